Background: an optimization exercise with open tools, aiming at small area, a short achievable clock period and few clock cycles. Do not read the settings as production practice. In this exercise RTL edits were held to simulation tests only and were not proved equivalent to the original. Runs are listed by start time; runs that overlapped did not see each other's results, and the first one shown may already differ from the original design. Some runs may be left out. An edit can pass the tests and still lose a function that they never use. The flow treats the clock pin as an ideal source, which a real chip does not have. No activity file was given, so power comes from the tool's default toggle rates.

==> flow/design.v <==
`timescale 1ns/1ps
module text_matrix (
    input  wire [63:0] text,
    input  wire [63:0] RKey,
    output wire [63:0] txt_matrix,
    output wire [63:0] key_matrix
);
genvar n;
generate
    for (n = 0; n < 16; n = n + 1) begin : g_cell
        assign txt_matrix[4*n +: 4] = text[4*(15-n) +: 4];
        assign key_matrix[4*n +: 4] = RKey[4*(15-n) +: 4];
    end
endgenerate
endmodule
`timescale 1ns/1ps
module round_const (
    input  wire [5:0]  j,
    output wire [63:0] round_cnst
);
reg [7:0] rc;
always @(*) begin
    case (j)
        6'd0:  rc = 8'h01;
        6'd1:  rc = 8'h03;
        6'd2:  rc = 8'h07;
        6'd3:  rc = 8'h0F;
        6'd4:  rc = 8'h1F;
        6'd5:  rc = 8'h3E;
        6'd6:  rc = 8'h3D;
        6'd7:  rc = 8'h3B;
        6'd8:  rc = 8'h37;
        6'd9:  rc = 8'h2F;
        6'd10: rc = 8'h1E;
        6'd11: rc = 8'h3C;
        6'd12: rc = 8'h39;
        6'd13: rc = 8'h33;
        6'd14: rc = 8'h27;
        6'd15: rc = 8'h0E;
        6'd16: rc = 8'h1D;
        6'd17: rc = 8'h3A;
        6'd18: rc = 8'h35;
        6'd19: rc = 8'h2B;
        6'd20: rc = 8'h16;
        6'd21: rc = 8'h2C;
        6'd22: rc = 8'h18;
        6'd23: rc = 8'h30;
        6'd24: rc = 8'h21;
        6'd25: rc = 8'h02;
        6'd26: rc = 8'h05;
        6'd27: rc = 8'h0B;
        6'd28: rc = 8'h17;
        6'd29: rc = 8'h2E;
        6'd30: rc = 8'h1C;
        6'd31: rc = 8'h38;
        6'd32: rc = 8'h31;
        default: rc = 8'h00;
    endcase
end
wire [3:0] hi = {1'b0, rc[5:3]};
wire [3:0] lo = {1'b0, rc[2:0]};
assign round_cnst = { lo, 4'd4, 4'd0, 4'd0, hi, 4'd2, 4'd0, 4'd0, lo, 4'd1, 4'd0, 4'd0, hi, 4'd0, 4'd0, 4'd0 };
endmodule
`timescale 1ns/1ps
module subcells (
    input  wire [63:0] in_matrix,
    output wire [63:0] out_matrix
);
function [3:0] s_box;
    input [3:0] x;
    begin
        case (x)
            4'h0: s_box = 4'hC;
            4'h1: s_box = 4'hA;
            4'h2: s_box = 4'hD;
            4'h3: s_box = 4'h3;
            4'h4: s_box = 4'hE;
            4'h5: s_box = 4'hB;
            4'h6: s_box = 4'hF;
            4'h7: s_box = 4'h7;
            4'h8: s_box = 4'h9;
            4'h9: s_box = 4'h8;
            4'hA: s_box = 4'h1;
            4'hB: s_box = 4'h5;
            4'hC: s_box = 4'h0;
            4'hD: s_box = 4'h2;
            4'hE: s_box = 4'h4;
            default: s_box = 4'h6;
        endcase
    end
endfunction
genvar m;
generate
    for (m = 0; m < 16; m = m + 1) begin : g_cell
        assign out_matrix[4*m +: 4] = s_box(in_matrix[4*m +: 4]);
    end
endgenerate
endmodule
`timescale 1ns/1ps
module Mixrow (
    input  wire [63:0] st_mixrow,
    output reg  [63:0] mixr_state
);
reg [3:0] mixrow_matrix [0:3][0:3];
reg [3:0] temp;
integer j, k, l;
function [3:0] galiosmultiplication;
    input [3:0] a, b;
    reg [3:0] ans;
    reg [3:0] temp_a;
    integer i;
    begin
        ans = 4'b0000;
        temp_a = a;
        for (i = 0; i < 4; i = i + 1) begin
            if (b[i] == 1'b1) begin
                ans = ans ^ temp_a;
            end
            if (temp_a[3] == 1'b1) begin
                temp_a = (temp_a << 1) ^ 4'h3;  
            end else begin
                temp_a = temp_a << 1;
            end
        end
        galiosmultiplication = ans;
    end
endfunction
always @(*) begin
    mixrow_matrix[0][0] = 4'd1;  mixrow_matrix[0][1] = 4'd4;  mixrow_matrix[0][2] = 4'd9;  mixrow_matrix[0][3] = 4'd13;
    mixrow_matrix[1][0] = 4'd4;  mixrow_matrix[1][1] = 4'd1;  mixrow_matrix[1][2] = 4'd13; mixrow_matrix[1][3] = 4'd9;
    mixrow_matrix[2][0] = 4'd9;  mixrow_matrix[2][1] = 4'd13; mixrow_matrix[2][2] = 4'd1;  mixrow_matrix[2][3] = 4'd4;
    mixrow_matrix[3][0] = 4'd13; mixrow_matrix[3][1] = 4'd9;  mixrow_matrix[3][2] = 4'd4;  mixrow_matrix[3][3] = 4'd1;
    mixr_state = 64'd0;
    for (j = 0; j < 4; j = j + 1) begin
        for (k = 0; k < 4; k = k + 1) begin
            temp = 4'b0000;
            for (l = 0; l < 4; l = l + 1) begin
                temp = temp ^ galiosmultiplication(st_mixrow[4*(4*j+l) +: 4], mixrow_matrix[l][k]);
            end
            mixr_state[4*(4*j+k) +: 4] = temp;
        end
    end
end
endmodule
`timescale 1ns/1ps
module Mixcoloumn (
    input  wire [63:0] st_mixcoloumn,
    output reg  [63:0] mixc_state
);
reg [3:0] mixcoloumn_matrix [0:3][0:3];
reg [3:0] temp;
integer j, k, l;
function [3:0] galiosmultiplication;
    input [3:0] a, b;
    reg [3:0] ans;
    reg [3:0] temp_a;
    integer i;
    begin
        ans = 4'b0000;
        temp_a = a;
        for (i = 0; i < 4; i = i + 1) begin
            if (b[i] == 1'b1) begin
                ans = ans ^ temp_a;
            end
            if (temp_a[3] == 1'b1) begin
                temp_a = (temp_a << 1) ^ 4'h3;  
            end else begin
                temp_a = temp_a << 1;
            end
        end
        galiosmultiplication = ans;
    end
endfunction
always @(*) begin
    mixcoloumn_matrix[0][0] = 4'd13; mixcoloumn_matrix[0][1] = 4'd9;  mixcoloumn_matrix[0][2] = 4'd4;  mixcoloumn_matrix[0][3] = 4'd1;
    mixcoloumn_matrix[1][0] = 4'd9;  mixcoloumn_matrix[1][1] = 4'd13; mixcoloumn_matrix[1][2] = 4'd1;  mixcoloumn_matrix[1][3] = 4'd4;
    mixcoloumn_matrix[2][0] = 4'd4;  mixcoloumn_matrix[2][1] = 4'd1;  mixcoloumn_matrix[2][2] = 4'd13; mixcoloumn_matrix[2][3] = 4'd9;
    mixcoloumn_matrix[3][0] = 4'd1;  mixcoloumn_matrix[3][1] = 4'd4;  mixcoloumn_matrix[3][2] = 4'd9;  mixcoloumn_matrix[3][3] = 4'd13;
    mixc_state = 64'd0;
    for (j = 0; j < 4; j = j + 1) begin
        for (k = 0; k < 4; k = k + 1) begin
            temp = 4'b0000;
            for (l = 0; l < 4; l = l + 1) begin
                temp = temp ^ galiosmultiplication(mixcoloumn_matrix[l][k], st_mixcoloumn[4*(4*j+l) +: 4]);
            end
            mixc_state[4*(4*j+k) +: 4] = temp;
        end
    end
end
endmodule
`timescale 1ns/1ps
module LOONG_ENC (
    input  wire        clk,
    input  wire        reset,         
    input  wire        start,
    input  wire [63:0] plaintext,
    input  wire [63:0] roundKey,
    output reg  [63:0] ciphertext,
    output reg         done
);
localparam [63:0] CIPHER_CONST = 64'h6407_1204_6107_1004;
wire [63:0] txt_m;
wire [63:0] key_m;
text_matrix matirx_form (
    .text(plaintext),
    .RKey(roundKey),
    .txt_matrix(txt_m),
    .key_matrix(key_m)
);
always @(posedge clk or negedge reset) begin
    if (~reset) done <= 1'b0;
    else        done <= start;
end
always @(posedge clk) begin
    ciphertext <= txt_m ^ key_m ^ CIPHER_CONST;
end
endmodule
==> flow/run.sh <==
#!/bin/bash
# synth_recipe.tcl (not shown) runs the flow's synth.tcl, then flattens the netlist and writes it again
# the make line also repeats each setting of config.mk as NAME=value (left out here)
make -C /OpenROAD-flow-scripts/flow DESIGN_CONFIG=/design/flow/config.mk WORK_HOME=/design/flow/orfs CLKGATE_MAP_FILE= SYNTH_SCRIPT=/design/flow/synth_recipe.tcl finish
==> flow/config.mk <==
export PLATFORM = sky130hd
export DESIGN_NAME = LOONG_ENC
export DESIGN_NICKNAME = LOONG_ENC
export VERILOG_FILES = /design/flow/design.v
export SDC_FILE = /design/flow/constraint.sdc
export NUM_CORES = 4
export LEC_CHECK = 0
export CAP_MARGIN = 20
export CORE_MARGIN = 2
export CORE_UTILIZATION = 40
export SLEW_MARGIN = 20
==> flow/constraint.sdc <==
create_clock -name core_clock -period 5.0 [get_ports {clk}]
set_input_delay 1.0000 -clock core_clock [delete_from_list [all_inputs] [get_ports {clk}]]
set_output_delay 1.0000 -clock core_clock [all_outputs]
set_load 0.01 [all_outputs]
==> results of run 1 <==
-- placed cells by master (no fill, tap or decap), drive strengths merged --
cell type	instances
clkbuf	14
xnor2	17
clkdlybuf4s50	195
dfxtp	64
dfrtp	1
bufinv	1
xor2	47
clkinv	1
-- kinds of logic (layout without fill, tap and decap cells) --
group     after synthesis  in the layout
xor+xnor               64             64
buf+inv                 0            211
flops                  65             65
-- synth_stat cells --
| master | n | area (um^2) |
|---|---|---|
| xor2_1 | 47 | 412 |
| dfrtp_1 | 1 | 25.0 |
| dfxtp_1 | 64 | 1280 |
| xnor2_1 | 17 | 149 |
-- per-stage QoR --
stage / cells / util / power, mW / area (um^2) / hold slack [ns]
floorplan: 129 / - / 0.660 / 1870 / 0.704
global placement: 376 / 0.880 / 0.880 / 3880 / 1.15
detailed placement: 376 / 0.880 / 0.892 / 3880 / 1.15
CTS: 392 / 0.927 / 1.38 / 4090 / 0.782
global route: 392 / 0.927 / 1.41 / 4090 / 0.776
finish: 392 / 0.927 / 1.38 / 4090 / 0.791
-- layer usage --
metal / GRT usage / up-vias / wire, um
li1: - / 802 / -
met1: 0.282 / 862 / 2510
met2: 0.679 / 149 / 5090
met3: 0.118 / 37 / 798
met4: 0.243 / 0 / 477
met5: 0 / - / 0
-- where the power goes --
group | switching, mW | internal [mW]
clock | 0.214 | 0.271
combinational | 0.103 | 0.201
sequential | 0.0188 | 0.573
total | 0.335 | 1.05
-- worst min-delay path by stage --
stage | to | slack (ns)
6_report | done | 0.79
5_1_grt | done | 0.78
4_1_cts | done | 0.78
3_5_place_dp | done | 1.15
3_3_place_gp | done | 1.15
2_1_floorplan | done | 0.70
-- cell type report --
cell class,instances,area [um^2],area share
clock buffer,14,173,0.0422
clock inverter,2,35.0,0.00856
multi-input combinational,64,561,0.137
sequential,65,1310,0.319
tap,52,65.1,0.0159
timing repair buffer,195,1950,0.477
-- sequential cells by signal, indices dropped and copies added (netlist names) --
register / count
ciphertext: 64
done: 1
==> impl_metrics.ini, run 1 <==
[critical_path]
max_stage_delay_ns = 0.58
arrival_ns = 1.24
startpoint_type = flip-flop
path_depth = 1
crit_fanout = 1
timing_worst_setup_path_type = reg2out
crit_start = ciphertext[19]
path_cells = clkdlybuf4s50_1
worst_setup_path_end_kind = output pin
cp_num_buf_inv = 1
crit_end = ciphertext[19]
slowest_stage = clkdlybuf4s50_1
crit_family = buffers and inverters
required_ns = 4.00

[pwr]
p_leak_nw = 1.66
p_per_area_mw_per_mm2 = 338
ir_worst_vdd_mv = 0.295

[timing]
fin_crit_ns = 2.24
relSlewSlack = 0.815
setup_viol = 0
final_hold_viol_count = 0
max_freq_ghz = 0.446
tightest_slew_ns = 0.275
finalCritPeriodShare = 0.449
fin_setup_tns_ns = 0
slew_violations = 0
setup_ws_ns = 2.76
rsz0062_at_grt = false

[placement]
finalWeightedCongestion = 0.753
hpwl_um = 5350
io_buffers = 195
dpl_worst_slack_ns = 3.13

[floorplan]
start_util = 0.423
die_y_um = 72.3
rows = 24
coreArea_mm2 = 0.00441
dieWidth_um = 72.3
io_pins = 196
dieArea_mm2 = 0.00523

[clocking]
clock_sinks = 65
ctsResizeCount = 0
ctsHtreeMaxLevel = 3
cts_setup_buffers = 0
cts_tree = done
postCtsHoldBufs = 0
cts_made_buffers = 9
cts_buffer_depth = 2
clk_pin_slew_ns = 0.07
cts-root-buf = clkbuf_8

[logic_synthesis]
synth_compound_area_frac = 0
muxShareOfSynthArea = 0
ys.warnings.count = 1
ys_types = 4
synth_top_family_by_area = XOR/XNOR gates
synth_area_per_cell_um2 = 14.5
synth_xor_area_frac = 0.300
ys_ff_latch = 65
synthCells = 129
synthAdderAreaFrac = 0
syn_nets = 260
synth-simple-area-share = 0
seq_area_frac_synth = 0.700
synth_area_mm2 = 0.00187

[grt]
grt.total_usage = 0.348
grt_pass1_wl_um = 12600
antenna_found_initial = 0
grt_pass1_vias = 2207
grt_max_degree = 11
grt.overflow.total = 0

[job]
drv_cap = 0

[routing]
avgViaCountPerCell = 4.72
drt_pass1_iterations = 4
wl_per_cell_um = 22.6
routed_wl_um = 8870
ant_nets = 0
drc = 0
drt_iter0_drc = 59
vias = 1850

[hold_path]
holdCritPathClass = in2async

[finish]
nNetsFinal = 466
diodes = 0
nFillCells = 119
drive_gt1_frac = 0.0412
syn_to_final_growth_pct = 119

[outcome]
status = timing/DRC/antenna clean
Testbench counts, summed over its fixed seeds: cycles 960.
==> run 2, diff against run 1 <==
==> flow/flow/run.sh (new file) <==
#!/bin/bash
# Layout flow: the standard flow, with small port buffers and a one-level
# clock tree without dummy loads. Each tool's output goes to its own log here.
set -euo pipefail
W=$(pwd)
bash standard.sh synth > "$W/synth.log" 2>&1
bash standard.sh \
  BUFFER_PORTS_ARGS="-buffer_cell sky130_fd_sc_hd__buf_1" \
  CTS_ARGS="-sink_clustering_enable -sink_clustering_size 100 -sink_clustering_max_diameter 500 -root_buf sky130_fd_sc_hd__clkbuf_16 -buf_list sky130_fd_sc_hd__clkbuf_16 -dont_use_dummy_load -repair_clock_nets" \
  finish > "$W/layout.log" 2>&1
==> flow/standard.sh (new file) <==
#!/bin/bash
# synth_recipe.tcl (not shown) runs the flow's synth.tcl, then flattens the netlist and writes it again
# the make line also repeats each setting of config.mk as NAME=value (left out here)
make -C /OpenROAD-flow-scripts/flow DESIGN_CONFIG=/design/flow/config.mk WORK_HOME=/design/flow/orfs CLKGATE_MAP_FILE= SYNTH_SCRIPT=/design/flow/synth_recipe.tcl "${@:-finish}"
removed: flow/run.sh
==> impl_metrics.ini, run 2 <==
[timing]
max_freq_ghz = 0.559
slew_violations = 0
relSlewSlack = 0.883
rsz0062_at_grt = false
final_hold_viol_count = 0
fin_crit_ns = 1.79
setup_viol = 0
fin_setup_tns_ns = 0
finalCritPeriodShare = 0.358
tightest_slew_ns = 0.176

[pwr]
pwr-share-comb = 0.123
p_per_area_mw_per_mm2 = 423
p_seq_frac = 0.481
ir_worst_vdd_mv = 0.280
pwr-share-clk = 0.396
p_sw_frac = 0.218
p_leak_nw = 1.13
p_sw_uw = 266
intPower_uw = 955

[routing]
avgViaCountPerCell = 3.98
routed_wl_um = 4350
drt_pass1_iterations = 4
drc = 0
ant_nets = 0
wl_per_cell_um = 11.3
vias = 1532
drt_iter0_drc = 32

[grt]
antenna_found_initial = 0
grt_max_degree = 11
grt_pass1_vias = 1332
grt.overflow.total = 0
grt.total_usage = 0.158
grt_pass1_wl_um = 5930

[logic_synthesis]
synthCells = 129
synth-simple-area-share = 0
ys_types = 4
synth_most_common_cell = dfxtp_1
synth_top_cell_area_share = 0.686
synthAdderAreaFrac = 0
synth_flop_cell = dfxtp_1
ys_ff_latch = 65
yosysTopAreaCell = dfxtp_1
synth_top_family_by_area = XOR/XNOR gates
seq_area_frac_synth = 0.700
synth_area_per_cell_um2 = 14.5
synth_edf_count = 0
syn_nets = 260
synthArstFlopShare = 0.0154
synth_area_mm2 = 0.00187
synth_xor_area_frac = 0.300
synth_commonest_cells = dfxtp_1, xor2_1, xnor2_1
ys.warnings.count = 1
synth_area_leaders = dfxtp_1, xor2_1, xnor2_1
muxShareOfSynthArea = 0
synth_compound_area_frac = 0

[job]
drv_cap = 0

[floorplan]
io_pins = 196
dieWidth_um = 72.3
dieArea_mm2 = 0.00523
rows = 24
die_y_um = 72.3
start_util = 0.423
coreArea_mm2 = 0.00441

[critical_path]
crit_fanout = 1
path_depth = 1
path_cells = buf_1
startpoint_type = flip-flop
max_stage_delay_ns = 0.31
timing_worst_setup_path_type = reg2out
crit_end = ciphertext[30]
crit_start = ciphertext[30]
arrival_ns = 0.79
worst_setup_path_end_kind = output pin
required_ns = 4.00
crit_family = flip-flops
slowest_stage = dfxtp_1
cp_num_buf_inv = 1

[clocking]
ctsHtreeMaxLevel = 3
cts-root-buf = clkbuf_16
cts_setup_buffers = 0
ctsResizeCount = 0
clk_pin_slew_ns = 0.05
postCtsHoldBufs = 0
cts_made_buffers = 9
cts_buffer_depth = 2
cts_tree = done
clock_sinks = 65

[finish]
final_cell_mix = buf_1, dfxtp_1, xor2_1
finalNonFillerCells = 385
diodes = 0
top_regs = ciphertext (64), done (1)
syn_to_final_growth_pct = 54.8
drive_gt1_frac = 0.0270
nNetsFinal = 466
final_common_cell = buf_1
largest_reg_flops = 64
top_register = ciphertext
final_cell_area_mm2 = 0.00289

[hold_path]
holdCritPathClass = in2async

[placement]
place_inst = 376
io_buffers = 195
hpwl_um = 3670
place_area_mm2 = 0.00266
finalWeightedCongestion = 0.791

[outcome]
status = timing/DRC/antenna clean
run 2: area by class of cell:
class                   count  area, um^2
clock buffers               9         225
fillers                   380        1530
multi-input cells          64         561
flip-flops and latches     65        1310
well taps                  52        65.1
repair buffers            195         732
run 2: worst min path at each step:
stage,cells after the start,start,slack [ns],end
2_1_floorplan,0,reset,0.70,done
3_3_place_gp,1,reset,0.76,done
3_5_place_dp,1,reset,0.76,done
4_1_cts,1,reset,0.44,done
5_1_grt,1,reset,0.43,done
6_report,1,reset,0.45,done
run 2: cells by family after synthesis:
logic type | count (synthesis)
DFF | 65
xor gates and xnor gates | 64
run 2: per-stage QoR:
stage | setup slack, ns | util | hold WS, ns | total power, mW
final | 3.21 | 0.654 | 0.448 | 1.22
after global routing | 3.16 | 0.654 | 0.435 | 1.28
after CTS | 3.20 | 0.654 | 0.435 | 1.24
after detailed placement | 3.53 | 0.603 | 0.764 | 0.750
after global placement | 3.53 | 0.603 | 0.764 | 0.749
after floorplan | 3.62 | - | 0.704 | 0.660
run 2: power groups by stage:
stage                     clock [mW]  sequential (mW)  combinational [mW]
final                          0.484            0.588               0.150
after global routing           0.524            0.592               0.165
after CTS                      0.502            0.588               0.153
after detailed placement           0            0.597               0.152
after global placement             0            0.596               0.152
after floorplan                    0            0.628              0.0320
run 2: per-layer routing:
metal / wire length (um) / share of wire / track usage / vias up
li1: - / - / - / 800
met4: 104 / 0.024 / 0.107 / 0
met5: 0 / 0 / 0 / -
met1: 1390 / 0.32 / 0.143 / 628
met3: 426 / 0.098 / 0.0542 / 7
met2: 2430 / 0.56 / 0.293 / 97
==> run 3, diff against run 2 <==
==> flow/flow/run.sh (replaced) <==
#!/bin/bash
# Layout flow: the standard synthesis and flow, with small port buffers and
# a one-level clock distribution (flow/clk.tcl) in place of the CTS tree.
# Each tool's output goes to its own log in the work folder.
set -euo pipefail
W=$(pwd)
bash standard.sh synth > "$W/synth.log" 2>&1
bash standard.sh \
  BUFFER_PORTS_ARGS="-buffer_cell sky130_fd_sc_hd__buf_1" \
  PRE_CTS_TCL="$W/flow/pre_cts.tcl" \
  finish > "$W/layout.log" 2>&1
==> flow/flow/clk.tcl (new file) <==
# Clock distribution: the clock port drives NCLK buffers, each at the centre
# of the registers of one sector of the die around the registers' centre.
proc my_clock_buffers { ncl cell } {
  set block [ord::get_db_block]
  set dbu [$block getDbUnitsPerMicron]
  set pins {}
  set xs 0.0; set ys 0.0
  foreach p [get_pins -of_objects [get_nets clk] -filter "direction==input"] {
    set inst [[sta::sta_to_db_pin $p] getInst]
    set bb [$inst getBBox]
    set x [expr {([$bb xMin] + [$bb xMax]) / 2.0 / $dbu}]
    set y [expr {([$bb yMin] + [$bb yMax]) / 2.0 / $dbu}]
    lappend pins [list $p $x $y]
    set xs [expr {$xs + $x}]; set ys [expr {$ys + $y}]
  }
  set n [llength $pins]
  set cx [expr {$xs / $n}]; set cy [expr {$ys / $n}]
  set pi 3.14159265358979
  set groups {}
  for {set g 0} {$g < $ncl} {incr g} { dict set groups $g {} }
  foreach e $pins {
    lassign $e p x y
    set a [expr {atan2($y - $cy, $x - $cx) + $pi}]
    set g [expr {int($a / (2 * $pi) * $ncl) % $ncl}]
    dict lappend groups $g $e
  }
  set k 0
  dict for {g es} $groups {
    if {[llength $es] == 0} continue
    set gx 0.0; set gy 0.0; set lp {}
    foreach e $es { lassign $e p x y; set gx [expr {$gx + $x}]; set gy [expr {$gy + $y}]; lappend lp $p }
    set m [llength $es]
    insert_buffer -buffer_cell $cell -net clk -load_pins $lp \
      -location [list [expr {$gx / $m}] [expr {$gy / $m}]] \
      -buffer_name clkbuf_$k -net_name clknet_$k
    puts "clock buffer clkbuf_$k: $m registers"
    incr k
  }
  foreach net [$block getNets] {
    if {[string match clknet_* [$net getName]] || [$net getName] eq "clk"} { $net setSigType CLOCK }
  }
}
==> flow/flow/pre_cts.tcl (new file) <==
# Runs before ORFS's CTS step: build the clock distribution here (the clock
# port drives four buffers, each feeding the registers of one sector), after
# which clock_tree_synthesis finds the clock net already buffered and skips it.
source [file join [file dirname [info script]] clk.tcl]
my_clock_buffers 4 sky130_fd_sc_hd__buf_6
==> impl_metrics.ini, run 3 <==
[logic_synthesis]
synth_most_common_cell = dfxtp_1
synth_xor_area_frac = 0.300
syn_nets = 260
yosysTopAreaCell = dfxtp_1
synth_top_family_by_area = XOR/XNOR gates
ys.warnings.count = 1
synth_compound_area_frac = 0
synthCells = 129
synthArstFlopShare = 0.0154
muxShareOfSynthArea = 0
synth_commonest_cells = dfxtp_1, xor2_1, xnor2_1
synth_area_per_cell_um2 = 14.5
ys_ff_latch = 65
synth_area_mm2 = 0.00187
synth_top_cell_area_share = 0.686
synthAdderAreaFrac = 0
synth_flop_cell = dfxtp_1
synth-simple-area-share = 0
synth_edf_count = 0
seq_area_frac_synth = 0.700
ys_types = 4
synth_area_leaders = dfxtp_1, xor2_1, xnor2_1

[finish]
final_common_cell = buf_1
nNetsFinal = 476
top_register = ciphertext
multi_input_area_um2 = 561
drive_gt1_frac = 0.0634
nFillCells = 376
diodes = 0
syn_to_final_growth_pct = 58.1
final_cell_mix = buf_1, dfxtp_1, xor2_1
largest_reg_flops = 64
top_regs = ciphertext (64), done (1)
final_cell_area_mm2 = 0.00295
final-seq-area_mm2 = 0.00131

[grt]
antenna_found_initial = 0
grt_max_degree = 11
grt_pass1_wl_um = 6400
grt.overflow.total = 0
grt.total_usage = 0.168
grt_pass1_vias = 1494

[clocking]
ctsResizeCount = 0
cts_setup_buffers = 0
cts_tree = done
postCtsHoldBufs = 0
clk_pin_slew_ns = 0.06

[timing]
max_freq_ghz = 0.485
slew_violations = 0
final_hold_viol_count = 0
setup_viol = 0
relSlewSlack = 0.883
tightest_slew_ns = 0.177
fin_setup_tns_ns = 0
finalCritPeriodShare = 0.412
rsz0062_at_grt = false
fin_crit_ns = 2.06

[critical_path]
max_stage_delay_ns = 0.33
path_cells = buf_1
worst_setup_path_end_kind = output pin
cp_num_buf_inv = 1
arrival_ns = 1.06
required_ns = 4.00
slowest_stage = dfxtp_1
crit_fanout = 1
startpoint_type = flip-flop
timing_worst_setup_path_type = reg2out
crit_family = flip-flops

[floorplan]
die_y_um = 72.3
rows = 24
coreArea_mm2 = 0.00441
start_util = 0.423
io_pins = 196
dieArea_mm2 = 0.00523
dieWidth_um = 72.3

[placement]
hpwl_um = 3670
place_area_mm2 = 0.00266
io_buffers = 195
finalWeightedCongestion = 0.791

[hold_path]
holdCritPathClass = in2async

[routing]
avgViaCountPerCell = 3.99
drt_pass1_iterations = 4
drt_iter0_drc = 30
vias = 1594
ant_nets = 0
drc = 0
routed_wl_um = 4600
wl_per_cell_um = 11.5

[job]
drv_cap = 0

[pwr]
p_leak_nw = 1.17
p_per_area_mw_per_mm2 = 442
ir_worst_vdd_mv = 0.296

[outcome]
status = timing/DRC/antenna clean
[run 3: kinds of logic after synthesis]
logic type,count (synthesis)
xor gates and xnor gates,64
DFF,65
[run 3: where the power goes]
part / switching [mW] / total (mW) / internal, mW
Clock: 0.207 / 0.568 / 0.361
Sequential: 0.0123 / 0.586 / 0.574
Combinational: 0.0828 / 0.150 / 0.0674
Total: 0.302 / 1.30 / 1.00
[run 3: cell type report, clock buffers not listed]
| class | count | area share |
|---|---|---|
| multi-input combinational | 64 | 0.190 |
| clock inverter | 1 | 0.00170 |
| sequential | 65 | 0.443 |
| timing repair buffer | 195 | 0.248 |
| tap | 52 | 0.0220 |
[run 3: worst max path at each step]
stage / from / to / slack, ns / cells after the start
6_report: ciphertext[30] / ciphertext[30] / 2.94 / 1
5_1_grt: ciphertext[30] / ciphertext[30] / 2.86 / 1
4_1_cts: ciphertext[30] / ciphertext[30] / 2.92 / 1
3_5_place_dp: ciphertext[30] / ciphertext[30] / 3.53 / 1
3_3_place_gp: ciphertext[29] / ciphertext[29] / 3.53 / 1
2_1_floorplan: done / done / 3.62 / 0
[run 3: routing by layer]
metal,global-route usage,part of all wire,wire (um),vias to the layer above
met5,0,0,0,-
met4,0.107,0.018,85,0
met3,0.0778,0.11,521,9
met2,0.317,0.57,2610,111
met1,0.136,0.30,1390,654
li1,-,-,-,820
[run 3: per-stage QoR]
step / utilization / power [mW] / setup slack (ns) / cells / hold WS [ns]
floorplan: - / 0.660 / 3.62 / 129 / 0.704
global placement: 0.603 / 0.749 / 3.53 / 376 / 0.764
detailed placement: 0.603 / 0.750 / 3.53 / 376 / 0.764
CTS: 0.669 / 1.33 / 2.92 / 399 / 0.159
global route: 0.669 / 1.38 / 2.86 / 399 / 0.149
finish: 0.669 / 1.30 / 2.94 / 399 / 0.183
==> run 4, diff against run 3 <==
--- a/flow/flow/run.sh
+++ b/flow/flow/run.sh
@@ -8,4 +8,5 @@
 bash standard.sh \
   BUFFER_PORTS_ARGS="-buffer_cell sky130_fd_sc_hd__buf_1" \
   PRE_CTS_TCL="$W/flow/pre_cts.tcl" \
+  CTS_ARGS="-buf_list sky130_fd_sc_hd__clkbuf_8 -root_buf sky130_fd_sc_hd__clkbuf_8 -dont_use_dummy_load" \
   finish > "$W/layout.log" 2>&1
==> flow/flow/pre_cts.tcl (replaced) <==
# Runs before ORFS's CTS step: build the clock distribution here (the clock
# port drives four buffers, each feeding the registers of one sector), after
# which clock_tree_synthesis finds the clock net already buffered and skips it.
source [file join [file dirname [info script]] clk.tcl]
my_clock_buffers 4 sky130_fd_sc_hd__clkbuf_8
==> impl_metrics.ini, run 4 <==
[outcome]
status = timing/DRC/antenna clean

[routing]
drt_iter0_drc = 27
routed_wl_um = 4310
wl_per_cell_um = 11.3
avgViaCountPerCell = 3.94
vias = 1498
ant_nets = 0
drc = 0
drt_pass1_iterations = 2

[timing]
relSlewSlack = 0.892
rsz0062_at_grt = false
fin_crit_ns = 1.66
setup_ws_ns = 3.34
tightest_slew_ns = 0.161
fin_setup_tns_ns = 0
slew_violations = 0
setup_viol = 0
final_hold_viol_count = 0
max_freq_ghz = 0.603
finalCritPeriodShare = 0.331

[clocking]
cts_setup_buffers = 0
postCtsHoldBufs = 0
ctsResizeCount = 0
clk_pin_slew_ns = 0.10

[critical_path]
timing_worst_setup_path_type = reg2out
worst_setup_path_end_kind = output pin
slowest_stage = dfxtp_1
crit_fanout = 1
startpoint_type = flip-flop
path_cells = buf_1
required_ns = 4.00
crit_family = flip-flops
cp_num_buf_inv = 1
max_stage_delay_ns = 0.33
arrival_ns = 0.66

[logic_synthesis]
seq_area_frac_synth = 0.700
synth_flop_cell = dfxtp_1
synth_commonest_cells = dfxtp_1, xor2_1, xnor2_1
syn_nets = 260
synthCells = 129
ys.warnings.count = 1
synth_most_common_cell = dfxtp_1
ys_types = 4
synth_edf_count = 0
synthArstFlopShare = 0.0154
synth_top_cell_area_share = 0.686
synth_area_leaders = dfxtp_1, xor2_1, xnor2_1
synth_area_per_cell_um2 = 14.5
synth_area_mm2 = 0.00187
ys_ff_latch = 65
yosysTopAreaCell = dfxtp_1

[floorplan]
rows = 24
coreArea_mm2 = 0.00441
die_y_um = 72.3
start_util = 0.423
dieWidth_um = 72.3
dieArea_mm2 = 0.00523
io_pins = 196

[finish]
final-seq-area_mm2 = 0.00131
nNetsFinal = 461
final_cell_mix = buf_1, dfxtp_1, xor2_1
syn_to_final_growth_pct = 45.6
drive_gt1_frac = 0.0122
final_common_cell = buf_1
top_regs = ciphertext (64), done (1)
multi_input_area_um2 = 561
top_register = ciphertext
nFillCells = 399
diodes = 0
final_cell_area_mm2 = 0.00272
largest_reg_flops = 64

[job]
drv_cap = 0

[grt]
grt.overflow.total = 0
grt_pass1_wl_um = 5860
grt_pass1_vias = 1287
grt_max_degree = 19
grt.total_usage = 0.140
antenna_found_initial = 0

[placement]
finalWeightedCongestion = 0.791
place_area_mm2 = 0.00266
dpl_worst_slack_ns = 3.53
io_buffers = 195
hpwl_um = 3670

[hold_path]
holdCritPathClass = in2async

[pwr]
p_per_area_mw_per_mm2 = 342
ir_worst_vdd_mv = 0.204
p_leak_nw = 1.05
## run 4: cell count changes in the layout (fill, tap and decap cells not counted)
cell	delta
buf_6	-4
clkbuf_1	-1
clkbuf_8	-13
clkinv_2	-1
## run 4: area by class of cell, clock buffers not listed
| type | instances | area share |
|---|---|---|
| Sequential cell | 65 | 0.480 |
| Multi-Input combinational cell | 64 | 0.206 |
| Tap cell | 52 | 0.0239 |
| Timing Repair Buffer | 195 | 0.269 |
## run 4: how the worst max path moves through the flow
stage	startpoint	endpoint	slack, ns	depth (start not counted)
after floorplan	done	done	3.62	0
after global placement	ciphertext[29]	ciphertext[29]	3.53	1
after detailed placement	ciphertext[30]	ciphertext[30]	3.53	1
after CTS	ciphertext[29]	ciphertext[29]	3.53	1
after global routing	ciphertext[30]	ciphertext[30]	3.30	1
final	ciphertext[30]	ciphertext[30]	3.34	1
## run 4: kinds of logic after synthesis
logic type	synth area share
DFF	0.700
xor gates and xnor gates	0.300
## run 4: metrics by stage
| stage | utilization | std cells | power, mW | hold slack (ns) |
|---|---|---|---|---|
| 5_1_grt | 0.616 | 380 | 0.977 | 0.568 |
| 3_5_place_dp | 0.603 | 376 | 0.750 | 0.764 |
| 6_report | 0.616 | 380 | 0.931 | 0.577 |
| 3_3_place_gp | 0.603 | 376 | 0.749 | 0.764 |
| 4_1_cts | 0.616 | 380 | 0.903 | 0.764 |
| 2_1_floorplan | - | 129 | 0.660 | 0.704 |
## run 4: per-layer routing
metal  GRT usage  wire (um)
met2       0.302       2420
met5           0          0
met1       0.137       1390
met4      0.0231         63
met3      0.0236        438
## run 4: power by group
| part | switching, mW | total [mW] | internal [mW] | leakage (nW) |
|---|---|---|---|---|
| sequential | 0.0123 | 0.585 | 0.573 | 0.552 |
| combinational | 0.0822 | 0.150 | 0.0674 | 0.466 |
| clock | 0.122 | 0.197 | 0.0741 | 0.0288 |
| total | 0.217 | 0.931 | 0.714 | 1.05 |
==> run 5, diff against run 4 <==
--- a/flow/config.mk
+++ b/flow/config.mk
@@ -7,5 +7,5 @@
 export LEC_CHECK = 0
 export CAP_MARGIN = 20
 export CORE_MARGIN = 2
-export CORE_UTILIZATION = 40
+export CORE_UTILIZATION = 60
 export SLEW_MARGIN = 20
==> impl_metrics.ini, run 5 <==
[grt]
antenna_found_initial = 0
grt_max_degree = 18
grt.total_usage = 0.255
grt.overflow.total = 0
grt_pass1_vias = 1523
grt_pass1_wl_um = 6770

[floorplan]
io_pins = 196
start_util = 0.622
dieArea_mm2 = 0.00357
rows = 20
die_y_um = 59.8
dieWidth_um = 59.8
coreArea_mm2 = 0.00300

[logic_synthesis]
ys_ff_latch = 65
ys_types = 4
synthArstFlopShare = 0.0154
synth_most_common_cell = dfxtp_1
synth_top_cell_area_share = 0.686
synth_area_mm2 = 0.00187
syn_nets = 260
synth_edf_count = 0
synthCells = 129
yosysTopAreaCell = dfxtp_1
ys.warnings.count = 1
synth_commonest_cells = dfxtp_1, xor2_1, xnor2_1
synth_area_per_cell_um2 = 14.5
synth_flop_cell = dfxtp_1
seq_area_frac_synth = 0.700
synth_area_leaders = dfxtp_1, xor2_1, xnor2_1

[finish]
final_common_cell = buf_1
top_regs = ciphertext (64), done (1)
largest_reg_flops = 64
diodes = 0
syn_to_final_growth_pct = 44.4
final_cell_mix = buf_1, dfxtp_1, xor2_1
nNetsFinal = 461
drive_gt1_frac = 0.0122
top_register = ciphertext

[job]
drv_cap = 0

[placement]
io_buffers = 195
hpwl_um = 4120
finalWeightedCongestion = 0.773

[routing]
routed_wl_um = 4860
drc = 0
avgViaCountPerCell = 4.41
drt_pass1_iterations = 5
vias = 1592
drt_iter0_drc = 26
wl_per_cell_um = 13.5
ant_nets = 0

[critical_path]
cp_num_buf_inv = 1
timing_worst_setup_path_type = reg2out
startpoint_type = flip-flop
crit_start = ciphertext[12]
max_stage_delay_ns = 0.34
path_cells = buf_1
path_depth = 1
crit_end = ciphertext[12]
worst_setup_path_end_kind = output pin
crit_family = flip-flops
crit_fanout = 1
slowest_stage = dfxtp_1
required_ns = 4.00
arrival_ns = 0.69

[timing]
fin_setup_tns_ns = 0
finalCritPeriodShare = 0.339
relSlewSlack = 0.868
tightest_slew_ns = 0.199
fin_crit_ns = 1.69
rsz0062_at_grt = false
hold_ws_ns = 0.593
slew_violations = 0
final_hold_viol_count = 0
max_freq_ghz = 0.590
setup_viol = 0

[pwr]
intPower_uw = 714
p_sw_frac = 0.231
p_leak_nw = 1.05
p_per_area_mw_per_mm2 = 345
pwr-share-clk = 0.204
p_seq_frac = 0.630
p_sw_uw = 215
p_total_uw = 929
ir_worst_vdd_mv = 0.279
pwr-share-comb = 0.166

[clocking]
postCtsHoldBufs = 0
ctsResizeCount = 0
cts_setup_buffers = 0
clk_pin_slew_ns = 0.09

[outcome]
status = timing/DRC/antenna clean

[hold_path]
holdCritPathClass = in2async
## run 5: worst min-delay path by stage
stage	from	endpoint	slack, ns
2_1_floorplan	reset	done	0.70
3_3_place_gp	reset	done	0.76
3_5_place_dp	reset	done	0.77
4_1_cts	reset	done	0.77
5_1_grt	reset	done	0.59
6_report	reset	done	0.59
## run 5: logic make-up (layout without fill, tap and decap cells)
logic type	count (synthesis)	after routing	synth area share
DFF	65	65	0.700
buffers and inverters	0	199	0
xor gates and xnor gates	64	64	0.300
## run 5: metal layers
layer | up-vias | track usage | wire length (um)
li1 | 785 | - | -
met4 | 0 | 0.0889 | 178
met3 | 17 | 0.0671 | 492
met2 | 105 | 0.526 | 2800
met1 | 685 | 0.227 | 1390
met5 | - | 0 | 0
## run 5: stage by stage
step	area (um^2)	utilization	instances	setup slack, ns
floorplan	1870	-	129	3.62
global placement	2640	0.879	357	3.54
detailed placement	2640	0.879	357	3.52
finish	2700	0.898	361	3.31
global route	2700	0.898	361	3.29
CTS	2700	0.898	361	3.49
## run 5: power groups by stage
stage | combinational, mW | clock [mW] | sequential (mW)
after floorplan | 0.0320 | 0 | 0.628
after global placement | 0.150 | 0 | 0.596
after detailed placement | 0.155 | 0 | 0.598
after CTS | 0.156 | 0.152 | 0.598
after global routing | 0.170 | 0.211 | 0.592
final | 0.154 | 0.189 | 0.586
## run 5: cell type report, clock buffers not listed
type / count / area, um^2
sequential: 65 / 1310
tap: 33 / 41.3
multi-input combinational: 64 / 561
timing repair buffer: 195 / 732
fill: 157 / 308
==> run 6, diff against run 5 <==
==> flow/flow/run.sh (replaced) <==
#!/bin/bash
# Layout flow: the standard synthesis and flow, with small port buffers and
# outputs on one edge (flow/pins.tcl) and a one-level clock distribution
# (flow/clk.tcl) in place of the CTS tree.
# Each tool's output goes to its own log in the work folder.
set -euo pipefail
W=$(pwd)
bash standard.sh synth > "$W/synth.log" 2>&1
bash standard.sh \
  BUFFER_PORTS_ARGS="-buffer_cell sky130_fd_sc_hd__buf_1" \
  PRE_IO_PLACEMENT_TCL="$W/flow/pins.tcl" \
  PRE_CTS_TCL="$W/flow/pre_cts.tcl" \
  CTS_ARGS="-buf_list sky130_fd_sc_hd__clkbuf_8 -root_buf sky130_fd_sc_hd__clkbuf_8 -dont_use_dummy_load" \
  finish > "$W/layout.log" 2>&1
==> flow/flow/clk.tcl (replaced) <==
# Clock distribution: the clock port drives ncl buffers, each at the centre of
# one group of registers; the groups split the registers, sorted along the axis
# on which they spread most, into runs of equal size.
proc my_clock_buffers { ncl cell } {
  set block [ord::get_db_block]
  set dbu [$block getDbUnitsPerMicron]
  set pins {}
  foreach p [get_pins -of_objects [get_nets clk] -filter "direction==input"] {
    set bb [[[sta::sta_to_db_pin $p] getInst] getBBox]
    lappend pins [list $p [expr {([$bb xMin] + [$bb xMax]) / 2.0 / $dbu}] \
                          [expr {([$bb yMin] + [$bb yMax]) / 2.0 / $dbu}]]
  }
  set xs [lmap e $pins {lindex $e 1}]
  set ys [lmap e $pins {lindex $e 2}]
  set dx [expr {[tcl::mathfunc::max {*}$xs] - [tcl::mathfunc::min {*}$xs]}]
  set dy [expr {[tcl::mathfunc::max {*}$ys] - [tcl::mathfunc::min {*}$ys]}]
  set pins [lsort -real -index [expr {$dx >= $dy ? 1 : 2}] $pins]
  set n [llength $pins]
  for {set k 0} {$k < $ncl} {incr k} {
    set es [lrange $pins [expr {$k * $n / $ncl}] [expr {($k + 1) * $n / $ncl - 1}]]
    set m [llength $es]
    if {$m == 0} continue
    set gx 0.0; set gy 0.0; set lp {}
    foreach e $es { lassign $e p x y; set gx [expr {$gx + $x}]; set gy [expr {$gy + $y}]; lappend lp $p }
    insert_buffer -buffer_cell $cell -net clk -load_pins $lp \
      -location [list [expr {$gx / $m}] [expr {$gy / $m}]] \
      -buffer_name clkbuf_$k -net_name clknet_$k
    puts "clock buffer clkbuf_$k: $m registers"
  }
  foreach net [$block getNets] {
    if {[string match clknet_* [$net getName]] || [$net getName] eq "clk"} { $net setSigType CLOCK }
  }
}
==> flow/flow/pins.tcl (new file) <==
# Runs before ORFS's pin placement: the outputs and the clock go on the bottom
# edge, so the output registers and their clock buffers sit in one band; the
# inputs go on the other edges.
set outs {done clk}
set pt {}
set rk {}
for {set i 0} {$i < 64} {incr i} {
  lappend outs "ciphertext\[$i\]"
  lappend pt "plaintext\[$i\]"
  lappend rk "roundKey\[$i\]"
}
set_io_pin_constraint -pin_names $outs -region bottom:*
set_io_pin_constraint -pin_names $pt -region left:*
set_io_pin_constraint -pin_names $rk -region right:*
set_io_pin_constraint -pin_names {start reset} -region top:*
--- a/flow/config.mk
+++ b/flow/config.mk
@@ -7,5 +7,5 @@
 export LEC_CHECK = 0
 export CAP_MARGIN = 20
 export CORE_MARGIN = 2
-export CORE_UTILIZATION = 60
+export CORE_UTILIZATION = 40
 export SLEW_MARGIN = 20
==> impl_metrics.ini, run 6 <==
[logic_synthesis]
synth_most_common_cell = dfxtp_1
synth_area_leaders = dfxtp_1, xor2_1, xnor2_1
synthCells = 129
yosysTopAreaCell = dfxtp_1
synth_flop_cell = dfxtp_1
synthArstFlopShare = 0.0154
seq_area_frac_synth = 0.700
ys.warnings.count = 1
synth_commonest_cells = dfxtp_1, xor2_1, xnor2_1
synth_edf_count = 0
syn_nets = 260
synth_area_mm2 = 0.00187
synth_area_per_cell_um2 = 14.5
ys_types = 4
synth_top_cell_area_share = 0.686
ys_ff_latch = 65

[floorplan]
start_util = 0.423
die_y_um = 72.3
rows = 24
dieWidth_um = 72.3

[outcome]
status = stopped before the end
error = [ERROR PPL-0111] 2 constraint(s) does not have available slots for the pins.
stop_stage = I/O pin placement (3_2_place_iop)
==> run 6: cells by family after synthesis <==
kind of cell | count (synthesis) | synth area share
XOR/XNOR | 64 | 0.300
flip-flops | 65 | 0.700
==> run 7, diff against run 6 <==
==> flow/flow/pins.tcl (replaced) <==
# Runs before ORFS's pin placement: the outputs and the clock go on the bottom
# edge, so the output registers and their clock buffers sit in one band; the
# inputs go on the other edges.
set outs {done clk}
set left {}
set right {}
set top {start reset}
for {set i 0} {$i < 64} {incr i} {
  lappend outs "ciphertext\[$i\]"
  if {$i < 48} {
    lappend left "plaintext\[$i\]"
    lappend right "roundKey\[$i\]"
  } else {
    lappend top "plaintext\[$i\]" "roundKey\[$i\]"
  }
}
set_io_pin_constraint -pin_names $outs -region bottom:*
set_io_pin_constraint -pin_names $left -region left:*
set_io_pin_constraint -pin_names $right -region right:*
set_io_pin_constraint -pin_names $top -region top:*
==> impl_metrics.ini, run 7 <==
[critical_path]
path_cells = buf_1
worst_setup_path_end_kind = output pin
startpoint_type = flip-flop
timing_worst_setup_path_type = reg2out
arrival_ns = 0.75
slowest_stage = dfxtp_1
crit_family = flip-flops
cp_num_buf_inv = 1
path_depth = 1
max_stage_delay_ns = 0.42
crit_end = ciphertext[0]
required_ns = 4.00
crit_start = ciphertext[0]
crit_fanout = 1

[floorplan]
dieWidth_um = 72.3
coreArea_mm2 = 0.00441
start_util = 0.423
dieArea_mm2 = 0.00523
rows = 24
io_pins = 196
die_y_um = 72.3

[logic_synthesis]
synth_most_common_cell = dfxtp_1
synthCells = 129
synth_area_leaders = dfxtp_1, xor2_1, xnor2_1
syn_nets = 260
synth_flop_cell = dfxtp_1
synth_compound_area_frac = 0
ys.warnings.count = 1
synth-simple-area-share = 0
muxShareOfSynthArea = 0
ys_types = 4
ys_ff_latch = 65
synth_edf_count = 0
synth_area_mm2 = 0.00187
synth_area_per_cell_um2 = 14.5
synth_top_cell_area_share = 0.686
synthAdderAreaFrac = 0
synth_xor_area_frac = 0.300
seq_area_frac_synth = 0.700
synthArstFlopShare = 0.0154
yosysTopAreaCell = dfxtp_1
synth_top_family_by_area = XOR/XNOR gates
synth_commonest_cells = dfxtp_1, xor2_1, xnor2_1

[routing]
vias = 1615
wl_per_cell_um = 20.9
routed_wl_um = 7990
drc = 0
ant_nets = 0
avgViaCountPerCell = 4.22
met1Wirelength_um = 2810
drt_iter0_drc = 60
met3WireLength_um = 1450
routed.top_layer = met5
met2_wirelength_um = 3540
drt_pass1_iterations = 4

[pwr]
ir_worst_vdd_mv = 0.185
p_leak_nw = 1.05
p_seq_frac = 0.611
p_sw_frac = 0.259
p_per_area_mw_per_mm2 = 354
pwr-share-clk = 0.215
intPower_uw = 715
p_sw_uw = 250
pwr-share-comb = 0.174

[timing]
final_hold_viol_count = 0
tightest_slew_ns = 0.271
fin_crit_ns = 1.75
setup_viol = 0
finalCritPeriodShare = 0.351
slew_violations = 0
rsz0062_at_grt = false
max_freq_ghz = 0.570
fin_setup_tns_ns = 0
relSlewSlack = 0.818

[finish]
utilization = 0.618
final_cell_mix = buf_1, dfxtp_1, xor2_1
drive_gt1_frac = 0.0122
top_regs = ciphertext (64), done (1)
largest_reg_flops = 64
top_register = ciphertext
syn_to_final_growth_pct = 46.0
final_common_cell = buf_1
nNetsFinal = 461

[placement]
io_buffers = 195
hpwl_um = 7290
finalWeightedCongestion = 0.918

[clocking]
clk_pin_slew_ns = 0.10
ctsResizeCount = 0
postCtsHoldBufs = 0
cts_setup_buffers = 0

[grt]
grt_pass1_wl_um = 10100
grt.overflow.total = 0
antenna_found_initial = 6
grt_max_degree = 18
grt.total_usage = 0.294
grt_pass1_vias = 1544

[job]
drv_cap = 0

[outcome]
status = timing/DRC/antenna clean

[hold_path]
holdCritPathClass = in2async
[run 7: power by group through the flow]
stage          Combinational, mW  Clock (mW)  Sequential [mW]
3_3_place_gp               0.169           0            0.602
5_1_grt                    0.178       0.237            0.594
4_1_cts                    0.171       0.152            0.603
2_1_floorplan             0.0320           0            0.628
3_5_place_dp               0.170           0            0.603
6_report                   0.167       0.207            0.590
[run 7: stage by stage]
stage / std cells / setup slack, ns / hold slack (ns) / cell area [um^2] / power [mW]
3_3_place_gp: 376 / 3.46 / 0.765 / 2660 / 0.771
2_1_floorplan: 129 / 3.62 / 0.704 / 1870 / 0.660
4_1_cts: 380 / 3.46 / 0.764 / 2720 / 0.925
6_report: 383 / 3.25 / 0.574 / 2730 / 0.965
3_5_place_dp: 376 / 3.47 / 0.764 / 2660 / 0.773
5_1_grt: 380 / 3.22 / 0.553 / 2720 / 1.01
[run 7: cell type report, clock buffers not listed]
| cell class | instances | area (um^2) |
|---|---|---|
| antenna | 3 | 7.51 |
| fill | 446 | 1690 |
| timing repair buffer | 195 | 732 |
| multi-input combinational | 64 | 561 |
| tap | 52 | 65.1 |
| sequential | 65 | 1310 |
[run 7: worst min path at each step]
stage / endpoint / from / cells past startpoint / slack (ns)
after floorplan: done / reset / 0 / 0.70
after global placement: done / reset / 1 / 0.77
after detailed placement: done / reset / 1 / 0.76
after CTS: done / reset / 1 / 0.76
after global routing: done / reset / 1 / 0.55
final: done / reset / 1 / 0.57
[run 7: cell families after synthesis]
family,after synthesis
DFF,65
xor gates and xnor gates,64
[run 7: per-layer routing]
metal / up-vias / GRT usage
li1: 789 / -
met2: 114 / 0.457
met4: 10 / 0.0461
met1: 686 / 0.361
met5: - / 0
met3: 16 / 0.172
==> run 8, diff against run 7 <==
==> flow/flow/run.sh (replaced) <==
#!/bin/bash
# Layout flow: the standard synthesis and flow, with small port buffers and
# output cells next to their pins (flow/place.tcl) and a one-level clock
# distribution (flow/clk.tcl) in place of the CTS tree.
# Each tool's output goes to its own log in the work folder.
set -euo pipefail
W=$(pwd)
bash standard.sh synth > "$W/synth.log" 2>&1
bash standard.sh \
  BUFFER_PORTS_ARGS="-buffer_cell sky130_fd_sc_hd__buf_1" \
  PRE_DETAIL_PLACE_TCL="$W/flow/place.tcl" \
  PRE_CTS_TCL="$W/flow/pre_cts.tcl" \
  CTS_ARGS="-buf_list sky130_fd_sc_hd__clkbuf_8 -root_buf sky130_fd_sc_hd__clkbuf_8 -dont_use_dummy_load" \
  finish > "$W/layout.log" 2>&1
==> flow/flow/place.tcl (new file) <==
# Runs before ORFS's detailed placement: each output port's buffer is moved to
# the core edge next to its pin, the register that drives it just inside, and
# the register's input gate inside that; detailed placement then legalizes.
set block [ord::get_db_block]
set core [$block getCoreArea]
set rowh 2720
proc my_driver {net} {
  foreach it [$net getITerms] { if {[$it isOutputSignal]} { return [$it getInst] } }
  return ""
}
proc my_input_driver {inst} {
  foreach it [$inst getITerms] {
    if {[$it isInputSignal] && [$it getNet] ne "NULL"} {
      set d [my_driver [$it getNet]]
      if {$d ne ""} { return $d }
    }
  }
  return ""
}
proc my_put {inst x y} {
  set m [$inst getMaster]
  $inst setLocation [expr {int($x - [$m getWidth] / 2)}] [expr {int($y - [$m getHeight] / 2)}]
  $inst setPlacementStatus PLACED
}
foreach bt [$block getBTerms] {
  if {[$bt getIoType] ne "OUTPUT"} continue
  set net [$bt getNet]
  set ob [my_driver $net]
  if {$ob eq ""} continue
  set ff [my_input_driver $ob]
  set bb [$bt getBBox]
  set px [expr {([$bb xMin] + [$bb xMax]) / 2}]
  set py [expr {([$bb yMin] + [$bb yMax]) / 2}]
  set x0 [$core xMin]; set x1 [$core xMax]; set y0 [$core yMin]; set y1 [$core yMax]
  set cx [expr {min(max($px, $x0 + 2000), $x1 - 2000)}]
  set cy [expr {min(max($py, $y0 + $rowh / 2), $y1 - $rowh / 2)}]
  # inward direction
  set d [list [expr {$px - $x0}] [expr {$x1 - $px}] [expr {$py - $y0}] [expr {$y1 - $py}]]
  set side [lsearch $d [tcl::mathfunc::min {*}$d]]
  switch $side {
    0 { set ux 1; set uy 0; set cx [expr {$x0 + 1000}] }
    1 { set ux -1; set uy 0; set cx [expr {$x1 - 1000}] }
    2 { set ux 0; set uy 1; set cy [expr {$y0 + $rowh / 2}] }
    3 { set ux 0; set uy -1; set cy [expr {$y1 - $rowh / 2}] }
  }
  set step [expr {$ux != 0 ? 4000 : $rowh}]
  my_put $ob $cx $cy
  if {$ff eq ""} continue
  my_put $ff [expr {$cx + $ux * 2 * $step}] [expr {$cy + $uy * $step}]
  set g [my_input_driver $ff]
  if {$g ne "" && ![string match input* [$g getName]]} {
    my_put $g [expr {$cx + $ux * 4 * $step}] [expr {$cy + $uy * 2 * $step}]
  }
}
removed: flow/flow/pins.tcl
==> impl_metrics.ini, run 8 <==
[timing]
rsz0062_at_grt = false
finalCritPeriodShare = 0.330
fin_setup_tns_ns = 0
hold_ws_ns = 0.588
final_hold_viol_count = 0
slew_violations = 0
max_freq_ghz = 0.606
fin_crit_ns = 1.65
setup_viol = 0
tightest_slew_ns = 0.156
setup_ws_ns = 3.35
relSlewSlack = 0.895

[routing]
drt_pass1_iterations = 4
vias = 1604
drc = 0
avgViaCountPerCell = 4.22
drt_iter0_drc = 38
routed_wl_um = 5010
wl_per_cell_um = 13.2
ant_nets = 0

[grt]
grt.total_usage = 0.167
antenna_found_initial = 0
grt_max_degree = 18
grt.overflow.total = 0
grt_pass1_vias = 1556
grt_pass1_wl_um = 6760

[placement]
dpl_worst_slack_ns = 3.53
place_area_mm2 = 0.00266
place_inst = 376
hpwl_um = 4340
io_buffers = 195
finalWeightedCongestion = 0.791

[critical_path]
arrival_ns = 0.65
crit_fanout = 1
cp_num_buf_inv = 1
timing_worst_setup_path_type = reg2out
path_cells = buf_1
crit_family = flip-flops
startpoint_type = flip-flop
slowest_stage = dfxtp_1
worst_setup_path_end_kind = output pin
required_ns = 4.00
max_stage_delay_ns = 0.34

[logic_synthesis]
seq_area_frac_synth = 0.700
synth_area_leaders = dfxtp_1, xor2_1, xnor2_1
ys_ff_latch = 65
synth_commonest_cells = dfxtp_1, xor2_1, xnor2_1
synth_top_cell_area_share = 0.686
ys.warnings.count = 1
synthCells = 129
synth_flop_cell = dfxtp_1
synth_area_per_cell_um2 = 14.5
synth_edf_count = 0
synth_most_common_cell = dfxtp_1
yosysTopAreaCell = dfxtp_1
ys_types = 4
synth_area_mm2 = 0.00187
synthArstFlopShare = 0.0154
syn_nets = 260

[outcome]
status = timing/DRC/antenna clean

[finish]
top_regs = ciphertext (64), done (1)
final_cell_mix = buf_1, dfxtp_1, xor2_1
largest_reg_flops = 64
final_cell_area_mm2 = 0.00272
final_common_cell = buf_1
utilization = 0.616
syn_to_final_growth_pct = 45.6
nNetsFinal = 461
diodes = 0
drive_gt1_frac = 0.0122
finalNonFillerCells = 380
top_register = ciphertext

[floorplan]
rows = 24
io_pins = 196
start_util = 0.423
dieArea_mm2 = 0.00523
dieWidth_um = 72.3
die_y_um = 72.3
coreArea_mm2 = 0.00441

[pwr]
p_leak_nw = 1.05
ir_worst_vdd_mv = 0.157
p_per_area_mw_per_mm2 = 345
p_total_uw = 937

[job]
drv_cap = 0

[clocking]
ctsResizeCount = 0
clk_pin_slew_ns = 0.09
postCtsHoldBufs = 0
cts_setup_buffers = 0

[hold_path]
holdCritPathClass = in2async
[run 8: cell families after synthesis]
family / synth area share
xor gates and xnor gates: 0.300
DFF: 0.700
[run 8: report_power, final]
| part | switching (mW) | internal (mW) |
|---|---|---|
| clock | 0.123 | 0.0741 |
| combinational | 0.0836 | 0.0673 |
| sequential | 0.0153 | 0.573 |
| total | 0.222 | 0.714 |
[run 8: routing by layer]
layer / global-route usage / share of wire
met5: 0 / 0
met4: 0.0335 / 0.014
met3: 0.0375 / 0.11
met2: 0.340 / 0.56
met1: 0.169 / 0.32
[run 8: worst max path at each step]
| stage | start | end | slack (ns) | cells after the start |
|---|---|---|---|---|
| floorplan | done | done | 3.62 | 0 |
| finish | ciphertext[48] | ciphertext[48] | 3.35 | 1 |
| CTS | ciphertext[56] | ciphertext[56] | 3.53 | 1 |
| global placement | ciphertext[29] | ciphertext[29] | 3.53 | 1 |
| global route | ciphertext[39] | ciphertext[39] | 3.31 | 1 |
| detailed placement | ciphertext[56] | ciphertext[56] | 3.53 | 1 |
[run 8: area by class of cell, clock buffers not listed]
type                       count  area [um^2]
multi-input combinational     64          561
timing repair buffer         195          732
tap                           52         65.1
sequential                    65         1310
fill                         371         1700
==> run 9, diff against run 8 <==
--- a/flow/flow/run.sh
+++ b/flow/flow/run.sh
@@ -10,5 +10,5 @@
   BUFFER_PORTS_ARGS="-buffer_cell sky130_fd_sc_hd__buf_1" \
   PRE_DETAIL_PLACE_TCL="$W/flow/place.tcl" \
   PRE_CTS_TCL="$W/flow/pre_cts.tcl" \
-  CTS_ARGS="-buf_list sky130_fd_sc_hd__clkbuf_8 -root_buf sky130_fd_sc_hd__clkbuf_8 -dont_use_dummy_load" \
+  CTS_ARGS="-buf_list sky130_fd_sc_hd__clkbuf_16 -root_buf sky130_fd_sc_hd__clkbuf_16 -dont_use_dummy_load" \
   finish > "$W/layout.log" 2>&1
==> flow/flow/pre_cts.tcl (replaced) <==
# Runs before ORFS's CTS step: build the clock distribution here (the clock
# port drives four buffers, each feeding the registers of one sector), after
# which clock_tree_synthesis finds the clock net already buffered and skips it.
source [file join [file dirname [info script]] clk.tcl]
my_clock_buffers 4 sky130_fd_sc_hd__clkbuf_16
==> impl_metrics.ini, run 9 <==
[critical_path]
arrival_ns = 0.62
startpoint_type = flip-flop
timing_worst_setup_path_type = reg2out
required_ns = 4.00
crit_fanout = 1
worst_setup_path_end_kind = output pin
slowest_stage = dfxtp_1
max_stage_delay_ns = 0.33
crit_family = flip-flops
path_cells = buf_1
cp_num_buf_inv = 1

[logic_synthesis]
muxShareOfSynthArea = 0
synth_top_family_by_area = XOR/XNOR gates
synthCells = 129
ys_types = 4
synth_area_mm2 = 0.00187
ys_ff_latch = 65
syn_nets = 260
yosysTopAreaCell = dfxtp_1
seq_area_frac_synth = 0.700
synth_compound_area_frac = 0
synth_top_cell_area_share = 0.686
synth_most_common_cell = dfxtp_1
synth_area_leaders = dfxtp_1, xor2_1, xnor2_1
synth_xor_area_frac = 0.300
synthArstFlopShare = 0.0154
synth_edf_count = 0
synth_flop_cell = dfxtp_1
synth_commonest_cells = dfxtp_1, xor2_1, xnor2_1
synth_area_per_cell_um2 = 14.5
synth-simple-area-share = 0
synthAdderAreaFrac = 0
ys.warnings.count = 1

[timing]
setup_viol = 0
rsz0062_at_grt = false
relSlewSlack = 0.896
fin_crit_ns = 1.62
slew_violations = 0
finalCritPeriodShare = 0.325
fin_setup_tns_ns = 0
tightest_slew_ns = 0.155
max_freq_ghz = 0.616
final_hold_viol_count = 0

[floorplan]
coreArea_mm2 = 0.00441
dieArea_mm2 = 0.00523
dieWidth_um = 72.3
die_y_um = 72.3
start_util = 0.423
rows = 24
io_pins = 196

[placement]
io_buffers = 195
finalWeightedCongestion = 0.791
place_area_mm2 = 0.00266
hpwl_um = 4340

[clocking]
clk_pin_slew_ns = 0.07
ctsResizeCount = 0
cts_setup_buffers = 0
postCtsHoldBufs = 0

[routing]
drt_iter0_drc = 30
drt_pass1_iterations = 4
routed_wl_um = 5020
vias = 1581
avgViaCountPerCell = 4.16
ant_nets = 0
drc = 0
wl_per_cell_um = 13.2

[finish]
diodes = 0
final_cell_area_mm2 = 0.00276
nNetsFinal = 461
largest_reg_flops = 64
final_common_cell = buf_1
drive_gt1_frac = 0.0122
syn_to_final_growth_pct = 48.1
top_regs = ciphertext (64), done (1)
final_cell_mix = buf_1, dfxtp_1, xor2_1
top_register = ciphertext
utilization = 0.626

[grt]
grt_max_degree = 18
grt_pass1_wl_um = 6780
grt.total_usage = 0.168
grt_pass1_vias = 1559
antenna_found_initial = 0
grt.overflow.total = 0

[hold_path]
holdCritPathClass = in2async

[outcome]
status = timing/DRC/antenna clean

[job]
drv_cap = 0

[pwr]
p_per_area_mw_per_mm2 = 364
ir_worst_vdd_mv = 0.170
p_total_mw = 1.01
p_leak_nw = 1.07
[run 9: area by class of cell, clock buffers not listed]
| type | instances | area (um^2) |
|---|---|---|
| Fill cell | 367 | 1650 |
| Multi-Input combinational cell | 64 | 561 |
| Sequential cell | 65 | 1310 |
| Tap cell | 52 | 65.1 |
| Timing Repair Buffer | 195 | 732 |
[run 9: cells by family after synthesis]
kind of cell,Yosys count
flip-flops,65
XOR/XNOR,64
[run 9: worst max path at each step]
stage / from / to / slack (ns) / cells after the start
2_1_floorplan: done / done / 3.62 / 0
4_1_cts: ciphertext[56] / ciphertext[56] / 3.53 / 1
3_5_place_dp: ciphertext[56] / ciphertext[56] / 3.53 / 1
6_report: ciphertext[56] / ciphertext[56] / 3.38 / 1
5_1_grt: ciphertext[39] / ciphertext[39] / 3.34 / 1
3_3_place_gp: ciphertext[29] / ciphertext[29] / 3.53 / 1
[run 9: metal layers]
layer,routed length (um),GRT usage,up-vias
met5,0,0,-
met4,72,0.0294,0
met3,536,0.0403,10
met2,2810,0.347,108
met1,1600,0.168,678
li1,-,-,785
[run 9: report_power, final]
group | total, mW | internal [mW] | leakage [nW] | switching [mW]
combinational | 0.151 | 0.0673 | 0.466 | 0.0836
clock | 0.266 | 0.144 | 0.0493 | 0.123
sequential | 0.588 | 0.573 | 0.552 | 0.0152
total | 1.01 | 0.784 | 1.07 | 0.221
[run 9: through the flow]
stage	worst slack, ns	cells	hold WS, ns
final	3.38	380	0.612
after global routing	3.34	380	0.614
after CTS	3.53	380	0.766
after detailed placement	3.53	376	0.765
after global placement	3.53	376	0.764
after floorplan	3.62	129	0.704
==> run 10, diff against run 9 <==
==> flow/flow/run.sh (replaced) <==
#!/bin/bash
# Layout flow: the standard synthesis and flow, with small port buffers and
# a one-level clock distribution (flow/clk.tcl) in place of the CTS tree.
# Each tool's output goes to its own log in the work folder.
set -euo pipefail
W=$(pwd)
bash standard.sh synth > "$W/synth.log" 2>&1
bash standard.sh \
  BUFFER_PORTS_ARGS="-buffer_cell sky130_fd_sc_hd__buf_1" \
  PRE_IO_PLACEMENT_TCL="$W/flow/pins.tcl" \
  PRE_CTS_TCL="$W/flow/pre_cts.tcl" \
  CTS_ARGS="-buf_list sky130_fd_sc_hd__clkbuf_16 -root_buf sky130_fd_sc_hd__clkbuf_16 -dont_use_dummy_load" \
  finish > "$W/layout.log" 2>&1
==> flow/flow/clk.tcl (replaced) <==
# Clock distribution: the clock port drives NCLK buffers, each at the centre
# of the registers of one sector of the die around the registers' centre.
proc my_clock_buffers { ncl cell } {
  set block [ord::get_db_block]
  set dbu [$block getDbUnitsPerMicron]
  set pins {}
  set xs 0.0; set ys 0.0
  foreach p [get_pins -of_objects [get_nets clk] -filter "direction==input"] {
    set inst [[sta::sta_to_db_pin $p] getInst]
    set bb [$inst getBBox]
    set x [expr {([$bb xMin] + [$bb xMax]) / 2.0 / $dbu}]
    set y [expr {([$bb yMin] + [$bb yMax]) / 2.0 / $dbu}]
    lappend pins [list $p $x $y]
    set xs [expr {$xs + $x}]; set ys [expr {$ys + $y}]
  }
  set n [llength $pins]
  set cx [expr {$xs / $n}]; set cy [expr {$ys / $n}]
  set pi 3.14159265358979
  set groups {}
  for {set g 0} {$g < $ncl} {incr g} { dict set groups $g {} }
  foreach e $pins {
    lassign $e p x y
    set a [expr {atan2($y - $cy, $x - $cx) + $pi}]
    set g [expr {int($a / (2 * $pi) * $ncl) % $ncl}]
    dict lappend groups $g $e
  }
  set k 0
  dict for {g es} $groups {
    if {[llength $es] == 0} continue
    set gx 0.0; set gy 0.0; set lp {}
    foreach e $es { lassign $e p x y; set gx [expr {$gx + $x}]; set gy [expr {$gy + $y}]; lappend lp $p }
    set m [llength $es]
    insert_buffer -buffer_cell $cell -net clk -load_pins $lp \
      -location [list [expr {$gx / $m}] [expr {$gy / $m}]] \
      -buffer_name clkbuf_$k -net_name clknet_$k
    puts "clock buffer clkbuf_$k: $m registers"
    incr k
  }
  foreach net [$block getNets] {
    if {[string match clknet_* [$net getName]] || [$net getName] eq "clk"} { $net setSigType CLOCK }
  }
}
==> flow/flow/pins.tcl (new file) <==
# Runs before ORFS's pin placement: the pins of each output bit and of the two
# input bits it is computed from sit side by side, so each bit's cells form a
# small slice at the die's edge. The slices go around the four edges.
proc my_slice {i} {
  set j [expr {4 * (15 - $i / 4) + $i % 4}]
  return [list "ciphertext\[$i\]" "plaintext\[$j\]" "roundKey\[$j\]"]
}
set edges {bottom right top left}
set counts {18 14 18 14}
set i 0
foreach e $edges c $counts {
  set names {}
  for {set k 0} {$k < $c} {incr k} { lappend names {*}[my_slice $i]; incr i }
  set_io_pin_constraint -group -order -pin_names $names
  set_io_pin_constraint -pin_names $names -region $e:*
}
removed: flow/flow/place.tcl
==> impl_metrics.ini, run 10 <==
[outcome]
status = timing/DRC/antenna clean

[finish]
final_cell_area_mm2 = 0.00276
top_register = ciphertext
drive_gt1_frac = 0.0122
top_regs = ciphertext (64), done (1)
nNetsFinal = 461
final_cell_mix = buf_1, dfxtp_1, xor2_1
nFillCells = 373
utilization = 0.626
largest_reg_flops = 64
diodes = 0
final_common_cell = buf_1
syn_to_final_growth_pct = 48.1

[logic_synthesis]
synth_commonest_cells = dfxtp_1, xor2_1, xnor2_1
synth_most_common_cell = dfxtp_1
yosysTopAreaCell = dfxtp_1
synth_xor_area_frac = 0.300
synth_top_family_by_area = XOR/XNOR gates
synth_top_cell_area_share = 0.686
ys_ff_latch = 65
synth_area_mm2 = 0.00187
synth_area_leaders = dfxtp_1, xor2_1, xnor2_1
synthCells = 129
synth_edf_count = 0
ys_types = 4
muxShareOfSynthArea = 0
synthAdderAreaFrac = 0
synth_flop_cell = dfxtp_1
synth_area_per_cell_um2 = 14.5
synth-simple-area-share = 0
ys.warnings.count = 1
synthArstFlopShare = 0.0154
syn_nets = 260
synth_compound_area_frac = 0
seq_area_frac_synth = 0.700

[pwr]
p_leak_nw = 1.07
intPower_uw = 784
p_per_area_mw_per_mm2 = 364
p_sw_frac = 0.221
pwr-share-clk = 0.266
ir_worst_vdd_mv = 0.217
p_seq_frac = 0.582
pwr-share-comb = 0.152
p_sw_uw = 222

[grt]
grt.total_usage = 0.149
antenna_found_initial = 0
grt_pass1_wl_um = 6210
grt_pass1_vias = 1354
grt_max_degree = 19
grt.overflow.total = 0

[critical_path]
path_cells = buf_1
path_depth = 1
crit_fanout = 1
required_ns = 4.00
arrival_ns = 0.65
crit_family = flip-flops
worst_setup_path_end_kind = output pin
slowest_stage = dfxtp_1
startpoint_type = flip-flop
timing_worst_setup_path_type = reg2out
max_stage_delay_ns = 0.31
cp_num_buf_inv = 1

[routing]
drt_iter0_drc = 22
wl_per_cell_um = 11.9
routed_wl_um = 4520
drt_pass1_iterations = 4
vias = 1510
avgViaCountPerCell = 3.97
drc = 0
ant_nets = 0

[clocking]
clk_pin_slew_ns = 0.07
cts_setup_buffers = 0
ctsResizeCount = 0
postCtsHoldBufs = 0

[timing]
finalCritPeriodShare = 0.329
final_hold_viol_count = 0
tightest_slew_ns = 0.218
fin_crit_ns = 1.65
relSlewSlack = 0.855
slew_violations = 0
setup_viol = 0
setup_ws_ns = 3.35
fin_setup_tns_ns = 0
rsz0062_at_grt = false
max_freq_ghz = 0.607

[placement]
place_area_mm2 = 0.00266
dpl_worst_slack_ns = 3.52
io_buffers = 195
hpwl_um = 3760
finalWeightedCongestion = 0.769

[floorplan]
dieWidth_um = 72.3
die_y_um = 72.3
start_util = 0.423
dieArea_mm2 = 0.00523
coreArea_mm2 = 0.00441
rows = 24
io_pins = 196

[job]
drv_cap = 0

[hold_path]
holdCritPathClass = in2async
-- run 10: worst max-delay path by stage --
| stage | from | endpoint |
|---|---|---|
| after floorplan | done | done |
| after global placement | ciphertext[5] | ciphertext[5] |
| after detailed placement | ciphertext[2] | ciphertext[2] |
| after CTS | ciphertext[5] | ciphertext[5] |
| after global routing | ciphertext[2] | ciphertext[2] |
| final | ciphertext[2] | ciphertext[2] |
-- run 10: kinds of logic after synthesis --
| group | Yosys count |
|---|---|
| XOR/XNOR | 64 |
| flip-flops | 65 |
-- run 10: power groups by stage --
stage               Combinational [mW]  Sequential (mW)  Clock, mW
floorplan                       0.0320            0.628          0
global placement                 0.156            0.596          0
detailed placement               0.154            0.597          0
CTS                              0.156            0.598      0.221
global route                     0.168            0.590      0.296
finish                           0.153            0.586      0.268
-- run 10: routing by layer --
layer	wire (um)	share of wire	GRT usage	up-vias
li1	-	-	-	786
met1	1670	0.37	0.170	612
met2	2280	0.50	0.286	100
met3	452	0.10	0.0250	12
met4	110	0.024	0.0377	0
met5	0	0	0	-
-- run 10: final cells by class, clock buffers not listed --
| type | count | area (um^2) | area share |
|---|---|---|---|
| Timing Repair Buffer | 195 | 732 | 0.265 |
| Tap cell | 52 | 65.1 | 0.0235 |
| Multi-Input combinational cell | 64 | 561 | 0.203 |
| Sequential cell | 65 | 1310 | 0.473 |
-- run 10: per-stage QoR --
| stage | hold slack (ns) | std cells | power [mW] |
|---|---|---|---|
| floorplan | 0.704 | 129 | 0.660 |
| global placement | 0.764 | 376 | 0.752 |
| detailed placement | 0.765 | 376 | 0.752 |
| CTS | 0.765 | 380 | 0.975 |
| global route | 0.612 | 380 | 1.05 |
| finish | 0.614 | 380 | 1.01 |
==> run 11, diff against run 10 <==
--- a/flow/flow/run.sh
+++ b/flow/flow/run.sh
@@ -8,6 +8,7 @@
 bash standard.sh \
   BUFFER_PORTS_ARGS="-buffer_cell sky130_fd_sc_hd__buf_1" \
   PRE_IO_PLACEMENT_TCL="$W/flow/pins.tcl" \
+  PRE_DETAIL_PLACE_TCL="$W/flow/place.tcl" \
   PRE_CTS_TCL="$W/flow/pre_cts.tcl" \
   CTS_ARGS="-buf_list sky130_fd_sc_hd__clkbuf_16 -root_buf sky130_fd_sc_hd__clkbuf_16 -dont_use_dummy_load" \
   finish > "$W/layout.log" 2>&1
==> flow/flow/place.tcl (new file) <==
# Runs before ORFS's detailed placement: each output bit's cells are moved to
# a slice at the die's edge next to its pins (the port buffers at the edge,
# then the XOR, then the register), and detailed placement then legalizes.
set block [ord::get_db_block]
set core [$block getCoreArea]
proc my_driver {net} {
  if {$net eq "NULL"} { return "" }
  foreach it [$net getITerms] { if {[$it isOutputSignal]} { return [$it getInst] } }
  return ""
}
proc my_fanin {inst} {
  set r {}
  foreach it [$inst getITerms] {
    if {[$it isInputSignal] && ![$it isClocked]} {
      set d [my_driver [$it getNet]]
      if {$d ne ""} { lappend r $d }
    }
  }
  return $r
}
proc my_pin_xy {bt} {
  set bb [$bt getBBox]
  return [list [expr {([$bb xMin] + [$bb xMax]) / 2}] [expr {([$bb yMin] + [$bb yMax]) / 2}]]
}
# put inst with its centre at distance "along" on the edge and "depth" um inside the core
proc my_put {inst side along depth} {
  global core
  set m [$inst getMaster]
  set d [expr {int($depth * 1000)}]
  set x0 [$core xMin]; set x1 [$core xMax]; set y0 [$core yMin]; set y1 [$core yMax]
  switch $side {
    bottom { set x $along; set y [expr {$y0 + $d}] }
    top    { set x $along; set y [expr {$y1 - $d}] }
    left   { set x [expr {$x0 + $d}]; set y $along }
    right  { set x [expr {$x1 - $d}]; set y $along }
  }
  set x [expr {min(max($x, $x0 + [$m getWidth] / 2), $x1 - [$m getWidth] / 2)}]
  set y [expr {min(max($y, $y0 + [$m getHeight] / 2), $y1 - [$m getHeight] / 2)}]
  $inst setLocation [expr {int($x - [$m getWidth] / 2)}] [expr {int($y - [$m getHeight] / 2)}]
  $inst setPlacementStatus PLACED
}
proc my_side {xy} {
  global core
  lassign $xy px py
  set d [list [expr {abs($px - [$core xMin])}] [expr {abs([$core xMax] - $px)}] \
              [expr {abs($py - [$core yMin])}] [expr {abs([$core yMax] - $py)}]]
  return [lindex {left right bottom top} [lsearch $d [tcl::mathfunc::min {*}$d]]]
}
set k 0
foreach bt [$block getBTerms] {
  if {[$bt getIoType] ne "OUTPUT"} continue
  set ob [my_driver [$bt getNet]]
  if {$ob eq ""} continue
  set xy [my_pin_xy $bt]
  set side [my_side $xy]
  set along [expr {$side eq "bottom" || $side eq "top" ? [lindex $xy 0] : [lindex $xy 1]}]
  set vert [expr {$side eq "bottom" || $side eq "top"}]
  my_put $ob $side $along [expr {$vert ? 1.36 : 0.7}]
  set ff [lindex [my_fanin $ob] 0]
  if {$ff eq ""} continue
  my_put $ff $side $along [expr {$vert ? (($k % 2) ? 9.52 : 6.8) : 8.0}]
  incr k
  foreach g [my_fanin $ff] {
    if {[string match input* [$g getName]]} continue
    my_put $g $side $along [expr {$vert ? 4.08 : 3.0}]
    foreach ib [my_fanin $g] {
      if {![string match input* [$ib getName]]} continue
      # the input buffer goes next to its own pin
      foreach it [$ib getITerms] {
        if {![$it isInputSignal]} continue
        foreach b [[$it getNet] getBTerms] {
          set ixy [my_pin_xy $b]
          set iside [my_side $ixy]
          set ivert [expr {$iside eq "bottom" || $iside eq "top"}]
          my_put $ib $iside [expr {$ivert ? [lindex $ixy 0] : [lindex $ixy 1]}] [expr {$ivert ? 1.36 : 0.7}]
        }
      }
    }
  }
}
==> impl_metrics.ini, run 11 <==
[logic_synthesis]
synth_area_mm2 = 0.00187
synth_edf_count = 0
seq_area_frac_synth = 0.700
muxShareOfSynthArea = 0
synth_top_family_by_area = XOR/XNOR gates
synth_commonest_cells = dfxtp_1, xor2_1, xnor2_1
synthArstFlopShare = 0.0154
synthAdderAreaFrac = 0
synth-simple-area-share = 0
synth_compound_area_frac = 0
yosysTopAreaCell = dfxtp_1
synth_area_leaders = dfxtp_1, xor2_1, xnor2_1
ys_ff_latch = 65
syn_nets = 260
ys_types = 4
synth_xor_area_frac = 0.300
synth_most_common_cell = dfxtp_1
ys.warnings.count = 1
synthCells = 129
synth_top_cell_area_share = 0.686
synth_area_per_cell_um2 = 14.5
synth_flop_cell = dfxtp_1

[placement]
io_buffers = 195
finalWeightedCongestion = 0.769

[floorplan]
start_util = 0.423
rows = 24
io_pins = 196
dieWidth_um = 72.3
die_y_um = 72.3

[outcome]
error = Error: detail_place.tcl, 5 can't read "core": no such variable
status = stopped before the end
stop_stage = detailed placement (3_5_place_dp)
run 11: cell counts after synthesis:
No cell type changed its count.
run 11: cells by family after synthesis:
family and after synthesis:
flip-flops 65, XOR/XNOR 64
run 11: worst min-delay path by stage:
stage | start | end | slack, ns | depth (start not counted)
3_3_place_gp | reset | done | 0.76 | 1
2_1_floorplan | reset | done | 0.70 | 0
run 11: stage by stage:
step	hold WS, ns	setup slack (ns)	cells	area, um^2	total power [mW]
3_3_place_gp	0.764	3.52	376	2660	0.752
2_1_floorplan	0.704	3.62	129	1870	0.660
run 11: power by group through the flow:
stage          registers, mW  clock network [mW]  logic (mW)
3_3_place_gp           0.596                   0       0.156
2_1_floorplan          0.628                   0      0.0320
==> run 12, diff against run 11 <==
--- a/flow/flow/place.tcl
+++ b/flow/flow/place.tcl
@@ -1,8 +1,8 @@
 # Runs before ORFS's detailed placement: each output bit's cells are moved to
 # a slice at the die's edge next to its pins (the port buffers at the edge,
 # then the XOR, then the register), and detailed placement then legalizes.
-set block [ord::get_db_block]
-set core [$block getCoreArea]
+set ::my_block [ord::get_db_block]
+set ::my_core [$::my_block getCoreArea]
 proc my_driver {net} {
   if {$net eq "NULL"} { return "" }
   foreach it [$net getITerms] { if {[$it isOutputSignal]} { return [$it getInst] } }
@@ -24,7 +24,7 @@
 }
 # put inst with its centre at distance "along" on the edge and "depth" um inside the core
 proc my_put {inst side along depth} {
-  global core
+  set core $::my_core
   set m [$inst getMaster]
   set d [expr {int($depth * 1000)}]
   set x0 [$core xMin]; set x1 [$core xMax]; set y0 [$core yMin]; set y1 [$core yMax]
@@ -40,14 +40,14 @@
   $inst setPlacementStatus PLACED
 }
 proc my_side {xy} {
-  global core
+  set core $::my_core
   lassign $xy px py
   set d [list [expr {abs($px - [$core xMin])}] [expr {abs([$core xMax] - $px)}] \
               [expr {abs($py - [$core yMin])}] [expr {abs([$core yMax] - $py)}]]
   return [lindex {left right bottom top} [lsearch $d [tcl::mathfunc::min {*}$d]]]
 }
 set k 0
-foreach bt [$block getBTerms] {
+foreach bt [$::my_block getBTerms] {
   if {[$bt getIoType] ne "OUTPUT"} continue
   set ob [my_driver [$bt getNet]]
   if {$ob eq ""} continue
==> impl_metrics.ini, run 12 <==
[grt]
grt.overflow.total = 0
grt_pass1_vias = 1567
grt.total_usage = 0.143
busiest_layer = met2
grt_pass1_wl_um = 6090
grt_max_degree = 20
antenna_found_initial = 0
grtUsageMet2 = 0.302
grt_use_met3 = 0.0319
grt_util_met1 = 0.127

[routing]
drc = 0
routed_wl_um = 4270
vias = 1579
drt_iter0_drc = 26
avgViaCountPerCell = 4.16
drt_pass1_iterations = 4
ant_nets = 0
wl_per_cell_um = 11.2

[clocking]
clk_pin_slew_ns = 0.07
cts_setup_buffers = 0
ctsResizeCount = 0
postCtsHoldBufs = 0

[critical_path]
path_cells = buf_1
cp_num_buf_inv = 1
crit_fanout = 1
max_stage_delay_ns = 0.38
timing_worst_setup_path_type = reg2out
arrival_ns = 0.65
slowest_stage = dfrtp_1
required_ns = 4.00
worst_setup_path_end_kind = output pin
crit_family = flip-flops
startpoint_type = flip-flop

[finish]
final-seq-area_mm2 = 0.00131
syn_to_final_growth_pct = 48.1
top_regs = ciphertext (64), done (1)
largest_reg_flops = 64
final_cell_mix = buf_1, dfxtp_1, xor2_1
diodes = 0
final_common_cell = buf_1
drive_gt1_frac = 0.0122
nNetsFinal = 461
top_register = ciphertext
multi_input_area_um2 = 561
nFillCells = 322

[logic_synthesis]
synth_flop_cell = dfxtp_1
synth_edf_count = 0
synth_area_per_cell_um2 = 14.5
synth_top_cell_area_share = 0.686
ys_ff_latch = 65
syn_nets = 260
ys.warnings.count = 1
synthArstFlopShare = 0.0154
synth_most_common_cell = dfxtp_1
yosysTopAreaCell = dfxtp_1
synth_area_leaders = dfxtp_1, xor2_1, xnor2_1
synth_area_mm2 = 0.00187
synth_commonest_cells = dfxtp_1, xor2_1, xnor2_1
ys_types = 4
synthCells = 129
seq_area_frac_synth = 0.700

[pwr]
p_per_area_mw_per_mm2 = 360
ir_worst_vdd_mv = 0.279
p_leak_nw = 1.07

[placement]
io_buffers = 195
dpl_worst_slack_ns = 3.53
finalWeightedCongestion = 0.769
hpwl_um = 3580

[floorplan]
coreArea_mm2 = 0.00441
die_y_um = 72.3
start_util = 0.423
dieArea_mm2 = 0.00523
rows = 24
io_pins = 196
dieWidth_um = 72.3

[job]
drv_cap = 0

[timing]
setup_ws_ns = 3.35
tightest_slew_ns = 0.200
rsz0062_at_grt = false
fin_crit_ns = 1.65
setup_viol = 0
relSlewSlack = 0.866
slew_violations = 0
finalCritPeriodShare = 0.330
fin_setup_tns_ns = 0
final_hold_viol_count = 0
max_freq_ghz = 0.606

[hold_path]
holdCritPathClass = in2async

[outcome]
status = timing/DRC/antenna clean
## run 12: cell counts after synthesis
Identical to the previous run, type by type.
## run 12: layout make-up, clock buffers not listed
type                       count  area share
tap                           52      0.0235
sequential                    65       0.473
timing repair buffer         195       0.265
multi-input combinational     64       0.203
## run 12: report_power, final
part           switching (mW)  internal, mW
clock network           0.112         0.143
logic                  0.0832        0.0673
registers              0.0154         0.573
total                   0.211         0.784
## run 12: metrics by stage
stage          area, um^2  power, mW   util  hold WS, ns  instances
2_1_floorplan        1870      0.660      -        0.704        129
3_3_place_gp         2660      0.752  0.603        0.764        376
3_5_place_dp         2660      0.752  0.603        0.765        376
4_1_cts              2760      0.975  0.626        0.783        380
5_1_grt              2760       1.04  0.626        0.621        380
6_report             2760      0.995  0.626        0.625        380
## run 12: cells by family (layout without fill, tap and decap cells)
family                 count (synthesis)  after routing  synth area share
XOR/XNOR                              64             64             0.300
buffers and inverters                  0            199                 0
flip-flops                            65             65             0.700
## run 12: path summary, 6_finish.rpt
kind	start	endpoint	depth (start not counted)
setup / recovery	done	done	1
hold / removal	reset	done	1
min in group core_clock	start	done	1
max in group asynchronous	reset	done	1
## run 12: layer usage
layer | vias to the layer above | share of wire | routed length [um]
li1 | 786 | - | -
met1 | 681 | 0.30 | 1300
met2 | 100 | 0.56 | 2390
met3 | 12 | 0.11 | 465
met4 | 0 | 0.028 | 119
met5 | - | 0 | 0
==> run 13, diff against run 12 <==
--- a/flow/flow/run.sh
+++ b/flow/flow/run.sh
@@ -7,8 +7,6 @@
 bash standard.sh synth > "$W/synth.log" 2>&1
 bash standard.sh \
   BUFFER_PORTS_ARGS="-buffer_cell sky130_fd_sc_hd__buf_1" \
-  PRE_IO_PLACEMENT_TCL="$W/flow/pins.tcl" \
-  PRE_DETAIL_PLACE_TCL="$W/flow/place.tcl" \
   PRE_CTS_TCL="$W/flow/pre_cts.tcl" \
   CTS_ARGS="-buf_list sky130_fd_sc_hd__clkbuf_16 -root_buf sky130_fd_sc_hd__clkbuf_16 -dont_use_dummy_load" \
   finish > "$W/layout.log" 2>&1
==> flow/flow/pre_cts.tcl (replaced) <==
# Runs before ORFS's CTS step: build the clock distribution here (the clock
# port drives four buffers, each feeding the registers of one sector), after
# which clock_tree_synthesis finds the clock net already buffered and skips it.
source [file join [file dirname [info script]] clk.tcl]
my_clock_buffers 2 sky130_fd_sc_hd__clkbuf_16
removed: flow/flow/pins.tcl
removed: flow/flow/place.tcl
==> impl_metrics.ini, run 13 <==
[outcome]
status = timing/DRC/antenna clean

[floorplan]
dieWidth_um = 72.3
dieArea_mm2 = 0.00523
io_pins = 196
rows = 24
coreArea_mm2 = 0.00441
die_y_um = 72.3
start_util = 0.423

[logic_synthesis]
synth_area_leaders = dfxtp_1, xor2_1, xnor2_1
synthArstFlopShare = 0.0154
yosysTopAreaCell = dfxtp_1
synth_edf_count = 0
synth_commonest_cells = dfxtp_1, xor2_1, xnor2_1
ys_types = 4
synthCells = 129
ys_ff_latch = 65
synth_most_common_cell = dfxtp_1
synth_area_mm2 = 0.00187
seq_area_frac_synth = 0.700
ys.warnings.count = 1
synth_area_per_cell_um2 = 14.5
syn_nets = 260
synth_flop_cell = dfxtp_1
synth_top_cell_area_share = 0.686

[finish]
syn_to_final_growth_pct = 45.4
finalNonFillerCells = 378
final_common_cell = buf_1
drive_gt1_frac = 0.00613
top_register = ciphertext
largest_reg_flops = 64
diodes = 0
top_regs = ciphertext (64), done (1)
final_cell_mix = buf_1, dfxtp_1, xor2_1
nNetsFinal = 459

[pwr]
p_seq_frac = 0.627
ir_worst_vdd_mv = 0.238
p_sw_frac = 0.233
pwr-share-comb = 0.160
p_sw_uw = 218
pwr-share-clk = 0.212
p_total_uw = 933
p_leak_nw = 1.04
p_per_area_mw_per_mm2 = 344
intPower_uw = 715

[placement]
dpl_worst_slack_ns = 3.53
finalWeightedCongestion = 0.791
place_inst = 376
hpwl_um = 3670
io_buffers = 195

[routing]
avgViaCountPerCell = 3.94
drt_pass1_iterations = 2
drc = 0
routed_wl_um = 4260
wl_per_cell_um = 11.3
drt_iter0_drc = 27
ant_nets = 0
vias = 1488

[grt]
grt.total_usage = 0.138
grt_use_met3 = 0.0222
grt_pass1_vias = 1274
grt_max_degree = 34
antenna_found_initial = 0
grtUsageMet2 = 0.295
grt_util_met1 = 0.140
grt_pass1_wl_um = 5780
busiest_layer = met2
grt.overflow.total = 0

[timing]
finalCritPeriodShare = 0.336
final_hold_viol_count = 0
fin_setup_tns_ns = 0
max_freq_ghz = 0.595
fin_crit_ns = 1.68
tightest_slew_ns = 0.161
setup_ws_ns = 3.32
hold_ws_ns = 0.567
rsz0062_at_grt = false
slew_violations = 0
setup_viol = 0
relSlewSlack = 0.892

[critical_path]
worst_setup_path_end_kind = output pin
max_stage_delay_ns = 0.34
crit_family = flip-flops
required_ns = 4.00
arrival_ns = 0.68
startpoint_type = flip-flop
timing_worst_setup_path_type = reg2out
cp_num_buf_inv = 1
path_cells = buf_1
slowest_stage = dfxtp_1
crit_fanout = 1

[clocking]
cts_setup_buffers = 0
postCtsHoldBufs = 0
ctsResizeCount = 0
clk_pin_slew_ns = 0.11

[job]
drv_cap = 0

[hold_path]
holdCritPathClass = in2async
-- run 13: kinds of logic (layout without fill, tap and decap cells) --
family                 count (synthesis)  count (layout)  synth area share
XOR/XNOR                              64              64             0.300
buffers and inverters                  0             197                 0
flip-flops                            65              65             0.700
-- run 13: through the flow --
| stage | area, um^2 | util |
|---|---|---|
| floorplan | 1870 | - |
| global placement | 2660 | 0.603 |
| detailed placement | 2660 | 0.603 |
| CTS | 2710 | 0.615 |
| global route | 2710 | 0.615 |
| finish | 2710 | 0.615 |
-- run 13: how the worst max path moves through the flow --
stage,startpoint,end,slack (ns),cells past startpoint
final,ciphertext[30],ciphertext[30],3.32,1
after global routing,ciphertext[30],ciphertext[30],3.27,1
after CTS,ciphertext[29],ciphertext[29],3.53,1
after detailed placement,ciphertext[30],ciphertext[30],3.53,1
after global placement,ciphertext[29],ciphertext[29],3.53,1
after floorplan,done,done,3.62,0
-- run 13: final cells by class, clock buffers not listed --
type	count	area, um^2
Fill cell	400	1700
Multi-Input combinational cell	64	561
Sequential cell	65	1310
Tap cell	52	65.1
Timing Repair Buffer	195	732
-- run 13: routing by layer --
layer	routed length (um)	vias to the layer above
met5	0	-
met4	49	0
met3	425	5
met2	2380	95
met1	1400	607
li1	-	781
-- run 13: power by group through the flow --
stage | clock network [mW] | logic (mW) | registers [mW]
floorplan | 0 | 0.0320 | 0.628
global placement | 0 | 0.152 | 0.596
detailed placement | 0 | 0.152 | 0.597
CTS | 0.152 | 0.153 | 0.598
global route | 0.222 | 0.165 | 0.591
finish | 0.198 | 0.150 | 0.585
==> run 14, diff against run 13 <==
==> flow/flow/pre_cts.tcl (replaced) <==
# Runs before ORFS's CTS step: build the clock distribution here (the clock
# port drives four buffers, each feeding the registers of one sector), after
# which clock_tree_synthesis finds the clock net already buffered and skips it.
source [file join [file dirname [info script]] clk.tcl]
my_clock_buffers 3 sky130_fd_sc_hd__clkbuf_16
==> impl_metrics.ini, run 14 <==
[finish]
final_common_cell = buf_1
top_regs = ciphertext (64), done (1)
syn_to_final_growth_pct = 46.7
top_register = ciphertext
final_cell_area_mm2 = 0.00274
multi_input_area_um2 = 561
nNetsFinal = 460
final-seq-area_mm2 = 0.00131
diodes = 0
final_cell_mix = buf_1, dfxtp_1, xor2_1
drive_gt1_frac = 0.00917
nFillCells = 399
largest_reg_flops = 64

[grt]
grtUsageMet2 = 0.296
grt_use_met3 = 0.0264
antenna_found_initial = 0
grt.total_usage = 0.140
grt.overflow.total = 0
grt_pass1_wl_um = 5860
grt_max_degree = 25
grt_util_met1 = 0.142
busiest_layer = met2
grt_pass1_vias = 1297

[timing]
fin_setup_tns_ns = 0
relSlewSlack = 0.883
final_hold_viol_count = 0
tightest_slew_ns = 0.176
setup_viol = 0
slew_violations = 0
fin_crit_ns = 1.64
max_freq_ghz = 0.610
rsz0062_at_grt = false
hold_ws_ns = 0.596
finalCritPeriodShare = 0.328
setup_ws_ns = 3.36

[floorplan]
coreArea_mm2 = 0.00441
start_util = 0.423
io_pins = 196
rows = 24
die_y_um = 72.3
dieArea_mm2 = 0.00523
dieWidth_um = 72.3

[routing]
wl_per_cell_um = 11.4
drt_pass1_iterations = 4
drt_iter0_drc = 21
avgViaCountPerCell = 3.93
ant_nets = 0
routed_wl_um = 4310
vias = 1489
drc = 0

[hold_path]
holdCritPathClass = in2async

[critical_path]
cp_num_buf_inv = 1
arrival_ns = 0.64
required_ns = 4.00
crit_fanout = 1
slowest_stage = dfxtp_1
max_stage_delay_ns = 0.33
worst_setup_path_end_kind = output pin
path_cells = buf_1
startpoint_type = flip-flop
timing_worst_setup_path_type = reg2out
crit_family = flip-flops

[pwr]
ir_worst_vdd_mv = 0.190
pwr-share-clk = 0.241
p_seq_frac = 0.604
intPower_uw = 749
p_leak_nw = 1.06
p_per_area_mw_per_mm2 = 354
p_sw_uw = 219
pwr-share-comb = 0.155
p_sw_frac = 0.226
p_total_uw = 968

[logic_synthesis]
synth_edf_count = 0
synth_top_cell_area_share = 0.686
synthCells = 129
synth_commonest_cells = dfxtp_1, xor2_1, xnor2_1
ys_types = 4
syn_nets = 260
ys.warnings.count = 1
seq_area_frac_synth = 0.700
ys_ff_latch = 65
synth_most_common_cell = dfxtp_1
synth_area_leaders = dfxtp_1, xor2_1, xnor2_1
synth_flop_cell = dfxtp_1
synthArstFlopShare = 0.0154
yosysTopAreaCell = dfxtp_1
synth_area_mm2 = 0.00187
synth_area_per_cell_um2 = 14.5

[outcome]
status = timing/DRC/antenna clean

[placement]
dpl_worst_slack_ns = 3.53
place_area_mm2 = 0.00266
hpwl_um = 3670
io_buffers = 195
finalWeightedCongestion = 0.791

[clocking]
ctsResizeCount = 0
cts_setup_buffers = 0
postCtsHoldBufs = 0
clk_pin_slew_ns = 0.09

[job]
drv_cap = 0
## run 14: cell counts after synthesis
Identical to the previous run, type by type.
## run 14: power groups by stage
stage                     Clock, mW  Sequential [mW]  Combinational, mW
after floorplan                   0            0.628             0.0320
after global placement            0            0.596              0.152
after detailed placement          0            0.597              0.152
after CTS                     0.186            0.598              0.153
after global routing          0.261            0.591              0.165
final                         0.233            0.585              0.150
## run 14: cell type report, clock buffers not listed
cell class              count  share of cell area
multi-input cells          64               0.205
repair buffers            195               0.267
well taps                  52              0.0238
flip-flops and latches     65               0.477
## run 14: final timing paths
check,startpoint,to,cells past startpoint
worst max-delay path,ciphertext[30],ciphertext[30],1
worst min-delay path,reset,done,1
max in group asynchronous,reset,done,1
min in group core_clock,start,done,1
## run 14: logic make-up (layout without fill, tap and decap cells)
family                 Yosys count  count (layout)  synth area share
flip-flops                      65              65             0.700
XOR/XNOR                        64              64             0.300
buffers and inverters            0             198                 0
## run 14: per-stage QoR
stage                     cells   util
final                       379  0.620
after CTS                   379  0.620
after global routing        379  0.620
after global placement      376  0.603
after floorplan             129      -
after detailed placement    376  0.603
## run 14: routing by layer
| layer | vias to the layer above | share of wire |
|---|---|---|
| li1 | 785 | - |
| met1 | 602 | 0.33 |
| met2 | 96 | 0.56 |
| met3 | 6 | 0.10 |
| met4 | 0 | 0.013 |
| met5 | - | 0 |
==> run 15, diff against run 14 <==
==> flow/flow/pre_cts.tcl (replaced) <==
# Runs before ORFS's CTS step: build the clock distribution here (the clock
# port drives four buffers, each feeding the registers of one sector), after
# which clock_tree_synthesis finds the clock net already buffered and skips it.
source [file join [file dirname [info script]] clk.tcl]
my_clock_buffers 4 sky130_fd_sc_hd__clkbuf_16
==> impl_metrics.ini, run 15 <==
[outcome]
status = timing/DRC/antenna clean

[critical_path]
crit_family = flip-flops
arrival_ns = 0.63
worst_setup_path_end_kind = output pin
startpoint_type = flip-flop
max_stage_delay_ns = 0.32
cp_num_buf_inv = 1
path_cells = buf_1
slowest_stage = dfxtp_1
crit_start = ciphertext[30]
crit_fanout = 1
timing_worst_setup_path_type = reg2out
required_ns = 4.00

[grt]
antenna_found_initial = 0
grt_pass1_wl_um = 5950
grt_pass1_vias = 1320
grt.overflow.total = 0
grt_max_degree = 19
grt.total_usage = 0.143

[placement]
finalWeightedCongestion = 0.791
hpwl_um = 3670
io_buffers = 195

[timing]
hold_ws_ns = 0.607
slew_violations = 0
setup_viol = 0
fin_crit_ns = 1.63
final_hold_viol_count = 0
rsz0062_at_grt = false
tightest_slew_ns = 0.173
finalCritPeriodShare = 0.325
max_freq_ghz = 0.615
relSlewSlack = 0.885
fin_setup_tns_ns = 0

[finish]
final_common_cell = buf_1
nFillCells = 397
top_regs = ciphertext (64), done (1)
final_cell_mix = buf_1, dfxtp_1, xor2_1
nNetsFinal = 461
syn_to_final_growth_pct = 48.1
diodes = 0
largest_reg_flops = 64
top_register = ciphertext
drive_gt1_frac = 0.0122

[pwr]
ir_worst_vdd_mv = 0.243
p_per_area_mw_per_mm2 = 362
p_leak_nw = 1.07

[logic_synthesis]
synth_flop_cell = dfxtp_1
synth_area_leaders = dfxtp_1, xor2_1, xnor2_1
synthArstFlopShare = 0.0154
ys.warnings.count = 1
ys_ff_latch = 65
ys_types = 4
synth_area_mm2 = 0.00187
seq_area_frac_synth = 0.700
yosysTopAreaCell = dfxtp_1
synthCells = 129
synth_commonest_cells = dfxtp_1, xor2_1, xnor2_1
syn_nets = 260
synth_area_per_cell_um2 = 14.5
synth_edf_count = 0
synth_most_common_cell = dfxtp_1
synth_top_cell_area_share = 0.686

[clocking]
ctsResizeCount = 0
cts_setup_buffers = 0
clk_pin_slew_ns = 0.07
postCtsHoldBufs = 0

[routing]
drc = 0
avgViaCountPerCell = 3.96
wl_per_cell_um = 11.4
drt_iter0_drc = 15
vias = 1504
drt_pass1_iterations = 2
ant_nets = 0
routed_wl_um = 4350

[floorplan]
start_util = 0.423
dieWidth_um = 72.3
rows = 24
dieArea_mm2 = 0.00523
io_pins = 196
die_y_um = 72.3
coreArea_mm2 = 0.00441

[job]
drv_cap = 0

[hold_path]
holdCritPathClass = in2async
## run 15: layout make-up, clock buffers not listed
| class | instances | area, um^2 | area share |
|---|---|---|---|
| Timing Repair Buffer | 195 | 732 | 0.265 |
| Sequential cell | 65 | 1310 | 0.473 |
| Tap cell | 52 | 65.1 | 0.0235 |
| Multi-Input combinational cell | 64 | 561 | 0.203 |
## run 15: kinds of logic (layout without fill, tap and decap cells)
logic type  after synthesis  in the layout  synth area share
flops                    65             65             0.700
xor+xnor                 64             64             0.300
buf+inv                   0            199                 0
## run 15: worst paths after layout
path | endpoint | cells after the start | slack [ns]
max in group asynchronous | done | 1 | 4.30
min | done | 1 | 0.61
min in group core_clock | done | 1 | 0.96
max | ciphertext[30] | 1 | 3.37
## run 15: per-layer routing
metal  global-route usage  up-vias  wire [um]
li1                     -      786          -
met1                0.133      619       1350
met2                0.314       95       2480
met3               0.0306        4        474
met4               0.0147        0         45
met5                    0        -          0
## run 15: report_power, final
group | internal, mW | total, mW | switching [mW]
clock | 0.144 | 0.264 | 0.121
combinational | 0.0674 | 0.150 | 0.0825
sequential | 0.573 | 0.585 | 0.0122
## run 15: metrics by stage
stage | std cells | area (um^2) | utilization | setup WS (ns) | power (mW)
after CTS | 380 | 2760 | 0.626 | 3.53 | 0.972
final | 380 | 2760 | 0.626 | 3.37 | 0.999
after floorplan | 129 | 1870 | - | 3.62 | 0.660
after global placement | 376 | 2660 | 0.603 | 3.53 | 0.749
after global routing | 380 | 2760 | 0.626 | 3.34 | 1.05
after detailed placement | 376 | 2660 | 0.603 | 3.53 | 0.750
==> run 16, diff against run 15 <==
--- a/flow/config.mk
+++ b/flow/config.mk
@@ -8,4 +8,5 @@
 export CAP_MARGIN = 20
 export CORE_MARGIN = 2
 export CORE_UTILIZATION = 40
+export PLACE_DENSITY = 0.9
 export SLEW_MARGIN = 20
==> impl_metrics.ini, run 16 <==
[grt]
grt.total_usage = 0.149
grt_pass1_vias = 1573
grt.overflow.total = 0
antenna_found_initial = 0
grt_pass1_wl_um = 6240
grt_max_degree = 20

[logic_synthesis]
synth_commonest_cells = dfxtp_1, xor2_1, xnor2_1
synth_area_leaders = dfxtp_1, xor2_1, xnor2_1
synth_most_common_cell = dfxtp_1
synth_edf_count = 0
synth_area_mm2 = 0.00187
synthCells = 129
seq_area_frac_synth = 0.700
ys_ff_latch = 65
synth_top_cell_area_share = 0.686
ys_types = 4
synth_flop_cell = dfxtp_1
synth_area_per_cell_um2 = 14.5
synthArstFlopShare = 0.0154
ys.warnings.count = 1
syn_nets = 260
yosysTopAreaCell = dfxtp_1

[placement]
place_inst = 376
dpl_worst_slack_ns = 3.52
finalWeightedCongestion = 0.743
io_buffers = 195
hpwl_um = 3860
place_area_mm2 = 0.00266

[floorplan]
dieWidth_um = 72.3
die_y_um = 72.3
dieArea_mm2 = 0.00523
io_pins = 196
rows = 24
start_util = 0.423
coreArea_mm2 = 0.00441

[finish]
utilization = 0.626
top_register = ciphertext
diodes = 0
syn_to_final_growth_pct = 48.1
final_cell_mix = buf_1, dfxtp_1, xor2_1
final_common_cell = buf_1
finalNonFillerCells = 380
top_regs = ciphertext (64), done (1)
final_cell_area_mm2 = 0.00276
largest_reg_flops = 64
drive_gt1_frac = 0.0122
nNetsFinal = 461

[critical_path]
startpoint_type = flip-flop
timing_worst_setup_path_type = reg2out
cp_num_buf_inv = 1
worst_setup_path_end_kind = output pin
slowest_stage = dfxtp_1
max_stage_delay_ns = 0.33
crit_fanout = 1
path_cells = buf_1
crit_family = flip-flops
crit_start = ciphertext[9]
crit_end = ciphertext[9]
arrival_ns = 0.65
required_ns = 4.00
path_depth = 1

[timing]
final_hold_viol_count = 0
setup_viol = 0
hold_ws_ns = 0.608
rsz0062_at_grt = false
setup_ws_ns = 3.35
tightest_slew_ns = 0.198
max_freq_ghz = 0.607
fin_setup_tns_ns = 0
fin_crit_ns = 1.65
relSlewSlack = 0.867
finalCritPeriodShare = 0.330
slew_violations = 0

[routing]
avgViaCountPerCell = 4.22
vias = 1604
routed_wl_um = 4450
wl_per_cell_um = 11.7
ant_nets = 0
drc = 0
drt_pass1_iterations = 4
drt_iter0_drc = 13

[job]
drv_cap = 0

[clocking]
postCtsHoldBufs = 0
clk_pin_slew_ns = 0.07
cts_setup_buffers = 0
ctsResizeCount = 0

[pwr]
p_total_mw = 1.00
p_leak_nw = 1.07
ir_worst_vdd_mv = 0.212
p_per_area_mw_per_mm2 = 363

[outcome]
status = timing/DRC/antenna clean

[hold_path]
holdCritPathClass = in2async
==> run 16: logic make-up (layout without fill, tap and decap cells) <==
| kind of cell | after synthesis | after routing | synth area share |
|---|---|---|---|
| buffers and inverters | 0 | 199 | 0 |
| DFF | 65 | 65 | 0.700 |
| xor gates and xnor gates | 64 | 64 | 0.300 |
==> run 16: worst min path at each step <==
stage / from / endpoint / slack [ns] / depth (start not counted)
after floorplan: reset / done / 0.70 / 0
after global placement: reset / done / 0.76 / 1
after detailed placement: reset / done / 0.77 / 1
after CTS: reset / done / 0.77 / 1
after global routing: reset / done / 0.62 / 1
final: reset / done / 0.61 / 1
==> run 16: layout make-up, clock buffers not listed <==
class | count | area, um^2
Tap cell | 52 | 65.1
Sequential cell | 65 | 1310
Timing Repair Buffer | 195 | 732
Multi-Input combinational cell | 64 | 561
Fill cell | 353 | 1650
==> run 16: per-layer routing <==
layer	track usage	part of all wire	wire, um	up-vias
met5	0	0	0	-
met4	0.0692	0.038	171	0
met3	0.0306	0.11	491	17
met2	0.339	0.58	2570	114
met1	0.106	0.27	1220	686
li1	-	-	-	787
==> run 16: report_power, final <==
group	switching [mW]	internal, mW
clock	0.120	0.144
combinational	0.0852	0.0674
sequential	0.0137	0.573
total	0.219	0.784
==> run 17, diff against run 16 <==
--- a/flow/config.mk
+++ b/flow/config.mk
@@ -8,5 +8,5 @@
 export CAP_MARGIN = 20
 export CORE_MARGIN = 2
 export CORE_UTILIZATION = 40
-export PLACE_DENSITY = 0.9
+export PLACE_DENSITY = 0.75
 export SLEW_MARGIN = 20
==> impl_metrics.ini, run 17 <==
[finish]
top_register = ciphertext
finalNonFillerCells = 380
largest_reg_flops = 64
drive_gt1_frac = 0.0122
top_regs = ciphertext (64), done (1)
nNetsFinal = 461
syn_to_final_growth_pct = 48.1
final_common_cell = buf_1
final_cell_mix = buf_1, dfxtp_1, xor2_1
diodes = 0

[timing]
tightest_slew_ns = 0.185
fin_setup_tns_ns = 0
rsz0062_at_grt = false
final_hold_viol_count = 0
max_freq_ghz = 0.617
setup_viol = 0
fin_crit_ns = 1.62
relSlewSlack = 0.877
slew_violations = 0
finalCritPeriodShare = 0.324

[floorplan]
dieArea_mm2 = 0.00523
dieWidth_um = 72.3
rows = 24
start_util = 0.423
die_y_um = 72.3
coreArea_mm2 = 0.00441
io_pins = 196

[routing]
avgViaCountPerCell = 4.10
drt_iter0_drc = 5
drt_pass1_iterations = 2
drc = 0
ant_nets = 0
vias = 1559
wl_per_cell_um = 11.8
routed_wl_um = 4490

[clocking]
cts_setup_buffers = 0
clk_pin_slew_ns = 0.07
postCtsHoldBufs = 0
ctsResizeCount = 0

[logic_synthesis]
synth_top_cell_area_share = 0.686
yosysTopAreaCell = dfxtp_1
ys_types = 4
synth_area_per_cell_um2 = 14.5
synth_most_common_cell = dfxtp_1
seq_area_frac_synth = 0.700
synth_flop_cell = dfxtp_1
synth_edf_count = 0
synthArstFlopShare = 0.0154
synth_area_leaders = dfxtp_1, xor2_1, xnor2_1
synth_area_mm2 = 0.00187
synth_commonest_cells = dfxtp_1, xor2_1, xnor2_1
ys_ff_latch = 65
ys.warnings.count = 1
syn_nets = 260
synthCells = 129

[critical_path]
crit_fanout = 1
path_cells = buf_1
crit_family = flip-flops
required_ns = 4.00
max_stage_delay_ns = 0.31
cp_num_buf_inv = 1
timing_worst_setup_path_type = reg2out
startpoint_type = flip-flop
worst_setup_path_end_kind = output pin
arrival_ns = 0.62
slowest_stage = dfxtp_1

[pwr]
p_sw_frac = 0.216
p_sw_uw = 216
pwr-share-clk = 0.264
p_per_area_mw_per_mm2 = 362
ir_worst_vdd_mv = 0.223
intPower_uw = 784
p_seq_frac = 0.586
pwr-share-comb = 0.150
p_leak_nw = 1.07

[grt]
grt_pass1_vias = 1479
grt.total_usage = 0.150
grt_max_degree = 19
grt.overflow.total = 0
antenna_found_initial = 0
grt_pass1_wl_um = 6240

[outcome]
status = timing/DRC/antenna clean

[hold_path]
holdCritPathClass = in2async

[placement]
finalWeightedCongestion = 0.760
place_inst = 376
io_buffers = 195
hpwl_um = 3920

[job]
drv_cap = 0
run 17: through the flow:
step / setup WS (ns) / util / instance area [um^2] / power [mW] / hold WS, ns
floorplan: 3.62 / - / 1870 / 0.660 / 0.704
global placement: 3.51 / 0.603 / 2660 / 0.747 / 0.766
detailed placement: 3.51 / 0.603 / 2660 / 0.751 / 0.765
CTS: 3.51 / 0.626 / 2760 / 0.973 / 0.765
global route: 3.34 / 0.626 / 2760 / 1.04 / 0.604
finish: 3.38 / 0.626 / 2760 / 1.00 / 0.609
run 17: worst max-delay path by stage:
stage / from / endpoint / slack (ns) / depth (start not counted)
2_1_floorplan: done / done / 3.62 / 0
3_3_place_gp: ciphertext[24] / ciphertext[24] / 3.51 / 1
3_5_place_dp: ciphertext[24] / ciphertext[24] / 3.51 / 1
4_1_cts: ciphertext[24] / ciphertext[24] / 3.51 / 1
5_1_grt: done / done / 3.34 / 1
6_report: ciphertext[24] / ciphertext[24] / 3.38 / 1
run 17: cells by family (layout without fill, tap and decap cells):
| kind of cell | count (synthesis) | in the layout | synth area share |
|---|---|---|---|
| xor gates and xnor gates | 64 | 64 | 0.300 |
| DFF | 65 | 65 | 0.700 |
| buffers and inverters | 0 | 199 | 0 |
run 17: cell type report, clock buffers not listed:
cell class              count  area [um^2]
fillers                   378         1650
repair buffers            195          732
multi-input cells          64          561
well taps                  52         65.1
flip-flops and latches     65         1310
run 17: metal layers:
| metal | GRT usage | vias to the layer above | part of all wire |
|---|---|---|---|
| met1 | 0.135 | 654 | 0.30 |
| met2 | 0.313 | 110 | 0.54 |
| met4 | 0.0398 | 0 | 0.020 |
| met5 | 0 | - | 0 |
| li1 | - | 786 | - |
| met3 | 0.0458 | 9 | 0.14 |
run 17: power by group through the flow:
| stage | logic (mW) | registers, mW | clock network, mW |
|---|---|---|---|
| 2_1_floorplan | 0.0320 | 0.628 | 0 |
| 3_3_place_gp | 0.149 | 0.598 | 0 |
| 3_5_place_dp | 0.152 | 0.598 | 0 |
| 4_1_cts | 0.153 | 0.599 | 0.221 |
| 5_1_grt | 0.165 | 0.590 | 0.287 |
| 6_report | 0.150 | 0.586 | 0.264 |
==> run 18, diff against run 17 <==
==> flow/flow/run.sh (replaced) <==
#!/bin/bash
# Layout flow: the standard synthesis and flow, with small port buffers and
# each output register and its port buffer next to the pin (flow/place.tcl)
# and a one-level clock distribution (flow/clk.tcl) in place of the CTS tree.
# Each tool's output goes to its own log in the work folder.
set -euo pipefail
W=$(pwd)
bash standard.sh synth > "$W/synth.log" 2>&1
bash standard.sh \
  BUFFER_PORTS_ARGS="-buffer_cell sky130_fd_sc_hd__buf_1" \
  PRE_DETAIL_PLACE_TCL="$W/flow/place.tcl" \
  POST_DETAIL_PLACE_TCL="$W/flow/post_dp.tcl" \
  PRE_CTS_TCL="$W/flow/pre_cts.tcl" \
  CTS_ARGS="-buf_list sky130_fd_sc_hd__clkbuf_16 -root_buf sky130_fd_sc_hd__clkbuf_16 -dont_use_dummy_load" \
  finish > "$W/layout.log" 2>&1
==> flow/flow/place.tcl (new file) <==
# Runs before ORFS's detailed placement: each output port's buffer goes on the
# free row sites nearest its pin, and the register that drives it on the free
# sites nearest that buffer. These cells are held (FIRM) while detailed
# placement legalizes the others around them; post_dp.tcl releases them.
namespace eval my_place {
  variable occ
  variable rows
  variable sitew
  variable moved {}

  proc init {} {
    variable occ; variable rows; variable sitew
    set block [ord::get_db_block]
    set rows {}
    foreach row [$block getRows] {
      set o [$row getOrigin]
      set sitew [[$row getSite] getWidth]
      lappend rows [list $row [lindex $o 0] [lindex $o 1] [$row getSiteCount] [[$row getSite] getHeight]]
      set occ([$row getName]) {}
    }
    # fixed cells (tap cells) block their sites
    foreach inst [$block getInsts] {
      if {[$inst isFixed]} { block_inst $inst }
    }
  }

  proc block_inst {inst} {
    variable occ; variable rows; variable sitew
    set bb [$inst getBBox]
    foreach r $rows {
      lassign $r row x0 y0 n h
      if {[$bb yMin] < $y0 + $h && [$bb yMax] > $y0} {
        set s [expr {([$bb xMin] - $x0) / $sitew}]
        set e [expr {([$bb xMax] - $x0 + $sitew - 1) / $sitew}]
        lappend occ([$row getName]) [list $s $e]
      }
    }
  }

  proc free {name s e} {
    variable occ
    foreach iv $occ($name) {
      if {$s < [lindex $iv 1] && $e > [lindex $iv 0]} { return 0 }
    }
    return 1
  }

  # place inst on the free sites nearest to the point (tx, ty), its centre
  proc put {inst tx ty} {
    variable occ; variable rows; variable sitew; variable moved
    set m [$inst getMaster]
    set w [expr {([$m getWidth] + $sitew - 1) / $sitew}]
    set best {}
    foreach r $rows {
      lassign $r row x0 y0 n h
      set dy [expr {abs($y0 + $h / 2 - $ty)}]
      if {$best ne "" && $dy >= [lindex $best 0]} continue
      set s0 [expr {int(round(($tx - $x0) / double($sitew) - $w / 2.0))}]
      for {set d 0} {$d < $n} {incr d} {
        set hit ""
        foreach s [list [expr {$s0 - $d}] [expr {$s0 + $d}]] {
          if {$s < 0 || $s + $w > $n} continue
          if {[free [$row getName] $s [expr {$s + $w}]]} { set hit $s; break }
        }
        if {$hit ne ""} break
        if {$best ne "" && $d * $sitew + $dy >= [lindex $best 0]} break
      }
      if {$hit eq ""} continue
      set cost [expr {abs($x0 + ($hit + $w / 2.0) * $sitew - $tx) + $dy}]
      if {$best eq "" || $cost < [lindex $best 0]} { set best [list $cost $row $x0 $y0 $hit $w] }
    }
    if {$best eq ""} { return 0 }
    lassign $best cost row x0 y0 s w
    $inst setOrient [$row getOrient]
    $inst setLocation [expr {$x0 + $s * $sitew}] $y0
    $inst setPlacementStatus FIRM
    lappend occ([$row getName]) [list $s [expr {$s + $w}]]
    lappend moved [$inst getName]
    return 1
  }

  proc driver {net} {
    if {$net eq "NULL"} { return "" }
    foreach it [$net getITerms] { if {[$it isOutputSignal]} { return [$it getInst] } }
    return ""
  }

  proc run {} {
    variable moved
    init
    set block [ord::get_db_block]
    set core [$block getCoreArea]
    set pairs {}
    foreach bt [$block getBTerms] {
      if {[$bt getIoType] ne "OUTPUT"} continue
      set ob [driver [$bt getNet]]
      if {$ob eq ""} continue
      set ff ""
      foreach it [$ob getITerms] { if {[$it isInputSignal]} { set ff [driver [$it getNet]] } }
      set bb [$bt getBBox]
      set px [expr {([$bb xMin] + [$bb xMax]) / 2}]
      set py [expr {([$bb yMin] + [$bb yMax]) / 2}]
      # the pin's point clamped into the core
      set tx [expr {min(max($px, [$core xMin]), [$core xMax])}]
      set ty [expr {min(max($py, [$core yMin]), [$core yMax])}]
      lappend pairs [list $ob $ff $tx $ty]
    }
    foreach p $pairs {
      lassign $p ob ff tx ty
      put $ob $tx $ty
    }
    foreach p $pairs {
      lassign $p ob ff tx ty
      if {$ff eq "" || ![string match *__df* [[$ff getMaster] getName]]} continue
      set bb [$ob getBBox]
      put $ff [expr {([$bb xMin] + [$bb xMax]) / 2}] [expr {([$bb yMin] + [$bb yMax]) / 2}]
    }
    puts "my_place: held [llength $moved] cells next to the output pins"
  }
}
my_place::run
==> flow/flow/post_dp.tcl (new file) <==
# Runs after ORFS's detailed placement: release the cells place.tcl held.
foreach inst [[ord::get_db_block] getInsts] {
  if {[$inst getPlacementStatus] eq "FIRM"} { $inst setPlacementStatus PLACED }
}
--- a/flow/config.mk
+++ b/flow/config.mk
@@ -8,5 +8,4 @@
 export CAP_MARGIN = 20
 export CORE_MARGIN = 2
 export CORE_UTILIZATION = 40
-export PLACE_DENSITY = 0.75
 export SLEW_MARGIN = 20
==> impl_metrics.ini, run 18 <==
[logic_synthesis]
synth_commonest_cells = dfxtp_1, xor2_1, xnor2_1
syn_nets = 260
synth_area_per_cell_um2 = 14.5
synth_area_leaders = dfxtp_1, xor2_1, xnor2_1
ys_ff_latch = 65
synth_area_mm2 = 0.00187
ys_types = 4
synth_top_cell_area_share = 0.686
yosysTopAreaCell = dfxtp_1
synthCells = 129
synth_edf_count = 0
ys.warnings.count = 1
seq_area_frac_synth = 0.700
synthArstFlopShare = 0.0154
synth_flop_cell = dfxtp_1
synth_most_common_cell = dfxtp_1

[clocking]
postCtsHoldBufs = 0
clk_pin_slew_ns = 0.07
ctsResizeCount = 0
cts_setup_buffers = 0

[timing]
tightest_slew_ns = 0.198
hold_ws_ns = 0.608
setup_viol = 0
final_hold_viol_count = 0
relSlewSlack = 0.867
fin_crit_ns = 1.62
max_freq_ghz = 0.618
rsz0062_at_grt = false
finalCritPeriodShare = 0.324
slew_violations = 0
fin_setup_tns_ns = 0

[finish]
final_common_cell = buf_1
top_regs = ciphertext (64), done (1)
syn_to_final_growth_pct = 48.1
top_register = ciphertext
nNetsFinal = 461
drive_gt1_frac = 0.0122
largest_reg_flops = 64
diodes = 0
final_cell_mix = buf_1, dfxtp_1, xor2_1

[pwr]
pwr-share-comb = 0.150
pwr-share-clk = 0.260
p_sw_uw = 213
p_sw_frac = 0.214
intPower_uw = 784
p_seq_frac = 0.590
p_per_area_mw_per_mm2 = 361
p_leak_nw = 1.07
ir_worst_vdd_mv = 0.213

[critical_path]
arrival_ns = 0.62
max_stage_delay_ns = 0.33
timing_worst_setup_path_type = reg2out
worst_setup_path_end_kind = output pin
slowest_stage = dfxtp_1
cp_num_buf_inv = 1
crit_family = flip-flops
startpoint_type = flip-flop
path_cells = buf_1
path_depth = 1
required_ns = 4.00
crit_fanout = 1

[placement]
hpwl_um = 4320
io_buffers = 195
finalWeightedCongestion = 0.791

[hold_path]
holdCritPathClass = in2async

[routing]
drt_pass1_iterations = 4
routed_wl_um = 4830
drc = 0
avgViaCountPerCell = 4.12
ant_nets = 0
wl_per_cell_um = 12.7
drt_iter0_drc = 8
vias = 1565

[floorplan]
start_util = 0.423
die_y_um = 72.3
rows = 24
io_pins = 196
dieArea_mm2 = 0.00523
coreArea_mm2 = 0.00441
dieWidth_um = 72.3

[grt]
grt.overflow.total = 0
grt_pass1_wl_um = 7270
grt_max_degree = 19
grt.total_usage = 0.173
grt_pass1_vias = 1603
antenna_found_initial = 0

[job]
drv_cap = 0

[outcome]
status = timing/DRC/antenna clean
run 18: cell counts after synthesis:
Identical to the previous run, type by type.
run 18: per-stage QoR:
stage	area [um^2]	total power [mW]	utilization	setup slack, ns	cells
6_report	2760	0.997	0.626	3.38	380
5_1_grt	2760	1.05	0.626	3.34	380
4_1_cts	2760	0.973	0.626	3.53	380
3_5_place_dp	2660	0.751	0.603	3.55	376
3_3_place_gp	2660	0.749	0.603	3.53	376
2_1_floorplan	1870	0.660	-	3.62	129
run 18: cells by family (layout without fill, tap and decap cells):
family / after synthesis / after routing / synth area share
flip-flops: 65 / 65 / 0.700
buffers and inverters: 0 / 199 / 0
XOR/XNOR: 64 / 64 / 0.300
run 18: routing by layer:
layer,track usage,up-vias,wire length [um]
met5,0,-,0
met4,0.0273,0,70
met3,0.0306,7,474
met2,0.363,98,2720
met1,0.176,675,1560
li1,-,785,-
run 18: final timing paths:
kind / endpoint / startpoint
min in group core_clock: done / start
worst min-delay path: done / reset
worst max-delay path: ciphertext[4] / ciphertext[4]
max in group asynchronous: done / reset
run 18: cell type report, clock buffers not listed:
type                       count  area, um^2
multi-input combinational     64         561
timing repair buffer         195         732
fill                         321        1650
sequential                    65        1310
tap                           52        65.1
run 18: power by group through the flow:
stage	clock, mW	sequential [mW]	combinational (mW)
final	0.259	0.588	0.150
after global routing	0.286	0.593	0.166
after CTS	0.221	0.600	0.152
after detailed placement	0	0.600	0.151
after global placement	0	0.596	0.152
after floorplan	0	0.628	0.0320
==> run 19, diff against run 18 <==
--- a/flow/flow/clk.tcl
+++ b/flow/flow/clk.tcl
@@ -1,7 +1,9 @@
 # Clock distribution: the clock port drives NCLK buffers, each at the centre
 # of the registers of one sector of the die around the registers' centre.
+source [file join [file dirname [info script]] sites.tcl]
 proc my_clock_buffers { ncl cell } {
   set block [ord::get_db_block]
+  my_sites::init 0
   set dbu [$block getDbUnitsPerMicron]
   set pins {}
   set xs 0.0; set ys 0.0
@@ -33,6 +35,8 @@
     insert_buffer -buffer_cell $cell -net clk -load_pins $lp \
       -location [list [expr {$gx / $m}] [expr {$gy / $m}]] \
       -buffer_name clkbuf_$k -net_name clknet_$k
+    # on the free sites nearest the group's centre, so that no cell moves
+    my_sites::put [$block findInst clkbuf_$k] [expr {int($gx / $m * $dbu)}] [expr {int($gy / $m * $dbu)}] PLACED
     puts "clock buffer clkbuf_$k: $m registers"
     incr k
   }
==> flow/flow/place.tcl (replaced) <==
# Runs before ORFS's detailed placement: each output port's buffer goes on the
# free row sites nearest its pin, and the register that drives it on the free
# sites nearest that buffer. These cells are held (FIRM) while detailed
# placement legalizes the others around them; post_dp.tcl releases them.
source [file join [file dirname [info script]] sites.tcl]
namespace eval my_place {
  proc driver {net} {
    if {$net eq "NULL"} { return "" }
    foreach it [$net getITerms] { if {[$it isOutputSignal]} { return [$it getInst] } }
    return ""
  }

  proc run {} {
    my_sites::init 1
    set block [ord::get_db_block]
    set core [$block getCoreArea]
    set pairs {}
    foreach bt [$block getBTerms] {
      if {[$bt getIoType] ne "OUTPUT"} continue
      set ob [driver [$bt getNet]]
      if {$ob eq ""} continue
      set ff ""
      foreach it [$ob getITerms] { if {[$it isInputSignal]} { set ff [driver [$it getNet]] } }
      set bb [$bt getBBox]
      set px [expr {([$bb xMin] + [$bb xMax]) / 2}]
      set py [expr {([$bb yMin] + [$bb yMax]) / 2}]
      # the pin's point clamped into the core
      set tx [expr {min(max($px, [$core xMin]), [$core xMax])}]
      set ty [expr {min(max($py, [$core yMin]), [$core yMax])}]
      lappend pairs [list $ob $ff $tx $ty]
    }
    foreach p $pairs {
      lassign $p ob ff tx ty
      my_sites::put $ob $tx $ty FIRM
    }
    foreach p $pairs {
      lassign $p ob ff tx ty
      if {$ff eq "" || ![string match *__df* [[$ff getMaster] getName]]} continue
      set bb [$ob getBBox]
      my_sites::put $ff [expr {([$bb xMin] + [$bb xMax]) / 2}] [expr {([$bb yMin] + [$bb yMax]) / 2}] FIRM
    }
    puts "my_place: held [llength $my_sites::moved] cells next to the output pins"
  }
}
my_place::run
==> flow/flow/sites.tcl (new file) <==
# Free-site search on the placement rows, shared by place.tcl and clk.tcl.
namespace eval my_sites {
  variable occ
  variable rows
  variable sitew
  variable moved {}

  # every placed cell (or, with fixed_only, every fixed cell) blocks its sites
  proc init {fixed_only} {
    variable occ; variable rows; variable sitew; variable moved
    set block [ord::get_db_block]
    set rows {}
    set moved {}
    array unset occ
    foreach row [$block getRows] {
      set o [$row getOrigin]
      set sitew [[$row getSite] getWidth]
      lappend rows [list $row [lindex $o 0] [lindex $o 1] [$row getSiteCount] [[$row getSite] getHeight]]
      set occ([$row getName]) {}
    }
    foreach inst [$block getInsts] {
      if {[$inst isFixed] || (!$fixed_only && [$inst isPlaced])} { block_inst $inst }
    }
  }
  proc block_inst {inst} {
    variable occ; variable rows; variable sitew
    set bb [$inst getBBox]
    foreach r $rows {
      lassign $r row x0 y0 n h
      if {[$bb yMin] < $y0 + $h && [$bb yMax] > $y0} {
        set s [expr {([$bb xMin] - $x0) / $sitew}]
        set e [expr {([$bb xMax] - $x0 + $sitew - 1) / $sitew}]
        lappend occ([$row getName]) [list $s $e]
      }
    }
  }

  proc free {name s e} {
    variable occ
    foreach iv $occ($name) {
      if {$s < [lindex $iv 1] && $e > [lindex $iv 0]} { return 0 }
    }
    return 1
  }

  # place inst on the free sites nearest to the point (tx, ty), its centre
  proc put {inst tx ty status} {
    variable occ; variable rows; variable sitew; variable moved
    set m [$inst getMaster]
    set w [expr {([$m getWidth] + $sitew - 1) / $sitew}]
    set best {}
    foreach r $rows {
      lassign $r row x0 y0 n h
      set dy [expr {abs($y0 + $h / 2 - $ty)}]
      if {$best ne "" && $dy >= [lindex $best 0]} continue
      set s0 [expr {int(round(($tx - $x0) / double($sitew) - $w / 2.0))}]
      for {set d 0} {$d < $n} {incr d} {
        set hit ""
        foreach s [list [expr {$s0 - $d}] [expr {$s0 + $d}]] {
          if {$s < 0 || $s + $w > $n} continue
          if {[free [$row getName] $s [expr {$s + $w}]]} { set hit $s; break }
        }
        if {$hit ne ""} break
        if {$best ne "" && $d * $sitew + $dy >= [lindex $best 0]} break
      }
      if {$hit eq ""} continue
      set cost [expr {abs($x0 + ($hit + $w / 2.0) * $sitew - $tx) + $dy}]
      if {$best eq "" || $cost < [lindex $best 0]} { set best [list $cost $row $x0 $y0 $hit $w] }
    }
    if {$best eq ""} { return 0 }
    lassign $best cost row x0 y0 s w
    $inst setOrient [$row getOrient]
    $inst setLocation [expr {$x0 + $s * $sitew}] $y0
    $inst setPlacementStatus $status
    lappend occ([$row getName]) [list $s [expr {$s + $w}]]
    lappend moved [$inst getName]
    return 1
  }

}
==> impl_metrics.ini, run 19 <==
[outcome]
status = stopped before the end
stop_stage = clock tree synthesis (4_1_cts)
error = Error: cts.tcl, 6 invalid command name "NULL"

[logic_synthesis]
synth_flop_cell = dfxtp_1
seq_area_frac_synth = 0.700
synth_xor_area_frac = 0.300
synth_edf_count = 0
synth_compound_area_frac = 0
ys_ff_latch = 65
synthAdderAreaFrac = 0
synthArstFlopShare = 0.0154
synth_top_cell_area_share = 0.686
yosysTopAreaCell = dfxtp_1
synth_area_leaders = dfxtp_1, xor2_1, xnor2_1
synth_commonest_cells = dfxtp_1, xor2_1, xnor2_1
synth-simple-area-share = 0
ys_types = 4
ys.warnings.count = 1
synth_area_per_cell_um2 = 14.5
syn_nets = 260
synth_top_family_by_area = XOR/XNOR gates
muxShareOfSynthArea = 0
synth_area_mm2 = 0.00187
synth_most_common_cell = dfxtp_1
synthCells = 129

[floorplan]
die_y_um = 72.3
dieWidth_um = 72.3
io_pins = 196
rows = 24
start_util = 0.423

[placement]
io_buffers = 195
hpwl_um = 4320
finalWeightedCongestion = 0.791
[run 19: how the worst max path moves through the flow]
stage,cells after the start,start,end
after global placement,1,ciphertext[29],ciphertext[29]
after detailed placement,1,done,done
after floorplan,0,done,done
[run 19: metrics by stage]
step                hold WS [ns]  setup slack (ns)  area [um^2]   util  cells
floorplan                  0.704              3.62         1870      -    129
global placement           0.764              3.53         2660  0.603    376
detailed placement         0.766              3.55         2660  0.603    376
[run 19: kinds of logic after synthesis]
kind of cell	count (synthesis)
DFF	65
xor gates and xnor gates	64
[run 19: power groups by stage]
stage | clock network [mW] | registers, mW | logic, mW
after detailed placement | 0 | 0.600 | 0.151
after floorplan | 0 | 0.628 | 0.0320
after global placement | 0 | 0.596 | 0.152
==> run 20, diff against run 19 <==
--- a/flow/flow/clk.tcl
+++ b/flow/flow/clk.tcl
@@ -32,11 +32,11 @@
     set gx 0.0; set gy 0.0; set lp {}
     foreach e $es { lassign $e p x y; set gx [expr {$gx + $x}]; set gy [expr {$gy + $y}]; lappend lp $p }
     set m [llength $es]
-    insert_buffer -buffer_cell $cell -net clk -load_pins $lp \
+    set buf [insert_buffer -buffer_cell $cell -net clk -load_pins $lp \
       -location [list [expr {$gx / $m}] [expr {$gy / $m}]] \
-      -buffer_name clkbuf_$k -net_name clknet_$k
+      -buffer_name clkbuf_$k -net_name clknet_$k]
     # on the free sites nearest the group's centre, so that no cell moves
-    my_sites::put [$block findInst clkbuf_$k] [expr {int($gx / $m * $dbu)}] [expr {int($gy / $m * $dbu)}] PLACED
+    my_sites::put [$block findInst [get_full_name $buf]] [expr {int($gx / $m * $dbu)}] [expr {int($gy / $m * $dbu)}] PLACED
     puts "clock buffer clkbuf_$k: $m registers"
     incr k
   }
==> impl_metrics.ini, run 20 <==
[timing]
tightest_slew_ns = 0.203
max_freq_ghz = 0.621
fin_crit_ns = 1.61
finalCritPeriodShare = 0.322
final_hold_viol_count = 0
fin_setup_tns_ns = 0
rsz0062_at_grt = false
setup_viol = 0
slew_violations = 0
hold_ws_ns = 0.608
relSlewSlack = 0.864

[routing]
wl_per_cell_um = 12.5
avgViaCountPerCell = 4.11
vias = 1561
drt_pass1_iterations = 4
drt_iter0_drc = 10
routed_wl_um = 4770
ant_nets = 0
drc = 0

[logic_synthesis]
synthArstFlopShare = 0.0154
synth_most_common_cell = dfxtp_1
synthCells = 129
synth_area_leaders = dfxtp_1, xor2_1, xnor2_1
synth_top_cell_area_share = 0.686
synth_area_per_cell_um2 = 14.5
synth_area_mm2 = 0.00187
ys.warnings.count = 1
yosysTopAreaCell = dfxtp_1
synth_flop_cell = dfxtp_1
synth_edf_count = 0
seq_area_frac_synth = 0.700
ys_ff_latch = 65
ys_types = 4
synth_commonest_cells = dfxtp_1, xor2_1, xnor2_1
syn_nets = 260

[critical_path]
startpoint_type = flip-flop
path_cells = buf_1
slowest_stage = dfxtp_1
worst_setup_path_end_kind = output pin
crit_family = flip-flops
timing_worst_setup_path_type = reg2out
required_ns = 4.00
arrival_ns = 0.61
crit_fanout = 1
max_stage_delay_ns = 0.32
cp_num_buf_inv = 1

[finish]
utilization = 0.626
largest_reg_flops = 64
final_cell_area_mm2 = 0.00276
drive_gt1_frac = 0.0122
nNetsFinal = 461
final_cell_mix = buf_1, dfxtp_1, xor2_1
nFillCells = 319
top_regs = ciphertext (64), done (1)
final_common_cell = buf_1
diodes = 0
top_register = ciphertext
syn_to_final_growth_pct = 48.1

[floorplan]
rows = 24
dieWidth_um = 72.3
io_pins = 196
dieArea_mm2 = 0.00523
die_y_um = 72.3
coreArea_mm2 = 0.00441
start_util = 0.423

[outcome]
status = timing/DRC/antenna clean

[hold_path]
holdCritPathClass = in2async

[clocking]
cts_setup_buffers = 0
postCtsHoldBufs = 0
clk_pin_slew_ns = 0.07
ctsResizeCount = 0

[placement]
place_area_mm2 = 0.00266
io_buffers = 195
finalWeightedCongestion = 0.791
hpwl_um = 4320

[pwr]
p_leak_nw = 1.07
p_per_area_mw_per_mm2 = 361
ir_worst_vdd_mv = 0.223

[grt]
antenna_found_initial = 0
grt.overflow.total = 0
grt.total_usage = 0.170
grt_pass1_vias = 1596
grt_max_degree = 19
grt_pass1_wl_um = 7180

[job]
drv_cap = 0
-- run 20: cell counts after synthesis --
No cell type changed its count.
-- run 20: stage by stage --
step	worst slack [ns]	power, mW	cells
after floorplan	3.62	0.660	129
after global placement	3.53	0.749	376
after detailed placement	3.55	0.751	376
after CTS	3.55	0.972	380
after global routing	3.36	1.05	380
final	3.39	0.999	380
-- run 20: path summary, 6_finish.rpt --
check / cells after the start / end / start / slack (ns)
worst min-delay path: 1 / done / reset / 0.61
max in group asynchronous: 1 / done / reset / 4.30
min in group core_clock: 1 / done / start / 0.96
worst max-delay path: 1 / ciphertext[61] / ciphertext[61] / 3.39
-- run 20: metal layers --
metal  wire [um]  global-route usage
met5           0                   0
met4          38              0.0252
met3         498              0.0278
met2        2700               0.357
met1        1530               0.176
-- run 20: cells by family (layout without fill, tap and decap cells) --
family,Yosys count,count (layout),synth area share
DFF,65,65,0.700
xor gates and xnor gates,64,64,0.300
buffers and inverters,0,199,0
-- run 20: cell type report, clock buffers not listed --
class                      count  area [um^2]  area share
tap                           52         65.1      0.0235
sequential                    65         1310       0.473
multi-input combinational     64          561       0.203
timing repair buffer         195          732       0.265
-- run 20: power by group --
| group | leakage, nW | internal, mW | switching [mW] | total [mW] |
|---|---|---|---|---|
| clock network | 0.0493 | 0.143 | 0.118 | 0.262 |
| logic | 0.466 | 0.0674 | 0.0821 | 0.150 |
| registers | 0.552 | 0.573 | 0.0141 | 0.587 |
==> run 21, diff against run 20 <==
==> flow/flow/run.sh (replaced) <==
#!/bin/bash
# Layout flow: the standard synthesis and flow, with small port buffers and
# output pins spread evenly (flow/pins.tcl), each output register and its
# port buffer next to the pin (flow/place.tcl)
# and a one-level clock distribution (flow/clk.tcl) in place of the CTS tree.
# Each tool's output goes to its own log in the work folder.
set -euo pipefail
W=$(pwd)
bash standard.sh synth > "$W/synth.log" 2>&1
bash standard.sh \
  BUFFER_PORTS_ARGS="-buffer_cell sky130_fd_sc_hd__buf_1" \
  PRE_IO_PLACEMENT_TCL="$W/flow/pins.tcl" \
  PRE_DETAIL_PLACE_TCL="$W/flow/place.tcl" \
  POST_DETAIL_PLACE_TCL="$W/flow/post_dp.tcl" \
  PRE_CTS_TCL="$W/flow/pre_cts.tcl" \
  CTS_ARGS="-buf_list sky130_fd_sc_hd__clkbuf_16 -root_buf sky130_fd_sc_hd__clkbuf_16 -dont_use_dummy_load" \
  finish > "$W/layout.log" 2>&1
==> flow/flow/pins.tcl (new file) <==
# Runs before ORFS's pin placement: the output pins are spread evenly around
# the die's four edges (each in a 1 um window), so that every output's
# register and port buffer can sit right next to its pin (place.tcl). The
# input pins are left to place_pins.
set die [[ord::get_db_block] getDieArea]
set dbu [[ord::get_db_block] getDbUnitsPerMicron]
set w [expr {[$die dx] / double($dbu)}]
set h [expr {[$die dy] / double($dbu)}]
set outs {done}
for {set i 0} {$i < 64} {incr i} { lappend outs "ciphertext\[$i\]" }
set n [llength $outs]
set per [list [expr {($n + 3) / 4}] [expr {($n + 2) / 4}] [expr {($n + 1) / 4}] [expr {$n / 4}]]
set k 0
foreach edge {bottom right top left} cnt $per {
  set len [expr {$edge eq "bottom" || $edge eq "top" ? $w : $h}]
  for {set j 0} {$j < $cnt} {incr j} {
    set c [expr {$len * ($j + 0.5) / $cnt}]
    set_io_pin_constraint -pin_names [list [lindex $outs $k]] \
      -region $edge:[format %.2f [expr {$c - 0.5}]]-[format %.2f [expr {$c + 0.5}]]
    incr k
  }
}
==> impl_metrics.ini, run 21 <==
[logic_synthesis]
synth_area_mm2 = 0.00187
synth_flop_cell = dfxtp_1
yosysTopAreaCell = dfxtp_1
synth_area_leaders = dfxtp_1, xor2_1, xnor2_1
syn_nets = 260
synth_edf_count = 0
ys_types = 4
ys_ff_latch = 65
synth_area_per_cell_um2 = 14.5
synth_most_common_cell = dfxtp_1
synth_top_cell_area_share = 0.686
synthCells = 129
synthArstFlopShare = 0.0154
synth_commonest_cells = dfxtp_1, xor2_1, xnor2_1
seq_area_frac_synth = 0.700
ys.warnings.count = 1

[floorplan]
rows = 24
die_y_um = 72.3
dieWidth_um = 72.3
start_util = 0.423

[outcome]
status = stopped before the end
error = [ERROR PPL-0076] Constraint with 1 pins on region 1.63um-2.63um on the BOTTOM edge does not have available slots.
stop_stage = I/O pin placement (3_2_place_iop)
[run 21: cell counts after synthesis]
No cell type changed its count.
[run 21: cell families after synthesis]
logic type  synth area share
XOR/XNOR               0.300
flip-flops             0.700
==> run 22, diff against run 21 <==
--- a/flow/flow/pins.tcl
+++ b/flow/flow/pins.tcl
@@ -14,9 +14,9 @@
 foreach edge {bottom right top left} cnt $per {
   set len [expr {$edge eq "bottom" || $edge eq "top" ? $w : $h}]
   for {set j 0} {$j < $cnt} {incr j} {
-    set c [expr {$len * ($j + 0.5) / $cnt}]
+    set c [expr {4.0 + ($len - 8.0) * ($j + 0.5) / $cnt}]
     set_io_pin_constraint -pin_names [list [lindex $outs $k]] \
-      -region $edge:[format %.2f [expr {$c - 0.5}]]-[format %.2f [expr {$c + 0.5}]]
+      -region $edge:[format %.2f [expr {$c - 0.7}]]-[format %.2f [expr {$c + 0.7}]]
     incr k
   }
 }
==> impl_metrics.ini, run 22 <==
[finish]
nFillCells = 327
syn_to_final_growth_pct = 48.1
largest_reg_flops = 64
final_cell_mix = buf_1, dfxtp_1, xor2_1
final_common_cell = buf_1
drive_gt1_frac = 0.0122
top_register = ciphertext
utilization = 0.626
top_regs = ciphertext (64), done (1)
final_cell_area_mm2 = 0.00276
diodes = 0
nNetsFinal = 461
finalNonFillerCells = 380

[routing]
wl_per_cell_um = 18.8
routed_wl_um = 7140
avgViaCountPerCell = 4.33
drt_iter0_drc = 75
drt_pass1_iterations = 4
ant_nets = 0
drc = 0
vias = 1644

[clocking]
ctsResizeCount = 0
clk_pin_slew_ns = 0.07
cts_setup_buffers = 0
postCtsHoldBufs = 0

[placement]
place_area_mm2 = 0.00266
place_inst = 376
finalWeightedCongestion = 0.736
hpwl_um = 6610
io_buffers = 195

[timing]
relSlewSlack = 0.735
finalCritPeriodShare = 0.327
setup_viol = 0
rsz0062_at_grt = false
fin_setup_tns_ns = 0
slew_violations = 0
max_freq_ghz = 0.612
fin_crit_ns = 1.63
tightest_slew_ns = 0.395
final_hold_viol_count = 0

[pwr]
p_per_area_mw_per_mm2 = 370
ir_worst_vdd_mv = 0.304
p_leak_nw = 1.07

[critical_path]
worst_setup_path_end_kind = output pin
arrival_ns = 0.63
crit_fanout = 1
path_cells = buf_1
timing_worst_setup_path_type = reg2out
required_ns = 4.00
slowest_stage = dfrtp_1
startpoint_type = flip-flop
crit_family = flip-flops
cp_num_buf_inv = 1
max_stage_delay_ns = 0.38

[floorplan]
io_pins = 196
die_y_um = 72.3
dieArea_mm2 = 0.00523
dieWidth_um = 72.3
start_util = 0.423
rows = 24
coreArea_mm2 = 0.00441

[logic_synthesis]
ys_types = 4
yosysTopAreaCell = dfxtp_1
synth_commonest_cells = dfxtp_1, xor2_1, xnor2_1
ys_ff_latch = 65
synth_most_common_cell = dfxtp_1
synth_top_cell_area_share = 0.686
seq_area_frac_synth = 0.700
synth_flop_cell = dfxtp_1
synth_area_leaders = dfxtp_1, xor2_1, xnor2_1
synthCells = 129
synthArstFlopShare = 0.0154
synth_area_per_cell_um2 = 14.5
synth_area_mm2 = 0.00187
ys.warnings.count = 1
syn_nets = 260
synth_edf_count = 0

[grt]
grt.total_usage = 0.263
antenna_found_initial = 1
grt_pass1_wl_um = 9580
grt.overflow.total = 0
grt_pass1_vias = 1699
grt_max_degree = 18

[outcome]
status = timing/DRC/antenna clean

[hold_path]
holdCritPathClass = in2async

[job]
drv_cap = 0
[run 22: cell counts after synthesis]
No cell type changed its count.
[run 22: path summary, 6_finish.rpt]
path                       startpoint    to  slack (ns)  cells after the start
setup / recovery                 done  done        3.37                      1
hold / removal                  reset  done        0.66                      1
max in group asynchronous       reset  done        4.18                      1
min in group core_clock         start  done        1.02                      1
[run 22: kinds of logic (layout without fill, tap and decap cells)]
family / Yosys count / count (layout) / share of synthesized area
flops: 65 / 65 / 0.700
xor+xnor: 64 / 64 / 0.300
buf+inv: 0 / 199 / 0
[run 22: area by class of cell, clock buffers not listed]
type / instances / area [um^2] / area share
multi-input cells: 64 / 561 / 0.203
flip-flops and latches: 65 / 1310 / 0.473
repair buffers: 195 / 732 / 0.265
well taps: 52 / 65.1 / 0.0235
[run 22: report_power, final]
| group | switching [mW] | internal (mW) | total, mW |
|---|---|---|---|
| Combinational | 0.107 | 0.0675 | 0.174 |
| Clock | 0.115 | 0.143 | 0.258 |
| Sequential | 0.0158 | 0.574 | 0.590 |
| Total | 0.237 | 0.785 | 1.02 |
[run 22: per-stage QoR]
stage	power, mW	hold slack, ns	setup WS [ns]
CTS	0.999	0.813	3.38
finish	1.02	0.662	3.37
global route	1.07	0.671	3.35
detailed placement	0.777	0.812	3.38
floorplan	0.660	0.704	3.62
global placement	0.774	0.771	3.42
[run 22: routing by layer]
layer  wire length, um  vias up  global-route usage
met3               632       14              0.0444
met5                13        -                   0
met1              2590      721               0.319
met4               136        2              0.0398
met2              3760      122               0.493
li1                  -      785                   -
==> run 23, diff against run 22 <==
--- a/flow/flow/place.tcl
+++ b/flow/flow/place.tcl
@@ -1,7 +1,8 @@
-# Runs before ORFS's detailed placement: each output port's buffer goes on the
-# free row sites nearest its pin, and the register that drives it on the free
-# sites nearest that buffer. These cells are held (FIRM) while detailed
-# placement legalizes the others around them; post_dp.tcl releases them.
+# Runs before ORFS's detailed placement: for each output in turn, its port
+# buffer and the register that drives it go side by side in one row, on the
+# free sites that bring the buffer nearest its pin. These cells are held
+# (FIRM) while detailed placement legalizes the others around them;
+# post_dp.tcl releases them.
 source [file join [file dirname [info script]] sites.tcl]
 namespace eval my_place {
   proc driver {net} {
@@ -31,13 +32,11 @@
     }
     foreach p $pairs {
       lassign $p ob ff tx ty
-      my_sites::put $ob $tx $ty FIRM
-    }
-    foreach p $pairs {
-      lassign $p ob ff tx ty
-      if {$ff eq "" || ![string match *__df* [[$ff getMaster] getName]]} continue
-      set bb [$ob getBBox]
-      my_sites::put $ff [expr {([$bb xMin] + [$bb xMax]) / 2}] [expr {([$bb yMin] + [$bb yMax]) / 2}] FIRM
+      if {$ff ne "" && [string match *__df* [[$ff getMaster] getName]]} {
+        my_sites::put_pair $ob $ff $tx $ty FIRM
+      } else {
+        my_sites::put $ob $tx $ty FIRM
+      }
     }
     puts "my_place: held [llength $my_sites::moved] cells next to the output pins"
   }
--- a/flow/flow/sites.tcl
+++ b/flow/flow/sites.tcl
@@ -77,4 +77,48 @@
     return 1
   }
 
+
+  # place a and b side by side in one row, a on the end nearest the point
+  # (tx, ty), on the free sites that bring a's centre nearest that point
+  proc put_pair {a b tx ty status} {
+    variable occ; variable rows; variable sitew; variable moved
+    set wa [expr {([[$a getMaster] getWidth] + $sitew - 1) / $sitew}]
+    set wb [expr {([[$b getMaster] getWidth] + $sitew - 1) / $sitew}]
+    set w [expr {$wa + $wb}]
+    set best {}
+    foreach r $rows {
+      lassign $r row x0 y0 n h
+      set dy [expr {abs($y0 + $h / 2 - $ty)}]
+      if {$best ne "" && $dy >= [lindex $best 0]} continue
+      # a on the left (sa = s) or on the right (sa = s + wb) of the span at s
+      foreach left {1 0} {
+        set off [expr {$left ? 0 : $wb}]
+        set s0 [expr {int(round(($tx - $x0) / double($sitew) - $wa / 2.0)) - $off}]
+        set hit ""
+        for {set d 0} {$d < $n} {incr d} {
+          foreach s [list [expr {$s0 - $d}] [expr {$s0 + $d}]] {
+            if {$s < 0 || $s + $w > $n} continue
+            if {[free [$row getName] $s [expr {$s + $w}]]} { set hit $s; break }
+          }
+          if {$hit ne ""} break
+          if {$best ne "" && $d * $sitew + $dy >= [lindex $best 0]} break
+        }
+        if {$hit eq ""} continue
+        set cost [expr {abs($x0 + ($hit + $off + $wa / 2.0) * $sitew - $tx) + $dy}]
+        if {$best eq "" || $cost < [lindex $best 0]} { set best [list $cost $row $x0 $y0 $hit $left] }
+      }
+    }
+    if {$best eq ""} { return 0 }
+    lassign $best cost row x0 y0 s left
+    set sa [expr {$left ? $s : $s + $wb}]
+    set sb [expr {$left ? $s + $wa : $s}]
+    foreach {inst si wi} [list $a $sa $wa $b $sb $wb] {
+      $inst setOrient [$row getOrient]
+      $inst setLocation [expr {$x0 + $si * $sitew}] $y0
+      $inst setPlacementStatus $status
+      lappend occ([$row getName]) [list $si [expr {$si + $wi}]]
+      lappend moved [$inst getName]
+    }
+    return 1
+  }
 }
==> impl_metrics.ini, run 23 <==
[pwr]
ir_worst_vdd_mv = 0.274
p_per_area_mw_per_mm2 = 370
p_total_mw = 1.02
p_leak_nw = 1.07

[grt]
grt_pass1_vias = 1606
grt.overflow.total = 0
antenna_found_initial = 0
grt_pass1_wl_um = 9440
busiest_layer = met2
grt.total_usage = 0.260
grt_max_degree = 18
grt_use_met3 = 0.0486
grt_util_met1 = 0.324
grtUsageMet2 = 0.466

[logic_synthesis]
yosysTopAreaCell = dfxtp_1
syn_nets = 260
ys.warnings.count = 1
synth_top_cell_area_share = 0.686
synth_flop_cell = dfxtp_1
synthArstFlopShare = 0.0154
seq_area_frac_synth = 0.700
synth_top_family_by_area = XOR/XNOR gates
synth_most_common_cell = dfxtp_1
ys_types = 4
synth_edf_count = 0
synth_area_mm2 = 0.00187
synth_compound_area_frac = 0
synth_xor_area_frac = 0.300
synthAdderAreaFrac = 0
synth_area_leaders = dfxtp_1, xor2_1, xnor2_1
synthCells = 129
synth_commonest_cells = dfxtp_1, xor2_1, xnor2_1
synth_area_per_cell_um2 = 14.5
muxShareOfSynthArea = 0
synth-simple-area-share = 0
ys_ff_latch = 65

[finish]
finalNonFillerCells = 380
nNetsFinal = 461
top_regs = ciphertext (64), done (1)
final_common_cell = buf_1
final_cell_area_mm2 = 0.00276
syn_to_final_growth_pct = 48.1
largest_reg_flops = 64
diodes = 0
utilization = 0.626
drive_gt1_frac = 0.0122
final_cell_mix = buf_1, dfxtp_1, xor2_1
top_register = ciphertext

[floorplan]
coreArea_mm2 = 0.00441
dieWidth_um = 72.3
io_pins = 196
rows = 24
die_y_um = 72.3
dieArea_mm2 = 0.00523
start_util = 0.423

[placement]
place_area_mm2 = 0.00266
dpl_worst_slack_ns = 3.41
finalWeightedCongestion = 0.736
place_inst = 376
io_buffers = 195
hpwl_um = 6510

[timing]
final_hold_viol_count = 0
max_freq_ghz = 0.614
slew_violations = 0
fin_crit_ns = 1.63
hold_ws_ns = 0.673
setup_viol = 0
relSlewSlack = 0.759
fin_setup_tns_ns = 0
setup_ws_ns = 3.37
finalCritPeriodShare = 0.326
tightest_slew_ns = 0.360
rsz0062_at_grt = false

[outcome]
status = timing/DRC/antenna clean

[critical_path]
slowest_stage = dfrtp_1
timing_worst_setup_path_type = reg2out
startpoint_type = flip-flop
max_stage_delay_ns = 0.37
required_ns = 4.00
worst_setup_path_end_kind = output pin
crit_family = flip-flops
arrival_ns = 0.63
cp_num_buf_inv = 1
crit_fanout = 1
path_cells = buf_1

[routing]
avgViaCountPerCell = 4.14
ant_nets = 0
drc = 0
wl_per_cell_um = 18.7
routed_wl_um = 7120
vias = 1572
drt_iter0_drc = 89
drt_pass1_iterations = 4

[clocking]
ctsResizeCount = 0
clk_pin_slew_ns = 0.07
cts_setup_buffers = 0
postCtsHoldBufs = 0

[hold_path]
holdCritPathClass = in2async

[job]
drv_cap = 0
==> run 23: cell counts after synthesis <==
Identical to the previous run, type by type.
==> run 23: worst paths after layout <==
| path | from | to | slack (ns) | cells past startpoint |
|---|---|---|---|---|
| setup / recovery | done | done | 3.37 | 1 |
| hold / removal | reset | done | 0.67 | 1 |
| max in group asynchronous | reset | done | 4.16 | 1 |
| min in group core_clock | start | done | 1.02 | 1 |
==> run 23: area by class of cell, clock buffers not listed <==
type                    count  area, um^2
fillers                   322        1650
well taps                  52        65.1
multi-input cells          64         561
repair buffers            195         732
flip-flops and latches     65        1310
==> run 23: metal layers <==
layer | wire [um] | part of all wire | vias to the layer above
li1 | - | - | 786
met3 | 698 | 0.098 | 10
met4 | 150 | 0.021 | 0
met2 | 3640 | 0.51 | 114
met1 | 2640 | 0.37 | 662
met5 | 0 | 0 | -
==> run 23: power by group <==
group / leakage, nW / total [mW] / switching, mW / internal (mW)
logic: 0.466 / 0.176 / 0.108 / 0.0676
registers: 0.552 / 0.587 / 0.0135 / 0.573
clock network: 0.0493 / 0.260 / 0.116 / 0.143
==> run 23: cells by family after synthesis <==
logic type / after synthesis
flip-flops: 65
XOR/XNOR: 64
==> run 24, diff against run 23 <==
==> flow/flow/run.sh (replaced) <==
#!/bin/bash
# Layout flow: the standard synthesis and flow, with small port buffers and
# a one-level clock distribution (flow/clk.tcl) in place of the CTS tree.
# Each tool's output goes to its own log in the work folder.
set -euo pipefail
W=$(pwd)
bash standard.sh synth > "$W/synth.log" 2>&1
bash standard.sh \
  BUFFER_PORTS_ARGS="-buffer_cell sky130_fd_sc_hd__buf_1" \
  PRE_CTS_TCL="$W/flow/pre_cts.tcl" \
  CTS_ARGS="-buf_list sky130_fd_sc_hd__buf_6 -root_buf sky130_fd_sc_hd__buf_6 -dont_use_dummy_load" \
  finish > "$W/layout.log" 2>&1
--- a/flow/flow/clk.tcl
+++ b/flow/flow/clk.tcl
@@ -1,9 +1,7 @@
 # Clock distribution: the clock port drives NCLK buffers, each at the centre
 # of the registers of one sector of the die around the registers' centre.
-source [file join [file dirname [info script]] sites.tcl]
 proc my_clock_buffers { ncl cell } {
   set block [ord::get_db_block]
-  my_sites::init 0
   set dbu [$block getDbUnitsPerMicron]
   set pins {}
   set xs 0.0; set ys 0.0
@@ -32,11 +30,9 @@
     set gx 0.0; set gy 0.0; set lp {}
     foreach e $es { lassign $e p x y; set gx [expr {$gx + $x}]; set gy [expr {$gy + $y}]; lappend lp $p }
     set m [llength $es]
-    set buf [insert_buffer -buffer_cell $cell -net clk -load_pins $lp \
+    insert_buffer -buffer_cell $cell -net clk -load_pins $lp \
       -location [list [expr {$gx / $m}] [expr {$gy / $m}]] \
-      -buffer_name clkbuf_$k -net_name clknet_$k]
-    # on the free sites nearest the group's centre, so that no cell moves
-    my_sites::put [$block findInst [get_full_name $buf]] [expr {int($gx / $m * $dbu)}] [expr {int($gy / $m * $dbu)}] PLACED
+      -buffer_name clkbuf_$k -net_name clknet_$k
     puts "clock buffer clkbuf_$k: $m registers"
     incr k
   }
==> flow/flow/pre_cts.tcl (replaced) <==
# Runs before ORFS's CTS step: build the clock distribution here (the clock
# port drives four buffers, each feeding the registers of one sector), after
# which clock_tree_synthesis finds the clock net already buffered and skips it.
source [file join [file dirname [info script]] clk.tcl]
my_clock_buffers 4 sky130_fd_sc_hd__buf_6
removed: flow/flow/pins.tcl
removed: flow/flow/place.tcl
removed: flow/flow/post_dp.tcl
removed: flow/flow/sites.tcl
==> impl_metrics.ini, run 24 <==
[logic_synthesis]
synthCells = 129
muxShareOfSynthArea = 0
synth_xor_area_frac = 0.300
synth_top_family_by_area = XOR/XNOR gates
synth_compound_area_frac = 0
seq_area_frac_synth = 0.700
ys_types = 4
synth_area_leaders = dfxtp_1, xor2_1, xnor2_1
syn_nets = 260
synthAdderAreaFrac = 0
ys.warnings.count = 1
synth_flop_cell = dfxtp_1
synth_area_mm2 = 0.00187
synth_edf_count = 0
synthArstFlopShare = 0.0154
synth-simple-area-share = 0
synth_area_per_cell_um2 = 14.5
ys_ff_latch = 65
yosysTopAreaCell = dfxtp_1
synth_most_common_cell = dfxtp_1
synth_top_cell_area_share = 0.686
synth_commonest_cells = dfxtp_1, xor2_1, xnor2_1

[critical_path]
path_cells = buf_1
crit_start = ciphertext[30]
worst_setup_path_end_kind = output pin
crit_fanout = 1
path_depth = 1
crit_family = flip-flops
startpoint_type = flip-flop
timing_worst_setup_path_type = reg2out
max_stage_delay_ns = 0.34
arrival_ns = 0.64
crit_end = ciphertext[30]
cp_num_buf_inv = 1
required_ns = 4.00
slowest_stage = dfxtp_1

[finish]
top_register = ciphertext
largest_reg_flops = 64
top_regs = ciphertext (64), done (1)
syn_to_final_growth_pct = 45.1
final_common_cell = buf_1
drive_gt1_frac = 0.0122
diodes = 0
final_cell_mix = buf_1, dfxtp_1, xor2_1
finalNonFillerCells = 380
nNetsFinal = 461

[timing]
fin_setup_tns_ns = 0
max_freq_ghz = 0.609
setup_viol = 0
finalCritPeriodShare = 0.329
final_hold_viol_count = 0
rsz0062_at_grt = false
fin_crit_ns = 1.64
relSlewSlack = 0.885
tightest_slew_ns = 0.173
slew_violations = 0

[floorplan]
coreArea_mm2 = 0.00441
io_pins = 196
dieArea_mm2 = 0.00523
die_y_um = 72.3
start_util = 0.423
dieWidth_um = 72.3
rows = 24

[pwr]
p_leak_nw = 1.04
p_per_area_mw_per_mm2 = 340
ir_worst_vdd_mv = 0.197

[grt]
grt_pass1_wl_um = 5840
antenna_found_initial = 0
grt_pass1_vias = 1288
grt.overflow.total = 0
grt.total_usage = 0.140
grt_max_degree = 19

[routing]
ant_nets = 0
vias = 1491
drt_pass1_iterations = 2
drt_iter0_drc = 28
avgViaCountPerCell = 3.92
drc = 0
wl_per_cell_um = 11.4
routed_wl_um = 4320

[placement]
io_buffers = 195
finalWeightedCongestion = 0.791
hpwl_um = 3670
place_inst = 376

[clocking]
ctsResizeCount = 0
postCtsHoldBufs = 0
cts_setup_buffers = 0
clk_pin_slew_ns = 0.11

[job]
drv_cap = 0

[hold_path]
holdCritPathClass = in2async

[outcome]
status = timing/DRC/antenna clean
==> run 24: cell families (layout without fill, tap and decap cells) <==
family / after synthesis / in the layout
XOR/XNOR: 64 / 64
flip-flops: 65 / 65
buffers and inverters: 0 / 199
==> run 24: worst min path at each step <==
stage / to / slack [ns] / cells past startpoint
6_report: done / 0.60 / 1
3_3_place_gp: done / 0.76 / 1
2_1_floorplan: done / 0.70 / 0
5_1_grt: done / 0.58 / 1
3_5_place_dp: done / 0.76 / 1
4_1_cts: done / 0.76 / 1
==> run 24: layout make-up, clock buffers not listed <==
cell class,count,area (um^2)
fillers,400,1710
multi-input cells,64,561
flip-flops and latches,65,1310
well taps,52,65.1
repair buffers,195,732
==> run 24: per-stage QoR <==
step / cell area [um^2] / setup slack (ns) / power (mW) / utilization / hold WS (ns)
2_1_floorplan: 1870 / 3.62 / 0.660 / - / 0.704
3_3_place_gp: 2660 / 3.53 / 0.749 / 0.603 / 0.764
3_5_place_dp: 2660 / 3.53 / 0.750 / 0.603 / 0.764
4_1_cts: 2710 / 3.53 / 0.893 / 0.614 / 0.764
5_1_grt: 2710 / 3.31 / 0.967 / 0.614 / 0.585
6_report: 2710 / 3.36 / 0.922 / 0.614 / 0.597
==> run 24: where the power goes <==
part,leakage [nW],internal (mW),switching (mW)
Sequential,0.552,0.573,0.0123
Combinational,0.466,0.0674,0.0823
Clock,0.0242,0.0646,0.123
Total,1.04,0.705,0.218
==> run 24: per-layer routing <==
layer | vias up | GRT usage | share of wire
li1 | 788 | - | -
met1 | 607 | 0.136 | 0.32
met2 | 96 | 0.302 | 0.57
met3 | 0 | 0.0306 | 0.11
met4 | 0 | 0.0126 | 0
met5 | - | 0 | 0
==> run 25, diff against run 24 <==
==> flow/flow/run.sh (replaced) <==
#!/bin/bash
# Layout flow: the standard synthesis and flow, with small port buffers and
# output pins spread evenly (flow/pins.tcl), each output register and its
# port buffer next to the pin (flow/place.tcl)
# and a one-level clock distribution (flow/clk.tcl) in place of the CTS tree.
# Each tool's output goes to its own log in the work folder.
set -euo pipefail
W=$(pwd)
bash standard.sh synth > "$W/synth.log" 2>&1
bash standard.sh \
  BUFFER_PORTS_ARGS="-buffer_cell sky130_fd_sc_hd__buf_1" \
  PRE_IO_PLACEMENT_TCL="$W/flow/pins.tcl" \
  PRE_DETAIL_PLACE_TCL="$W/flow/place.tcl" \
  POST_DETAIL_PLACE_TCL="$W/flow/post_dp.tcl" \
  PRE_CTS_TCL="$W/flow/pre_cts.tcl" \
  CTS_ARGS="-buf_list sky130_fd_sc_hd__buf_6 -root_buf sky130_fd_sc_hd__buf_6 -dont_use_dummy_load" \
  finish > "$W/layout.log" 2>&1
--- a/flow/flow/clk.tcl
+++ b/flow/flow/clk.tcl
@@ -1,7 +1,9 @@
 # Clock distribution: the clock port drives NCLK buffers, each at the centre
 # of the registers of one sector of the die around the registers' centre.
+source [file join [file dirname [info script]] sites.tcl]
 proc my_clock_buffers { ncl cell } {
   set block [ord::get_db_block]
+  my_sites::init 0
   set dbu [$block getDbUnitsPerMicron]
   set pins {}
   set xs 0.0; set ys 0.0
@@ -30,9 +32,11 @@
     set gx 0.0; set gy 0.0; set lp {}
     foreach e $es { lassign $e p x y; set gx [expr {$gx + $x}]; set gy [expr {$gy + $y}]; lappend lp $p }
     set m [llength $es]
-    insert_buffer -buffer_cell $cell -net clk -load_pins $lp \
+    set buf [insert_buffer -buffer_cell $cell -net clk -load_pins $lp \
       -location [list [expr {$gx / $m}] [expr {$gy / $m}]] \
-      -buffer_name clkbuf_$k -net_name clknet_$k
+      -buffer_name clkbuf_$k -net_name clknet_$k]
+    # on the free sites nearest the group's centre, so that no cell moves
+    my_sites::put [$block findInst [get_full_name $buf]] [expr {int($gx / $m * $dbu)}] [expr {int($gy / $m * $dbu)}] PLACED
     puts "clock buffer clkbuf_$k: $m registers"
     incr k
   }
==> flow/flow/pins.tcl (new file) <==
# Runs before ORFS's pin placement: the output pins are spread evenly around
# the die's four edges (each in a 1 um window), so that every output's
# register and port buffer can sit right next to its pin (place.tcl). The
# input pins are left to place_pins.
set die [[ord::get_db_block] getDieArea]
set dbu [[ord::get_db_block] getDbUnitsPerMicron]
set w [expr {[$die dx] / double($dbu)}]
set h [expr {[$die dy] / double($dbu)}]
set outs {done}
for {set i 0} {$i < 64} {incr i} { lappend outs "ciphertext\[$i\]" }
set n [llength $outs]
set per [list [expr {($n + 3) / 4}] [expr {($n + 2) / 4}] [expr {($n + 1) / 4}] [expr {$n / 4}]]
set k 0
foreach edge {bottom right top left} cnt $per {
  set len [expr {$edge eq "bottom" || $edge eq "top" ? $w : $h}]
  for {set j 0} {$j < $cnt} {incr j} {
    set c [expr {4.0 + ($len - 8.0) * ($j + 0.5) / $cnt}]
    set_io_pin_constraint -pin_names [list [lindex $outs $k]] \
      -region $edge:[format %.2f [expr {$c - 0.7}]]-[format %.2f [expr {$c + 0.7}]]
    incr k
  }
}
==> flow/flow/place.tcl (new file) <==
# Runs before ORFS's detailed placement: for each output in turn, its port
# buffer and the register that drives it go side by side in one row, on the
# free sites that bring the buffer nearest its pin. These cells are held
# (FIRM) while detailed placement legalizes the others around them;
# post_dp.tcl releases them.
source [file join [file dirname [info script]] sites.tcl]
namespace eval my_place {
  proc driver {net} {
    if {$net eq "NULL"} { return "" }
    foreach it [$net getITerms] { if {[$it isOutputSignal]} { return [$it getInst] } }
    return ""
  }

  proc run {} {
    my_sites::init 1
    set block [ord::get_db_block]
    set core [$block getCoreArea]
    set pairs {}
    foreach bt [$block getBTerms] {
      if {[$bt getIoType] ne "OUTPUT"} continue
      set ob [driver [$bt getNet]]
      if {$ob eq ""} continue
      set ff ""
      foreach it [$ob getITerms] { if {[$it isInputSignal]} { set ff [driver [$it getNet]] } }
      set bb [$bt getBBox]
      set px [expr {([$bb xMin] + [$bb xMax]) / 2}]
      set py [expr {([$bb yMin] + [$bb yMax]) / 2}]
      # the pin's point clamped into the core
      set tx [expr {min(max($px, [$core xMin]), [$core xMax])}]
      set ty [expr {min(max($py, [$core yMin]), [$core yMax])}]
      lappend pairs [list $ob $ff $tx $ty]
    }
    foreach p $pairs {
      lassign $p ob ff tx ty
      if {$ff ne "" && [string match *__df* [[$ff getMaster] getName]]} {
        my_sites::put_pair $ob $ff $tx $ty FIRM
      } else {
        my_sites::put $ob $tx $ty FIRM
      }
    }
    puts "my_place: held [llength $my_sites::moved] cells next to the output pins"
  }
}
my_place::run
==> flow/flow/post_dp.tcl (new file) <==
# Runs after ORFS's detailed placement: release the cells place.tcl held.
foreach inst [[ord::get_db_block] getInsts] {
  if {[$inst getPlacementStatus] eq "FIRM"} { $inst setPlacementStatus PLACED }
}
==> flow/flow/sites.tcl: back to that of run 23 <==
==> impl_metrics.ini, run 25 <==
[pwr]
p_leak_nw = 1.04
pwr-share-clk = 0.189
pwr-share-comb = 0.187
p_per_area_mw_per_mm2 = 347
p_sw_frac = 0.250
ir_worst_vdd_mv = 0.298
intPower_uw = 705
p_sw_uw = 236
p_seq_frac = 0.624

[timing]
slew_violations = 0
fin_crit_ns = 1.63
setup_viol = 0
hold_ws_ns = 0.670
relSlewSlack = 0.732
max_freq_ghz = 0.612
final_hold_viol_count = 0
rsz0062_at_grt = false
fin_setup_tns_ns = 0
finalCritPeriodShare = 0.327
tightest_slew_ns = 0.401

[critical_path]
path_cells = buf_1
timing_worst_setup_path_type = reg2out
required_ns = 4.00
crit_fanout = 1
startpoint_type = flip-flop
max_stage_delay_ns = 0.38
worst_setup_path_end_kind = output pin
crit_family = flip-flops
slowest_stage = dfrtp_1
arrival_ns = 0.63
cp_num_buf_inv = 1

[logic_synthesis]
synth_xor_area_frac = 0.300
ys_ff_latch = 65
synth_most_common_cell = dfxtp_1
synth_area_per_cell_um2 = 14.5
yosysTopAreaCell = dfxtp_1
synth_area_leaders = dfxtp_1, xor2_1, xnor2_1
synth_flop_cell = dfxtp_1
synth_top_cell_area_share = 0.686
synth_edf_count = 0
synth_top_family_by_area = XOR/XNOR gates
synth_area_mm2 = 0.00187
synth_commonest_cells = dfxtp_1, xor2_1, xnor2_1
synthArstFlopShare = 0.0154
synth-simple-area-share = 0
syn_nets = 260
seq_area_frac_synth = 0.700
synth_compound_area_frac = 0
ys.warnings.count = 1
synthAdderAreaFrac = 0
muxShareOfSynthArea = 0
ys_types = 4
synthCells = 129

[floorplan]
dieWidth_um = 72.3
io_pins = 196
dieArea_mm2 = 0.00523
start_util = 0.423
rows = 24
die_y_um = 72.3
coreArea_mm2 = 0.00441

[routing]
avgViaCountPerCell = 4.16
drc = 0
ant_nets = 0
drt_iter0_drc = 92
wl_per_cell_um = 18.7
drt_pass1_iterations = 4
vias = 1581
routed_wl_um = 7120

[grt]
grt_use_met3 = 0.0542
grt_util_met1 = 0.315
grtUsageMet2 = 0.457
grt.total_usage = 0.259
grt_pass1_vias = 1598
busiest_layer = met2
grt_max_degree = 18
grt.overflow.total = 0
grt_pass1_wl_um = 9380
antenna_found_initial = 0

[job]
drv_cap = 0

[finish]
final-seq-area_mm2 = 0.00131
drive_gt1_frac = 0.0122
multi_input_area_um2 = 561
diodes = 0
top_regs = ciphertext (64), done (1)
top_register = ciphertext
syn_to_final_growth_pct = 45.1
final_common_cell = buf_1
final_cell_mix = buf_1, dfxtp_1, xor2_1
nFillCells = 329
nNetsFinal = 461
utilization = 0.614
largest_reg_flops = 64

[outcome]
status = timing/DRC/antenna clean

[clocking]
cts_setup_buffers = 0
postCtsHoldBufs = 0
ctsResizeCount = 0
clk_pin_slew_ns = 0.10

[placement]
finalWeightedCongestion = 0.736
hpwl_um = 6510
io_buffers = 195

[hold_path]
holdCritPathClass = in2async
## run 25: cell counts after synthesis
No cell type changed its count.
## run 25: worst paths after layout
check                      slack [ns]  start   end  depth (start not counted)
setup / recovery                 3.37   done  done                          1
hold / removal                   0.67  reset  done                          1
max in group asynchronous        4.16  reset  done                          1
min in group core_clock          1.03  start  done                          1
## run 25: cell families (layout without fill, tap and decap cells)
group | after synthesis | count (layout)
flops | 65 | 65
xor+xnor | 64 | 64
buf+inv | 0 | 199
## run 25: area by class of cell, clock buffers not listed
class,count,share of cell area
repair buffers,195,0.270
flip-flops and latches,65,0.482
well taps,52,0.0240
multi-input cells,64,0.207
## run 25: metal layers
metal	routed length, um	share of wire
met5	0	0
met4	208	0.029
met1	2590	0.36
met3	738	0.10
met2	3580	0.50
## run 25: through the flow
stage	setup WS [ns]	area, um^2	total power [mW]	cells
2_1_floorplan	3.62	1870	0.660	129
3_3_place_gp	3.42	2660	0.774	376
3_5_place_dp	3.41	2660	0.777	376
4_1_cts	3.41	2710	0.920	380
5_1_grt	3.33	2710	0.975	380
6_report	3.37	2710	0.941	380
## run 25: power by group through the flow
stage                     combinational (mW)  sequential (mW)  clock [mW]
after detailed placement               0.178            0.598           0
after global routing                   0.190            0.592       0.193
final                                  0.176            0.587       0.178
after floorplan                       0.0320            0.628           0
after global placement                 0.168            0.606           0
after CTS                              0.179            0.598       0.143
==> run 26, diff against run 25 <==
--- a/flow/flow/run.sh
+++ b/flow/flow/run.sh
@@ -13,5 +13,5 @@
   PRE_DETAIL_PLACE_TCL="$W/flow/place.tcl" \
   POST_DETAIL_PLACE_TCL="$W/flow/post_dp.tcl" \
   PRE_CTS_TCL="$W/flow/pre_cts.tcl" \
-  CTS_ARGS="-buf_list sky130_fd_sc_hd__buf_6 -root_buf sky130_fd_sc_hd__buf_6 -dont_use_dummy_load" \
+  CTS_ARGS="-buf_list sky130_fd_sc_hd__clkbuf_8 -root_buf sky130_fd_sc_hd__clkbuf_8 -dont_use_dummy_load" \
   finish > "$W/layout.log" 2>&1
==> flow/flow/pre_cts.tcl (replaced) <==
# Runs before ORFS's CTS step: build the clock distribution here (the clock
# port drives four buffers, each feeding the registers of one sector), after
# which clock_tree_synthesis finds the clock net already buffered and skips it.
source [file join [file dirname [info script]] clk.tcl]
my_clock_buffers 4 sky130_fd_sc_hd__clkbuf_8
==> impl_metrics.ini, run 26 <==
[routing]
drt_iter0_drc = 76
drc = 0
wl_per_cell_um = 18.7
ant_nets = 0
vias = 1574
routed_wl_um = 7110
avgViaCountPerCell = 4.14
drt_pass1_iterations = 4

[logic_synthesis]
synth_compound_area_frac = 0
synth_area_mm2 = 0.00187
ys_ff_latch = 65
synth_area_per_cell_um2 = 14.5
synth_top_cell_area_share = 0.686
synth_most_common_cell = dfxtp_1
ys_types = 4
synth_edf_count = 0
syn_nets = 260
yosysTopAreaCell = dfxtp_1
synthArstFlopShare = 0.0154
synth_commonest_cells = dfxtp_1, xor2_1, xnor2_1
synth_xor_area_frac = 0.300
synthAdderAreaFrac = 0
ys.warnings.count = 1
muxShareOfSynthArea = 0
synth_area_leaders = dfxtp_1, xor2_1, xnor2_1
synth-simple-area-share = 0
synth_flop_cell = dfxtp_1
seq_area_frac_synth = 0.700
synthCells = 129
synth_top_family_by_area = XOR/XNOR gates

[placement]
place_inst = 376
hpwl_um = 6510
finalWeightedCongestion = 0.736
io_buffers = 195
dpl_worst_slack_ns = 3.41

[finish]
top_register = ciphertext
finalNonFillerCells = 380
diodes = 0
drive_gt1_frac = 0.0122
nFillCells = 327
syn_to_final_growth_pct = 45.6
top_regs = ciphertext (64), done (1)
final-seq-area_mm2 = 0.00131
nNetsFinal = 461
final_cell_mix = buf_1, dfxtp_1, xor2_1
final_common_cell = buf_1
largest_reg_flops = 64
utilization = 0.616
multi_input_area_um2 = 561

[critical_path]
max_stage_delay_ns = 0.38
worst_setup_path_end_kind = output pin
crit_start = done
arrival_ns = 0.65
path_cells = buf_1
required_ns = 4.00
cp_num_buf_inv = 1
crit_family = flip-flops
crit_end = done
timing_worst_setup_path_type = reg2out
slowest_stage = dfrtp_1
path_depth = 1
startpoint_type = flip-flop
crit_fanout = 1

[timing]
slew_violations = 0
max_freq_ghz = 0.605
fin_crit_ns = 1.65
tightest_slew_ns = 0.424
final_hold_viol_count = 0
setup_viol = 0
relSlewSlack = 0.716
rsz0062_at_grt = false
hold_ws_ns = 0.650
setup_ws_ns = 3.35
finalCritPeriodShare = 0.331
fin_setup_tns_ns = 0

[clocking]
cts_setup_buffers = 0
postCtsHoldBufs = 0
ctsResizeCount = 0
clk_pin_slew_ns = 0.09

[outcome]
status = timing/DRC/antenna clean

[pwr]
p_leak_nw = 1.05
ir_worst_vdd_mv = 0.294
p_per_area_mw_per_mm2 = 350

[floorplan]
rows = 24
die_y_um = 72.3
io_pins = 196
dieWidth_um = 72.3
start_util = 0.423
dieArea_mm2 = 0.00523
coreArea_mm2 = 0.00441

[grt]
grt_use_met3 = 0.0625
grtUsageMet2 = 0.458
grt.total_usage = 0.259
busiest_layer = met2
grt.overflow.total = 0
antenna_found_initial = 0
grt_pass1_vias = 1603
grt_pass1_wl_um = 9400
grt_max_degree = 18
grt_util_met1 = 0.315

[hold_path]
holdCritPathClass = in2async

[job]
drv_cap = 0
-- run 26: cell counts after synthesis --
Identical to the previous run, type by type.
-- run 26: where the power goes --
part | switching [mW] | total, mW | leakage [nW] | internal [mW]
registers | 0.0137 | 0.587 | 0.552 | 0.573
clock network | 0.115 | 0.189 | 0.0288 | 0.0738
logic | 0.109 | 0.176 | 0.466 | 0.0676
total | 0.238 | 0.952 | 1.05 | 0.714
-- run 26: per-layer routing --
metal  part of all wire  vias to the layer above
met3               0.11                       11
li1                   -                      785
met5                  0                        -
met4              0.027                        0
met1               0.36                      654
met2               0.50                      124
-- run 26: final cells by class, clock buffers not listed --
| class | instances | share of cell area |
|---|---|---|
| sequential | 65 | 0.480 |
| tap | 52 | 0.0239 |
| timing repair buffer | 195 | 0.269 |
| multi-input combinational | 64 | 0.206 |
-- run 26: cells by family after synthesis --
kind of cell / count (synthesis)
flops: 65
xor+xnor: 64
-- run 26: worst min path at each step --
| stage | startpoint | to | slack, ns | cells past startpoint |
|---|---|---|---|---|
| floorplan | reset | done | 0.70 | 0 |
| global placement | reset | done | 0.77 | 1 |
| detailed placement | reset | done | 0.82 | 1 |
| CTS | reset | done | 0.82 | 1 |
| global route | reset | done | 0.65 | 1 |
| finish | reset | done | 0.65 | 1 |
-- run 26: through the flow --
stage / power [mW] / cell area (um^2)
floorplan: 0.660 / 1870
global placement: 0.774 / 2660
detailed placement: 0.777 / 2660
CTS: 0.929 / 2720
global route: 0.986 / 2720
finish: 0.952 / 2720
==> run 27, diff against run 26 <==
--- a/flow/flow/run.sh
+++ b/flow/flow/run.sh
@@ -13,5 +13,5 @@
   PRE_DETAIL_PLACE_TCL="$W/flow/place.tcl" \
   POST_DETAIL_PLACE_TCL="$W/flow/post_dp.tcl" \
   PRE_CTS_TCL="$W/flow/pre_cts.tcl" \
-  CTS_ARGS="-buf_list sky130_fd_sc_hd__clkbuf_8 -root_buf sky130_fd_sc_hd__clkbuf_8 -dont_use_dummy_load" \
+  CTS_ARGS="-buf_list sky130_fd_sc_hd__buf_8 -root_buf sky130_fd_sc_hd__buf_8 -dont_use_dummy_load" \
   finish > "$W/layout.log" 2>&1
==> flow/flow/pre_cts.tcl (replaced) <==
# Runs before ORFS's CTS step: build the clock distribution here (the clock
# port drives four buffers, each feeding the registers of one sector), after
# which clock_tree_synthesis finds the clock net already buffered and skips it.
source [file join [file dirname [info script]] clk.tcl]
my_clock_buffers 4 sky130_fd_sc_hd__buf_8
==> impl_metrics.ini, run 27 <==
[critical_path]
timing_worst_setup_path_type = reg2out
crit_family = flip-flops
crit_end = done
cp_num_buf_inv = 1
path_cells = buf_1
required_ns = 4.00
crit_fanout = 1
slowest_stage = dfrtp_1
arrival_ns = 0.61
max_stage_delay_ns = 0.37
worst_setup_path_end_kind = output pin
startpoint_type = flip-flop
crit_start = done
path_depth = 1

[job]
drv_cap = 0

[grt]
grt_pass1_wl_um = 9400
grt.total_usage = 0.259
grt.overflow.total = 0
grt_max_degree = 18
antenna_found_initial = 0
grt_pass1_vias = 1603

[logic_synthesis]
synth_area_mm2 = 0.00187
synth_area_leaders = dfxtp_1, xor2_1, xnor2_1
synthCells = 129
syn_nets = 260
synth_area_per_cell_um2 = 14.5
synth_most_common_cell = dfxtp_1
synth_flop_cell = dfxtp_1
seq_area_frac_synth = 0.700
ys_types = 4
ys_ff_latch = 65
synth_top_cell_area_share = 0.686
synth_edf_count = 0
yosysTopAreaCell = dfxtp_1
ys.warnings.count = 1
synthArstFlopShare = 0.0154
synth_commonest_cells = dfxtp_1, xor2_1, xnor2_1

[finish]
utilization = 0.617
final_common_cell = buf_1
largest_reg_flops = 64
final_cell_mix = buf_1, dfxtp_1, xor2_1
nNetsFinal = 461
top_regs = ciphertext (64), done (1)
top_register = ciphertext
diodes = 0
drive_gt1_frac = 0.0122
syn_to_final_growth_pct = 45.9

[routing]
ant_nets = 0
routed_wl_um = 7070
drc = 0
drt_iter0_drc = 70
wl_per_cell_um = 18.6
avgViaCountPerCell = 4.16
drt_pass1_iterations = 4
vias = 1581

[timing]
final_hold_viol_count = 0
hold_ws_ns = 0.689
setup_viol = 0
setup_ws_ns = 3.39
max_freq_ghz = 0.621
tightest_slew_ns = 0.424
finalCritPeriodShare = 0.322
fin_crit_ns = 1.61
rsz0062_at_grt = false
relSlewSlack = 0.716
slew_violations = 0
fin_setup_tns_ns = 0

[floorplan]
io_pins = 196
dieArea_mm2 = 0.00523
start_util = 0.423
rows = 24
coreArea_mm2 = 0.00441
dieWidth_um = 72.3
die_y_um = 72.3

[outcome]
status = timing/DRC/antenna clean

[placement]
hpwl_um = 6510
io_buffers = 195
finalWeightedCongestion = 0.736
dpl_worst_slack_ns = 3.41

[pwr]
p_per_area_mw_per_mm2 = 355
p_total_uw = 968
p_leak_nw = 1.05
ir_worst_vdd_mv = 0.302

[hold_path]
holdCritPathClass = in2async

[clocking]
clk_pin_slew_ns = 0.08
cts_setup_buffers = 0
ctsResizeCount = 0
postCtsHoldBufs = 0
-- run 27: cell count changes in the layout (fill, tap and decap cells not counted) --
| cell | previous run | this run |
|---|---|---|
| buf_8 | 0 | 4 |
| clkbuf_8 | 4 | 0 |
-- run 27: worst min path at each step --
stage,startpoint,to,cells after the start
finish,reset,done,1
global route,reset,done,1
CTS,reset,done,1
detailed placement,reset,done,1
global placement,reset,done,1
floorplan,reset,done,0
-- run 27: cells by family (layout without fill, tap and decap cells) --
kind of cell / Yosys count / in the layout / share of synthesized area
xor gates and xnor gates: 64 / 64 / 0.300
DFF: 65 / 65 / 0.700
buffers and inverters: 0 / 199 / 0
-- run 27: final cells by class, clock buffers not listed --
class / count / area (um^2)
Fill cell: 326 / 1690
Sequential cell: 65 / 1310
Timing Repair Buffer: 195 / 732
Multi-Input combinational cell: 64 / 561
Tap cell: 52 / 65.1
-- run 27: layer usage --
| metal | wire length [um] | global-route usage | share of wire | up-vias |
|---|---|---|---|---|
| li1 | - | - | - | 786 |
| met2 | 3560 | 0.458 | 0.50 | 126 |
| met4 | 208 | 0.0692 | 0.029 | 0 |
| met1 | 2580 | 0.315 | 0.36 | 656 |
| met3 | 725 | 0.0625 | 0.10 | 13 |
| met5 | 0 | 0 | 0 | - |
-- run 27: where the power goes --
group	switching (mW)	leakage [nW]	internal (mW)	total, mW
Sequential	0.0137	0.552	0.574	0.587
Combinational	0.109	0.466	0.0676	0.176
Clock	0.114	0.0297	0.0908	0.205
-- run 27: metrics by stage --
| step | instance area, um^2 | instances |
|---|---|---|
| 2_1_floorplan | 1870 | 129 |
| 3_3_place_gp | 2660 | 376 |
| 3_5_place_dp | 2660 | 376 |
| 4_1_cts | 2720 | 380 |
| 5_1_grt | 2720 | 380 |
| 6_report | 2720 | 380 |
==> run 28, diff against run 27 <==
==> flow/flow/run.sh (replaced) <==
#!/bin/bash
# Layout flow: the standard synthesis and flow, with small port buffers and
# a one-level clock distribution (flow/clk.tcl) in place of the CTS tree.
# Each tool's output goes to its own log in the work folder.
set -euo pipefail
W=$(pwd)
bash standard.sh synth > "$W/synth.log" 2>&1
bash standard.sh \
  BUFFER_PORTS_ARGS="-buffer_cell sky130_fd_sc_hd__buf_1" \
  PRE_CTS_TCL="$W/flow/pre_cts.tcl" \
  CTS_ARGS="-buf_list sky130_fd_sc_hd__buf_8 -root_buf sky130_fd_sc_hd__buf_8 -dont_use_dummy_load" \
  finish > "$W/layout.log" 2>&1
--- a/flow/flow/clk.tcl
+++ b/flow/flow/clk.tcl
@@ -1,9 +1,7 @@
 # Clock distribution: the clock port drives NCLK buffers, each at the centre
 # of the registers of one sector of the die around the registers' centre.
-source [file join [file dirname [info script]] sites.tcl]
 proc my_clock_buffers { ncl cell } {
   set block [ord::get_db_block]
-  my_sites::init 0
   set dbu [$block getDbUnitsPerMicron]
   set pins {}
   set xs 0.0; set ys 0.0
@@ -32,11 +30,9 @@
     set gx 0.0; set gy 0.0; set lp {}
     foreach e $es { lassign $e p x y; set gx [expr {$gx + $x}]; set gy [expr {$gy + $y}]; lappend lp $p }
     set m [llength $es]
-    set buf [insert_buffer -buffer_cell $cell -net clk -load_pins $lp \
+    insert_buffer -buffer_cell $cell -net clk -load_pins $lp \
       -location [list [expr {$gx / $m}] [expr {$gy / $m}]] \
-      -buffer_name clkbuf_$k -net_name clknet_$k]
-    # on the free sites nearest the group's centre, so that no cell moves
-    my_sites::put [$block findInst [get_full_name $buf]] [expr {int($gx / $m * $dbu)}] [expr {int($gy / $m * $dbu)}] PLACED
+      -buffer_name clkbuf_$k -net_name clknet_$k
     puts "clock buffer clkbuf_$k: $m registers"
     incr k
   }
removed: flow/flow/pins.tcl
removed: flow/flow/place.tcl
removed: flow/flow/post_dp.tcl
removed: flow/flow/sites.tcl
==> impl_metrics.ini, run 28 <==
[clocking]
clk_pin_slew_ns = 0.09
cts_setup_buffers = 0
postCtsHoldBufs = 0
ctsResizeCount = 0

[floorplan]
io_pins = 196
rows = 24
die_y_um = 72.3
dieWidth_um = 72.3
dieArea_mm2 = 0.00523
start_util = 0.423
coreArea_mm2 = 0.00441

[logic_synthesis]
seq_area_frac_synth = 0.700
synth_area_leaders = dfxtp_1, xor2_1, xnor2_1
syn_nets = 260
synth_most_common_cell = dfxtp_1
ys.warnings.count = 1
ys_types = 4
synthCells = 129
synth_area_per_cell_um2 = 14.5
ys_ff_latch = 65
synthArstFlopShare = 0.0154
synth_commonest_cells = dfxtp_1, xor2_1, xnor2_1
yosysTopAreaCell = dfxtp_1
synth_area_mm2 = 0.00187
synth_top_cell_area_share = 0.686
synth_flop_cell = dfxtp_1
synth_edf_count = 0

[grt]
grt_use_met3 = 0.0306
grt_util_met1 = 0.137
grtUsageMet2 = 0.304
busiest_layer = met2
grt.total_usage = 0.141
grt_max_degree = 19
grt.overflow.total = 0
grt_pass1_vias = 1293
antenna_found_initial = 0
grt_pass1_wl_um = 5880

[placement]
finalWeightedCongestion = 0.791
io_buffers = 195
place_inst = 376
dpl_worst_slack_ns = 3.53
hpwl_um = 3670

[timing]
max_freq_ghz = 0.617
finalCritPeriodShare = 0.324
final_hold_viol_count = 0
rsz0062_at_grt = false
relSlewSlack = 0.885
setup_ws_ns = 3.38
slew_violations = 0
tightest_slew_ns = 0.173
fin_setup_tns_ns = 0
fin_crit_ns = 1.62
setup_viol = 0

[routing]
ant_nets = 0
vias = 1497
drc = 0
avgViaCountPerCell = 3.94
routed_wl_um = 4310
wl_per_cell_um = 11.4
drt_iter0_drc = 28
drt_pass1_iterations = 2

[critical_path]
worst_setup_path_end_kind = output pin
cp_num_buf_inv = 1
max_stage_delay_ns = 0.33
arrival_ns = 0.62
startpoint_type = flip-flop
timing_worst_setup_path_type = reg2out
crit_fanout = 1
crit_family = flip-flops
required_ns = 4.00
slowest_stage = dfxtp_1
path_cells = buf_1

[job]
drv_cap = 0

[pwr]
p_leak_nw = 1.05
ir_worst_vdd_mv = 0.215
p_seq_frac = 0.617
pwr-share-clk = 0.225
intPower_uw = 732
p_sw_frac = 0.229
pwr-share-comb = 0.158
p_per_area_mw_per_mm2 = 348
p_sw_uw = 217
p_total_uw = 949

[outcome]
status = timing/DRC/antenna clean

[finish]
top_regs = ciphertext (64), done (1)
top_register = ciphertext
nNetsFinal = 461
syn_to_final_growth_pct = 45.9
diodes = 0
utilization = 0.617
final_common_cell = buf_1
finalNonFillerCells = 380
drive_gt1_frac = 0.0122
final_cell_mix = buf_1, dfxtp_1, xor2_1
largest_reg_flops = 64

[hold_path]
holdCritPathClass = in2async
-- run 28: layout make-up, clock buffers not listed --
type | instances | area [um^2]
fillers | 401 | 1690
well taps | 52 | 65.1
multi-input cells | 64 | 561
flip-flops and latches | 65 | 1310
repair buffers | 195 | 732
-- run 28: layer usage --
layer,vias to the layer above,routed length [um]
met5,-,0
met4,0,40
met3,4,472
met2,95,2410
met1,611,1390
li1,787,-
-- run 28: logic make-up after synthesis --
| logic type | share of synthesized area |
|---|---|
| XOR/XNOR | 0.300 |
| flip-flops | 0.700 |
-- run 28: final timing paths --
check / startpoint / to / slack (ns) / cells past startpoint
max: ciphertext[30] / ciphertext[30] / 3.38 / 1
max in group asynchronous: reset / done / 4.29 / 1
min in group core_clock: start / done / 0.97 / 1
min: reset / done / 0.62 / 1
-- run 28: power groups by stage --
| stage | clock [mW] | sequential, mW | combinational, mW |
|---|---|---|---|
| 2_1_floorplan | 0 | 0.628 | 0.0320 |
| 3_3_place_gp | 0 | 0.596 | 0.152 |
| 3_5_place_dp | 0 | 0.597 | 0.152 |
| 4_1_cts | 0.168 | 0.598 | 0.153 |
| 5_1_grt | 0.239 | 0.591 | 0.165 |
| 6_report | 0.214 | 0.585 | 0.150 |
-- run 28: through the flow --
stage                     hold WS (ns)  instance area (um^2)
after floorplan                  0.704                  1870
after global placement           0.764                  2660
after detailed placement         0.764                  2660
after CTS                        0.764                  2720
after global routing             0.607                  2720
final                            0.617                  2720
==> run 29, diff against run 28 <==
==> flow/flow/run.sh (replaced) <==
#!/bin/bash
# Layout flow: the standard synthesis and flow, with small port buffers and
# output pins spread evenly (flow/pins.tcl), each output register and its
# port buffer next to the pin (flow/place.tcl)
# and a one-level clock distribution (flow/clk.tcl) in place of the CTS tree.
# Each tool's output goes to its own log in the work folder.
set -euo pipefail
W=$(pwd)
bash standard.sh synth > "$W/synth.log" 2>&1
bash standard.sh \
  BUFFER_PORTS_ARGS="-buffer_cell sky130_fd_sc_hd__buf_1" \
  PRE_IO_PLACEMENT_TCL="$W/flow/pins.tcl" \
  PRE_DETAIL_PLACE_TCL="$W/flow/place.tcl" \
  POST_DETAIL_PLACE_TCL="$W/flow/post_dp.tcl" \
  PRE_CTS_TCL="$W/flow/pre_cts.tcl" \
  CTS_ARGS="-buf_list sky130_fd_sc_hd__buf_12 -root_buf sky130_fd_sc_hd__buf_12 -dont_use_dummy_load" \
  finish > "$W/layout.log" 2>&1
--- a/flow/flow/clk.tcl
+++ b/flow/flow/clk.tcl
@@ -1,7 +1,9 @@
 # Clock distribution: the clock port drives NCLK buffers, each at the centre
 # of the registers of one sector of the die around the registers' centre.
+source [file join [file dirname [info script]] sites.tcl]
 proc my_clock_buffers { ncl cell } {
   set block [ord::get_db_block]
+  my_sites::init 0
   set dbu [$block getDbUnitsPerMicron]
   set pins {}
   set xs 0.0; set ys 0.0
@@ -30,9 +32,11 @@
     set gx 0.0; set gy 0.0; set lp {}
     foreach e $es { lassign $e p x y; set gx [expr {$gx + $x}]; set gy [expr {$gy + $y}]; lappend lp $p }
     set m [llength $es]
-    insert_buffer -buffer_cell $cell -net clk -load_pins $lp \
+    set buf [insert_buffer -buffer_cell $cell -net clk -load_pins $lp \
       -location [list [expr {$gx / $m}] [expr {$gy / $m}]] \
-      -buffer_name clkbuf_$k -net_name clknet_$k
+      -buffer_name clkbuf_$k -net_name clknet_$k]
+    # on the free sites nearest the group's centre, so that no cell moves
+    my_sites::put [$block findInst [get_full_name $buf]] [expr {int($gx / $m * $dbu)}] [expr {int($gy / $m * $dbu)}] PLACED
     puts "clock buffer clkbuf_$k: $m registers"
     incr k
   }
==> flow/flow/pins.tcl (new file) <==
# Runs before ORFS's pin placement: the output pins are spread evenly around
# the die's four edges (each in a 1 um window), so that every output's
# register and port buffer can sit right next to its pin (place.tcl). The
# input pins are left to place_pins.
set die [[ord::get_db_block] getDieArea]
set dbu [[ord::get_db_block] getDbUnitsPerMicron]
set w [expr {[$die dx] / double($dbu)}]
set h [expr {[$die dy] / double($dbu)}]
set outs {done}
for {set i 0} {$i < 64} {incr i} { lappend outs "ciphertext\[$i\]" }
set n [llength $outs]
set per [list [expr {($n + 3) / 4}] [expr {($n + 2) / 4}] [expr {($n + 1) / 4}] [expr {$n / 4}]]
set k 0
foreach edge {bottom right top left} cnt $per {
  set len [expr {$edge eq "bottom" || $edge eq "top" ? $w : $h}]
  for {set j 0} {$j < $cnt} {incr j} {
    set c [expr {4.0 + ($len - 8.0) * ($j + 0.5) / $cnt}]
    set_io_pin_constraint -pin_names [list [lindex $outs $k]] \
      -region $edge:[format %.2f [expr {$c - 0.7}]]-[format %.2f [expr {$c + 0.7}]]
    incr k
  }
}
==> flow/flow/place.tcl (new file) <==
# Runs before ORFS's detailed placement: for each output in turn, its port
# buffer and the register that drives it go side by side in one row, on the
# free sites that bring the buffer nearest its pin. These cells are held
# (FIRM) while detailed placement legalizes the others around them;
# post_dp.tcl releases them.
source [file join [file dirname [info script]] sites.tcl]
namespace eval my_place {
  proc driver {net} {
    if {$net eq "NULL"} { return "" }
    foreach it [$net getITerms] { if {[$it isOutputSignal]} { return [$it getInst] } }
    return ""
  }

  proc run {} {
    my_sites::init 1
    set block [ord::get_db_block]
    set core [$block getCoreArea]
    set pairs {}
    foreach bt [$block getBTerms] {
      if {[$bt getIoType] ne "OUTPUT"} continue
      set ob [driver [$bt getNet]]
      if {$ob eq ""} continue
      set ff ""
      foreach it [$ob getITerms] { if {[$it isInputSignal]} { set ff [driver [$it getNet]] } }
      set bb [$bt getBBox]
      set px [expr {([$bb xMin] + [$bb xMax]) / 2}]
      set py [expr {([$bb yMin] + [$bb yMax]) / 2}]
      # the pin's point clamped into the core
      set tx [expr {min(max($px, [$core xMin]), [$core xMax])}]
      set ty [expr {min(max($py, [$core yMin]), [$core yMax])}]
      lappend pairs [list $ob $ff $tx $ty]
    }
    foreach p $pairs {
      lassign $p ob ff tx ty
      if {$ff ne "" && [string match *__df* [[$ff getMaster] getName]]} {
        my_sites::put_pair $ob $ff $tx $ty FIRM
      } else {
        my_sites::put $ob $tx $ty FIRM
      }
    }
    puts "my_place: held [llength $my_sites::moved] cells next to the output pins"
  }
}
my_place::run
==> flow/flow/post_dp.tcl (new file) <==
# Runs after ORFS's detailed placement: release the cells place.tcl held.
foreach inst [[ord::get_db_block] getInsts] {
  if {[$inst getPlacementStatus] eq "FIRM"} { $inst setPlacementStatus PLACED }
}
==> flow/flow/pre_cts.tcl (replaced) <==
# Runs before ORFS's CTS step: build the clock distribution here (the clock
# port drives four buffers, each feeding the registers of one sector), after
# which clock_tree_synthesis finds the clock net already buffered and skips it.
source [file join [file dirname [info script]] clk.tcl]
my_clock_buffers 4 sky130_fd_sc_hd__buf_12
==> flow/flow/sites.tcl: back to that of run 23 <==
==> impl_metrics.ini, run 29 <==
[floorplan]
dieArea_mm2 = 0.00523
die_y_um = 72.3
dieWidth_um = 72.3
start_util = 0.423
coreArea_mm2 = 0.00441
io_pins = 196
rows = 24

[timing]
slew_violations = 0
setup_viol = 0
rsz0062_at_grt = false
final_hold_viol_count = 0
hold_ws_ns = 0.701
max_freq_ghz = 0.625
relSlewSlack = 0.722
finalCritPeriodShare = 0.320
fin_crit_ns = 1.60
fin_setup_tns_ns = 0
tightest_slew_ns = 0.416

[placement]
place_area_mm2 = 0.00266
hpwl_um = 6510
finalWeightedCongestion = 0.736
io_buffers = 195

[routing]
routed_wl_um = 7100
drc = 0
drt_iter0_drc = 75
avgViaCountPerCell = 4.13
wl_per_cell_um = 18.7
ant_nets = 0
drt_pass1_iterations = 4
vias = 1568

[outcome]
status = timing/DRC/antenna clean

[logic_synthesis]
synth_commonest_cells = dfxtp_1, xor2_1, xnor2_1
yosysTopAreaCell = dfxtp_1
synth_flop_cell = dfxtp_1
ys_ff_latch = 65
synth_top_cell_area_share = 0.686
ys_types = 4
ys.warnings.count = 1
synthCells = 129
syn_nets = 260
synth_area_per_cell_um2 = 14.5
synthArstFlopShare = 0.0154
synth_area_leaders = dfxtp_1, xor2_1, xnor2_1
seq_area_frac_synth = 0.700
synth_area_mm2 = 0.00187
synth_most_common_cell = dfxtp_1
synth_edf_count = 0

[grt]
grtUsageMet2 = 0.466
grt_pass1_vias = 1603
grt_use_met3 = 0.0486
busiest_layer = met2
antenna_found_initial = 0
grt_util_met1 = 0.324
grt_pass1_wl_um = 9430
grt.overflow.total = 0
grt_max_degree = 18
grt.total_usage = 0.260

[critical_path]
startpoint_type = flip-flop
crit_family = flip-flops
cp_num_buf_inv = 1
arrival_ns = 0.60
required_ns = 4.00
crit_fanout = 1
max_stage_delay_ns = 0.37
timing_worst_setup_path_type = reg2out
slowest_stage = dfrtp_1
path_cells = buf_1
worst_setup_path_end_kind = output pin

[clocking]
clk_pin_slew_ns = 0.06
postCtsHoldBufs = 0
cts_setup_buffers = 0
ctsResizeCount = 0

[pwr]
p_sw_frac = 0.235
p_seq_frac = 0.584
pwr-share-clk = 0.241
ir_worst_vdd_mv = 0.275
pwr-share-comb = 0.175
p_leak_nw = 1.06
p_per_area_mw_per_mm2 = 367
p_sw_uw = 237
p_total_mw = 1.01
intPower_uw = 770

[finish]
largest_reg_flops = 64
final_cell_mix = buf_1, dfxtp_1, xor2_1
top_regs = ciphertext (64), done (1)
nNetsFinal = 461
final_cell_area_mm2 = 0.00274
diodes = 0
top_register = ciphertext
syn_to_final_growth_pct = 47.0
final_common_cell = buf_1
drive_gt1_frac = 0.0122

[job]
drv_cap = 0

[hold_path]
holdCritPathClass = in2async
## run 29: cell types whose count changed in the layout (fill, tap and decap cells not counted)
cell | previous run | this run
buf_12 | 0 | 4
buf_8 | 4 | 0
## run 29: path summary, 6_finish.rpt
path,depth (start not counted),end,slack [ns],from
worst max-delay path,1,done,3.40,done
worst min-delay path,1,done,0.70,reset
max in group asynchronous,1,done,4.13,reset
min in group core_clock,1,done,1.06,start
## run 29: logic make-up (layout without fill, tap and decap cells)
kind of cell,count (synthesis),in the layout,share of synthesized area
xor+xnor,64,64,0.300
buf+inv,0,199,0
flops,65,65,0.700
## run 29: power groups by stage
stage	combinational [mW]	sequential (mW)	clock, mW
2_1_floorplan	0.0320	0.628	0
3_3_place_gp	0.168	0.606	0
3_5_place_dp	0.178	0.598	0
4_1_cts	0.179	0.598	0.205
5_1_grt	0.190	0.593	0.264
6_report	0.176	0.588	0.243
## run 29: area by class of cell, clock buffers not listed
class | instances | area, um^2
timing repair buffer | 195 | 732
sequential | 65 | 1310
multi-input combinational | 64 | 561
fill | 326 | 1670
tap | 52 | 65.1
## run 29: stage by stage
step                      cells  setup slack [ns]   util
final                       380              3.40  0.622
after global routing        380              3.37  0.622
after CTS                   380              3.41  0.622
after detailed placement    376              3.41  0.603
after global placement      376              3.42  0.603
after floorplan             129              3.62      -
## run 29: layer usage
layer	wire length [um]	vias up	share of wire
met2	3610	119	0.51
met5	0	-	0
met4	174	0	0.025
li1	-	786	-
met1	2650	651	0.37
met3	658	12	0.093
==> run 30, diff against run 29 <==
==> flow/flow/pins.tcl (replaced) <==
# Runs before ORFS's pin placement: the output pins are spread evenly along the
# die's edges, each in a window about 1.4 um wide, so that every output's
# register and port buffer can sit right next to its pin (place.tcl). On the
# left and right edges each output gets about one row of its own; the top and
# bottom edges, where the pairs lie along the edge, take fewer, away from the
# corners. done sits in the middle of the bottom edge. The input pins are left
# to place_pins.
set die [[ord::get_db_block] getDieArea]
set dbu [[ord::get_db_block] getDbUnitsPerMicron]
set w [expr {[$die dx] / double($dbu)}]
set h [expr {[$die dy] / double($dbu)}]
set cts {}
for {set i 0} {$i < 64} {incr i} { lappend cts "ciphertext\[$i\]" }
set bottom [concat [lrange $cts 0 4] done [lrange $cts 5 9]]
set right [lrange $cts 10 31]
set top [lrange $cts 32 41]
set left [lrange $cts 42 63]
foreach edge {bottom right top left} margin {12.0 5.0 12.0 5.0} {
  set names [set $edge]
  set cnt [llength $names]
  set len [expr {$edge eq "bottom" || $edge eq "top" ? $w : $h}]
  for {set j 0} {$j < $cnt} {incr j} {
    set c [expr {$margin + ($len - 2 * $margin) * ($j + 0.5) / $cnt}]
    set_io_pin_constraint -pin_names [list [lindex $names $j]] \
      -region $edge:[format %.2f [expr {$c - 0.7}]]-[format %.2f [expr {$c + 0.7}]]
  }
}
--- a/flow/flow/place.tcl
+++ b/flow/flow/place.tcl
@@ -30,6 +30,10 @@
       set ty [expr {min(max($py, [$core yMin]), [$core yMax])}]
       lappend pairs [list $ob $ff $tx $ty]
     }
+    # done first: its register is the slowest to drive its buffer
+    set pairs [lsort -command {apply {{a b} {
+      expr {[string match "done*" [[lindex $b 0] getName]] - [string match "done*" [[lindex $a 0] getName]]}
+    }}} $pairs]
     foreach p $pairs {
       lassign $p ob ff tx ty
       if {$ff ne "" && [string match *__df* [[$ff getMaster] getName]]} {
==> impl_metrics.ini, run 30 <==
[outcome]
status = timing/DRC/antenna clean

[logic_synthesis]
seq_area_frac_synth = 0.700
synth_area_per_cell_um2 = 14.5
synth_top_cell_area_share = 0.686
synthArstFlopShare = 0.0154
synth_area_leaders = dfxtp_1, xor2_1, xnor2_1
synth_commonest_cells = dfxtp_1, xor2_1, xnor2_1
synthCells = 129
synth_flop_cell = dfxtp_1
synth_most_common_cell = dfxtp_1
syn_nets = 260
synth_area_mm2 = 0.00187
yosysTopAreaCell = dfxtp_1
ys.warnings.count = 1
ys_ff_latch = 65
synth_edf_count = 0
ys_types = 4

[placement]
place_inst = 376
finalWeightedCongestion = 0.759
dpl_worst_slack_ns = 3.40
io_buffers = 195
hpwl_um = 6370
place_area_mm2 = 0.00266

[finish]
drive_gt1_frac = 0.0122
final_common_cell = buf_1
nNetsFinal = 461
nFillCells = 311
final_cell_mix = buf_1, dfxtp_1, xor2_1
finalNonFillerCells = 381
top_regs = ciphertext (64), done (1)
utilization = 0.622
largest_reg_flops = 64
top_register = ciphertext
final_cell_area_mm2 = 0.00275
syn_to_final_growth_pct = 47.1

[critical_path]
max_stage_delay_ns = 0.35
crit_family = flip-flops
required_ns = 4.00
slowest_stage = dfrtp_1
startpoint_type = flip-flop
crit_fanout = 1
cp_num_buf_inv = 1
path_cells = buf_1
crit_start = done
path_depth = 1
timing_worst_setup_path_type = reg2out
worst_setup_path_end_kind = output pin
arrival_ns = 0.58

[floorplan]
dieWidth_um = 72.3
die_y_um = 72.3
io_pins = 196
rows = 24
start_util = 0.423
coreArea_mm2 = 0.00441
dieArea_mm2 = 0.00523

[timing]
final_hold_viol_count = 0
fin_crit_ns = 1.58
hold_ws_ns = 0.666
max_freq_ghz = 0.631
fin_setup_tns_ns = 0
rsz0062_at_grt = false
setup_ws_ns = 3.42
setup_viol = 0
tightest_slew_ns = 0.411
slew_violations = 0
relSlewSlack = 0.725
finalCritPeriodShare = 0.317

[clocking]
clk_pin_slew_ns = 0.07
ctsResizeCount = 0
postCtsHoldBufs = 0
cts_setup_buffers = 0

[routing]
routed_wl_um = 6980
drt_iter0_drc = 55
vias = 1564
avgViaCountPerCell = 4.10
ant_nets = 0
drc = 0
drt_pass1_iterations = 4
wl_per_cell_um = 18.3

[pwr]
p_leak_nw = 1.06
p_per_area_mw_per_mm2 = 366
p_total_mw = 1.01
ir_worst_vdd_mv = 0.236

[grt]
grt_pass1_vias = 1605
grt_pass1_wl_um = 9250
grt_max_degree = 18
antenna_found_initial = 1
grt.total_usage = 0.254
grt.overflow.total = 0

[job]
drv_cap = 0

[hold_path]
holdCritPathClass = in2async
[run 30: cell counts after synthesis]
Identical to the previous run, type by type.
[run 30: how the worst max path moves through the flow]
| stage | slack (ns) | end |
|---|---|---|
| global route | 3.38 | ciphertext[5] |
| finish | 3.42 | done |
| global placement | 3.42 | ciphertext[46] |
| CTS | 3.39 | ciphertext[46] |
| floorplan | 3.62 | done |
| detailed placement | 3.40 | ciphertext[46] |
[run 30: final cells by class, clock buffers not listed]
class | count | area (um^2) | share of cell area
sequential | 65 | 1310 | 0.476
timing repair buffer | 195 | 732 | 0.267
multi-input combinational | 64 | 561 | 0.204
tap | 52 | 65.1 | 0.0237
antenna | 1 | 2.50 | 0.000911
[run 30: cell families (layout without fill, tap and decap cells)]
family | after synthesis | after routing | share of synthesized area
DFF | 65 | 65 | 0.700
xor gates and xnor gates | 64 | 64 | 0.300
buffers and inverters | 0 | 199 | 0
other | 0 | 1 | 0
[run 30: power by group]
part	internal (mW)	switching (mW)
clock network	0.128	0.115
logic	0.0676	0.108
registers	0.574	0.0133
[run 30: per-layer routing]
metal,track usage,part of all wire
met1,0.285,0.36
met2,0.442,0.49
met3,0.0958,0.12
met4,0.0860,0.027
met5,0,0
==> run 31, diff against run 30 <==
--- a/flow/flow/place.tcl
+++ b/flow/flow/place.tcl
@@ -32,7 +32,7 @@
     }
     # done first: its register is the slowest to drive its buffer
     set pairs [lsort -command {apply {{a b} {
-      expr {[string match "done*" [[lindex $b 0] getName]] - [string match "done*" [[lindex $a 0] getName]]}
+      expr {[string match "done*" [[lindex $b 1] getName]] - [string match "done*" [[lindex $a 1] getName]]}
     }}} $pairs]
     foreach p $pairs {
       lassign $p ob ff tx ty
==> impl_metrics.ini, run 31 <==
[routing]
drt_iter0_drc = 73
drt_pass1_iterations = 4
ant_nets = 0
avgViaCountPerCell = 4.15
wl_per_cell_um = 18.4
vias = 1577
drc = 0
routed_wl_um = 6980

[finish]
final-seq-area_mm2 = 0.00131
nFillCells = 308
nNetsFinal = 461
drive_gt1_frac = 0.0122
syn_to_final_growth_pct = 47.0
top_regs = ciphertext (64), done (1)
diodes = 0
finalNonFillerCells = 380
final_cell_mix = buf_1, dfxtp_1, xor2_1
final_common_cell = buf_1
multi_input_area_um2 = 561
top_register = ciphertext
largest_reg_flops = 64

[critical_path]
path_cells = buf_1
startpoint_type = flip-flop
required_ns = 4.00
slowest_stage = dfrtp_1
max_stage_delay_ns = 0.37
timing_worst_setup_path_type = reg2out
crit_family = flip-flops
worst_setup_path_end_kind = output pin
arrival_ns = 0.60
cp_num_buf_inv = 1
crit_fanout = 1

[logic_synthesis]
seq_area_frac_synth = 0.700
synth_flop_cell = dfxtp_1
synth_most_common_cell = dfxtp_1
synth_area_leaders = dfxtp_1, xor2_1, xnor2_1
synth_area_per_cell_um2 = 14.5
yosysTopAreaCell = dfxtp_1
synthArstFlopShare = 0.0154
synth_commonest_cells = dfxtp_1, xor2_1, xnor2_1
synth_edf_count = 0
synthCells = 129
synth_top_cell_area_share = 0.686
ys.warnings.count = 1
syn_nets = 260
ys_types = 4
ys_ff_latch = 65
synth_area_mm2 = 0.00187

[hold_path]
holdCritPathClass = in2async

[timing]
tightest_slew_ns = 0.421
relSlewSlack = 0.718
rsz0062_at_grt = false
max_freq_ghz = 0.624
fin_crit_ns = 1.60
final_hold_viol_count = 0
finalCritPeriodShare = 0.320
setup_viol = 0
slew_violations = 0
fin_setup_tns_ns = 0

[grt]
grt_pass1_wl_um = 9190
grt.total_usage = 0.253
antenna_found_initial = 0
grt_max_degree = 18
grt_pass1_vias = 1589
grt.overflow.total = 0

[pwr]
p_total_mw = 1.01
p_per_area_mw_per_mm2 = 367
ir_worst_vdd_mv = 0.234
p_leak_nw = 1.06

[clocking]
ctsResizeCount = 0
postCtsHoldBufs = 0
clk_pin_slew_ns = 0.07
cts_setup_buffers = 0

[floorplan]
dieArea_mm2 = 0.00523
io_pins = 196
coreArea_mm2 = 0.00441
start_util = 0.423
dieWidth_um = 72.3
rows = 24
die_y_um = 72.3

[job]
drv_cap = 0

[placement]
hpwl_um = 6360
place_inst = 376
io_buffers = 195
finalWeightedCongestion = 0.759

[outcome]
status = timing/DRC/antenna clean
-- run 31: cell counts after synthesis --
No cell type changed its count.
-- run 31: cell families after synthesis --
logic type	Yosys count	share of synthesized area
flip-flops	65	0.700
XOR/XNOR	64	0.300
-- run 31: power breakdown --
group	leakage [nW]	internal (mW)	switching, mW	total (mW)
Combinational	0.466	0.0676	0.107	0.175
Clock	0.0376	0.128	0.116	0.244
Sequential	0.552	0.574	0.0133	0.588
Total	1.06	0.770	0.236	1.01
-- run 31: worst max-delay path by stage --
| stage | start | endpoint | slack (ns) | cells after the start |
|---|---|---|---|---|
| after floorplan | done | done | 3.62 | 0 |
| after global placement | ciphertext[46] | ciphertext[46] | 3.42 | 1 |
| after detailed placement | roundKey[18] | ciphertext[46] | 3.40 | 2 |
| after CTS | roundKey[18] | ciphertext[46] | 3.40 | 2 |
| after global routing | ciphertext[5] | ciphertext[5] | 3.37 | 1 |
| final | done | done | 3.40 | 1 |
-- run 31: metrics by stage --
step                worst slack (ns)  hold slack (ns)  instance area, um^2  utilization
floorplan                       3.62            0.704                 1870            -
global placement                3.42            0.764                 2660        0.603
detailed placement              3.40            0.791                 2660        0.603
CTS                             3.40            0.792                 2740        0.622
global route                    3.37            0.660                 2740        0.622
finish                          3.40            0.661                 2740        0.622
-- run 31: layer usage --
| layer | track usage | part of all wire | wire [um] | up-vias |
|---|---|---|---|---|
| li1 | - | - | - | 786 |
| met1 | 0.294 | 0.35 | 2450 | 647 |
| met2 | 0.441 | 0.50 | 3490 | 136 |
| met3 | 0.0875 | 0.13 | 890 | 8 |
| met4 | 0.0734 | 0.023 | 161 | 0 |
| met5 | 0 | 0 | 0 | - |
-- run 31: layout make-up, clock buffers not listed --
cell class / instances / area share
multi-input combinational: 64 / 0.204
timing repair buffer: 195 / 0.267
tap: 52 / 0.0237
sequential: 65 / 0.476
==> run 32, diff against run 31 <==
--- a/flow/flow/sites.tcl
+++ b/flow/flow/sites.tcl
@@ -79,7 +79,8 @@
 
 
   # place a and b side by side in one row, a on the end nearest the point
-  # (tx, ty), on the free sites that bring a's centre nearest that point
+  # (tx, ty), on the free sites that bring a's centre nearest that point; a is
+  # a buffer and b the register driving it
   proc put_pair {a b tx ty status} {
     variable occ; variable rows; variable sitew; variable moved
     set wa [expr {([[$a getMaster] getWidth] + $sitew - 1) / $sitew}]
@@ -112,8 +113,13 @@
     lassign $best cost row x0 y0 s left
     set sa [expr {$left ? $s : $s + $wb}]
     set sb [expr {$left ? $s + $wa : $s}]
+    # the cells' pins face each other: the register's output and the buffer's
+    # input are on the cells' right and left ends, so with a on the left both
+    # are mirrored about the y axis
+    set orient [$row getOrient]
+    if {$left} { set orient [dict get {R0 MY MX R180} $orient] }
     foreach {inst si wi} [list $a $sa $wa $b $sb $wb] {
-      $inst setOrient [$row getOrient]
+      $inst setOrient $orient
       $inst setLocation [expr {$x0 + $si * $sitew}] $y0
       $inst setPlacementStatus $status
       lappend occ([$row getName]) [list $si [expr {$si + $wi}]]
==> impl_metrics.ini, run 32 <==
[logic_synthesis]
syn_nets = 260
synth_area_leaders = dfxtp_1, xor2_1, xnor2_1
synth_edf_count = 0
ys_ff_latch = 65
yosysTopAreaCell = dfxtp_1
synth_area_mm2 = 0.00187
synthArstFlopShare = 0.0154
synth_area_per_cell_um2 = 14.5
synthCells = 129
ys.warnings.count = 1
synth_commonest_cells = dfxtp_1, xor2_1, xnor2_1
ys_types = 4
synth_most_common_cell = dfxtp_1
synth_flop_cell = dfxtp_1
seq_area_frac_synth = 0.700
synth_top_cell_area_share = 0.686

[clocking]
cts_setup_buffers = 0
postCtsHoldBufs = 0
clk_pin_slew_ns = 0.07
ctsResizeCount = 0

[pwr]
p_leak_nw = 1.06
ir_worst_vdd_mv = 0.231
p_total_mw = 1.01
p_per_area_mw_per_mm2 = 366

[critical_path]
crit_fanout = 1
slowest_stage = dfrtp_1
crit_start = done
max_stage_delay_ns = 0.37
arrival_ns = 0.60
required_ns = 4.00
startpoint_type = flip-flop
cp_num_buf_inv = 1
timing_worst_setup_path_type = reg2out
crit_family = flip-flops
path_cells = buf_1
worst_setup_path_end_kind = output pin

[outcome]
status = timing/DRC/antenna clean

[job]
drv_cap = 0

[timing]
setup_viol = 0
max_freq_ghz = 0.624
final_hold_viol_count = 0
fin_crit_ns = 1.60
tightest_slew_ns = 0.421
fin_setup_tns_ns = 0
slew_violations = 0
rsz0062_at_grt = false
setup_ws_ns = 3.40
finalCritPeriodShare = 0.320
relSlewSlack = 0.719

[grt]
grt.total_usage = 0.253
grt_pass1_vias = 1589
grtUsageMet2 = 0.441
grt_use_met3 = 0.0875
grt.overflow.total = 0
busiest_layer = met2
grt_util_met1 = 0.294
grt_pass1_wl_um = 9190
antenna_found_initial = 0
grt_max_degree = 18

[floorplan]
start_util = 0.423
dieArea_mm2 = 0.00523
rows = 24
coreArea_mm2 = 0.00441
dieWidth_um = 72.3
io_pins = 196
die_y_um = 72.3

[finish]
nNetsFinal = 461
top_register = ciphertext
syn_to_final_growth_pct = 47.0
largest_reg_flops = 64
drive_gt1_frac = 0.0122
final_cell_mix = buf_1, dfxtp_1, xor2_1
top_regs = ciphertext (64), done (1)
final_common_cell = buf_1
diodes = 0

[routing]
drt_pass1_iterations = 4
wl_per_cell_um = 18.3
routed_wl_um = 6970
ant_nets = 0
vias = 1581
drt_iter0_drc = 72
avgViaCountPerCell = 4.16
drc = 0

[hold_path]
holdCritPathClass = in2async

[placement]
hpwl_um = 5980
finalWeightedCongestion = 0.759
dpl_worst_slack_ns = 3.42
io_buffers = 195
-- run 32: cell counts in the layout (fill, tap and decap cells not counted) --
No cell type changed its count.
-- run 32: area by class of cell, clock buffers not listed --
type / count / area (um^2)
Timing Repair Buffer: 195 / 732
Multi-Input combinational cell: 64 / 561
Sequential cell: 65 / 1310
Fill cell: 308 / 1670
Tap cell: 52 / 65.1
-- run 32: final timing paths --
path	slack [ns]	cells past startpoint	to
min	0.66	1	done
max in group asynchronous	4.21	1	done
max	3.40	1	done
min in group core_clock	1.03	1	done
-- run 32: logic make-up (layout without fill, tap and decap cells) --
group / after synthesis / in the layout / share of synthesized area
xor+xnor: 64 / 64 / 0.300
buf+inv: 0 / 199 / 0
flops: 65 / 65 / 0.700
-- run 32: layer usage --
layer	part of all wire	routed length, um
met3	0.12	831
met2	0.50	3490
met4	0.023	157
met1	0.36	2490
met5	0	0
-- run 32: power by group --
part | switching, mW | leakage, nW | internal, mW | total, mW
Clock | 0.114 | 0.0376 | 0.128 | 0.243
Combinational | 0.107 | 0.466 | 0.0676 | 0.175
Sequential | 0.0132 | 0.552 | 0.574 | 0.588
-- run 32: metrics by stage --
stage	hold slack [ns]	cell area, um^2	utilization	instances
finish	0.661	2740	0.622	380
global placement	0.764	2660	0.603	376
floorplan	0.704	1870	-	129
CTS	0.792	2740	0.622	380
detailed placement	0.794	2660	0.603	376
global route	0.660	2740	0.622	380
==> run 33, diff against run 32 <==
--- a/flow/flow/run.sh
+++ b/flow/flow/run.sh
@@ -13,5 +13,6 @@
   PRE_DETAIL_PLACE_TCL="$W/flow/place.tcl" \
   POST_DETAIL_PLACE_TCL="$W/flow/post_dp.tcl" \
   PRE_CTS_TCL="$W/flow/pre_cts.tcl" \
+  POST_CTS_TCL="$W/flow/post_cts.tcl" \
   CTS_ARGS="-buf_list sky130_fd_sc_hd__buf_12 -root_buf sky130_fd_sc_hd__buf_12 -dont_use_dummy_load" \
   finish > "$W/layout.log" 2>&1
==> flow/flow/post_cts.tcl (new file) <==
# Runs after ORFS's CTS step, whose legalization puts every cell back in its
# row's orientation: mirror cells again where that shortens the wiring (as
# ORFS's detailed placement step does), so that each output register's Q pin
# faces its port buffer's input.
optimize_mirroring
==> impl_metrics.ini, run 33 <==
[timing]
slew_violations = 0
fin_crit_ns = 1.60
relSlewSlack = 0.693
tightest_slew_ns = 0.458
setup_viol = 0
setup_ws_ns = 3.40
rsz0062_at_grt = false
fin_setup_tns_ns = 0
finalCritPeriodShare = 0.320
final_hold_viol_count = 0
max_freq_ghz = 0.624

[critical_path]
arrival_ns = 0.60
crit_fanout = 1
timing_worst_setup_path_type = reg2out
slowest_stage = dfrtp_1
startpoint_type = flip-flop
crit_family = flip-flops
worst_setup_path_end_kind = output pin
max_stage_delay_ns = 0.37
required_ns = 4.00
cp_num_buf_inv = 1
path_cells = buf_1

[routing]
avgViaCountPerCell = 4.14
met1Wirelength_um = 2470
drt_pass1_iterations = 4
ant_nets = 0
met3WireLength_um = 923
drt_iter0_drc = 58
vias = 1575
routed_wl_um = 7030
drc = 0
routed.top_layer = met4
met2_wirelength_um = 3550
wl_per_cell_um = 18.5

[logic_synthesis]
seq_area_frac_synth = 0.700
ys.warnings.count = 1
synth_top_cell_area_share = 0.686
ys_ff_latch = 65
synthCells = 129
synth_flop_cell = dfxtp_1
synth_edf_count = 0
synth_most_common_cell = dfxtp_1
synth_commonest_cells = dfxtp_1, xor2_1, xnor2_1
synth_area_leaders = dfxtp_1, xor2_1, xnor2_1
ys_types = 4
syn_nets = 260
synthArstFlopShare = 0.0154
yosysTopAreaCell = dfxtp_1
synth_area_per_cell_um2 = 14.5
synth_area_mm2 = 0.00187

[finish]
final_cell_area_mm2 = 0.00274
utilization = 0.622
finalNonFillerCells = 380
top_regs = ciphertext (64), done (1)
drive_gt1_frac = 0.0122
diodes = 0
final_common_cell = buf_1
syn_to_final_growth_pct = 47.0
largest_reg_flops = 64
top_register = ciphertext
nNetsFinal = 461
nFillCells = 308
final_cell_mix = buf_1, dfxtp_1, xor2_1

[placement]
place_area_mm2 = 0.00266
place_inst = 376
io_buffers = 195
hpwl_um = 5980
finalWeightedCongestion = 0.759
dpl_worst_slack_ns = 3.42

[floorplan]
start_util = 0.423
die_y_um = 72.3
rows = 24
dieWidth_um = 72.3
io_pins = 196
dieArea_mm2 = 0.00523
coreArea_mm2 = 0.00441

[grt]
antenna_found_initial = 0
grt_pass1_vias = 1469
grt_max_degree = 18
grt.overflow.total = 0
grt_pass1_wl_um = 8300
grt.total_usage = 0.230

[outcome]
status = timing/DRC/antenna clean

[hold_path]
holdCritPathClass = in2async

[pwr]
ir_worst_vdd_mv = 0.232
p_per_area_mw_per_mm2 = 368
p_leak_nw = 1.06

[job]
drv_cap = 0

[clocking]
clk_pin_slew_ns = 0.07
## run 33: cell counts in the layout (fill, tap and decap cells not counted)
Identical to the previous run, type by type.
## run 33: through the flow
step / power [mW] / hold WS (ns)
2_1_floorplan: 0.660 / 0.704
3_3_place_gp: 0.774 / 0.764
3_5_place_dp: 0.769 / 0.794
5_1_grt: 1.04 / 0.660
6_report: 1.01 / 0.660
## run 33: power breakdown
| part | switching (mW) | internal (mW) | total [mW] |
|---|---|---|---|
| Combinational | 0.108 | 0.0676 | 0.176 |
| Sequential | 0.0133 | 0.574 | 0.587 |
| Clock | 0.118 | 0.129 | 0.247 |
## run 33: cells by family after synthesis
group,count (synthesis),synth area share
DFF,65,0.700
xor gates and xnor gates,64,0.300
## run 33: final timing paths
kind                       start   end  slack (ns)  cells past startpoint
setup / recovery            done  done        3.40                      1
hold / removal             reset  done        0.66                      1
max in group asynchronous  reset  done        4.22                      1
min in group core_clock    start  done        1.04                      1
## run 33: routing by layer
| layer | up-vias | GRT usage |
|---|---|---|
| met2 | 133 | 0.448 |
| met3 | 4 | 0.0903 |
| li1 | 787 | - |
| met1 | 651 | 0.227 |
| met4 | 0 | 0.0461 |
| met5 | - | 0 |
## run 33: area by class of cell, clock buffers not listed
| class | count | area (um^2) | share of cell area |
|---|---|---|---|
| sequential | 65 | 1310 | 0.476 |
| tap | 52 | 65.1 | 0.0237 |
| timing repair buffer | 195 | 732 | 0.267 |
| multi-input combinational | 64 | 561 | 0.204 |
==> run 34, diff against run 33 <==
--- a/flow/flow/run.sh
+++ b/flow/flow/run.sh
@@ -14,5 +14,6 @@
   POST_DETAIL_PLACE_TCL="$W/flow/post_dp.tcl" \
   PRE_CTS_TCL="$W/flow/pre_cts.tcl" \
   POST_CTS_TCL="$W/flow/post_cts.tcl" \
+  SKIP_INCREMENTAL_REPAIR=1 \
   CTS_ARGS="-buf_list sky130_fd_sc_hd__buf_12 -root_buf sky130_fd_sc_hd__buf_12 -dont_use_dummy_load" \
   finish > "$W/layout.log" 2>&1
==> impl_metrics.ini, run 34 <==
[pwr]
p_per_area_mw_per_mm2 = 362
p_sw_uw = 223
pwr-share-clk = 0.239
p_total_uw = 992
p_sw_frac = 0.225
pwr-share-comb = 0.173
intPower_uw = 769
ir_worst_vdd_mv = 0.228
p_seq_frac = 0.589
p_leak_nw = 1.06

[finish]
largest_reg_flops = 64
final_cell_mix = buf_1, dfxtp_1, xor2_1
drive_gt1_frac = 0.0122
nNetsFinal = 461
diodes = 0
syn_to_final_growth_pct = 47.0
utilization = 0.622
final_common_cell = buf_1
top_register = ciphertext
finalNonFillerCells = 380
top_regs = ciphertext (64), done (1)

[floorplan]
dieWidth_um = 72.3
coreArea_mm2 = 0.00441
io_pins = 196
dieArea_mm2 = 0.00523
die_y_um = 72.3
rows = 24
start_util = 0.423

[grt]
grt_pass1_wl_um = 8300
grt_max_degree = 18
grt.total_usage = 0.230
antenna_found_initial = 0
grt_pass1_vias = 1469
grt.overflow.total = 0

[logic_synthesis]
synth_area_leaders = dfxtp_1, xor2_1, xnor2_1
synthCells = 129
ys_types = 4
synthArstFlopShare = 0.0154
synth_commonest_cells = dfxtp_1, xor2_1, xnor2_1
synth_area_per_cell_um2 = 14.5
syn_nets = 260
synth_most_common_cell = dfxtp_1
yosysTopAreaCell = dfxtp_1
synth_edf_count = 0
ys_ff_latch = 65
synth_flop_cell = dfxtp_1
synth_area_mm2 = 0.00187
synth_top_cell_area_share = 0.686
ys.warnings.count = 1
seq_area_frac_synth = 0.700

[critical_path]
cp_num_buf_inv = 1
startpoint_type = flip-flop
crit_family = flip-flops
arrival_ns = 0.58
max_stage_delay_ns = 0.36
worst_setup_path_end_kind = output pin
slowest_stage = dfrtp_1
crit_fanout = 1
required_ns = 4.00
path_cells = buf_1
timing_worst_setup_path_type = reg2out

[hold_path]
holdCritPathClass = in2async

[timing]
fin_crit_ns = 1.58
relSlewSlack = 0.714
setup_viol = 0
fin_setup_tns_ns = 0
tightest_slew_ns = 0.427
final_hold_viol_count = 0
max_freq_ghz = 0.632
setup_ws_ns = 3.42
finalCritPeriodShare = 0.317
slew_violations = 0

[routing]
vias = 1565
avgViaCountPerCell = 4.12
routed_wl_um = 6410
drc = 0
ant_nets = 0
drt_pass1_iterations = 4
drt_iter0_drc = 49
wl_per_cell_um = 16.9

[placement]
io_buffers = 195
dpl_worst_slack_ns = 3.42
finalWeightedCongestion = 0.759
place_inst = 376
hpwl_um = 5980

[job]
drv_cap = 0

[outcome]
status = timing/DRC/antenna clean

[clocking]
clk_pin_slew_ns = 0.06
[run 34: path summary, 6_finish.rpt]
kind,cells past startpoint,slack [ns],from,endpoint
worst max-delay path,1,3.42,done,done
worst min-delay path,1,0.67,reset,done
max in group asynchronous,1,4.21,reset,done
min in group core_clock,1,1.03,start,done
[run 34: through the flow]
step	cell area [um^2]	hold WS [ns]
2_1_floorplan	1870	0.704
3_3_place_gp	2660	0.764
5_1_grt	2740	0.659
3_5_place_dp	2660	0.794
6_report	2740	0.666
[run 34: cell type report, clock buffers not listed]
| class | instances | area [um^2] |
|---|---|---|
| timing repair buffer | 195 | 732 |
| tap | 52 | 65.1 |
| multi-input combinational | 64 | 561 |
| fill | 308 | 1670 |
| sequential | 65 | 1310 |
[run 34: routing by layer]
metal / GRT usage / wire length [um]
met1: 0.227 / 2000
met2: 0.448 / 3470
met3: 0.0903 / 820
met4: 0.0461 / 114
met5: 0 / 0
[run 34: cells by family after synthesis]
kind of cell  after synthesis  synth area share
flops                      65             0.700
xor+xnor                   64             0.300
[run 34: power groups by stage]
stage	logic [mW]	registers (mW)	clock network (mW)
final	0.172	0.584	0.237
after global routing	0.185	0.589	0.259
after detailed placement	0.175	0.594	0
after global placement	0.168	0.606	0
after floorplan	0.0320	0.628	0
==> run 35, diff against run 34 <==
--- a/flow/flow/run.sh
+++ b/flow/flow/run.sh
@@ -1,9 +1,15 @@
 #!/bin/bash
-# Layout flow: the standard synthesis and flow, with small port buffers and
-# output pins spread evenly (flow/pins.tcl), each output register and its
-# port buffer next to the pin (flow/place.tcl)
-# and a one-level clock distribution (flow/clk.tcl) in place of the CTS tree.
-# Each tool's output goes to its own log in the work folder.
+# Layout flow: the standard synthesis and ORFS flow (standard.sh), with
+#  - buf_1 port buffers;
+#  - the output pins spread evenly along the edges (flow/pins.tcl);
+#  - each output register and its port buffer side by side next to the pin
+#    (flow/place.tcl, released by flow/post_dp.tcl), mirrored so that the
+#    register's Q faces the buffer (flow/post_cts.tcl; incremental repair after
+#    global routing is skipped, as its legalization would undo the mirroring);
+#  - a one-level clock distribution, four buf_12 driven by the clock port
+#    (flow/clk.tcl via flow/pre_cts.tcl), in place of the CTS tree.
+# Each tool's output goes to its own log in the work folder (synth.log,
+# layout.log, and ORFS's per-step logs under orfs/logs).
 set -euo pipefail
 W=$(pwd)
 bash standard.sh synth > "$W/synth.log" 2>&1
--- a/flow/flow/clk.tcl
+++ b/flow/flow/clk.tcl
@@ -1,5 +1,6 @@
-# Clock distribution: the clock port drives NCLK buffers, each at the centre
-# of the registers of one sector of the die around the registers' centre.
+# Clock distribution: the clock port drives ncl buffers, each on the free sites
+# nearest the centre of the registers of one sector of the die around the
+# registers' centre.
 source [file join [file dirname [info script]] sites.tcl]
 proc my_clock_buffers { ncl cell } {
   set block [ord::get_db_block]
==> impl_metrics.ini, run 35 <==
[outcome]
status = timing/DRC/antenna clean

[logic_synthesis]
seq_area_frac_synth = 0.700
synth_top_cell_area_share = 0.686
synth_area_mm2 = 0.00187
ys_ff_latch = 65
synth_commonest_cells = dfxtp_1, xor2_1, xnor2_1
yosysTopAreaCell = dfxtp_1
ys.warnings.count = 1
synthArstFlopShare = 0.0154
synth_area_per_cell_um2 = 14.5
synth_most_common_cell = dfxtp_1
synth_area_leaders = dfxtp_1, xor2_1, xnor2_1
syn_nets = 260
synth_flop_cell = dfxtp_1
synth_edf_count = 0
ys_types = 4
synthCells = 129

[floorplan]
rows = 24
coreArea_mm2 = 0.00441
io_pins = 196
dieArea_mm2 = 0.00523
dieWidth_um = 72.3
start_util = 0.423
die_y_um = 72.3

[finish]
final_cell_mix = buf_1, dfxtp_1, xor2_1
top_regs = ciphertext (64), done (1)
syn_to_final_growth_pct = 47.0
drive_gt1_frac = 0.0122
top_register = ciphertext
nNetsFinal = 461
largest_reg_flops = 64
final_common_cell = buf_1
utilization = 0.622
diodes = 0

[timing]
setup_viol = 0
finalCritPeriodShare = 0.317
fin_crit_ns = 1.58
max_freq_ghz = 0.632
tightest_slew_ns = 0.427
relSlewSlack = 0.714
fin_setup_tns_ns = 0
final_hold_viol_count = 0
slew_violations = 0

[placement]
io_buffers = 195
hpwl_um = 5980
finalWeightedCongestion = 0.759

[grt]
grt_pass1_wl_um = 8300
grt_max_degree = 18
antenna_found_initial = 0
grt.total_usage = 0.230
grt.overflow.total = 0
grt_pass1_vias = 1469

[critical_path]
slowest_stage = dfrtp_1
crit_fanout = 1
worst_setup_path_end_kind = output pin
max_stage_delay_ns = 0.36
arrival_ns = 0.58
cp_num_buf_inv = 1
timing_worst_setup_path_type = reg2out
startpoint_type = flip-flop
crit_family = flip-flops
required_ns = 4.00
path_cells = buf_1

[routing]
drt_pass1_iterations = 4
drc = 0
vias = 1565
ant_nets = 0
wl_per_cell_um = 16.9
drt_iter0_drc = 49
avgViaCountPerCell = 4.12
routed_wl_um = 6410

[pwr]
ir_worst_vdd_mv = 0.228
p_leak_nw = 1.06
p_per_area_mw_per_mm2 = 362

[job]
drv_cap = 0

[hold_path]
holdCritPathClass = in2async

[clocking]
clk_pin_slew_ns = 0.06
[run 35: cell counts after synthesis]
No cell type changed its count.
[run 35: report_power, final]
| part | internal, mW | switching, mW |
|---|---|---|
| logic | 0.0677 | 0.104 |
| clock network | 0.128 | 0.109 |
| registers | 0.574 | 0.0101 |
[run 35: worst paths after layout]
kind	from	to	slack (ns)	depth (start not counted)
worst max-delay path	done	done	3.42	1
min in group core_clock	start	done	1.03	1
max in group asynchronous	reset	done	4.21	1
worst min-delay path	reset	done	0.67	1
[run 35: final cells by class, clock buffers not listed]
type,count,area [um^2]
fill,308,1670
multi-input combinational,64,561
sequential,65,1310
tap,52,65.1
timing repair buffer,195,732
[run 35: cell families (layout without fill, tap and decap cells)]
kind of cell           Yosys count  after routing  synth area share
flip-flops                      65             65             0.700
buffers and inverters            0            199                 0
XOR/XNOR                        64             64             0.300
[run 35: routing by layer]
metal | global-route usage | wire (um) | vias up
met1 | 0.227 | 2000 | 640
met3 | 0.0903 | 820 | 6
met5 | 0 | 0 | -
li1 | - | - | 785
met2 | 0.448 | 3470 | 134
met4 | 0.0461 | 114 | 0
[run 35: stage by stage]
step / instance area [um^2] / total power, mW / cells / hold WS, ns / setup slack (ns)
floorplan: 1870 / 0.660 / 129 / 0.704 / 3.62
detailed placement: 2660 / 0.769 / 376 / 0.794 / 3.42
global placement: 2660 / 0.774 / 376 / 0.764 / 3.42
global route: 2740 / 1.03 / 380 / 0.659 / 3.39
finish: 2740 / 0.992 / 380 / 0.666 / 3.42
==> run 36, diff against run 35 <==
--- a/flow/flow/run.sh
+++ b/flow/flow/run.sh
@@ -21,5 +21,5 @@
   PRE_CTS_TCL="$W/flow/pre_cts.tcl" \
   POST_CTS_TCL="$W/flow/post_cts.tcl" \
   SKIP_INCREMENTAL_REPAIR=1 \
-  CTS_ARGS="-buf_list sky130_fd_sc_hd__buf_12 -root_buf sky130_fd_sc_hd__buf_12 -dont_use_dummy_load" \
+  CTS_ARGS="-buf_list sky130_fd_sc_hd__buf_16 -root_buf sky130_fd_sc_hd__buf_16 -dont_use_dummy_load" \
   finish > "$W/layout.log" 2>&1
==> flow/flow/pre_cts.tcl (replaced) <==
# Runs before ORFS's CTS step: build the clock distribution here (the clock
# port drives four buffers, each feeding the registers of one sector), after
# which clock_tree_synthesis finds the clock net already buffered and skips it.
source [file join [file dirname [info script]] clk.tcl]
my_clock_buffers 4 sky130_fd_sc_hd__buf_16
==> impl_metrics.ini, run 36 <==
[outcome]
status = timing/DRC/antenna clean

[logic_synthesis]
seq_area_frac_synth = 0.700
synth_flop_cell = dfxtp_1
syn_nets = 260
synth_top_cell_area_share = 0.686
synthCells = 129
ys_types = 4
ys.warnings.count = 1
synth_most_common_cell = dfxtp_1
synth_area_leaders = dfxtp_1, xor2_1, xnor2_1
yosysTopAreaCell = dfxtp_1
synth_area_per_cell_um2 = 14.5
synth_area_mm2 = 0.00187
synth_edf_count = 0
synth_commonest_cells = dfxtp_1, xor2_1, xnor2_1
ys_ff_latch = 65
synthArstFlopShare = 0.0154

[grt]
antenna_found_initial = 0
grt.overflow.total = 0
grt_max_degree = 18
grt.total_usage = 0.230
grt_pass1_vias = 1472
grt_pass1_wl_um = 8320

[finish]
syn_to_final_growth_pct = 48.6
final_common_cell = buf_1
top_regs = ciphertext (64), done (1)
nNetsFinal = 461
top_register = ciphertext
final_cell_mix = buf_1, dfxtp_1, xor2_1
diodes = 0
largest_reg_flops = 64
multi_input_area_um2 = 561
nFillCells = 303
final-seq-area_mm2 = 0.00131
drive_gt1_frac = 0.0122
final_cell_area_mm2 = 0.00277

[critical_path]
crit_family = flip-flops
slowest_stage = dfrtp_1
path_cells = buf_1
startpoint_type = flip-flop
max_stage_delay_ns = 0.36
required_ns = 4.00
arrival_ns = 0.58
worst_setup_path_end_kind = output pin
timing_worst_setup_path_type = reg2out
cp_num_buf_inv = 1
crit_fanout = 1

[routing]
drc = 0
avgViaCountPerCell = 4.08
drt_iter0_drc = 36
ant_nets = 0
vias = 1549
routed_wl_um = 6360
drt_pass1_iterations = 4
wl_per_cell_um = 16.7

[pwr]
p_leak_nw = 1.07
p_sw_frac = 0.214
p_seq_frac = 0.559
ir_worst_vdd_mv = 0.272
pwr-share-comb = 0.164
p_sw_uw = 223
intPower_uw = 821
p_per_area_mw_per_mm2 = 376
pwr-share-clk = 0.277

[job]
drv_cap = 0

[clocking]
clk_pin_slew_ns = 0.06

[timing]
max_freq_ghz = 0.632
fin_setup_tns_ns = 0
setup_viol = 0
setup_ws_ns = 3.42
slew_violations = 0
final_hold_viol_count = 0
finalCritPeriodShare = 0.317
fin_crit_ns = 1.58
tightest_slew_ns = 0.418
relSlewSlack = 0.721

[floorplan]
rows = 24
coreArea_mm2 = 0.00441
io_pins = 196
dieArea_mm2 = 0.00523
die_y_um = 72.3
start_util = 0.423
dieWidth_um = 72.3

[placement]
place_area_mm2 = 0.00266
hpwl_um = 5980
finalWeightedCongestion = 0.759
io_buffers = 195
dpl_worst_slack_ns = 3.42

[hold_path]
holdCritPathClass = in2async
[run 36: cell types whose count changed in the layout (fill, tap and decap cells not counted)]
cell    previous run  this run
buf_12             4         0
buf_16             0         4
[run 36: worst max-delay path by stage]
stage | start | to | slack, ns | depth (start not counted)
floorplan | done | done | 3.62 | 0
global placement | ciphertext[46] | ciphertext[46] | 3.42 | 1
detailed placement | roundKey[18] | ciphertext[46] | 3.42 | 2
global route | done | done | 3.38 | 1
finish | done | done | 3.42 | 1
[run 36: metal layers]
metal  vias up  GRT usage  routed length, um
li1        786          -                  -
met1       633      0.229               2010
met2       122      0.448               3440
met3         8     0.0889                783
met4         0     0.0461                127
met5         -          0                  0
[run 36: stage by stage]
stage	total power, mW	hold WS (ns)	util	std cells
2_1_floorplan	0.660	0.704	-	129
6_report	1.04	0.665	0.628	380
3_3_place_gp	0.774	0.764	0.603	376
3_5_place_dp	0.769	0.794	0.603	376
5_1_grt	1.09	0.657	0.628	380
[run 36: cell type report, clock buffers not listed]
type,count,share of cell area
tap,52,0.0235
timing repair buffer,195,0.264
multi-input combinational,64,0.202
sequential,65,0.471
[run 36: kinds of logic after synthesis]
kind of cell  share of synthesized area
flip-flops                        0.700
XOR/XNOR                          0.300
[run 36: power groups by stage]
stage / sequential, mW / combinational, mW / clock (mW)
after floorplan: 0.628 / 0.0320 / 0
after global placement: 0.606 / 0.168 / 0
after detailed placement: 0.594 / 0.175 / 0
after global routing: 0.589 / 0.185 / 0.313
final: 0.584 / 0.171 / 0.290
==> run 37, diff against run 36 <==
--- a/flow/flow/run.sh
+++ b/flow/flow/run.sh
@@ -21,5 +21,5 @@
   PRE_CTS_TCL="$W/flow/pre_cts.tcl" \
   POST_CTS_TCL="$W/flow/post_cts.tcl" \
   SKIP_INCREMENTAL_REPAIR=1 \
-  CTS_ARGS="-buf_list sky130_fd_sc_hd__buf_16 -root_buf sky130_fd_sc_hd__buf_16 -dont_use_dummy_load" \
+  CTS_ARGS="-buf_list sky130_fd_sc_hd__buf_8 -root_buf sky130_fd_sc_hd__buf_8 -dont_use_dummy_load" \
   finish > "$W/layout.log" 2>&1
==> flow/flow/pre_cts.tcl (replaced) <==
# Runs before ORFS's CTS step: build the clock distribution here (the clock
# port drives four buffers, each feeding the registers of one sector), after
# which clock_tree_synthesis finds the clock net already buffered and skips it.
source [file join [file dirname [info script]] clk.tcl]
my_clock_buffers 4 sky130_fd_sc_hd__buf_8
==> impl_metrics.ini, run 37 <==
[timing]
hold_ws_ns = 0.653
finalCritPeriodShare = 0.320
setup_viol = 0
slew_violations = 0
relSlewSlack = 0.715
fin_setup_tns_ns = 0
final_hold_viol_count = 0
tightest_slew_ns = 0.427
max_freq_ghz = 0.626
fin_crit_ns = 1.60

[grt]
grt_max_degree = 18
grt.overflow.total = 0
antenna_found_initial = 0
grt_pass1_wl_um = 8290
grt.total_usage = 0.229
grt_pass1_vias = 1469

[logic_synthesis]
synth_most_common_cell = dfxtp_1
synth_top_cell_area_share = 0.686
synth_area_mm2 = 0.00187
synth_commonest_cells = dfxtp_1, xor2_1, xnor2_1
synth_edf_count = 0
synthCells = 129
synth_area_per_cell_um2 = 14.5
syn_nets = 260
yosysTopAreaCell = dfxtp_1
ys_ff_latch = 65
synth_flop_cell = dfxtp_1
seq_area_frac_synth = 0.700
ys.warnings.count = 1
synth_area_leaders = dfxtp_1, xor2_1, xnor2_1
ys_types = 4
synthArstFlopShare = 0.0154

[pwr]
intPower_uw = 731
p_per_area_mw_per_mm2 = 351
p_seq_frac = 0.610
pwr-share-comb = 0.180
p_sw_uw = 224
p_leak_nw = 1.05
p_sw_frac = 0.235
pwr-share-clk = 0.210
ir_worst_vdd_mv = 0.238
p_total_uw = 956

[floorplan]
die_y_um = 72.3
coreArea_mm2 = 0.00441
dieArea_mm2 = 0.00523
io_pins = 196
rows = 24
dieWidth_um = 72.3
start_util = 0.423

[critical_path]
max_stage_delay_ns = 0.36
cp_num_buf_inv = 1
timing_worst_setup_path_type = reg2out
arrival_ns = 0.60
slowest_stage = dfrtp_1
worst_setup_path_end_kind = output pin
required_ns = 4.00
startpoint_type = flip-flop
crit_family = flip-flops
path_cells = buf_1
crit_fanout = 1

[placement]
hpwl_um = 5980
place_area_mm2 = 0.00266
io_buffers = 195
finalWeightedCongestion = 0.759

[routing]
wl_per_cell_um = 16.9
drt_iter0_drc = 50
drc = 0
met2_wirelength_um = 3510
met3WireLength_um = 784
avgViaCountPerCell = 4.11
drt_pass1_iterations = 4
met1Wirelength_um = 2050
routed_wl_um = 6430
vias = 1561
routed.top_layer = met4
ant_nets = 0

[finish]
drive_gt1_frac = 0.0122
final_common_cell = buf_1
nNetsFinal = 461
syn_to_final_growth_pct = 45.9
largest_reg_flops = 64
final_cell_mix = buf_1, dfxtp_1, xor2_1
final_cell_area_mm2 = 0.00272
top_register = ciphertext
top_regs = ciphertext (64), done (1)
diodes = 0

[outcome]
status = timing/DRC/antenna clean

[job]
drv_cap = 0

[clocking]
clk_pin_slew_ns = 0.08

[hold_path]
holdCritPathClass = in2async
-- run 37: cell counts after synthesis --
No cell type changed its count.
-- run 37: cell type report, clock buffers not listed --
| cell class | count | area [um^2] |
|---|---|---|
| fillers | 310 | 1690 |
| multi-input cells | 64 | 561 |
| flip-flops and latches | 65 | 1310 |
| repair buffers | 195 | 732 |
| well taps | 52 | 65.1 |
-- run 37: path summary, 6_finish.rpt --
check                        to  start  slack [ns]  cells after the start
hold / removal             done  reset        0.65                      1
max in group asynchronous  done  reset        4.22                      1
setup / recovery           done   done        3.40                      1
min in group core_clock    done  start        1.02                      1
-- run 37: cell families (layout without fill, tap and decap cells) --
group,Yosys count,in the layout,synth area share
flops,65,65,0.700
xor+xnor,64,64,0.300
buf+inv,0,199,0
-- run 37: power groups by stage --
stage	clock, mW	sequential [mW]	combinational, mW
floorplan	0	0.628	0.0320
global placement	0	0.606	0.168
detailed placement	0	0.594	0.175
global route	0.220	0.589	0.185
finish	0.201	0.583	0.172
-- run 37: routing by layer --
layer,track usage,vias to the layer above
met5,0,-
met4,0.0461,0
met3,0.0903,4
met2,0.448,127
met1,0.226,645
li1,-,785
-- run 37: metrics by stage --
step                worst slack (ns)  std cells  utilization
floorplan                       3.62        129            -
global placement                3.42        376        0.603
detailed placement              3.42        376        0.603
global route                    3.37        380        0.617
finish                          3.40        380        0.617
==> run 38, diff against run 37 <==
--- a/flow/flow/run.sh
+++ b/flow/flow/run.sh
@@ -21,5 +21,5 @@
   PRE_CTS_TCL="$W/flow/pre_cts.tcl" \
   POST_CTS_TCL="$W/flow/post_cts.tcl" \
   SKIP_INCREMENTAL_REPAIR=1 \
-  CTS_ARGS="-buf_list sky130_fd_sc_hd__buf_8 -root_buf sky130_fd_sc_hd__buf_8 -dont_use_dummy_load" \
+  CTS_ARGS="-buf_list sky130_fd_sc_hd__buf_12 -root_buf sky130_fd_sc_hd__buf_12 -dont_use_dummy_load" \
   finish > "$W/layout.log" 2>&1
==> flow/flow/pre_cts.tcl (replaced) <==
# Runs before ORFS's CTS step: build the clock distribution here (the clock
# port drives four buffers, each feeding the registers of one sector), after
# which clock_tree_synthesis finds the clock net already buffered and skips it.
source [file join [file dirname [info script]] clk.tcl]
my_clock_buffers 3 sky130_fd_sc_hd__buf_12
==> impl_metrics.ini, run 38 <==
[pwr]
p_leak_nw = 1.05
ir_worst_vdd_mv = 0.239
p_per_area_mw_per_mm2 = 353

[routing]
ant_nets = 0
wl_per_cell_um = 16.9
drt_pass1_iterations = 4
avgViaCountPerCell = 4.09
drt_iter0_drc = 29
routed_wl_um = 6410
drc = 0
vias = 1550

[placement]
place_inst = 376
place_area_mm2 = 0.00266
finalWeightedCongestion = 0.759
hpwl_um = 5980
io_buffers = 195

[timing]
relSlewSlack = 0.732
slew_violations = 0
tightest_slew_ns = 0.400
max_freq_ghz = 0.628
setup_viol = 0
fin_setup_tns_ns = 0
finalCritPeriodShare = 0.318
final_hold_viol_count = 0
fin_crit_ns = 1.59
hold_ws_ns = 0.658

[floorplan]
rows = 24
dieArea_mm2 = 0.00523
coreArea_mm2 = 0.00441
io_pins = 196
dieWidth_um = 72.3
start_util = 0.423
die_y_um = 72.3

[logic_synthesis]
synth_most_common_cell = dfxtp_1
synth_flop_cell = dfxtp_1
synthCells = 129
syn_nets = 260
synth_area_leaders = dfxtp_1, xor2_1, xnor2_1
synthArstFlopShare = 0.0154
ys_types = 4
synth_area_per_cell_um2 = 14.5
seq_area_frac_synth = 0.700
synth_commonest_cells = dfxtp_1, xor2_1, xnor2_1
yosysTopAreaCell = dfxtp_1
ys_ff_latch = 65
synth_area_mm2 = 0.00187
synth_top_cell_area_share = 0.686
ys.warnings.count = 1
synth_edf_count = 0

[grt]
grt.overflow.total = 0
antenna_found_initial = 0
grt_pass1_vias = 1479
grt_max_degree = 27
grt_pass1_wl_um = 8310
grt.total_usage = 0.230

[finish]
nNetsFinal = 460
diodes = 0
final_cell_area_mm2 = 0.00272
finalNonFillerCells = 379
final_cell_mix = buf_1, dfxtp_1, xor2_1
final_common_cell = buf_1
top_register = ciphertext
syn_to_final_growth_pct = 45.9
top_regs = ciphertext (64), done (1)
largest_reg_flops = 64
drive_gt1_frac = 0.00917

[critical_path]
arrival_ns = 0.59
timing_worst_setup_path_type = reg2out
worst_setup_path_end_kind = output pin
crit_family = flip-flops
max_stage_delay_ns = 0.36
required_ns = 4.00
slowest_stage = dfrtp_1
cp_num_buf_inv = 1
path_cells = buf_1
startpoint_type = flip-flop
crit_fanout = 1

[clocking]
clk_pin_slew_ns = 0.07

[outcome]
status = timing/DRC/antenna clean

[hold_path]
holdCritPathClass = in2async

[job]
drv_cap = 0
run 38: metal layers:
layer,global-route usage,up-vias,share of wire
met3,0.0847,13,0.12
met5,0,-,0
li1,-,783,-
met1,0.228,629,0.32
met2,0.442,125,0.53
met4,0.0650,0,0.031
run 38: stage by stage:
step	setup slack (ns)	power (mW)	util
floorplan	3.62	0.660	-
global placement	3.42	0.774	0.603
detailed placement	3.42	0.769	0.603
global route	3.36	1.00	0.617
finish	3.41	0.962	0.617
run 38: worst paths after layout:
path,start,endpoint,slack [ns],cells past startpoint
setup / recovery,done,done,3.41,1
hold / removal,reset,done,0.66,1
max in group asynchronous,reset,done,4.21,1
min in group core_clock,start,done,1.03,1
run 38: cell families after synthesis:
logic type	after synthesis	share of synthesized area
xor+xnor	64	0.300
flops	65	0.700
run 38: cell type report, clock buffers not listed:
type,instances,area (um^2)
tap,52,65.1
timing repair buffer,195,732
multi-input combinational,64,561
sequential,65,1310
fill,310,1690
run 38: report_power, final:
part | switching, mW | total (mW) | leakage, nW | internal, mW
clock network | 0.110 | 0.207 | 0.0282 | 0.0974
registers | 0.0102 | 0.584 | 0.552 | 0.573
logic | 0.104 | 0.171 | 0.466 | 0.0677
total | 0.223 | 0.962 | 1.05 | 0.738
==> run 39, diff against run 38 <==
--- a/flow/flow/run.sh
+++ b/flow/flow/run.sh
@@ -21,5 +21,5 @@
   PRE_CTS_TCL="$W/flow/pre_cts.tcl" \
   POST_CTS_TCL="$W/flow/post_cts.tcl" \
   SKIP_INCREMENTAL_REPAIR=1 \
-  CTS_ARGS="-buf_list sky130_fd_sc_hd__buf_12 -root_buf sky130_fd_sc_hd__buf_12 -dont_use_dummy_load" \
+  CTS_ARGS="-buf_list sky130_fd_sc_hd__buf_16 -root_buf sky130_fd_sc_hd__buf_16 -dont_use_dummy_load" \
   finish > "$W/layout.log" 2>&1
==> flow/flow/pre_cts.tcl (replaced) <==
# Runs before ORFS's CTS step: build the clock distribution here (the clock
# port drives four buffers, each feeding the registers of one sector), after
# which clock_tree_synthesis finds the clock net already buffered and skips it.
source [file join [file dirname [info script]] clk.tcl]
my_clock_buffers 2 sky130_fd_sc_hd__buf_16
==> impl_metrics.ini, run 39 <==
[outcome]
status = timing/DRC/antenna clean

[logic_synthesis]
synth_most_common_cell = dfxtp_1
synth_area_mm2 = 0.00187
synth_area_per_cell_um2 = 14.5
ys.warnings.count = 1
synthCells = 129
syn_nets = 260
synth_flop_cell = dfxtp_1
ys_types = 4
synth_area_leaders = dfxtp_1, xor2_1, xnor2_1
seq_area_frac_synth = 0.700
synth_commonest_cells = dfxtp_1, xor2_1, xnor2_1
ys_ff_latch = 65
synthArstFlopShare = 0.0154
synth_top_cell_area_share = 0.686
yosysTopAreaCell = dfxtp_1
synth_edf_count = 0

[placement]
place_inst = 376
finalWeightedCongestion = 0.759
dpl_worst_slack_ns = 3.42
io_buffers = 195
hpwl_um = 5980
place_area_mm2 = 0.00266

[critical_path]
crit_start = done
worst_setup_path_end_kind = output pin
startpoint_type = flip-flop
slowest_stage = dfrtp_1
max_stage_delay_ns = 0.37
arrival_ns = 0.63
required_ns = 4.00
crit_end = done
cp_num_buf_inv = 1
timing_worst_setup_path_type = reg2out
path_depth = 1
path_cells = buf_1
crit_fanout = 1
crit_family = flip-flops

[pwr]
ir_worst_vdd_mv = 0.213
pwr-share-clk = 0.211
intPower_uw = 731
p_per_area_mw_per_mm2 = 351
pwr-share-comb = 0.179
p_sw_frac = 0.235
p_seq_frac = 0.609
p_leak_nw = 1.04
p_sw_uw = 224

[timing]
fin_setup_tns_ns = 0
fin_crit_ns = 1.63
finalCritPeriodShare = 0.326
relSlewSlack = 0.715
max_freq_ghz = 0.614
setup_ws_ns = 3.37
tightest_slew_ns = 0.426
final_hold_viol_count = 0
setup_viol = 0
slew_violations = 0

[routing]
wl_per_cell_um = 16.9
drt_pass1_iterations = 4
avgViaCountPerCell = 4.10
ant_nets = 0
routed_wl_um = 6370
drt_iter0_drc = 43
drc = 0
vias = 1548

[finish]
final_cell_mix = buf_1, dfxtp_1, xor2_1
nNetsFinal = 459
top_register = ciphertext
final_common_cell = buf_1
final_cell_area_mm2 = 0.00272
drive_gt1_frac = 0.00613
multi_input_area_um2 = 561
top_regs = ciphertext (64), done (1)
largest_reg_flops = 64
final-seq-area_mm2 = 0.00131
syn_to_final_growth_pct = 45.6
diodes = 0
finalNonFillerCells = 378
nFillCells = 309

[clocking]
clk_pin_slew_ns = 0.10

[grt]
grt_pass1_vias = 1464
grt.overflow.total = 0
grt_pass1_wl_um = 8270
grt_max_degree = 34
antenna_found_initial = 0
grt.total_usage = 0.229

[job]
drv_cap = 0

[hold_path]
holdCritPathClass = in2async

[floorplan]
start_util = 0.423
io_pins = 196
coreArea_mm2 = 0.00441
rows = 24
dieWidth_um = 72.3
dieArea_mm2 = 0.00523
die_y_um = 72.3
## run 39: changes by cell type in the layout (fill, tap and decap cells not counted), sizes merged
cell,before,now
buf,198,197
## run 39: how the worst min path moves through the flow
| stage | endpoint | slack, ns | from | cells after the start |
|---|---|---|---|---|
| 2_1_floorplan | done | 0.70 | reset | 0 |
| 3_3_place_gp | done | 0.76 | reset | 1 |
| 3_5_place_dp | done | 0.79 | reset | 1 |
| 5_1_grt | done | 0.61 | reset | 1 |
| 6_report | done | 0.62 | reset | 1 |
## run 39: power groups by stage
stage / logic, mW / registers (mW) / clock network, mW
6_report: 0.171 / 0.582 / 0.202
5_1_grt: 0.185 / 0.588 / 0.221
3_5_place_dp: 0.175 / 0.594 / 0
3_3_place_gp: 0.168 / 0.606 / 0
2_1_floorplan: 0.0320 / 0.628 / 0
## run 39: cells by family (layout without fill, tap and decap cells)
kind of cell           Yosys count  count (layout)  synth area share
XOR/XNOR                        64              64             0.300
flip-flops                      65              65             0.700
buffers and inverters            0             197                 0
## run 39: cell type report, clock buffers not listed
cell class	instances	area share
Multi-Input combinational cell	64	0.206
Sequential cell	65	0.480
Timing Repair Buffer	195	0.269
Tap cell	52	0.0239
## run 39: metrics by stage
stage / hold WS, ns / utilization / power, mW
floorplan: 0.704 / - / 0.660
global placement: 0.764 / 0.603 / 0.774
global route: 0.612 / 0.616 / 0.995
detailed placement: 0.794 / 0.603 / 0.769
finish: 0.625 / 0.616 / 0.956
## run 39: metal layers
| metal | track usage | vias to the layer above | routed length [um] |
|---|---|---|---|
| li1 | - | 781 | - |
| met1 | 0.227 | 637 | 2000 |
| met2 | 0.451 | 122 | 3460 |
| met3 | 0.0833 | 8 | 777 |
| met4 | 0.0440 | 0 | 132 |
| met5 | 0 | - | 0 |
==> run 40, diff against run 39 <==
--- a/flow/flow/run.sh
+++ b/flow/flow/run.sh
@@ -21,5 +21,5 @@
   PRE_CTS_TCL="$W/flow/pre_cts.tcl" \
   POST_CTS_TCL="$W/flow/post_cts.tcl" \
   SKIP_INCREMENTAL_REPAIR=1 \
-  CTS_ARGS="-buf_list sky130_fd_sc_hd__buf_16 -root_buf sky130_fd_sc_hd__buf_16 -dont_use_dummy_load" \
+  CTS_ARGS="-buf_list sky130_fd_sc_hd__buf_12 -root_buf sky130_fd_sc_hd__buf_12 -dont_use_dummy_load" \
   finish > "$W/layout.log" 2>&1
==> flow/flow/pre_cts.tcl (replaced) <==
# Runs before ORFS's CTS step: build the clock distribution here (the clock
# port drives four buffers, each feeding the registers of one sector), after
# which clock_tree_synthesis finds the clock net already buffered and skips it.
source [file join [file dirname [info script]] clk.tcl]
my_clock_buffers 4 sky130_fd_sc_hd__buf_12
--- a/flow/config.mk
+++ b/flow/config.mk
@@ -7,5 +7,5 @@
 export LEC_CHECK = 0
 export CAP_MARGIN = 20
 export CORE_MARGIN = 2
-export CORE_UTILIZATION = 40
+export CORE_UTILIZATION = 50
 export SLEW_MARGIN = 20
==> impl_metrics.ini, run 40 <==
[finish]
final_cell_area_mm2 = 0.00274
multi_input_area_um2 = 561
diodes = 0
top_regs = ciphertext (64), done (1)
nFillCells = 213
final_common_cell = buf_1
largest_reg_flops = 64
nNetsFinal = 461
final-seq-area_mm2 = 0.00131
top_register = ciphertext
drive_gt1_frac = 0.0122
final_cell_mix = buf_1, dfxtp_1, xor2_1
syn_to_final_growth_pct = 46.7

[logic_synthesis]
synth_edf_count = 0
synth_most_common_cell = dfxtp_1
synth_flop_cell = dfxtp_1
synthCells = 129
synth_commonest_cells = dfxtp_1, xor2_1, xnor2_1
synth_area_mm2 = 0.00187
ys_types = 4
yosysTopAreaCell = dfxtp_1
seq_area_frac_synth = 0.700
synth_area_per_cell_um2 = 14.5
ys_ff_latch = 65
syn_nets = 260
synthArstFlopShare = 0.0154
synth_area_leaders = dfxtp_1, xor2_1, xnor2_1
ys.warnings.count = 1
synth_top_cell_area_share = 0.686

[critical_path]
crit_family = flip-flops
path_depth = 1
slowest_stage = dfxtp_1
path_cells = buf_1
cp_num_buf_inv = 1
startpoint_type = flip-flop
max_stage_delay_ns = 0.31
required_ns = 4.00
timing_worst_setup_path_type = reg2out
crit_fanout = 1
worst_setup_path_end_kind = output pin
arrival_ns = 0.58

[grt]
grt_pass1_vias = 1579
grt_max_degree = 21
grt.overflow.total = 0
grt.total_usage = 0.289
grt_pass1_wl_um = 8430
antenna_found_initial = 1

[pwr]
p_leak_nw = 1.06
ir_worst_vdd_mv = 0.262
p_per_area_mw_per_mm2 = 363

[job]
drv_cap = 0

[floorplan]
io_pins = 196
start_util = 0.514
dieWidth_um = 65.1
dieArea_mm2 = 0.00424
die_y_um = 65.1
rows = 22
coreArea_mm2 = 0.00363

[timing]
relSlewSlack = 0.750
tightest_slew_ns = 0.374
fin_setup_tns_ns = 0
slew_violations = 0
max_freq_ghz = 0.632
setup_viol = 0
final_hold_viol_count = 0
finalCritPeriodShare = 0.316
fin_crit_ns = 1.58

[routing]
wl_per_cell_um = 17.0
drc = 0
drt_pass1_iterations = 4
drt_iter0_drc = 64
vias = 1580
ant_nets = 0
avgViaCountPerCell = 4.20
routed_wl_um = 6400

[hold_path]
holdCritPathClass = in2async

[outcome]
status = timing/DRC/antenna clean

[clocking]
clk_pin_slew_ns = 0.07

[placement]
io_buffers = 195
finalWeightedCongestion = 0.794
place_area_mm2 = 0.00266
hpwl_um = 5960
==> run 40: cell counts after synthesis <==
Identical to the previous run, type by type.
==> run 40: final timing paths <==
path	start	end
min in group core_clock	start	done
min	reset	done
max	ciphertext[40]	ciphertext[40]
max in group asynchronous	reset	done
==> run 40: kinds of logic after synthesis <==
| kind of cell | Yosys count | share of synthesized area |
|---|---|---|
| XOR/XNOR | 64 | 0.300 |
| flip-flops | 65 | 0.700 |
==> run 40: report_power, final <==
part	leakage [nW]	switching, mW	internal [mW]
combinational	0.466	0.102	0.0676
sequential	0.552	0.0101	0.574
clock	0.0376	0.114	0.128
total	1.06	0.226	0.770
==> run 40: final cells by class, clock buffers not listed <==
class,count,share of cell area
multi-input combinational,64,0.205
sequential,65,0.477
timing repair buffer,195,0.267
tap,48,0.0219
==> run 40: metrics by stage <==
step | utilization | setup slack [ns] | cells | power [mW] | hold WS (ns)
6_report | 0.754 | 3.42 | 376 | 0.995 | 0.668
5_1_grt | 0.754 | 3.37 | 376 | 1.03 | 0.662
3_5_place_dp | 0.732 | 3.39 | 372 | 0.766 | 0.790
3_3_place_gp | 0.732 | 3.43 | 372 | 0.769 | 0.770
2_1_floorplan | - | 3.62 | 129 | 0.660 | 0.704
==> run 40: per-layer routing <==
| layer | GRT usage | wire (um) | share of wire | vias to the layer above |
|---|---|---|---|---|
| met3 | 0.0599 | 564 | 0.088 | 10 |
| met5 | 0 | 13 | 0.0020 | - |
| li1 | - | - | - | 786 |
| met2 | 0.581 | 3610 | 0.56 | 115 |
| met4 | 0.0703 | 149 | 0.023 | 2 |
| met1 | 0.301 | 2060 | 0.32 | 667 |
==> run 41, diff against run 40 <==
--- a/flow/config.mk
+++ b/flow/config.mk
@@ -7,5 +7,5 @@
 export LEC_CHECK = 0
 export CAP_MARGIN = 20
 export CORE_MARGIN = 2
-export CORE_UTILIZATION = 50
+export CORE_UTILIZATION = 30
 export SLEW_MARGIN = 20
==> impl_metrics.ini, run 41 <==
[finish]
final_common_cell = buf_1
top_regs = ciphertext (64), done (1)
top_register = ciphertext
largest_reg_flops = 64
final_cell_area_mm2 = 0.00277
drive_gt1_frac = 0.0122
syn_to_final_growth_pct = 48.5
diodes = 0
nNetsFinal = 461
final_cell_mix = buf_1, dfxtp_1, xor2_1
nFillCells = 506

[timing]
fin_setup_tns_ns = 0
relSlewSlack = 0.698
max_freq_ghz = 0.633
tightest_slew_ns = 0.452
fin_crit_ns = 1.58
final_hold_viol_count = 0
finalCritPeriodShare = 0.316
setup_viol = 0
slew_violations = 0

[placement]
hpwl_um = 6330
place_area_mm2 = 0.00269
io_buffers = 195
finalWeightedCongestion = 0.792

[outcome]
status = timing/DRC/antenna clean

[grt]
grt_util_met1 = 0.211
grt_pass1_vias = 1458
grtUsageMet2 = 0.350
grt_use_met3 = 0.0517
busiest_layer = met2
grt_pass1_wl_um = 9110
grt.overflow.total = 0
antenna_found_initial = 0
grt.total_usage = 0.186
grt_max_degree = 18

[floorplan]
die_y_um = 82.9
start_util = 0.313
io_pins = 196
coreArea_mm2 = 0.00596
dieArea_mm2 = 0.00687
dieWidth_um = 82.9
rows = 28

[logic_synthesis]
synth_commonest_cells = dfxtp_1, xor2_1, xnor2_1
synth_most_common_cell = dfxtp_1
ys_ff_latch = 65
yosysTopAreaCell = dfxtp_1
ys_types = 4
synth_top_cell_area_share = 0.686
synth_area_leaders = dfxtp_1, xor2_1, xnor2_1
synthArstFlopShare = 0.0154
syn_nets = 260
synthCells = 129
synth_edf_count = 0
synth_area_mm2 = 0.00187
ys.warnings.count = 1
synth_area_per_cell_um2 = 14.5
synth_flop_cell = dfxtp_1
seq_area_frac_synth = 0.700

[critical_path]
crit_family = flip-flops
max_stage_delay_ns = 0.36
cp_num_buf_inv = 1
startpoint_type = flip-flop
required_ns = 4.00
path_cells = buf_1
crit_fanout = 1
timing_worst_setup_path_type = reg2out
slowest_stage = dfrtp_1
worst_setup_path_end_kind = output pin
arrival_ns = 0.58

[routing]
routed_wl_um = 6730
ant_nets = 0
wl_per_cell_um = 16.7
avgViaCountPerCell = 3.77
drc = 0
drt_iter0_drc = 24
vias = 1521
drt_pass1_iterations = 4

[job]
drv_cap = 0

[clocking]
clk_pin_slew_ns = 0.06

[pwr]
ir_worst_vdd_mv = 0.294
p_per_area_mw_per_mm2 = 359
p_leak_nw = 1.06

[hold_path]
holdCritPathClass = in2async
## run 41: report_power, final
| part | leakage (nW) | switching, mW | internal (mW) |
|---|---|---|---|
| Combinational | 0.466 | 0.106 | 0.0677 |
| Sequential | 0.552 | 0.0102 | 0.574 |
| Clock | 0.0376 | 0.110 | 0.128 |
## run 41: worst paths after layout
path	to	cells past startpoint	start
setup / recovery	done	1	done
min in group core_clock	done	1	start
hold / removal	done	1	reset
max in group asynchronous	done	1	reset
## run 41: cells by family after synthesis
family and synth area share:
xor+xnor 0.300, flops 0.700
## run 41: stage by stage
| stage | std cells | setup slack, ns | power [mW] | hold slack (ns) | utilization |
|---|---|---|---|---|---|
| 6_report | 403 | 3.42 | 0.996 | 0.688 | 0.466 |
| 5_1_grt | 403 | 3.40 | 1.03 | 0.680 | 0.466 |
| 3_5_place_dp | 399 | 3.35 | 0.775 | 0.817 | 0.452 |
| 3_3_place_gp | 399 | 3.40 | 0.781 | 0.770 | 0.452 |
| 2_1_floorplan | 129 | 3.62 | 0.660 | 0.704 | - |
## run 41: final cells by class, clock buffers not listed
class | count | area (um^2) | share of cell area
multi-input cells | 64 | 561 | 0.202
repair buffers | 195 | 732 | 0.264
well taps | 75 | 93.8 | 0.0338
flip-flops and latches | 65 | 1310 | 0.471
## run 41: layer usage
layer,vias up,share of wire
met3,8,0.11
met4,0,0.020
li1,785,-
met1,603,0.37
met5,-,0
met2,125,0.50

==> port drivers added, routing unchanged <==
The results above use ideal ports. As a check the final layouts listed here were re-extracted and re-timed, cells and wires unchanged.
Step 1 assumes that a clkbuf_16 drives the clock port and a buf_2 every other input.
Step 2, shift: input delay + t, output delay - t, t = (earliest + latest rising clock arrival at the registers) / 2. This alone moves slack from input paths to output paths.
a / b / c = ideal ports / drivers / drivers and shift; a / b = the first two.
run	t, ns	setup WS [ns]	latest minus earliest clock arrival (ns)	cell pins on the clock port's net
run 1	0.368	2.756 / 2.729 / 3.097	0.007 / 0.008	1
run 2	0.336	3.210 / 3.179 / 3.515	0.010 / 0.009	1
run 3	0.589	2.939 / 2.911 / 3.499	0.008 / 0.009	1
run 4	0.202	3.343 / 3.290 / 3.492	0.018 / 0.018	4
run 5	0.201	3.306 / 3.252 / 3.452	0.009 / 0.009	4
run 7	0.206	3.245 / 3.197 / 3.403	0.010 / 0.010	4
run 8	0.198	3.349 / 3.305 / 3.503	0.013 / 0.012	4
run 9	0.198	3.376 / 3.314 / 3.511	0.005 / 0.005	4
run 10	0.200	3.353 / 3.289 / 3.488	0.009 / 0.009	4
run 12	0.199	3.350 / 3.281 / 3.479	0.014 / 0.015	4
run 13	0.212	3.320 / 3.277 / 3.489	0.008 / 0.008	2
run 14	0.200	3.360 / 3.307 / 3.507	0.009 / 0.010	3
run 15	0.202	3.374 / 3.305 / 3.507	0.012 / 0.012	4
run 16	0.204	3.352 / 3.283 / 3.486	0.011 / 0.011	4
run 17	0.201	3.378 / 3.309 / 3.510	0.009 / 0.008	4
run 18	0.200	3.381 / 3.314 / 3.514	0.008 / 0.007	4
run 20	0.198	3.389 / 3.325 / 3.522	0.007 / 0.007	4
run 22	0.202	3.367 / 3.296 / 3.371	0.004 / 0.004	4
run 23	0.203	3.372 / 3.301 / 3.412	0.004 / 0.005	4
run 24	0.182	3.357 / 3.302 / 3.484	0.019 / 0.019	4
run 25	0.184	3.367 / 3.306 / 3.382	0.010 / 0.010	4
run 26	0.203	3.346 / 3.291 / 3.361	0.009 / 0.008	4
run 27	0.180	3.389 / 3.321 / 3.352	0.007 / 0.007	4
run 28	0.180	3.379 / 3.313 / 3.493	0.017 / 0.017	4
run 29	0.181	3.401 / 3.324 / 3.357	0.007 / 0.007	4
run 30	0.183	3.416 / 3.340 / 3.376	0.007 / 0.007	4
run 31	0.183	3.398 / 3.322 / 3.345	0.007 / 0.007	4
run 32	0.182	3.398 / 3.322 / 3.348	0.006 / 0.007	4
run 33	0.185	3.398 / 3.321 / 3.306	0.007 / 0.006	4
run 34	0.178	3.417 / 3.343 / 3.345	0.006 / 0.006	4
run 35	0.178	3.417 / 3.343 / 3.345	0.006 / 0.006	4
run 36	0.197	3.417 / 3.325 / 3.352	0.006 / 0.006	4
run 37	0.177	3.402 / 3.338 / 3.350	0.008 / 0.008	4
run 38	0.182	3.409 / 3.342 / 3.363	0.011 / 0.011	3
run 39	0.197	3.371 / 3.310 / 3.349	0.005 / 0.005	2
run 40	0.177	3.418 / 3.347 / 3.379	0.018 / 0.017	4
run 41	0.185	3.420 / 3.338 / 3.355	0.005 / 0.005	4
After both steps setup and hold are still met in every run listed. For run 33, which loses most, drivers alone change the setup slack by -0.077 ns; drivers and shift together by -0.092 ns.
